This is an optimization exercise on Yosys and OpenROAD, whose aim is small area, not a production implementation.
RTL that was checked went through simulation tests only; none was proved equivalent to the original.
Runs are listed by start time; runs that overlapped did not see each other's results, and the first one shown may already differ from the original design.
Some runs may be left out. An edit can pass the tests and still lose a function that they never use.
Function not checked in runs 1 and 3 to 7: the RTL went through the layout flow alone.
In runs 10 to 19 the design's own scripts or RTL, not TritonCTS, make the clock network.
The clock input has no modelled driver; a real chip could not lean on it and would need a root buffer or a full tree.

==> flow/design.v <==
`timescale 1ns / 1ps
module UART_RX 
  #(parameter CLKS_PER_BIT=217)
  (
   input        i_Clock,
   input        i_Rst,
   input        i_Rx_Serial,
   output       o_Rx_DV,
   output [7:0] o_Rx_Byte
   );
  parameter s_IDLE         = 3'b000;
  parameter s_RX_START_BIT = 3'b001;
  parameter s_RX_DATA_BITS = 3'b010;
  parameter s_RX_STOP_BIT  = 3'b011;
  parameter s_CLEANUP      = 3'b100;
  reg           r_Rx_Data_R;
  reg           r_Rx_Data;
  reg [7:0]     r_Clock_Count;
  reg [2:0]     r_Bit_Index;  
  reg [7:0]     r_Rx_Byte;
  reg           r_Rx_DV;
  reg [2:0]     r_SM_Main;
  always @(posedge i_Clock)
    begin
      if (i_Rst)
        begin
          r_Rx_Data_R <= 1'b1;
          r_Rx_Data   <= 1'b1;
        end
      else
        begin
          r_Rx_Data_R <= i_Rx_Serial;
          r_Rx_Data   <= r_Rx_Data_R;
        end
    end
  always @(posedge i_Clock)
    begin
      if (i_Rst)
        begin
          r_Clock_Count <= 0;
          r_Bit_Index   <= 0;
          r_Rx_Byte     <= 0;
          r_Rx_DV       <= 1'b0;
          r_SM_Main     <= s_IDLE;
        end
      else
      case (r_SM_Main)
        s_IDLE :
          begin
            r_Rx_DV       <= 1'b0;
            r_Clock_Count <= 0;
            r_Bit_Index   <= 0;
            if (r_Rx_Data == 1'b0)           
              r_SM_Main <= s_RX_START_BIT;
            else
              r_SM_Main <= s_IDLE;
          end
        s_RX_START_BIT :
          begin
            if (r_Clock_Count == (CLKS_PER_BIT-1)/2)
              begin
                if (r_Rx_Data == 1'b0)
                  begin
                    r_Clock_Count <= 0;   
                    r_SM_Main     <= s_RX_DATA_BITS;
                  end
                else
                  r_SM_Main <= s_IDLE;
              end
            else
              begin
                r_Clock_Count <= r_Clock_Count + 1;
                r_SM_Main     <= s_RX_START_BIT;
              end
          end  
        s_RX_DATA_BITS :
          begin
            if (r_Clock_Count < CLKS_PER_BIT-1)
              begin
                r_Clock_Count <= r_Clock_Count + 1;
                r_SM_Main     <= s_RX_DATA_BITS;
              end
            else
              begin
                r_Clock_Count          <= 0;
                r_Rx_Byte[r_Bit_Index] <= r_Rx_Data;
                if (r_Bit_Index < 7)
                  begin
                    r_Bit_Index <= r_Bit_Index + 1;
                    r_SM_Main   <= s_RX_DATA_BITS;
                  end
                else
                  begin
                    r_Bit_Index <= 0;
                    r_SM_Main   <= s_RX_STOP_BIT;
                  end
              end
          end  
        s_RX_STOP_BIT :
          begin
            if (r_Clock_Count < CLKS_PER_BIT-1)
              begin
                r_Clock_Count <= r_Clock_Count + 1;
                r_SM_Main     <= s_RX_STOP_BIT;
              end
            else
              begin
                r_Rx_DV       <= 1'b1;
                r_Clock_Count <= 0;
                r_SM_Main     <= s_CLEANUP;
              end
          end  
        s_CLEANUP :
          begin
            r_SM_Main <= s_IDLE;
            r_Rx_DV   <= 1'b0;
          end
        default :
          r_SM_Main <= s_IDLE;
      endcase
    end   
  assign o_Rx_DV   = r_Rx_DV;
  assign o_Rx_Byte = r_Rx_Byte;
endmodule
`timescale 1ns / 1ps
module VGA_Sync_Pulses
    #(parameter TOTAL_COLS = 800,
    parameter TOTAL_ROWS = 525,
    parameter ACTIVE_COLS = 640,
    parameter ACTIVE_ROWS = 480)
    (input i_Clk,
    input i_Rst,
    output o_HSync,
    output o_VSync,
    output reg [9:0] o_Col_Count,
    output reg [9:0] o_Row_Count
    );
    always @(posedge i_Clk)
    begin
        if (i_Rst)
        begin
            o_Col_Count <= 0;
            o_Row_Count <= 0;
        end
        else
        begin
        o_Col_Count <= 0;
        if (o_Col_Count == TOTAL_COLS-1)
        begin
            o_Col_Count <= 0;
            if (o_Row_Count == TOTAL_ROWS-1)
                o_Row_Count <= 0;
            else
                o_Row_Count <= o_Row_Count+1;
        end
        else
            o_Col_Count <= o_Col_Count+1;
        end
    end
    assign o_HSync = o_Col_Count < ACTIVE_COLS-1 ? 1'b1: 1'b0;
    assign o_VSync = o_Row_Count < ACTIVE_ROWS-1 ? 1'b1: 1'b0;
endmodule
`timescale 1ns / 1ps
module Debounce_Switch(input clk, rst, pb_1, output pb_out);
wire slow_clk_en;
wire Q1,Q2,Q2_bar,Q0;
clock_enable u1(clk,rst,slow_clk_en);
my_dff_en d0(clk,rst,slow_clk_en,pb_1,Q0);
my_dff_en d1(clk,rst,slow_clk_en,Q0,Q1);
my_dff_en d2(clk,rst,slow_clk_en,Q1,Q2);
assign Q2_bar = ~Q2;
assign pb_out = Q1 & Q2_bar;
endmodule
module clock_enable(input Clk_100M,input rst,output slow_clk_en);
    reg [26:0]counter;
    always @(posedge Clk_100M)
    begin
       if (rst)
           counter <= 0;
       else
           counter <= (counter>=24999)?0:counter+1;
    end
    assign slow_clk_en = (counter == 24999)?1'b1:1'b0;
endmodule
module my_dff_en(input DFF_CLOCK, rst, clock_enable,D, output reg Q);
    always @ (posedge DFF_CLOCK) begin
  if(rst)
           Q <= 1'b0;
  else if(clock_enable==1) 
           Q <= D;
    end
endmodule
`timescale 1ns / 1ps
module Sync_To_Count #(
                        parameter TOTAL_COLS = 800,
                        parameter TOTAL_ROWS = 525
                    )
                    (
                        input i_Clk,
                        input i_Rst,
                        input i_HSync,
                        input i_VSync,
                        output reg o_HSync,
                        output reg o_VSync,
                        output reg [9:0] o_Col_Count,
                        output reg [9:0] o_Row_Count
                    );
    wire w_Frame_Start;
    always @(posedge i_Clk)
    begin
        if (i_Rst)
        begin
            o_VSync <= 1'b0;
            o_HSync <= 1'b0;
        end
        else
        begin
            o_VSync <= i_VSync;
            o_HSync <= i_HSync;
        end
    end
    always @(posedge i_Clk)
    begin
        if (i_Rst == 1'b1 || w_Frame_Start == 1'b1)
        begin
            o_Col_Count <= 0;
            o_Row_Count <= 0;
        end
        else
        begin
            if(o_Col_Count == TOTAL_COLS-1)
            begin
                if (o_Row_Count == TOTAL_ROWS-1)
                begin
                    o_Row_Count <= 0;
                end
                else
                begin
                    o_Row_Count <= o_Row_Count+1;
                end
                o_Col_Count <= 0;
            end
            else
            begin
                o_Col_Count <= o_Col_Count+1;
            end
        end
    end
    assign w_Frame_Start = (~o_VSync & i_VSync);
endmodule
`timescale 1ns / 1ps
module Pong_Paddle_Ctrl
  #(parameter c_PLAYER_PADDLE_X=0,
    parameter c_PADDLE_HEIGHT=6,
    parameter c_GAME_HEIGHT=30)
  (input            i_Clk,
   input            i_Rst,
   input [5:0]      i_Col_Count_Div,
   input [5:0]      i_Row_Count_Div,
   input            i_Paddle_Up,
   input            i_Paddle_Dn,
   output reg       o_Draw_Paddle,
   output reg [5:0] o_Paddle_Y);
  parameter c_PADDLE_SPEED = 125000;
  reg [31:0] r_Paddle_Count;
  wire w_Paddle_Count_En;
  assign w_Paddle_Count_En = i_Paddle_Up ^ i_Paddle_Dn;
  always @(posedge i_Clk)
  begin
    if (i_Rst == 1'b1)
    begin
      r_Paddle_Count <= 0;
      o_Paddle_Y     <= 0;
    end
    else
    begin
    if (w_Paddle_Count_En == 1'b1)
    begin
      if (r_Paddle_Count == c_PADDLE_SPEED)
        r_Paddle_Count <= 0;
      else
        r_Paddle_Count <= r_Paddle_Count + 1;
    end
    if (i_Paddle_Up == 1'b1 && r_Paddle_Count == c_PADDLE_SPEED &&
        o_Paddle_Y !== 0)
      o_Paddle_Y <= o_Paddle_Y - 1;
    else if (i_Paddle_Dn == 1'b1 && r_Paddle_Count == c_PADDLE_SPEED &&
             o_Paddle_Y !== c_GAME_HEIGHT-c_PADDLE_HEIGHT-1)
      o_Paddle_Y <= o_Paddle_Y + 1;
    end
    end
    always @(posedge i_Clk) begin
      if (i_Rst == 1'b1)
      o_Draw_Paddle <= 1'b0;
    else if (i_Col_Count_Div == c_PLAYER_PADDLE_X && i_Row_Count_Div >= o_Paddle_Y &&
        i_Row_Count_Div <= o_Paddle_Y + c_PADDLE_HEIGHT)
      o_Draw_Paddle <= 1'b1;
    else
      o_Draw_Paddle <= 1'b0;
  end
endmodule
`timescale 1ns / 1ps
module Pong_Ball_Ctrl 
  #(parameter c_GAME_WIDTH=40, 
    parameter c_GAME_HEIGHT=30) 
  (input            i_Clk,
   input            i_Rst,
   input            i_Game_Active,
   input [5:0]      i_Col_Count_Div,
   input [5:0]      i_Row_Count_Div,
   output reg       o_Draw_Ball,
   output reg [5:0] o_Ball_X,
   output reg [5:0] o_Ball_Y);
  parameter c_BALL_SPEED = 125000;
  reg [5:0]  r_Ball_X_Prev;
  reg [5:0]  r_Ball_Y_Prev;    
  reg [31:0] r_Ball_Count;
  always @(posedge i_Clk)
  begin
    if (i_Rst == 1'b1)
    begin
      o_Ball_X      <= 0;
      o_Ball_Y      <= 0;
      r_Ball_X_Prev <= 0;
      r_Ball_Y_Prev <= 0;
      r_Ball_Count  <= 0;
    end
    else if (i_Game_Active == 1'b0)
    begin
      o_Ball_X      <= c_GAME_WIDTH/2;
      o_Ball_Y      <= c_GAME_HEIGHT/2;
      r_Ball_X_Prev <= c_GAME_WIDTH/2 + 1;
      r_Ball_Y_Prev <= c_GAME_HEIGHT/2 - 1;
    end
    else
    begin
      if (r_Ball_Count < c_BALL_SPEED)
        r_Ball_Count <= r_Ball_Count + 1;
      else
      begin
        r_Ball_Count <= 0;
        r_Ball_X_Prev <= o_Ball_X;
        r_Ball_Y_Prev <= o_Ball_Y;
        if ((r_Ball_X_Prev < o_Ball_X && o_Ball_X == c_GAME_WIDTH-1) || (r_Ball_X_Prev > o_Ball_X && o_Ball_X != 0))
          o_Ball_X <= o_Ball_X - 1;
        else
          o_Ball_X <= o_Ball_X + 1;
        if ((r_Ball_Y_Prev < o_Ball_Y && o_Ball_Y == c_GAME_HEIGHT-1) || (r_Ball_Y_Prev > o_Ball_Y && o_Ball_Y != 0))
          o_Ball_Y <= o_Ball_Y - 1;
        else
          o_Ball_Y <= o_Ball_Y + 1;
      end
    end
  end  
  always @(posedge i_Clk)
  begin
    if (i_Rst == 1'b1)
      o_Draw_Ball <= 1'b0;
    else if (i_Col_Count_Div == o_Ball_X && i_Row_Count_Div == o_Ball_Y)
      o_Draw_Ball <= 1'b1;
    else
      o_Draw_Ball <= 1'b0;
  end
endmodule
`timescale 1ns / 1ps
module Pong_Top
  #(parameter c_TOTAL_COLS=800,
    parameter c_TOTAL_ROWS=525,
    parameter c_ACTIVE_COLS=640,
    parameter c_ACTIVE_ROWS=480)
  (input            i_Clk,
   input            i_Rst,
   input            i_HSync,
   input            i_VSync,
   input            i_Game_Start,
   input            i_Paddle_Up_P1,
   input            i_Paddle_Dn_P1,
   input            i_Paddle_Up_P2,
   input            i_Paddle_Dn_P2,
   output reg       o_HSync,
   output reg       o_VSync,
   output [3:0] o_Red_Video,
   output [3:0] o_Grn_Video,
   output [3:0] o_Blu_Video);
  parameter c_GAME_WIDTH  = 40;
  parameter c_GAME_HEIGHT = 30;
  parameter c_SCORE_LIMIT = 9;
  parameter c_PADDLE_HEIGHT = 6;
  parameter c_PADDLE_COL_P1 = 0;   
  parameter c_PADDLE_COL_P2 = c_GAME_WIDTH-1;  
  parameter IDLE    = 3'b000;
  parameter RUNNING = 3'b001;
  parameter P1_WINS = 3'b010;
  parameter P2_WINS = 3'b011;
  parameter CLEANUP = 3'b100;
  reg [2:0] r_SM_Main;
  wire       w_HSync, w_VSync;
  wire [9:0] w_Col_Count, w_Row_Count;
  wire       w_Draw_Paddle_P1, w_Draw_Paddle_P2;
  wire [5:0] w_Paddle_Y_P1, w_Paddle_Y_P2;
  wire       w_Draw_Ball, w_Draw_Any;
  wire       w_Game_Active;
  wire [5:0] w_Ball_X, w_Ball_Y;
  reg [3:0] r_P1_Score;
  reg [3:0] r_P2_Score;
  wire [5:0] w_Col_Count_Div, w_Row_Count_Div;
  Sync_To_Count #(.TOTAL_COLS(c_TOTAL_COLS),
                  .TOTAL_ROWS(c_TOTAL_ROWS)) Sync_To_Count_Inst
    (.i_Clk(i_Clk),
     .i_Rst(i_Rst),
     .i_HSync(i_HSync),
     .i_VSync(i_VSync),
     .o_HSync(w_HSync),
     .o_VSync(w_VSync),
     .o_Col_Count(w_Col_Count),
     .o_Row_Count(w_Row_Count));
  always @(posedge i_Clk)
  begin
    if (i_Rst == 1'b1)
    begin
      o_HSync <= 1'b0;
      o_VSync <= 1'b0;
    end
    else
    begin
      o_HSync <= w_HSync;
      o_VSync <= w_VSync;
    end
  end
  assign w_Col_Count_Div = w_Col_Count[9:4];
  assign w_Row_Count_Div = w_Row_Count[9:4];
  Pong_Paddle_Ctrl #(.c_PLAYER_PADDLE_X(c_PADDLE_COL_P1),
                     .c_GAME_HEIGHT(c_GAME_HEIGHT)) P1_Inst
    (.i_Clk(i_Clk),
     .i_Rst(i_Rst),
     .i_Col_Count_Div(w_Col_Count_Div),
     .i_Row_Count_Div(w_Row_Count_Div),
     .i_Paddle_Up(i_Paddle_Up_P1),
     .i_Paddle_Dn(i_Paddle_Dn_P1),
     .o_Draw_Paddle(w_Draw_Paddle_P1),
     .o_Paddle_Y(w_Paddle_Y_P1));
  Pong_Paddle_Ctrl #(.c_PLAYER_PADDLE_X(c_PADDLE_COL_P2),
                     .c_GAME_HEIGHT(c_GAME_HEIGHT)) P2_Inst
    (.i_Clk(i_Clk),
     .i_Rst(i_Rst),
     .i_Col_Count_Div(w_Col_Count_Div),
     .i_Row_Count_Div(w_Row_Count_Div),
     .i_Paddle_Up(i_Paddle_Up_P2),
     .i_Paddle_Dn(i_Paddle_Dn_P2),
     .o_Draw_Paddle(w_Draw_Paddle_P2),
     .o_Paddle_Y(w_Paddle_Y_P2));
  Pong_Ball_Ctrl Pong_Ball_Ctrl_Inst
    (.i_Clk(i_Clk),
     .i_Rst(i_Rst),
     .i_Game_Active(w_Game_Active),
     .i_Col_Count_Div(w_Col_Count_Div),
     .i_Row_Count_Div(w_Row_Count_Div),
     .o_Draw_Ball(w_Draw_Ball),
     .o_Ball_X(w_Ball_X),
     .o_Ball_Y(w_Ball_Y));
  always @(posedge i_Clk)
  begin
    if (i_Rst == 1'b1)
    begin
      r_SM_Main  <= IDLE;
      r_P1_Score <= 0;
      r_P2_Score <= 0;
    end
    else
    case (r_SM_Main)
    IDLE :
    begin
      if (i_Game_Start == 1'b1)
        r_SM_Main <= RUNNING;
    end
    RUNNING :
    begin
      if (w_Ball_X == 0 && 
          (w_Ball_Y < w_Paddle_Y_P1 || w_Ball_Y > w_Paddle_Y_P1 + c_PADDLE_HEIGHT))
        r_SM_Main <= P2_WINS;
      else if (w_Ball_X == c_GAME_WIDTH-1 && 
               (w_Ball_Y < w_Paddle_Y_P2 || w_Ball_Y > w_Paddle_Y_P2  + c_PADDLE_HEIGHT))
        r_SM_Main <= P1_WINS;
    end
    P1_WINS :
    begin
      if (r_P1_Score == c_SCORE_LIMIT-1)
        r_P1_Score <= 0;
      else
      begin
        r_P1_Score <= r_P1_Score + 1;
        r_SM_Main <= CLEANUP;
      end
    end
    P2_WINS :
    begin
      if (r_P2_Score == c_SCORE_LIMIT-1)
        r_P2_Score <= 0;
      else
      begin
        r_P2_Score <= r_P2_Score + 1;
        r_SM_Main <= CLEANUP;
      end
    end
    CLEANUP :
      r_SM_Main <= IDLE;
    endcase
  end
  assign w_Game_Active = (r_SM_Main == RUNNING) ? 1'b1 : 1'b0;
  assign w_Draw_Any = w_Draw_Ball | w_Draw_Paddle_P1 | w_Draw_Paddle_P2;
  assign o_Red_Video = w_Draw_Any ? 4'b1111 : 4'b0000;
  assign o_Grn_Video = w_Draw_Any ? 4'b1111 : 4'b0000;
  assign o_Blu_Video = w_Draw_Any ? 4'b1111 : 4'b0000;
endmodule
`timescale 1ns / 1ps
module VGA_Sync_Porch #(parameter VIDEO_WIDTH = 3,   
                        parameter TOTAL_COLS  = 3,   
                        parameter TOTAL_ROWS  = 3,   
                        parameter ACTIVE_COLS = 2,
                        parameter ACTIVE_ROWS = 2)
  (input i_Clk,
   input i_Rst,
   input i_HSync,
   input i_VSync,
   input [VIDEO_WIDTH-1:0] i_Red_Video,
   input [VIDEO_WIDTH-1:0] i_Grn_Video,
   input [VIDEO_WIDTH-1:0] i_Blu_Video,
   output reg o_HSync,
   output reg o_VSync,
   output reg [VIDEO_WIDTH-1:0] o_Red_Video,
   output reg [VIDEO_WIDTH-1:0] o_Grn_Video,
   output reg [VIDEO_WIDTH-1:0] o_Blu_Video
   );
  parameter c_FRONT_PORCH_HORZ = 18;
  parameter c_BACK_PORCH_HORZ  = 50;
  parameter c_FRONT_PORCH_VERT = 10;
  parameter c_BACK_PORCH_VERT  = 33;
  wire w_HSync;
  wire w_VSync;
  wire [9:0] w_Col_Count;
  wire [9:0] w_Row_Count;
  reg [VIDEO_WIDTH-1:0] r_Red_Video;
  reg [VIDEO_WIDTH-1:0] r_Grn_Video;
  reg [VIDEO_WIDTH-1:0] r_Blu_Video;
  Sync_To_Count #(.TOTAL_COLS(TOTAL_COLS),
                  .TOTAL_ROWS(TOTAL_ROWS)) UUT 
  (.i_Clk      (i_Clk),
   .i_Rst      (i_Rst),
   .i_HSync    (i_HSync),
   .i_VSync    (i_VSync),
   .o_HSync    (w_HSync),
   .o_VSync    (w_VSync),
   .o_Col_Count(w_Col_Count),
   .o_Row_Count(w_Row_Count)
  );
  always @(posedge i_Clk)
  begin
    if (i_Rst)
    begin
      o_HSync <= 1'b0;
      o_VSync <= 1'b0;
    end
    else
    begin
    if ((w_Col_Count < c_FRONT_PORCH_HORZ + ACTIVE_COLS) || 
        (w_Col_Count > TOTAL_COLS - c_BACK_PORCH_HORZ - 1))
      o_HSync <= 1'b1;
    else
      o_HSync <= w_HSync;
    if ((w_Row_Count < c_FRONT_PORCH_VERT + ACTIVE_ROWS) ||
        (w_Row_Count > TOTAL_ROWS - c_BACK_PORCH_VERT - 1))
      o_VSync <= 1'b1;
    else
      o_VSync <= w_VSync;
    end
  end
  always @(posedge i_Clk)
  begin
    if (i_Rst)
    begin
      r_Red_Video <= 0;
      r_Grn_Video <= 0;
      r_Blu_Video <= 0;
      o_Red_Video <= 0;
      o_Grn_Video <= 0;
      o_Blu_Video <= 0;
    end
    else
    begin
    r_Red_Video <= i_Red_Video;
    r_Grn_Video <= i_Grn_Video;
    r_Blu_Video <= i_Blu_Video;
    o_Red_Video <= r_Red_Video;
    o_Grn_Video <= r_Grn_Video;
    o_Blu_Video <= r_Blu_Video;
    end
  end
endmodule
`timescale 1ns / 1ps
module Project10_Pong_Top
  (input  i_Clk,        
   input  i_Rst,        
   input  i_UART_RX,  
   input  i_Switch_1,
   input  i_Switch_2,
   input  i_Switch_3,
   input  i_Switch_4,
   output o_VGA_HSync,
   output o_VGA_VSync,
   output o_VGA_Red_0,
   output o_VGA_Red_1,
   output o_VGA_Red_2,
   output o_VGA_Grn_0,
   output o_VGA_Grn_1,
   output o_VGA_Grn_2,
   output o_VGA_Blu_0,
   output o_VGA_Blu_1,
   output o_VGA_Blu_2   
   );
  parameter c_VIDEO_WIDTH = 3;
  parameter c_TOTAL_COLS  = 800;
  parameter c_TOTAL_ROWS  = 525;
  parameter c_ACTIVE_COLS = 640;
  parameter c_ACTIVE_ROWS = 480;
  wire [c_VIDEO_WIDTH-1:0] w_Red_Video_Pong, w_Red_Video_Porch;
  wire [c_VIDEO_WIDTH-1:0] w_Grn_Video_Pong, w_Grn_Video_Porch;
  wire [c_VIDEO_WIDTH-1:0] w_Blu_Video_Pong, w_Blu_Video_Porch;
  wire w_RX_DV, w_HSync_VGA, w_VSync_VGA, w_HSync_Pong, w_VSync_Pong;
  wire w_Switch_1, w_Switch_2, w_Switch_3, w_Switch_4;
  UART_RX #(.CLKS_PER_BIT(217)) UART_RX_Inst
  (.i_Clock(i_Clk),
   .i_Rst(i_Rst),
   .i_Rx_Serial(i_UART_RX),
   .o_Rx_DV(w_RX_DV),
   .o_Rx_Byte());
  VGA_Sync_Pulses #(.TOTAL_COLS(c_TOTAL_COLS),
                    .TOTAL_ROWS(c_TOTAL_ROWS),
                    .ACTIVE_COLS(c_ACTIVE_COLS),
                    .ACTIVE_ROWS(c_ACTIVE_ROWS)) VGA_Sync_Pulses_Inst 
  (.i_Clk(i_Clk),
   .i_Rst(i_Rst),
   .o_HSync(w_HSync_VGA),
   .o_VSync(w_VSync_VGA),
   .o_Col_Count(),
   .o_Row_Count()
  );
  Debounce_Switch Switch_1
    (.clk(i_Clk),
     .rst(i_Rst),
     .pb_1(i_Switch_1),
     .pb_out(w_Switch_1));
  Debounce_Switch Switch_2
    (.clk(i_Clk),
     .rst(i_Rst),
     .pb_1(i_Switch_2),
     .pb_out(w_Switch_2));
  Debounce_Switch Switch_3
    (.clk(i_Clk),
     .rst(i_Rst),
     .pb_1(i_Switch_3),
     .pb_out(w_Switch_3));
  Debounce_Switch Switch_4
    (.clk(i_Clk),
     .rst(i_Rst),
     .pb_1(i_Switch_4),
     .pb_out(w_Switch_4));
  Pong_Top #(.c_TOTAL_COLS(c_TOTAL_COLS),
             .c_TOTAL_ROWS(c_TOTAL_ROWS),
             .c_ACTIVE_COLS(c_ACTIVE_COLS),
             .c_ACTIVE_ROWS(c_ACTIVE_ROWS)) Pong_Inst
  (.i_Clk(i_Clk),
   .i_Rst(i_Rst),
   .i_HSync(w_HSync_VGA),
   .i_VSync(w_VSync_VGA),
   .i_Game_Start(w_RX_DV),
   .i_Paddle_Up_P1(w_Switch_1),
   .i_Paddle_Dn_P1(w_Switch_2),
   .i_Paddle_Up_P2(w_Switch_3),
   .i_Paddle_Dn_P2(w_Switch_4),
   .o_HSync(w_HSync_Pong),
   .o_VSync(w_VSync_Pong),
   .o_Red_Video(w_Red_Video_Pong),
   .o_Grn_Video(w_Grn_Video_Pong),
   .o_Blu_Video(w_Blu_Video_Pong));
  VGA_Sync_Porch  #(.VIDEO_WIDTH(c_VIDEO_WIDTH),
                    .TOTAL_COLS(c_TOTAL_COLS),
                    .TOTAL_ROWS(c_TOTAL_ROWS),
                    .ACTIVE_COLS(c_ACTIVE_COLS),
                    .ACTIVE_ROWS(c_ACTIVE_ROWS))
  VGA_Sync_Porch_Inst
   (.i_Clk(i_Clk),
    .i_Rst(i_Rst),
    .i_HSync(w_HSync_Pong),
    .i_VSync(w_VSync_Pong),
    .i_Red_Video(w_Red_Video_Pong),
    .i_Grn_Video(w_Grn_Video_Pong),
    .i_Blu_Video(w_Blu_Video_Pong),
    .o_HSync(o_VGA_HSync),
    .o_VSync(o_VGA_VSync),
    .o_Red_Video(w_Red_Video_Porch),
    .o_Grn_Video(w_Grn_Video_Porch),
    .o_Blu_Video(w_Blu_Video_Porch));
  assign o_VGA_Red_0 = w_Red_Video_Porch[0];
  assign o_VGA_Red_1 = w_Red_Video_Porch[1];
  assign o_VGA_Red_2 = w_Red_Video_Porch[2];
  assign o_VGA_Grn_0 = w_Grn_Video_Porch[0];
  assign o_VGA_Grn_1 = w_Grn_Video_Porch[1];
  assign o_VGA_Grn_2 = w_Grn_Video_Porch[2];
  assign o_VGA_Blu_0 = w_Blu_Video_Porch[0];
  assign o_VGA_Blu_1 = w_Blu_Video_Porch[1];
  assign o_VGA_Blu_2 = w_Blu_Video_Porch[2];
endmodule
==> flow/run.sh <==
#!/bin/bash
# synth_recipe.tcl (not shown) runs the flow's synth.tcl, then flattens the netlist and writes it again
# the make line also repeats each setting of config.mk as NAME=value (left out here)
make -C /OpenROAD-flow-scripts/flow DESIGN_CONFIG=/design/flow/config.mk WORK_HOME=/design/flow/orfs CLKGATE_MAP_FILE= SYNTH_SCRIPT=/design/flow/synth_recipe.tcl finish
==> flow/config.mk <==
export PLATFORM = sky130hd
export DESIGN_NAME = Project10_Pong_Top
export DESIGN_NICKNAME = Project10_Pong_Top
export VERILOG_FILES = /design/flow/design.v
export SDC_FILE = /design/flow/constraint.sdc
export NUM_CORES = 4
export LEC_CHECK = 0
export CAP_MARGIN = 20
export CORE_MARGIN = 2
export CORE_UTILIZATION = 40
export SLEW_MARGIN = 20
==> flow/constraint.sdc <==
create_clock -name core_clock -period 10.0 [get_ports {i_Clk}]
set_input_delay 2.0000 -clock core_clock [delete_from_list [all_inputs] [get_ports {i_Clk}]]
set_output_delay 2.0000 -clock core_clock [all_outputs]
set_load 0.01 [all_outputs]
==> results of run 1 <==
final timing paths:
kind,startpoint,end,slack (ps),cells after the start
max,Pong_Inst.Pong_Ball_Ctrl_Inst.o_Ball_Y[3],Pong_Inst.Pong_Ball_Ctrl_Inst.o_Ball_Y[5],6330,13
min,UART_RX_Inst.r_Rx_Data_R,UART_RX_Inst.r_Rx_Data,410,1
max reg2reg,Pong_Inst.Pong_Ball_Ctrl_Inst.o_Ball_Y[3],Pong_Inst.Pong_Ball_Ctrl_Inst.o_Ball_Y[5],6330,13
min reg2reg,UART_RX_Inst.r_Rx_Data_R,UART_RX_Inst.r_Rx_Data,410,1
placed cells by master (no fill, tap or decap), types with 16 or more instances in the layout:
cell type / count
a21o_1: 26
a21oi_1: 78
and3_1: 25
and4_1: 19
clkbuf_16: 38
clkdlybuf4s50_1: 16
conb_1: 48
dfxtp_1: 353
ha_1: 99
inv_1: 78
mux2i_1: 33
nand2_1: 126
nand3_1: 89
nand4_1: 51
nor2_1: 343
nor2b_1: 18
nor3_1: 40
nor4_1: 34
o21ai_0: 33
xnor2_1: 86
xor2_1: 123
metrics by stage:
step	hold slack [ps]	instances	setup slack [ps]	area, sq um
2_1_floorplan	389	1935	6760	16800
3_3_place_gp	403	2427	5760	17400
3_5_place_dp	396	2427	5730	17400
4_1_cts	414	2497	6300	18600
5_1_grt	438	2497	5980	18700
6_report	411	2497	6330	18700
sequential cells by signal, indices dropped and copies added, names as in the netlist, 27 cells and up:
register and flops:
Switch_4.u1.counter 27, Switch_2.u1.counter 27, Pong_Inst.Pong_Ball_Ctrl_Inst.r_Ball_Count 32, Pong_Inst.P1_Inst.r_Paddle_Count 32
Switch_1.u1.counter 27, Switch_3.u1.counter 27, Pong_Inst.P2_Inst.r_Paddle_Count 32
Yosys cell counts (8+ instances only):
master,count,area share (%)
a21o_1,26,1.2
a21oi_1,78,2.4
a31oi_1,15,0.57
and2_1,15,0.57
and3_1,25,0.94
and4_1,19,1.0
buf_1,8,0.18
buf_4,8,0.36
clkbuf_1,42,0.95
dfxtp_1,353,43
ha_1,99,7.5
inv_1,78,1.8
mux2i_1,33,2.0
nand2_1,128,2.9
nand2b_1,9,0.34
nand3_1,89,2.7
nand4_1,51,1.9
nor2_1,343,7.8
nor2b_1,18,0.68
nor3_1,40,1.2
nor4_1,34,1.3
nor4b_1,8,0.42
o21ai_0,33,1.0
or3_1,15,0.57
xnor2_1,86,4.5
xor2_1,123,6.5
routing by layer:
layer	share of wire (%)	routed length [microns]
met1	51	15800
met4	1.7	518
met2	45	13900
met5	0	0
met3	2.6	816
final cells by class:
| cell class | count | area share (%) |
|---|---|---|
| Sequential cell | 353 | 37.9 |
| Inverter | 78 | 1.57 |
| Timing Repair Buffer | 21 | 1.05 |
| Tap cell | 532 | 3.57 |
| Multi-Input combinational cell | 1443 | 49.1 |
| Clock inverter | 17 | 1.12 |
| Clock buffer | 53 | 5.72 |
cells by family after synthesis:
group,share of synthesized area (%)
buffers and inverters,3.35
AOI/OAI and AO/OA,8.34
other,0.0226
and+or+nand+nor,24.2
xor gates and xnor gates,11.2
muxes,2.20
adders and majority gates,8.01
DFF,42.6
==> summary.md, run 1 <==
| Metric | Value |
|---|---|
| Status | `no timing/DRC/antenna violations` |
| Syn_area_per_cell | `8.78 sq um` |
| Met2 Use GR | `24.0%` |
| First-pass GRT wire length | `54800 microns` |
| Number of enable flip-flop cells after synthesis | `0` |
| Clock latency (worst-skew pair) | `540 ps` |
| Final Util | `45.6%` |
| Worst path bufs/invs | `1` |
| Dpl hpwl | `21200 microns` |
| Final hold viol count | `0` |
| Routing usage on met3 | `2.44%` |
| Post-CTS Resized | `0` |
| Sequential-to-total area share from yosys stat | `42.6%` |
| Hold buffer count at CTS | `0` |
| Layout Skew | `22.3 ps` |
| RePlAce Congestion | `0.786` |
| Vias in the first global route | `11880` |
| Fmax | `272 MHz` |
| Largest net degree at the start of global routing | `76` |
| Critical path launch point type | `register` |
| Via density | `4.96` |
| Number of port buffers | `17` |
| Synth unique cells | `78` |
| Gr busiest metal | `met2` |
| Number of CTS-inserted buffers | `38` |
| Post-route ant nets | `0` |
| DRC | `0` |
| Wirelength, routed | `31100 microns` |
| Critical Path AT | `4100 ps` |
| CTS tree | `built` |
| Mapped Area | `16600 sq um` |
| Tcrit/Tclk final | `36.7%` |
| Initial Util | `40.5%` |
| Postcts setup bufs | `0` |
| Post-synth ARST share | `0%` |
| # diodes | `0` |
| Core area | `40900 sq um` |
| Core Rows | `74` |
| Reg area | `7070 sq um` |
| CTS root buf | `clkbuf_16` |
| Remaining Overflow, GRT | `0` |
| Total Routing Usage GR | `14.6%` |
| CP required | `10430 ps` |
| Slowest stage delay, CP | `660 ps` |
| 1st-pass router iterations | `7` |
| Max Cap Viol | `0` |
| Slew Viols, Final | `0` |
| Multi-input gate area | `9160 sq um` |
| Clk buf depth | `3` |
| Synth Register Bits | `353` |
| Clk slew on worst S/H paths | `60 ps` |
| Num ports | `18` |
| Die X | `208 microns` |
| Die H | `208 microns` |
| Setup Viol. Count Final | `0` |
| Crit path cell chain | `inv_1, ha_1, a21o_1, a21o_1, a221oi_1, mux2_2, ha_1, a21o_1, a21oi_1, o21ai_0, xor2_1, a211oi_1, a31o_2` |
| Via count | `12393` |
| CP max-delay cell | `dfxtp_1` |
| Final nets | `2045` |
| Area Growth Syn to Fin | `12.5%` |
| Unrepaired setup endpoints after global routing | `false` |
| Iteration-0 DRC count of the detailed router | `561` |
| HP Class | `register to register` |
| Clock sink total | `353` |
| Worst-Margin Slew | `1070 ps` |
| Share of layout cells above drive strength 1 | `5.04%` |
| M1 GR Usage | `19.8%` |
| Initial antenna violation count | `0` |
| Fillers | `3999` |
| H-tree levels | `2` |
| Avg WL per Cell | `12.5 microns` |
| Synth warnings | `13` |
| Worst path top cell family by delay | `compound AO/OA/AOI/OAI gates` |
| Synth Instances | `1888` |
| Relative slew margins | `28.1%` |
| Fin Setup TNS | `0 ps` |
| Kind of critical path | `register to register` |
| Critical path fanouts, max | `11` |
| Main synth FF type | `dfxtp_1` |
| Tmin final | `3670 ps` |
| Critical Path Sink Type | `register` |
| Die area | `43100 sq um` |
| Most frequent CP cell | `a21o_1` |
Power of run 1 is not shown: the default activity estimate is doubtful for this run.
==> run 2, diff against run 1 <==
==> flow/design.v (replaced) <==
`timescale 1ns / 1ps
module Project10_Pong_Top
  (input  i_Clk,
   input  i_Rst,
   input  i_UART_RX,
   input  i_Switch_1,
   input  i_Switch_2,
   input  i_Switch_3,
   input  i_Switch_4,
   output o_VGA_HSync,
   output o_VGA_VSync,
   output o_VGA_Red_0,
   output o_VGA_Red_1,
   output o_VGA_Red_2,
   output o_VGA_Grn_0,
   output o_VGA_Grn_1,
   output o_VGA_Grn_2,
   output o_VGA_Blu_0,
   output o_VGA_Blu_1,
   output o_VGA_Blu_2);
  reg       r_Rx_R, r_Rx;
  reg [11:0] r_U_Cnt;
  wire      w_U_Idle = &r_U_Cnt;
  wire      w_Rx_DV  = (r_U_Cnt == 12'd2062);
  always @(posedge i_Clk)
    if (i_Rst) begin
      r_Rx_R  <= 1'b1;
      r_Rx    <= 1'b1;
      r_U_Cnt <= 12'hFFF;
    end else begin
      r_Rx_R <= i_UART_RX;
      r_Rx   <= r_Rx_R;
      if (w_U_Idle) begin
        if (!r_Rx) r_U_Cnt <= 12'd0;
      end else if ((r_U_Cnt == 12'd108 && r_Rx) || w_Rx_DV)
        r_U_Cnt <= 12'hFFF;
      else
        r_U_Cnt <= r_U_Cnt + 1'b1;
    end
  reg [14:0] r_Db_Cnt;
  wire       w_Db_En = (r_Db_Cnt == 15'd24999);
  reg  [3:0] r_Q0, r_Q1, r_Q2;
  wire [3:0] w_Pb = r_Q1 & ~r_Q2;
  always @(posedge i_Clk)
    if (i_Rst || w_Db_En) r_Db_Cnt <= 0;
    else                  r_Db_Cnt <= r_Db_Cnt + 1'b1;
  always @(posedge i_Clk)
    if (i_Rst) begin
      r_Q0 <= 0;
      r_Q1 <= 0;
      r_Q2 <= 0;
    end else if (w_Db_En) begin
      r_Q0 <= {i_Switch_4, i_Switch_3, i_Switch_2, i_Switch_1};
      r_Q1 <= r_Q0;
      r_Q2 <= r_Q1;
    end
  localparam SPEED = 17'd125000;
  reg [16:0] r_P1_Cnt, r_P2_Cnt;
  reg  [4:0] r_P1_Y, r_P2_Y;
  wire       w_P1_Lim = (r_P1_Cnt == SPEED);
  wire       w_P2_Lim = (r_P2_Cnt == SPEED);
  always @(posedge i_Clk)
    if (i_Rst) begin
      r_P1_Cnt <= 0;
      r_P1_Y   <= 0;
    end else begin
      if (w_Pb[0] ^ w_Pb[1])
        r_P1_Cnt <= w_P1_Lim ? 17'd0 : r_P1_Cnt + 1'b1;
      if (w_Pb[0] && w_P1_Lim && r_P1_Y != 0)
        r_P1_Y <= r_P1_Y - 1'b1;
      else if (w_Pb[1] && w_P1_Lim && r_P1_Y != 23)
        r_P1_Y <= r_P1_Y + 1'b1;
    end
  always @(posedge i_Clk)
    if (i_Rst) begin
      r_P2_Cnt <= 0;
      r_P2_Y   <= 0;
    end else begin
      if (w_Pb[2] ^ w_Pb[3])
        r_P2_Cnt <= w_P2_Lim ? 17'd0 : r_P2_Cnt + 1'b1;
      if (w_Pb[2] && w_P2_Lim && r_P2_Y != 0)
        r_P2_Y <= r_P2_Y - 1'b1;
      else if (w_Pb[3] && w_P2_Lim && r_P2_Y != 23)
        r_P2_Y <= r_P2_Y + 1'b1;
    end
  localparam IDLE = 3'd0, RUNNING = 3'd1, P1_WINS = 3'd2, P2_WINS = 3'd3, CLEANUP = 3'd4;
  reg  [2:0] r_SM;
  reg  [3:0] r_P1_Score, r_P2_Score;
  wire       w_Active = (r_SM == RUNNING);
  reg [16:0] r_B_Cnt;
  reg  [5:0] r_B_X;
  reg  [4:0] r_B_Y;
  reg        r_B_DX, r_B_DY;
  wire       w_B_Lim = (r_B_Cnt == SPEED);
  wire w_Miss1 = ({1'b0, r_B_Y} < {1'b0, r_P1_Y}) || ({1'b0, r_B_Y} > {1'b0, r_P1_Y} + 6'd6);
  wire w_Miss2 = ({1'b0, r_B_Y} < {1'b0, r_P2_Y}) || ({1'b0, r_B_Y} > {1'b0, r_P2_Y} + 6'd6);
  always @(posedge i_Clk)
    if (i_Rst) begin
      r_SM       <= IDLE;
      r_P1_Score <= 0;
      r_P2_Score <= 0;
    end else
      case (r_SM)
        IDLE:    if (w_Rx_DV) r_SM <= RUNNING;
        RUNNING: if (r_B_X == 0 && w_Miss1) r_SM <= P2_WINS;
                 else if (r_B_X == 39 && w_Miss2) r_SM <= P1_WINS;
        P1_WINS: if (r_P1_Score == 8) r_P1_Score <= 0;
                 else begin
                   r_P1_Score <= r_P1_Score + 1'b1;
                   r_SM       <= CLEANUP;
                 end
        P2_WINS: if (r_P2_Score == 8) r_P2_Score <= 0;
                 else begin
                   r_P2_Score <= r_P2_Score + 1'b1;
                   r_SM       <= CLEANUP;
                 end
        CLEANUP: r_SM <= IDLE;
        default: ;
      endcase
  always @(posedge i_Clk)
    if (i_Rst || !w_Active) begin
      if (i_Rst) r_B_Cnt <= 0;
      r_B_X  <= 6'd20;
      r_B_Y  <= 5'd15;
      r_B_DX <= 1'b0;
      r_B_DY <= 1'b1;
    end else begin
      r_B_Cnt <= w_B_Lim ? 17'd0 : r_B_Cnt + 1'b1;
      if (w_B_Lim) begin
        if ((r_B_DX && r_B_X == 39) || (!r_B_DX && r_B_X != 0)) begin
          r_B_X  <= r_B_X - 1'b1;
          r_B_DX <= 1'b0;
        end else begin
          r_B_X  <= r_B_X + 1'b1;
          r_B_DX <= 1'b1;
        end
        if ((r_B_DY && r_B_Y == 29) || (!r_B_DY && r_B_Y != 0)) begin
          r_B_Y  <= r_B_Y - 1'b1;
          r_B_DY <= 1'b0;
        end else begin
          r_B_Y  <= r_B_Y + 1'b1;
          r_B_DY <= 1'b1;
        end
      end
    end
  reg [9:0] r_Col, r_Row;
  reg       r_Rst_D;    
  always @(posedge i_Clk) r_Rst_D <= i_Rst;
  always @(posedge i_Clk)
    if (i_Rst) begin
      r_Col <= 10'd799;
      r_Row <= 10'd524;
    end else if (r_Col == 10'd799) begin
      r_Col <= 0;
      r_Row <= (r_Row == 10'd524) ? 10'd0 : r_Row + 1'b1;
    end else
      r_Col <= r_Col + 1'b1;
  wire [5:0] w_Col_Div = r_Col[9:4];
  wire [5:0] w_Row_Div = r_Row[9:4];
  wire w_Draw_Ball = (w_Col_Div == r_B_X) && (w_Row_Div == {1'b0, r_B_Y});
  wire w_Draw_P1   = (w_Col_Div == 0) && (w_Row_Div >= {1'b0, r_P1_Y}) &&
                     (w_Row_Div <= {1'b0, r_P1_Y} + 6'd6);
  wire w_Draw_P2   = (w_Col_Div == 39) && (w_Row_Div >= {1'b0, r_P2_Y}) &&
                     (w_Row_Div <= {1'b0, r_P2_Y} + 6'd6);
  reg r_Draw, r_Vid1, r_Vid2;
  always @(posedge i_Clk)
    if (i_Rst) begin
      r_Draw <= 1'b0;
      r_Vid1 <= 1'b0;
      r_Vid2 <= 1'b0;
    end else begin
      r_Draw <= r_Rst_D | w_Draw_Ball | w_Draw_P1 | w_Draw_P2;
      r_Vid1 <= r_Draw;
      r_Vid2 <= r_Vid1;
    end
  wire w_HS_Low = (r_Col >= 10'd661) && (r_Col <= 10'd752);
  wire w_VS_Low = (r_Row == 10'd490 && r_Col >= 10'd3) || (r_Row == 10'd491) ||
                  (r_Row == 10'd492 && r_Col <= 10'd2);
  assign o_VGA_HSync = ~r_Rst_D & ~w_HS_Low;
  assign o_VGA_VSync = ~r_Rst_D & ~w_VS_Low;
  assign o_VGA_Red_0 = r_Vid2;
  assign o_VGA_Red_1 = r_Vid2;
  assign o_VGA_Red_2 = r_Vid2;
  assign o_VGA_Grn_0 = r_Vid2;
  assign o_VGA_Grn_1 = r_Vid2;
  assign o_VGA_Grn_2 = r_Vid2;
  assign o_VGA_Blu_0 = r_Vid2;
  assign o_VGA_Blu_1 = r_Vid2;
  assign o_VGA_Blu_2 = r_Vid2;
endmodule
==> run 2 against run 1 <==
Against the previous run:
- largest cell class unchanged
- design area shrank 49%
- hold slack better by 1.5 ps
- cell count decreased by 48%
- highest routed layer unchanged
- die area down 47%
- setup slack lost 1400 ps
- non-clock buffer count is the same
- routed wire length decreased by 47%
- core utilization shrank 0.22 points
==> summary.md, run 2 <==
| Metric | Value |
|---|---|
| Status | `no timing/DRC/antenna violations` |
| Iteration-0 DRC count of the detailed router | `312 (-44%)` |
| Yosys top cell area share | `30.8% (-12 points)` |
| HP Class | `register to register` |
| Critical Path Sink Type | `output pin` |
| Initial Util | `40.9% (+0.35 points)` |
| 1st-pass router iterations | `4 (-3)` |
| Postcts setup bufs | `0 (unchanged)` |
| Number of enable flip-flop cells after synthesis | `17 (+17)` |
| Tmin final | `5030 ps (+1350 ps)` |
| Final hold viol count | `0 (unchanged)` |
| Wirelength, routed | `16400 microns (-47%)` |
| Dpl hpwl | `11500 microns (-46%)` |
| Die area | `22800 sq um (-47%)` |
| Clk buf depth | `2 (-1)` |
| Clk slew on worst S/H paths | `60 ps (about the same)` |
| CTS tree | `built` |
| Top Registers | `r_B_Cnt x17, r_P1_Cnt x17, r_P2_Cnt x17` |
| Largest net degree at the start of global routing | `63 (-17%)` |
| First-pass GRT wire length | `28500 microns (-48%)` |
| Syn_area_per_cell | `8.71 sq um (-0.86%)` |
| Via count | `6628 (-47%)` |
| Slew Viols, Final | `0 (unchanged)` |
| Critical path fanouts, max | `6 (-5)` |
| Synth unique cells | `62 (-21%)` |
| Fin Setup TNS | `0 ps (unchanged)` |
| Post-CTS Resized | `0 (unchanged)` |
| Top-count cell post-synth | `nor2_1` |
| Kind of critical path | `register to output pin` |
| Most frequent cells after synthesis | `134 x nor2_1, 133 x dfxtp_1, 72 x ha_1` |
| Core area | `21200 sq um (-48%)` |
| Number of CTS-inserted buffers | `17 (-55%)` |
| Avg WL per Cell | `12.7 microns (+2.1%)` |
| Main synth FF type | `dfxtp_1` |
| Top cells by area, synth | `dfxtp_1 31%, ha_1 10%, xor2_1 6.0%, edfxtp_1 5.9%, nor2_1 5.8%` |
| Total Routing Usage GR | `15.3% (+0.75 points)` |
| Via density | `5.15 (+3.7%)` |
| CTS root buf | `clkbuf_16` |
| Vias in the first global route | `6150 (-48%)` |
| Worst hold slack | `412 ps (+1.47 ps)` |
| Relative slew margins | `45.4% (+17 points)` |
| Critical path launch point type | `register` |
| Clock sink total | `150 (-58%)` |
| Tcrit/Tclk final | `50.3% (+14 points)` |
| CP required | `8000 ps (-2430 ps)` |
| Setup ws final | `4970 ps (-1350 ps)` |
| Hold Crit Start | `r_Rx_R` |
| Remaining Overflow, GRT | `0 (unchanged)` |
| Fmax | `199 MHz (-27%)` |
| Worst-Margin Slew | `817 ps (-252 ps)` |
| Final nets | `1083 (-47%)` |
| Crit path launch | `r_Col[5]` |
| Post-route ant nets | `0 (unchanged)` |
| Max Cap Viol | `0 (unchanged)` |
| Post-Place Setup Slack | `5430 ps (-301 ps)` |
| # diodes | `0 (unchanged)` |
| Area Growth Syn to Fin | `11.0%` |
| Num ports | `18 (unchanged)` |
| Critical Path AT | `3030 ps (-1070 ps)` |
| Post-synth ARST share | `0% (unchanged)` |
| Number of port buffers | `17 (unchanged)` |
| Synth Instances | `993 (-47%)` |
| Core Rows | `53 (-28%)` |
| Mapped Area | `8650 sq um (-48%)` |
| DRC | `0 (unchanged)` |
| Sequential-to-total area share from yosys stat | `36.7% (-5.9 points)` |
| Unrepaired setup endpoints after global routing | `false` |
| Initial antenna violation count | `0 (unchanged)` |
| Layout Skew | `10.5 ps (-11.8 ps)` |
| Most frequent cells in the layout | `134 x nor2_1, 133 x dfxtp_1, 72 x ha_1, 65 x nand2_1, 59 x xor2_1` |
| Hold buffer count at CTS | `0 (unchanged)` |
| Setup Viol. Count Final | `0 (unchanged)` |
| Most common cell after layout, fill and taps aside | `nor2_1` |
| Die H | `151 microns (-27%)` |
| Clock latency (worst-skew pair) | `430 ps (-110 ps)` |
| Synth warnings | `1 (-12)` |
| Share of layout cells above drive strength 1 | `4.74% (-0.30 points)` |
| Post-synth top area cell | `dfxtp_1` |
| H-tree levels | `4 (+2)` |
| Synth Register Bits | `150 (-58%)` |
| Critical R2R Launch | `r_B_X[0]` |
| RePlAce Congestion | `0.837 (+6.5%)` |
| Die X | `151 microns (-27%)` |
==> run 2: cell count changes in the layout (fill, tap and decap cells not counted), moves of 21 or more <==
cell | previous run | this run
dfxtp_1 | 353 | 133
nor2_1 | 343 | 134
xor2_1 | 123 | 59
nand2_1 | 126 | 65
nand3_1 | 89 | 35
conb_1 | 48 | 0
xnor2_1 | 86 | 44
inv_1 | 78 | 48
a21oi_1 | 78 | 49
ha_1 | 99 | 72
nand4_1 | 51 | 26
clkbuf_16 | 38 | 17
==> run 2: critical path, stage by stage (launching register included) <==
cell	delay, ps
dfxtp_1	370
or3_4	410
or4_4	440
or4_1	410
a21oi_1	160
o21ai_1	90
a21oi_1	170
clkdlybuf4s50_1	560
==> run 2: worst paths after layout <==
kind | slack (ps) | to | cells past startpoint
hold / removal | 410 | r_Rx | 1
setup reg to reg | 7030 | r_B_X[5] | 11
hold reg to reg | 410 | r_Rx | 1
setup / recovery | 4970 | o_VGA_VSync | 7
==> run 2: cell families after synthesis <==
group	count (synthesis)	synth area share, %
compound gates	160	11.1
xor+xnor	103	10.4
fa+ha+maj	78	11.6
buf+inv	82	3.98
flops	150	36.7
simple gates	395	23.3
mux	25	2.89
==> run 2: final cells by class <==
type	count	area, sq um
clock buffers	19	443
clock inverters	13	123
fillers	2020	11600
inverters	49	184
multi-input cells	761	5130
flip-flops and latches	150	3170
well taps	275	344
repair buffers	21	199
==> run 2: routing by layer <==
metal  share of wire, %  track usage, %  wire length (microns)  vias up
met1                 51            20.4                   8300     3059
met4                1.2            4.77                    193        0
met3                2.6            3.46                    429       12
met5                  0               0                      0        -
met2                 46            24.7                   7460       56
li1                   -               -                      -     3501
==> run 2: through the flow <==
step	cells	util [%]	instance area (sq um)
floorplan	993	-	8650
global placement	1255	42.6	9020
detailed placement	1255	42.6	9020
global route	1288	45.4	9600
finish	1288	45.4	9600
CTS	1287	45.3	9590
Power of run 2 is not shown: the default activity estimate is doubtful for this run.
==> run 3, diff against run 2 <==
==> flow/design.v (replaced) <==
`timescale 1ns / 1ps
module Project10_Pong_Top
  (input  i_Clk,
   input  i_Rst,
   input  i_UART_RX,
   input  i_Switch_1,
   input  i_Switch_2,
   input  i_Switch_3,
   input  i_Switch_4,
   output o_VGA_HSync,
   output o_VGA_VSync,
   output o_VGA_Red_0,
   output o_VGA_Red_1,
   output o_VGA_Red_2,
   output o_VGA_Grn_0,
   output o_VGA_Grn_1,
   output o_VGA_Grn_2,
   output o_VGA_Blu_0,
   output o_VGA_Blu_1,
   output o_VGA_Blu_2);
  function automatic ge6(input [5:0] a, input [5:0] b);
    integer i;
    reg gt, eq;
    begin
      gt = 1'b0;
      eq = 1'b1;
      for (i = 5; i >= 0; i = i - 1) begin
        gt = gt | (eq & a[i] & ~b[i]);
        eq = eq & ~(a[i] ^ b[i]);
      end
      ge6 = gt | eq;
    end
  endfunction
  function automatic [5:0] add6(input [4:0] p);
    reg c3, c4;
    begin
      c3 = p[2] | p[1];
      c4 = p[3] & c3;
      add6 = {p[4] & c4, p[4] ^ c4, p[3] ^ c3, ~(p[2] ^ p[1]), ~p[1], p[0]};
    end
  endfunction
  function automatic in_paddle(input [5:0] a, input [4:0] p);
    in_paddle = ge6(a, {1'b0, p}) & ge6(add6(p), a);
  endfunction
  localparam [11:0] U_MID_M = 12'hFE7, U_MID_V = 12'h303;
  localparam [11:0] U_END_M = 12'hDEF, U_END_V = 12'h889;
  reg        r_Rx_R, r_Rx;
  reg [11:0] r_U;
  wire       w_U_Idle = ~|r_U[10:0];
  wire       w_U_Mid  = ((r_U & U_MID_M) == U_MID_V);
  wire       w_Rx_DV  = ((r_U & U_END_M) == U_END_V);
  always @(posedge i_Clk)
    if (i_Rst) begin
      r_Rx_R <= 1'b1;
      r_Rx   <= 1'b1;
    end else begin
      r_Rx_R <= i_UART_RX;
      r_Rx   <= r_Rx_R;
    end
  always @(posedge i_Clk)
    if (i_Rst || (w_U_Mid && r_Rx) || w_Rx_DV)
      r_U <= 12'd0;
    else
      r_U <= {r_U[10:0], (r_U[11] ^ r_U[10]) | (w_U_Idle & ~r_Rx)};
  localparam [14:0] DB_START = 15'd2935;
  localparam [14:0] DB_END_M = 15'h7B3F, DB_END_V = 15'h612E;
  reg [14:0] r_Db;
  wire       w_Db_En = ((r_Db & DB_END_M) == DB_END_V);
  reg  [3:0] r_Q0, r_Q1, r_Q2;
  wire [3:0] w_Pb = r_Q1 & ~r_Q2;
  always @(posedge i_Clk)
    if (i_Rst || w_Db_En) r_Db <= DB_START;
    else                  r_Db <= {r_Db[13:0], r_Db[14] ^ r_Db[13]};
  always @(posedge i_Clk)
    if (i_Rst) begin
      r_Q0 <= 0;
      r_Q1 <= 0;
      r_Q2 <= 0;
    end else if (w_Db_En) begin
      r_Q0 <= {i_Switch_4, i_Switch_3, i_Switch_2, i_Switch_1};
      r_Q1 <= r_Q0;
      r_Q2 <= r_Q1;
    end
  reg [16:0] r_P1_Cnt, r_P2_Cnt;
  reg  [4:0] r_P1_Y, r_P2_Y;
  wire       w_P1_En  = w_Pb[0] ^ w_Pb[1];
  wire       w_P2_En  = w_Pb[2] ^ w_Pb[3];
  wire       w_P1_Lim = &{r_P1_Cnt[16:13], r_P1_Cnt[11], r_P1_Cnt[6], r_P1_Cnt[3]};
  wire       w_P2_Lim = &{r_P2_Cnt[16:13], r_P2_Cnt[11], r_P2_Cnt[6], r_P2_Cnt[3]};
  wire       w_P1_Dec = w_Pb[0] & w_P1_Lim & (r_P1_Y != 0);
  wire       w_P1_Inc = ~w_P1_Dec & w_Pb[1] & w_P1_Lim & (r_P1_Y != 23);
  wire       w_P2_Dec = w_Pb[2] & w_P2_Lim & (r_P2_Y != 0);
  wire       w_P2_Inc = ~w_P2_Dec & w_Pb[3] & w_P2_Lim & (r_P2_Y != 23);
  always @(posedge i_Clk)
    if (i_Rst || (w_P1_En && w_P1_Lim)) r_P1_Cnt <= 0;
    else                                r_P1_Cnt <= r_P1_Cnt + w_P1_En;
  always @(posedge i_Clk)
    if (i_Rst || (w_P2_En && w_P2_Lim)) r_P2_Cnt <= 0;
    else                                r_P2_Cnt <= r_P2_Cnt + w_P2_En;
  always @(posedge i_Clk)
    if (i_Rst) begin
      r_P1_Y <= 0;
      r_P2_Y <= 0;
    end else begin
      if (w_P1_Dec)      r_P1_Y <= r_P1_Y - 1'b1;
      else if (w_P1_Inc) r_P1_Y <= r_P1_Y + 1'b1;
      if (w_P2_Dec)      r_P2_Y <= r_P2_Y - 1'b1;
      else if (w_P2_Inc) r_P2_Y <= r_P2_Y + 1'b1;
    end
  localparam IDLE = 3'b000, RUNNING = 3'b001, P1_WINS = 3'b010,
             P2_WINS = 3'b110, CLEANUP = 3'b100;
  reg  [2:0] r_SM;
  reg  [3:0] r_P1_Score, r_P2_Score;    
  wire       w_Active = r_SM[0];
  reg [16:0] r_B_Cnt;
  reg  [5:0] r_B_X;
  reg  [4:0] r_B_Y;
  reg        r_B_DX, r_B_DY;
  wire       w_B_Lim = &{r_B_Cnt[16:13], r_B_Cnt[11], r_B_Cnt[6], r_B_Cnt[3]};
  wire       w_B_Edge = (r_B_X == 6'd0) | (r_B_X == 6'd39);
  wire [4:0] w_Edge_Paddle = r_B_X[5] ? r_P2_Y : r_P1_Y;
  wire       w_Miss = w_B_Edge & ~in_paddle({1'b0, r_B_Y}, w_Edge_Paddle);
  always @(posedge i_Clk)
    if (i_Rst) begin
      r_SM       <= IDLE;
      r_P1_Score <= 0;
      r_P2_Score <= 0;
    end else
      case (r_SM)
        IDLE:    if (w_Rx_DV) r_SM <= RUNNING;
        RUNNING: if (w_Miss) r_SM <= r_B_X[5] ? P1_WINS : P2_WINS;
        P1_WINS: if (r_P1_Score[3]) r_P1_Score <= 0;
                 else begin
                   r_P1_Score <= r_P1_Score + 1'b1;
                   r_SM       <= CLEANUP;
                 end
        P2_WINS: if (r_P2_Score[3]) r_P2_Score <= 0;
                 else begin
                   r_P2_Score <= r_P2_Score + 1'b1;
                   r_SM       <= CLEANUP;
                 end
        CLEANUP: r_SM <= IDLE;
        default: ;
      endcase
  always @(posedge i_Clk)
    if (i_Rst || (w_Active && w_B_Lim)) r_B_Cnt <= 0;
    else                                r_B_Cnt <= r_B_Cnt + w_Active;
  always @(posedge i_Clk)
    if (i_Rst || !w_Active) begin
      r_B_X  <= 6'd20;
      r_B_Y  <= 5'd15;
      r_B_DX <= 1'b0;
      r_B_DY <= 1'b1;
    end else if (w_B_Lim) begin
      if ((r_B_DX && r_B_X == 39) || (!r_B_DX && r_B_X != 0)) begin
        r_B_X  <= r_B_X - 1'b1;
        r_B_DX <= 1'b0;
      end else begin
        r_B_X  <= r_B_X + 1'b1;
        r_B_DX <= 1'b1;
      end
      if ((r_B_DY && r_B_Y == 29) || (!r_B_DY && r_B_Y != 0)) begin
        r_B_Y  <= r_B_Y - 1'b1;
        r_B_DY <= 1'b0;
      end else begin
        r_B_Y  <= r_B_Y + 1'b1;
        r_B_DY <= 1'b1;
      end
    end
  reg [9:0] r_Col, r_Row;
  reg       r_Rst_D;    
  wire      w_Col_End = &{r_Col[9:8], r_Col[4:0]};    
  wire      w_Row_End = r_Row[9] & r_Row[3] & r_Row[2];   
  always @(posedge i_Clk) r_Rst_D <= i_Rst;
  always @(posedge i_Clk)
    if (i_Rst) begin
      r_Col <= 10'd799;
      r_Row <= 10'd524;
    end else if (w_Col_End) begin
      r_Col <= 0;
      r_Row <= w_Row_End ? 10'd0 : r_Row + 1'b1;
    end else
      r_Col <= r_Col + 1'b1;
  wire [5:0] w_Col_Div = r_Col[9:4];
  wire [5:0] w_Row_Div = r_Row[9:4];
  wire w_Draw_Ball   = (w_Col_Div == r_B_X) && (w_Row_Div == {1'b0, r_B_Y});
  wire w_Col_Paddle  = (w_Col_Div == 6'd0) | (w_Col_Div == 6'd39);
  wire [4:0] w_Col_Paddle_Y = w_Col_Div[5] ? r_P2_Y : r_P1_Y;
  wire w_Draw_Paddle = w_Col_Paddle & in_paddle(w_Row_Div, w_Col_Paddle_Y);
  reg r_Draw, r_Vid1, r_Vid2;
  always @(posedge i_Clk)
    if (i_Rst) begin
      r_Draw <= 1'b0;
      r_Vid1 <= 1'b0;
      r_Vid2 <= 1'b0;
    end else begin
      r_Draw <= r_Rst_D | w_Draw_Ball | w_Draw_Paddle;
      r_Vid1 <= r_Draw;
      r_Vid2 <= r_Vid1;
    end
  wire w_HS_Low = (r_Col >= 10'd661) && (r_Col <= 10'd752);
  wire w_VS_Low = (r_Row == 10'd490 && r_Col >= 10'd3) || (r_Row == 10'd491) ||
                  (r_Row == 10'd492 && r_Col <= 10'd2);
  assign o_VGA_HSync = ~r_Rst_D & ~w_HS_Low;
  assign o_VGA_VSync = ~r_Rst_D & ~w_VS_Low;
  assign o_VGA_Red_0 = r_Vid2;
  assign o_VGA_Red_1 = r_Vid2;
  assign o_VGA_Red_2 = r_Vid2;
  assign o_VGA_Grn_0 = r_Vid2;
  assign o_VGA_Grn_1 = r_Vid2;
  assign o_VGA_Grn_2 = r_Vid2;
  assign o_VGA_Blu_0 = r_Vid2;
  assign o_VGA_Blu_1 = r_Vid2;
  assign o_VGA_Blu_2 = r_Vid2;
endmodule
--- a/flow/config.mk
+++ b/flow/config.mk
@@ -9,3 +9,6 @@
 export CORE_MARGIN = 2
-export CORE_UTILIZATION = 40
+export CORE_UTILIZATION = 60
+export CTS_BUF_LIST = sky130_fd_sc_hd__clkbuf_8
+export CTS_CLUSTER_DIAMETER = 200
+export CTS_CLUSTER_SIZE = 60
 export SLEW_MARGIN = 20
==> run 3 against run 2 <==
Against the previous run:
- still clean
- setup slack better by 480 ps
- non-clock buffer count down 3
- clock skew up 2.2 ps
- hold slack worse by 3.9 ps
- sequential cell count unchanged
- synthesized area down 14%
- die area down 41%
- via count down 14%
- count of clock-buffer cells in the layout up 1
- core utilization up 22 points
- fmax up 11%
- largest cell class unchanged
- highest routed layer unchanged
==> summary.md, run 3 <==
| Metric | Value |
|---|---|
| Wirelength, routed | `14400 microns (-12%)` |
| Fmax | `220 MHz (+11%)` |
| Area Growth Syn to Fin | `8.06%` |
| Vias in the first global route | `5614 (-8.7%)` |
| Via count | `5732 (-14%)` |
| Die H | `116 microns (-23%)` |
| RePlAce Congestion | `0.814 (-2.8%)` |
| Synth Register Bits | `150 (unchanged)` |
| Synth unique cells | `66 (+6.5%)` |
| Final hold viol count | `0 (unchanged)` |
| Initial antenna violation count | `0 (unchanged)` |
| # diodes | `0 (unchanged)` |
| Syn_area_per_cell | `8.71 sq um (about the same)` |
| Synth warnings | `1 (unchanged)` |
| Reg-to-reg slack, setup | `7160 ps (+130 ps)` |
| Tmin final | `4540 ps (-484 ps)` |
| Worst-Margin Slew | `832 ps (+15.1 ps)` |
| Slew Viols, Final | `0 (unchanged)` |
| Num ports | `18 (unchanged)` |
| Main synth FF type | `dfxtp_1` |
| Mapped Area | `7470 sq um (-14%)` |
| Layout Cells excl Fill | `1029 (-20%)` |
| Critical Path AT | `2540 ps (-490 ps)` |
| CP required | `8000 ps (about the same)` |
| Critical path fanouts, max | `16 (+10)` |
| Total Routing Usage GR | `23.2% (+7.9 points)` |
| Top-count cell post-synth | `dfxtp_1` |
| Fin Setup TNS | `0 ps (unchanged)` |
| Post-synth ARST share | `0% (unchanged)` |
| Top Registers | `r_B_Cnt x17, r_P1_Cnt x17, r_P2_Cnt x17` |
| Iteration-0 DRC count of the detailed router | `390 (+25%)` |
| Critical path launch point type | `register` |
| Post-CTS Resized | `0 (unchanged)` |
| Kind of critical path | `register to output pin` |
| 1st-pass router iterations | `4 (unchanged)` |
| Clk buf depth | `2 (unchanged)` |
| Number of port buffers | `17 (unchanged)` |
| Number of enable flip-flop cells after synthesis | `0 (-17)` |
| Hold buffer count at CTS | `0 (unchanged)` |
| Layout Skew | `12.7 ps (+2.19 ps)` |
| Post-Place Setup Slack | `5940 ps (+509 ps)` |
| Post-route ant nets | `0 (unchanged)` |
| Number of CTS-inserted buffers | `17 (unchanged)` |
| Relative slew margins | `44.4% (-1.0 points)` |
| Clk slew on worst S/H paths | `80 ps (+20 ps)` |
| Most frequent cells in the layout | `150 x dfxtp_1, 116 x nor2_1, 62 x nand2_1, 47 x xor2_1, 39 x ha_1` |
| Sequential-to-total area share from yosys stat | `40.2% (+3.5 points)` |
| Tcrit/Tclk final | `45.4% (-4.8 points)` |
| Via density | `5.57 (+8.2%)` |
| Setup ws final | `5460 ps (+484 ps)` |
| Remaining Overflow, GRT | `0 (unchanged)` |
| Post-synth top area cell | `dfxtp_1` |
| Largest net degree at the start of global routing | `61 (-3.2%)` |
| Share of layout cells above drive strength 1 | `6.16% (+1.4 points)` |
| First-pass GRT wire length | `25000 microns (-12%)` |
| Unrepaired setup endpoints after global routing | `false` |
| Final nets | `900 (-17%)` |
| Max Cap Viol | `0 (unchanged)` |
| Clock sink total | `150 (unchanged)` |
| CTS root buf | `clkbuf_8` |
| Core area | `12100 sq um (-43%)` |
| Critical Path Sink Type | `output pin` |
| Avg WL per Cell | `14.0 microns (+10%)` |
| Clock latency (worst-skew pair) | `460 ps (+30 ps)` |
| Postcts setup bufs | `0 (unchanged)` |
| Die area | `13400 sq um (-41%)` |
| Synth Instances | `857 (-14%)` |
| Setup Viol. Count Final | `0 (unchanged)` |
| Die X | `116 microns (-23%)` |
| Most common cell after layout, fill and taps aside | `dfxtp_1` |
| Dpl hpwl | `10200 microns (-11%)` |
| Fillers | `1020 (-50%)` |
| CTS tree | `built` |
| Cells after DPL | `998 (-20%)` |
| Most frequent cells after synthesis | `150 x dfxtp_1, 116 x nor2_1, 62 x nand2_1` |
| Core Rows | `40 (-25%)` |
| HP Class | `register to register` |
| Initial Util | `61.9% (+21 points)` |
| H-tree levels | `4 (unchanged)` |
| Top cells by area, synth | `dfxtp_1 40%, ha_1 6.5%, nor2_1 5.8%, xor2_1 5.5%, xnor2_1 4.2%` |
| Status | `no timing/DRC/antenna violations` |
| Yosys top cell area share | `40.2% (+9.4 points)` |
| DRC | `0 (unchanged)` |
==> run 3: cell types whose count changed after synthesis, moves of 14 or more <==
cell | previous run | this run
o21ai_0 | 52 | 16
ha_1 | 72 | 39
inv_1 | 48 | 34
nor2_1 | 134 | 116
edfxtp_1 | 17 | 0
dfxtp_1 | 133 | 150
==> run 3: cell families (layout without fill, tap and decap cells) <==
| family | Yosys count | after routing | share of synthesized area, % |
|---|---|---|---|
| AND/OR/NAND/NOR | 363 | 363 | 24.2 |
| flip-flops | 150 | 150 | 40.2 |
| AO/OA/AOI/OAI | 114 | 114 | 9.95 |
| XOR/XNOR | 83 | 83 | 9.74 |
| buffers and inverters | 79 | 83 | 4.79 |
| adder cells (fa/ha/maj) | 45 | 45 | 8.01 |
| multiplexers | 23 | 23 | 3.12 |
==> run 3: worst paths after layout <==
check	from	end	depth (start not counted)
max	r_Col[9]	o_VGA_VSync	6
min	r_Rx_R	r_Rx	1
max reg2reg	r_Col[9]	r_Draw	10
min reg2reg	r_Rx_R	r_Rx	1
==> run 3: per-stage QoR <==
step	hold slack (ps)	utilization [%]	instance area, sq um
after detailed placement	401	63.2	7620
after CTS	415	66.9	8070
after global placement	393	63.2	7620
final	408	66.9	8070
after global routing	420	66.9	8070
after floorplan	386	-	7470
==> run 3: cell type report <==
type                    instances  area [sq um]  share of cell area [%]
multi-input cells             628          4110                    50.9
flip-flops and latches        150          3000                    37.2
clock buffers                  20           275                    3.41
well taps                     168           210                    2.61
clock inverters                11           174                    2.16
repair buffers                 18           173                    2.14
inverters                      34           128                    1.58
==> run 3: critical path, cell delays in order, from the launching register on <==
cell and delay (ps):
dfxtp_1 510, nor4_1 540, nand2_1 90, o21ai_0 160
a22oi_1 80, a21oi_1 170, clkdlybuf4s50_1 550
==> run 3: metal layers <==
layer / routed length, microns / track usage [%]
met5: 0 / 0
met4: 206 / 8.51
met1: 6670 / 28.5
met3: 315 / 5.07
met2: 7200 / 40.1
Power of run 3 is not shown: the default activity estimate is doubtful for this run.
==> run 4, diff against run 3 <==
--- a/flow/config.mk
+++ b/flow/config.mk
@@ -11,4 +11,4 @@
 export CTS_BUF_LIST = sky130_fd_sc_hd__clkbuf_8
-export CTS_CLUSTER_DIAMETER = 200
-export CTS_CLUSTER_SIZE = 60
+export CTS_CLUSTER_DIAMETER = 50
+export CTS_CLUSTER_SIZE = 10
 export SLEW_MARGIN = 20
==> run 4 against run 3 <==
Against the previous run:
- fmax unchanged
- setup slack unchanged
- non-clock buffer count unchanged
- core utilization is the same
- largest cell class unchanged
- global-route usage unchanged
- clock skew is the same
- sequential cell count did not move
- count of clock-buffer cells in the layout unchanged
- cell count is the same
- synthesized cell count is the same
- sequential share of layout area unchanged
- die area unchanged
==> summary.md, run 4 <==
| Metric | Value |
|---|---|
| Status | `no timing/DRC/antenna violations` |
| Clock latency (worst-skew pair) | `460 ps (about the same)` |
| Area share of fa/ha/maj cells after synthesis | `8.01% (unchanged)` |
| CP required | `8000 ps (about the same)` |
| Top cells by area, synth | `dfxtp_1 40%, ha_1 6.5%, nor2_1 5.8%, xor2_1 5.5%, xnor2_1 4.2%` |
| Main combinational cell family by area after synthesis | `simple AND/OR/NAND/NOR gates` |
| Core area | `12100 sq um (unchanged)` |
| Finished Cell Area | `8070 sq um (unchanged)` |
| Reg area | `3000 sq um (unchanged)` |
| Setup Viol. Count Final | `0 (unchanged)` |
| Initial Util | `61.9% (unchanged)` |
| Post-route ant nets | `0 (unchanged)` |
| Clock sink total | `150 (unchanged)` |
| Synth Register Bits | `150 (unchanged)` |
| Total Routing Usage GR | `23.2% (unchanged)` |
| Critical path launch point type | `register` |
| Post-synth ARST share | `0% (unchanged)` |
| Largest net degree at the start of global routing | `61 (unchanged)` |
| Wirelength, routed | `14400 microns (unchanged)` |
| # diodes | `0 (unchanged)` |
| Most common cell after layout, fill and taps aside | `dfxtp_1` |
| Slew Viols, Final | `0 (unchanged)` |
| Top-count cell post-synth | `dfxtp_1` |
| Area Growth Syn to Fin | `8.06% (unchanged)` |
| Initial antenna violation count | `0 (unchanged)` |
| Clk buf depth | `2 (unchanged)` |
| Most frequent cells after synthesis | `150 x dfxtp_1, 116 x nor2_1, 62 x nand2_1` |
| Via count | `5732 (unchanged)` |
| Crit path cell chain | `nor4_1, nand2_1, o21ai_0, a22oi_1, a21oi_1, clkdlybuf4s50_1` |
| DRC | `0 (unchanged)` |
| Synth unique cells | `66 (unchanged)` |
| XOR/XNOR share of the synthesized area | `9.74% (unchanged)` |
| Layout Skew | `12.7 ps (unchanged)` |
| Die H | `116 microns (unchanged)` |
| Final Util | `66.9% (unchanged)` |
| CTS root buf | `clkbuf_8` |
| Worst path top cell family by delay | `simple AND/OR/NAND/NOR gates` |
| Critical Path AT | `2540 ps (about the same)` |
| Synth warnings | `1 (unchanged)` |
| Number of port buffers | `17 (unchanged)` |
| Sequential-to-total area share from yosys stat | `40.2% (unchanged)` |
| Via density | `5.57 (unchanged)` |
| Simple-Gate Fraction of Synth Area | `24.2% (unchanged)` |
| Fin Setup TNS | `0 ps (unchanged)` |
| Dpl hpwl | `10200 microns (unchanged)` |
| Synth Instances | `857 (unchanged)` |
| Share of layout cells above drive strength 1 | `6.16% (unchanged)` |
| Mux cell area share after synthesis | `3.12% (unchanged)` |
| Final hold viol count | `0 (unchanged)` |
| Relative slew margins | `44.4% (unchanged)` |
| First-pass GRT wire length | `25000 microns (unchanged)` |
| RePlAce Congestion | `0.814 (unchanged)` |
| Multi-input gate area | `4110 sq um (unchanged)` |
| Clk slew on worst S/H paths | `80 ps (about the same)` |
| Avg WL per Cell | `14.0 microns (unchanged)` |
| Mapped Area | `7470 sq um (unchanged)` |
| Top Registers | `r_B_Cnt x17, r_P1_Cnt x17, r_P2_Cnt x17` |
| Tmin final | `4540 ps (unchanged)` |
| Most frequent cells in the layout | `150 x dfxtp_1, 116 x nor2_1, 62 x nand2_1, 47 x xor2_1, 39 x ha_1` |
| Syn_area_per_cell | `8.71 sq um (unchanged)` |
| Post-Place Setup Slack | `5940 ps (unchanged)` |
| Post-synth top area cell | `dfxtp_1` |
| Placed Area | `7620 sq um (unchanged)` |
| Postcts setup bufs | `0 (unchanged)` |
| Worst-Margin Slew | `832 ps (unchanged)` |
| Setup ws final | `5460 ps (unchanged)` |
| Main synth FF type | `dfxtp_1` |
| Iteration-0 DRC count of the detailed router | `390 (unchanged)` |
| Worst path bufs/invs | `1 (unchanged)` |
| Die X | `116 microns (unchanged)` |
| Kind of critical path | `register to output pin` |
| Tcrit/Tclk final | `45.4% (unchanged)` |
| Post-CTS Resized | `0 (unchanged)` |
| Fillers | `1020 (unchanged)` |
| Unrepaired setup endpoints after global routing | `false` |
| Max Cap Viol | `0 (unchanged)` |
| CP max-delay cell | `clkdlybuf4s50_1` |
| Fmax | `220 MHz (unchanged)` |
| Hold buffer count at CTS | `0 (unchanged)` |
| Slowest stage delay, CP | `550 ps (about the same)` |
| Critical Path Sink Type | `output pin` |
| Num ports | `18 (unchanged)` |
| Number of enable flip-flop cells after synthesis | `0 (unchanged)` |
| Critical path fanouts, max | `16 (unchanged)` |
| Final nets | `900 (unchanged)` |
| Core Rows | `40 (unchanged)` |
| Vias in the first global route | `5614 (unchanged)` |
| Remaining Overflow, GRT | `0 (unchanged)` |
| CTS tree | `built` |
| HP Class | `register to register` |
| Die area | `13400 sq um (unchanged)` |
| 1st-pass router iterations | `4 (unchanged)` |
| H-tree levels | `4 (unchanged)` |
| Number of CTS-inserted buffers | `17 (unchanged)` |
| Yosys top cell area share | `40.2% (unchanged)` |
| Synth Area in Compound Gates | `9.95% (unchanged)` |
[run 4: cell counts after synthesis]
Identical to the previous run, type by type.
[run 4: stage by stage]
step                hold WS [ps]  cells
floorplan                    386    857
global placement             393    998
detailed placement           401    998
CTS                          415   1029
global route                 420   1029
finish                       408   1029
[run 4: final timing paths]
path                 start  slack [ps]          end  cells past startpoint
setup / recovery  r_Col[9]        5460  o_VGA_VSync                      6
hold / removal      r_Rx_R         410         r_Rx                      1
hold reg to reg     r_Rx_R         410         r_Rx                      1
setup reg to reg  r_Col[9]        7160       r_Draw                     10
[run 4: logic make-up after synthesis]
kind of cell / after synthesis
and+or+nand+nor: 363
buffers and inverters: 79
xor gates and xnor gates: 83
AOI/OAI and AO/OA: 114
DFF: 150
muxes: 23
adders and majority gates: 45
[run 4: layout make-up]
type,count,area share [%]
multi-input cells,628,50.9
flip-flops and latches,150,37.2
clock buffers,20,3.41
well taps,168,2.61
clock inverters,11,2.16
repair buffers,18,2.14
inverters,34,1.58
[run 4: routing by layer]
| metal | global-route usage (%) | wire length, microns |
|---|---|---|
| met1 | 28.5 | 6670 |
| met5 | 0 | 0 |
| met3 | 5.07 | 315 |
| met4 | 8.51 | 206 |
| met2 | 40.1 | 7200 |
Power of run 4 is not shown: the default activity estimate is doubtful for this run.
==> run 5, diff against run 4 <==
--- a/flow/config.mk
+++ b/flow/config.mk
@@ -10,5 +10,5 @@
 export CORE_UTILIZATION = 60
-export CTS_BUF_LIST = sky130_fd_sc_hd__clkbuf_8
-export CTS_CLUSTER_DIAMETER = 50
-export CTS_CLUSTER_SIZE = 10
+export CTS_BUF_LIST = sky130_fd_sc_hd__clkbuf_16
+export CTS_CLUSTER_DIAMETER = 500
+export CTS_CLUSTER_SIZE = 100
 export SLEW_MARGIN = 20
==> run 5 against run 4 <==
Against the previous run:
- design area is 2.0% higher
- die area stayed put
- critical path type unchanged
- non-clock buffer count stayed put
- cell count stayed put
- global-route usage is 0.29 points higher
- routed wire length is 1.2% higher
- setup slack better by 52 ps
==> summary.md, run 5 <==
| Metric | Value |
|---|---|
| Clk buf depth | `2 (unchanged)` |
| Synth Register Bits | `150 (unchanged)` |
| DRC | `0 (unchanged)` |
| Sequential-to-total area share from yosys stat | `40.2% (unchanged)` |
| Core Rows | `40 (unchanged)` |
| Top Registers | `r_B_Cnt x17, r_P1_Cnt x17, r_P2_Cnt x17` |
| Most common cell after layout, fill and taps aside | `dfxtp_1` |
| # diodes | `0 (unchanged)` |
| RePlAce Congestion | `0.814 (unchanged)` |
| R2R cell count | `11 (+1)` |
| Setup Viol. Count Final | `0 (unchanged)` |
| Via density | `5.62 (+0.92%)` |
| Iteration-0 DRC count of the detailed router | `314 (-19%)` |
| Die X | `116 microns (unchanged)` |
| Fillers | `995 (-2.5%)` |
| Vias in the first global route | `5681 (+1.2%)` |
| Tmin final | `4490 ps (-52.3 ps)` |
| Critical Path Sink Type | `output pin` |
| Wirelength, routed | `14600 microns (+1.2%)` |
| Clock latency (worst-skew pair) | `430 ps (-30 ps)` |
| Crit path cell chain | `nor4_1, nand2_1, o21ai_0, a22oi_1, a21oi_1, clkdlybuf4s50_1` |
| H-tree levels | `4 (unchanged)` |
| CP required | `8000 ps (about the same)` |
| Worst path bufs/invs | `1 (unchanged)` |
| Largest net degree at the start of global routing | `61 (unchanged)` |
| Critical path fanouts, max | `16 (unchanged)` |
| Number of CTS-inserted buffers | `17 (unchanged)` |
| Worst path top cell family by delay | `simple AND/OR/NAND/NOR gates` |
| Clock sink total | `150 (unchanged)` |
| HP Class | `register to register` |
| CP max-delay cell | `clkdlybuf4s50_1` |
| Area Growth Syn to Fin | `10.2%` |
| Post-synth ARST share | `0% (unchanged)` |
| CTS tree | `built` |
| Slowest stage delay, CP | `550 ps (about the same)` |
| Via count | `5785 (+0.92%)` |
| Number of enable flip-flop cells after synthesis | `0 (unchanged)` |
| Total Routing Usage GR | `23.5% (+0.29 points)` |
| Final nets | `900 (unchanged)` |
| Top-count cell post-synth | `dfxtp_1` |
| Critical path launch point type | `register` |
| Syn_area_per_cell | `8.71 sq um (unchanged)` |
| Max Cap Viol | `0 (unchanged)` |
| CP Depth | `6 (unchanged)` |
| Post-CTS Resized | `0 (unchanged)` |
| Unrepaired setup endpoints after global routing | `false` |
| Worst-Margin Slew | `819 ps (-13.2 ps)` |
| Yosys top cell area share | `40.2% (unchanged)` |
| Dpl hpwl | `10200 microns (unchanged)` |
| Tcrit/Tclk final | `44.9% (-0.52 points)` |
| Synth unique cells | `66 (unchanged)` |
| Postcts setup bufs | `0 (unchanged)` |
| CTS root buf | `clkbuf_16` |
| Most frequent cells after synthesis | `150 x dfxtp_1, 116 x nor2_1, 62 x nand2_1` |
| Main synth FF type | `dfxtp_1` |
| Clk slew on worst S/H paths | `60 ps (-20 ps)` |
| Slew Viols, Final | `0 (unchanged)` |
| Hold buffer count at CTS | `0 (unchanged)` |
| Final hold viol count | `0 (unchanged)` |
| Worst hold path stage count | `1 (unchanged)` |
| First-pass GRT wire length | `25200 microns (+0.80%)` |
| Fmax | `223 MHz (+1.2%)` |
| 1st-pass router iterations | `5 (+1)` |
| Initial antenna violation count | `0 (unchanged)` |
| Critical Path AT | `2490 ps (-50 ps)` |
| Mapped Area | `7470 sq um (unchanged)` |
| Post-route ant nets | `0 (unchanged)` |
| Synth warnings | `1 (unchanged)` |
| Reg area | `3000 sq um (unchanged)` |
| Avg WL per Cell | `14.2 microns (+1.2%)` |
| Die H | `116 microns (unchanged)` |
| Status | `no timing/DRC/antenna violations` |
| Num ports | `18 (unchanged)` |
| Layout Skew | `11.1 ps (-1.56 ps)` |
| Post-synth top area cell | `dfxtp_1` |
| Remaining Overflow, GRT | `0 (unchanged)` |
| Fin Setup TNS | `0 ps (unchanged)` |
| Most frequent cells in the layout | `150 x dfxtp_1, 116 x nor2_1, 62 x nand2_1, 47 x xor2_1, 39 x ha_1` |
| Relative slew margins | `45.3% (+0.88 points)` |
| Synth Instances | `857 (unchanged)` |
| Number of port buffers | `17 (unchanged)` |
| Initial Util | `61.9% (unchanged)` |
| Die area | `13400 sq um (unchanged)` |
| Share of layout cells above drive strength 1 | `5.81% (-0.35 points)` |
| Top cells by area, synth | `dfxtp_1 40%, ha_1 6.5%, nor2_1 5.8%, xor2_1 5.5%, xnor2_1 4.2%` |
| Kind of critical path | `register to output pin` |
| Core area | `12100 sq um (unchanged)` |
| Multi-input gate area | `4110 sq um (unchanged)` |
[run 5: cell counts after synthesis]
No cell type changed its count.
[run 5: metrics by stage]
stage,cell area (sq um),util [%],std cells,hold slack [ps],setup slack [ps]
6_report,8230,68.2,1029,408,5510
3_3_place_gp,7620,63.2,998,393,5940
5_1_grt,8230,68.2,1029,420,5210
3_5_place_dp,7620,63.2,998,401,5940
4_1_cts,8230,68.2,1029,416,5490
2_1_floorplan,7470,-,857,386,6440
[run 5: metal layers]
layer / global-route usage, % / part of all wire, % / vias up
met5: 0 / 0 / -
met4: 10.2 / 2.0 / 0
met3: 4.76 / 2.7 / 28
met2: 40.7 / 50 / 88
met1: 28.4 / 46 / 2748
li1: - / - / 2921
[run 5: worst paths after layout]
| check | start | to | slack (ps) |
|---|---|---|---|
| setup / recovery | r_Col[9] | o_VGA_VSync | 5510 |
| hold / removal | r_Rx_R | r_Rx | 410 |
| setup reg to reg | r_B_X[0] | r_B_X[5] | 7180 |
| hold reg to reg | r_Rx_R | r_Rx | 410 |
[run 5: kinds of logic (layout without fill, tap and decap cells)]
family / count (synthesis) / in the layout / synth area share [%]
compound gates: 114 / 114 / 9.95
xor+xnor: 83 / 83 / 9.74
simple gates: 363 / 363 / 24.2
buf+inv: 79 / 83 / 4.79
mux: 23 / 23 / 3.12
flops: 150 / 150 / 40.2
fa+ha+maj: 45 / 45 / 8.01
[run 5: layout make-up]
type / count / share of cell area [%]
clock buffer: 17 / 5.17
clock inverter: 14 / 2.25
inverter: 34 / 1.55
multi-input combinational: 628 / 49.9
sequential: 150 / 36.5
tap: 168 / 2.55
timing repair buffer: 18 / 2.10
[run 5: worst register-to-register path: stages, from the launching register on]
cell,delay (ps)
dfxtp_1,410
nor3_1,290
a21oi_1,100
o2bb2ai_1,270
inv_1,180
ha_1,320
a211oi_1,310
o21bai_1,130
a21oi_1,190
xnor2_1,100
or3_1,310
a21oi_1,140
Power of run 5 is not shown: the default activity estimate is doubtful for this run.
==> run 6, diff against run 5 <==
--- a/flow/config.mk
+++ b/flow/config.mk
@@ -10,5 +10,3 @@
 export CORE_UTILIZATION = 60
-export CTS_BUF_LIST = sky130_fd_sc_hd__clkbuf_16
-export CTS_CLUSTER_DIAMETER = 500
-export CTS_CLUSTER_SIZE = 100
+export CTS_BUF_LIST = sky130_fd_sc_hd__clkbuf_4 sky130_fd_sc_hd__clkbuf_8 sky130_fd_sc_hd__clkbuf_16
 export SLEW_MARGIN = 20
==> run 6 against run 5 <==
Against the previous run:
- sequential cell count is the same
- fmax is essentially flat
- setup slack lost 1.1 ps
- sequential share of layout area shrank 0.15 points
- synthesized cell count is the same
- register-to-register slack is essentially flat
- clock skew grew 2.5 ps
- global-route usage grew 0.11 points
- count of clock-buffer cells in the layout grew 4
- via count is essentially flat
- still clean
- highest routed layer unchanged
==> summary.md, run 6 <==
| Metric | Value |
|---|---|
| Status | `no timing/DRC/antenna violations` |
| Slowest stage delay, CP | `550 ps (about the same)` |
| Wire length on met3 | `489 microns (+23%)` |
| Final Util | `68.5% (+0.28 points)` |
| Initial Util | `61.9% (unchanged)` |
| Clk slew on worst S/H paths | `60 ps (about the same)` |
| Wirelength, routed | `14700 microns (+0.79%)` |
| Die H | `116 microns (unchanged)` |
| Number of port buffers | `17 (unchanged)` |
| Post-CTS Resized | `0 (unchanged)` |
| Layout Cells excl Fill | `1029 (unchanged)` |
| Final nets | `900 (unchanged)` |
| Unrepaired setup endpoints after global routing | `false` |
| Final hold viol count | `0 (unchanged)` |
| Most common cell after layout, fill and taps aside | `dfxtp_1` |
| Number of CTS-inserted buffers | `17 (unchanged)` |
| CTS root buf | `clkbuf_16` |
| Metal2 WL | `7270 microns (+0.75%)` |
| Worst-Margin Slew | `819 ps (+0.944 ps)` |
| Remaining Overflow, GRT | `0 (unchanged)` |
| Relative slew margins | `45.2% (-0.063 points)` |
| Most frequent cells after synthesis | `150 x dfxtp_1, 116 x nor2_1, 62 x nand2_1` |
| Fmax | `223 MHz (about the same)` |
| Avg WL per Cell | `14.3 microns (+0.79%)` |
| Hold buffer count at CTS | `0 (unchanged)` |
| Kind of critical path | `register to output pin` |
| Top-count cell post-synth | `dfxtp_1` |
| HP Class | `register to register` |
| Cells after DPL | `998 (unchanged)` |
| Critical path launch point type | `register` |
| Num ports | `18 (unchanged)` |
| Die area | `13400 sq um (unchanged)` |
| Critical path fanouts, max | `16 (unchanged)` |
| Finished Cell Area | `8260 sq um (+0.41%)` |
| Area Growth Syn to Fin | `10.7%` |
| Syn_area_per_cell | `8.71 sq um (unchanged)` |
| Most frequent cells in the layout | `150 x dfxtp_1, 116 x nor2_1, 62 x nand2_1, 47 x xor2_1, 39 x ha_1` |
| First-pass GRT wire length | `25300 microns (+0.30%)` |
| Critical Path AT | `2490 ps (about the same)` |
| Die X | `116 microns (unchanged)` |
| Setup Viol. Count Final | `0 (unchanged)` |
| Post-synth ARST share | `0% (unchanged)` |
| Top Registers | `r_B_Cnt x17, r_P1_Cnt x17, r_P2_Cnt x17` |
| Tmin final | `4490 ps (+1.09 ps)` |
| Sequential-to-total area share from yosys stat | `40.2% (unchanged)` |
| Share of layout cells above drive strength 1 | `6.27% (+0.46 points)` |
| Synth Instances | `857 (unchanged)` |
| Synth warnings | `1 (unchanged)` |
| Clock sink total | `150 (unchanged)` |
| Core area | `12100 sq um (unchanged)` |
| CP max-delay cell | `clkdlybuf4s50_1` |
| Clock latency (worst-skew pair) | `440 ps (about the same)` |
| Largest net degree at the start of global routing | `61 (unchanged)` |
| H-tree levels | `4 (unchanged)` |
| Post-synth top area cell | `dfxtp_1` |
| Top cells by area, synth | `dfxtp_1 40%, ha_1 6.5%, nor2_1 5.8%, xor2_1 5.5%, xnor2_1 4.2%` |
| Synth unique cells | `66 (unchanged)` |
| Slew Viols, Final | `0 (unchanged)` |
| Crit path cell chain | `nor4_1, nand2_1, o21ai_0, a22oi_1, a21oi_1, clkdlybuf4s50_1` |
| Vias in the first global route | `5691 (+0.18%)` |
| Via count | `5789 (+0.069%)` |
| Core Rows | `40 (unchanged)` |
| Highest Signal Layer | `met4` |
| Met1 WL | `6620 microns (-0.81%)` |
| Placed Area | `7620 sq um (unchanged)` |
| Dpl hpwl | `10200 microns (unchanged)` |
| Critical Path Sink Type | `output pin` |
| Layout Skew | `13.7 ps (+2.50 ps)` |
| Iteration-0 DRC count of the detailed router | `337 (+7.3%)` |
| Initial antenna violation count | `0 (unchanged)` |
| 1st-pass router iterations | `5 (unchanged)` |
| Yosys top cell area share | `40.2% (unchanged)` |
| Main synth FF type | `dfxtp_1` |
| Fin Setup TNS | `0 ps (unchanged)` |
| Postcts setup bufs | `0 (unchanged)` |
| Tcrit/Tclk final | `44.9% (about the same)` |
| Post-route ant nets | `0 (unchanged)` |
| Number of enable flip-flop cells after synthesis | `0 (unchanged)` |
| Mapped Area | `7470 sq um (unchanged)` |
| Total Routing Usage GR | `23.6% (+0.11 points)` |
| Synth Register Bits | `150 (unchanged)` |
| Via density | `5.63 (about the same)` |
| # diodes | `0 (unchanged)` |
| Max Cap Viol | `0 (unchanged)` |
| CP required | `8000 ps (about the same)` |
| DRC | `0 (unchanged)` |
| Clk buf depth | `2 (unchanged)` |
| CTS tree | `built` |
| RePlAce Congestion | `0.814 (unchanged)` |
run 6: cell counts after synthesis:
Identical to the previous run, type by type.
run 6: worst paths after layout:
check,to,start,slack [ps],cells past startpoint
worst min-delay path,r_Rx,r_Rx_R,410,1
worst max register to register,r_Draw,r_Col[9],7180,10
worst max-delay path,o_VGA_VSync,r_Col[9],5510,6
worst min register to register,r_Rx,r_Rx_R,410,1
run 6: final cells by class:
type / instances / area (sq um)
clock buffers: 21 / 474
clock inverters: 10 / 170
fillers: 995 / 3800
inverters: 34 / 128
multi-input cells: 628 / 4110
flip-flops and latches: 150 / 3000
well taps: 168 / 210
repair buffers: 18 / 173
run 6: kinds of logic after synthesis:
kind of cell,share of synthesized area [%]
buffers and inverters,4.79
flip-flops,40.2
XOR/XNOR,9.74
multiplexers,3.12
AO/OA/AOI/OAI,9.95
adder cells (fa/ha/maj),8.01
AND/OR/NAND/NOR,24.2
run 6: per-stage QoR:
stage          hold slack, ps  setup WS (ps)
2_1_floorplan             386           6440
3_3_place_gp              393           5940
3_5_place_dp              401           5940
4_1_cts                   415           5490
5_1_grt                   418           5210
6_report                  407           5510
run 6: metal layers:
metal | up-vias | global-route usage (%)
met3 | 29 | 4.92
met1 | 2747 | 28.4
li1 | 2919 | -
met4 | 0 | 10.7
met2 | 94 | 40.7
met5 | - | 0
run 6: worst max-delay path: cells and delay by family, from the launching register on:
family | cells | cell delay (ps)
AO/OA/AOI/OAI | 3 | 400
buffers and inverters | 1 | 550
flip-flops | 1 | 500
AND/OR/NAND/NOR | 2 | 620
Power of run 6 is not shown: the default activity estimate is doubtful for this run.
==> run 7, diff against run 6 <==
==> flow/flow/run.sh (new file) <==
#!/bin/bash
# The standard layout (standard.sh, standard synthesis unchanged),
# with two changes to how the layout is made:
#  - the ports are buffered with sky130_fd_sc_hd__buf_1;
#  - clock tree synthesis does not add dummy load cells.
# ORFS writes each step's full log under orfs/logs/; the make output is
# in standard.log.
set -euo pipefail
bash standard.sh \
  BUFFER_PORTS_ARGS="-buffer_cell sky130_fd_sc_hd__buf_1" \
  CTS_ARGS="-sink_clustering_enable -repair_clock_nets -dont_use_dummy_load -buf_list sky130_fd_sc_hd__clkbuf_8" \
  finish > standard.log 2>&1
==> flow/standard.sh (new file) <==
#!/bin/bash
# synth_recipe.tcl (not shown) runs the flow's synth.tcl, then flattens the netlist and writes it again
# the make line also repeats each setting of config.mk as NAME=value (left out here)
make -C /OpenROAD-flow-scripts/flow DESIGN_CONFIG=/design/flow/config.mk WORK_HOME=/design/flow/orfs CLKGATE_MAP_FILE= SYNTH_SCRIPT=/design/flow/synth_recipe.tcl "${@:-finish}"
--- a/flow/config.mk
+++ b/flow/config.mk
@@ -10,3 +10,3 @@
 export CORE_UTILIZATION = 60
-export CTS_BUF_LIST = sky130_fd_sc_hd__clkbuf_4 sky130_fd_sc_hd__clkbuf_8 sky130_fd_sc_hd__clkbuf_16
+export CTS_BUF_LIST = sky130_fd_sc_hd__clkbuf_8
 export SLEW_MARGIN = 20
removed: flow/run.sh
==> run 7 against run 6 <==
Against the previous run:
- register-to-register slack barely moved
- via count fell by 2.7%
- die area did not move
- count of clock-buffer cells in the layout fell by 4
- synthesized area did not move
- first-iteration DRC count fell by 21%
- sequential share of layout area rose by 2.4 points
- highest routed layer unchanged
==> summary.md, run 7 <==
| Metric | Value |
|---|---|
| Number of CTS-inserted buffers | `17 (unchanged)` |
| Syn_area_per_cell | `8.71 sq um (unchanged)` |
| Fmax | `237 MHz (+6.5%)` |
| Synth warnings | `1 (unchanged)` |
| Area Growth Syn to Fin | `3.84%` |
| Fillers | `1065 (+7.0%)` |
| RR Endpoint | `r_SM[2]` |
| Layout Skew | `17.9 ps (+4.21 ps)` |
| R2R cell count | `9 (-1)` |
| Slew Viols, Final | `0 (unchanged)` |
| Critical R2R Launch | `r_B_X[5]` |
| Relative slew margins | `46.9% (+1.7 points)` |
| Share of layout cells above drive strength 1 | `4.72% (-1.5 points)` |
| Number of port buffers | `17 (unchanged)` |
| Total Routing Usage GR | `21.6% (-2.0 points)` |
| Critical path fanouts, max | `16 (unchanged)` |
| Worst-Margin Slew | `794 ps (-25.5 ps)` |
| Clk buf depth | `2 (unchanged)` |
| RePlAce Congestion | `0.836 (+2.7%)` |
| CTS tree | `built` |
| CTS root buf | `clkbuf_8` |
| Tmin final | `4220 ps (-276 ps)` |
| Reg-to-reg slack, setup | `7190 ps (about the same)` |
| Multi-input gate area | `4110 sq um (unchanged)` |
| Vias in the first global route | `5374 (-5.6%)` |
| Critical path launch point type | `register` |
| H-tree levels | `4 (unchanged)` |
| Fin Setup TNS | `0 ps (unchanged)` |
| DRC | `0 (unchanged)` |
| Most frequent cells in the layout | `150 x dfxtp_1, 116 x nor2_1, 62 x nand2_1, 47 x xor2_1, 39 x ha_1` |
| Status | `no timing/DRC/antenna violations` |
| Initial Util | `61.9% (unchanged)` |
| Core area | `12100 sq um (unchanged)` |
| First-pass GRT wire length | `23600 microns (-6.6%)` |
| Main synth FF type | `dfxtp_1` |
| Synth Instances | `857 (unchanged)` |
| Dpl hpwl | `9630 microns (-5.5%)` |
| CP required | `8000 ps (about the same)` |
| Crit path to | `o_VGA_VSync` |
| Most common cell after layout, fill and taps aside | `dfxtp_1` |
| Setup Viol. Count Final | `0 (unchanged)` |
| Mapped Area | `7470 sq um (unchanged)` |
| Critical Path AT | `2220 ps (-270 ps)` |
| Via density | `5.55 (-1.4%)` |
| Iteration-0 DRC count of the detailed router | `267 (-21%)` |
| Die X | `116 microns (unchanged)` |
| Synth unique cells | `66 (unchanged)` |
| Yosys top cell area share | `40.2% (unchanged)` |
| Post-synth ARST share | `0% (unchanged)` |
| Final nets | `900 (unchanged)` |
| Number of enable flip-flop cells after synthesis | `0 (unchanged)` |
| Postcts setup bufs | `0 (unchanged)` |
| Top cells by area, synth | `dfxtp_1 40%, ha_1 6.5%, nor2_1 5.8%, xor2_1 5.5%, xnor2_1 4.2%` |
| Die H | `116 microns (unchanged)` |
| # diodes | `0 (unchanged)` |
| Max Cap Viol | `0 (unchanged)` |
| Hold buffer count at CTS | `0 (unchanged)` |
| Top Registers | `r_B_Cnt x17, r_P1_Cnt x17, r_P2_Cnt x17` |
| Avg WL per Cell | `13.4 microns (-6.3%)` |
| Die area | `13400 sq um (unchanged)` |
| Clock latency (worst-skew pair) | `440 ps (about the same)` |
| Final hold viol count | `0 (unchanged)` |
| Unrepaired setup endpoints after global routing | `false` |
| Critical Path Sink Type | `output pin` |
| 1st-pass router iterations | `4 (-1)` |
| Initial antenna violation count | `0 (unchanged)` |
| Most frequent cells after synthesis | `150 x dfxtp_1, 116 x nor2_1, 62 x nand2_1` |
| Post-CTS Resized | `0 (unchanged)` |
| Core Rows | `40 (unchanged)` |
| Remaining Overflow, GRT | `0 (unchanged)` |
| Synth Register Bits | `150 (unchanged)` |
| Clk slew on worst S/H paths | `60 ps (about the same)` |
| Num ports | `18 (unchanged)` |
| Clock sink total | `150 (unchanged)` |
| Wirelength, routed | `13600 microns (-7.6%)` |
| Post-route ant nets | `0 (unchanged)` |
| Sequential-to-total area share from yosys stat | `40.2% (unchanged)` |
| Top-count cell post-synth | `dfxtp_1` |
| Post-synth top area cell | `dfxtp_1` |
| Tcrit/Tclk final | `42.2% (-2.8 points)` |
| Kind of critical path | `register to output pin` |
| HP Class | `register to register` |
| Largest net degree at the start of global routing | `61 (unchanged)` |
| Reg area | `3000 sq um (unchanged)` |
| Via count | `5633 (-2.7%)` |
| Crit path launch | `r_Col[9]` |
run 7: how the worst min path moves through the flow:
stage,start,to,slack (ps),cells after the start
global route,r_Db[10],r_Db[11],440,1
CTS,r_Db[10],r_Db[11],420,1
global placement,r_Db[10],r_Db[11],390,1
finish,r_Db[7],r_Db[8],420,1
floorplan,r_Db[10],r_Db[11],390,1
detailed placement,r_Db[10],r_Db[11],400,1
run 7: stage by stage:
stage / area, sq um / hold WS, ps / cells / worst slack [ps] / util (%)
2_1_floorplan: 7470 / 386 / 857 / 6440 / -
3_3_place_gp: 7520 / 393 / 998 / 6060 / 62.3
3_5_place_dp: 7520 / 399 / 998 / 5990 / 62.3
4_1_cts: 7750 / 419 / 1015 / 5770 / 64.3
5_1_grt: 7750 / 438 / 1015 / 5560 / 64.3
6_report: 7750 / 419 / 1015 / 5780 / 64.3
run 7: critical path, stage by stage, from the launching register on:
cell and delay [ps]:
dfxtp_1 520, nor4_1 540, nand2_1 100, o21ai_0 200, a22oi_1 90, a21oi_1 170, buf_1 180
run 7: kinds of logic after synthesis:
group                    share of synthesized area [%]
AO/OA/AOI/OAI                                     9.95
adder cells (fa/ha/maj)                           8.01
flip-flops                                        40.2
multiplexers                                      3.12
XOR/XNOR                                          9.74
AND/OR/NAND/NOR                                   24.2
buffers and inverters                             4.79
run 7: final cells by class:
class	instances	area share, %
multi-input cells	628	53.0
flip-flops and latches	150	38.7
clock buffers	17	3.02
well taps	168	2.71
inverters	34	1.65
repair buffers	18	0.936
run 7: routing by layer:
layer / global-route usage, % / routed length, microns
met5: 0 / 0
met4: 5.70 / 91
met3: 5.49 / 351
met2: 36.3 / 6390
met1: 27.8 / 6730
Power of run 7 is not shown: the default activity estimate is doubtful for this run.
==> run 8, diff against run 7 <==
--- a/flow/design.v
+++ b/flow/design.v
@@ -20,21 +20,11 @@
    output o_VGA_Blu_2);
-  function automatic ge6(input [5:0] a, input [5:0] b);
+  function automatic [16:0] inc(input [16:0] q, input cin);
     integer i;
-    reg gt, eq;
+    reg c;
     begin
-      gt = 1'b0;
-      eq = 1'b1;
-      for (i = 5; i >= 0; i = i - 1) begin
-        gt = gt | (eq & a[i] & ~b[i]);
-        eq = eq & ~(a[i] ^ b[i]);
+      c = cin;
+      for (i = 0; i < 17; i = i + 1) begin
+        inc[i] = q[i] ^ c;
+        c = c & q[i];
       end
-      ge6 = gt | eq;
-    end
-  endfunction
-  function automatic [5:0] add6(input [4:0] p);
-    reg c3, c4;
-    begin
-      c3 = p[2] | p[1];
-      c4 = p[3] & c3;
-      add6 = {p[4] & c4, p[4] ^ c4, p[3] ^ c3, ~(p[2] ^ p[1]), ~p[1], p[0]};
     end
@@ -42,3 +32,14 @@
   function automatic in_paddle(input [5:0] a, input [4:0] p);
-    in_paddle = ge6(a, {1'b0, p}) & ge6(add6(p), a);
+    integer i;
+    reg b;
+    reg [5:0] d, pp;
+    begin
+      b = 1'b0;
+      pp = {1'b0, p};
+      for (i = 0; i < 6; i = i + 1) begin
+        d[i] = a[i] ^ pp[i] ^ b;
+        b = (~a[i] & pp[i]) | (~(a[i] ^ pp[i]) & b);
+      end
+      in_paddle = ~b & ~(d[5] | d[4] | d[3]) & ~(d[2] & d[1] & d[0]);
+    end
   endfunction
@@ -93,8 +94,6 @@
   wire       w_P2_Inc = ~w_P2_Dec & w_Pb[3] & w_P2_Lim & (r_P2_Y != 23);
-  always @(posedge i_Clk)
-    if (i_Rst || (w_P1_En && w_P1_Lim)) r_P1_Cnt <= 0;
-    else                                r_P1_Cnt <= r_P1_Cnt + w_P1_En;
-  always @(posedge i_Clk)
-    if (i_Rst || (w_P2_En && w_P2_Lim)) r_P2_Cnt <= 0;
-    else                                r_P2_Cnt <= r_P2_Cnt + w_P2_En;
+  always @(posedge i_Clk) begin
+    r_P1_Cnt <= (i_Rst | (w_P1_En & w_P1_Lim)) ? 17'd0 : inc(r_P1_Cnt, w_P1_En);
+    r_P2_Cnt <= (i_Rst | (w_P2_En & w_P2_Lim)) ? 17'd0 : inc(r_P2_Cnt, w_P2_En);
+  end
   always @(posedge i_Clk)
@@ -145,26 +144,18 @@
   always @(posedge i_Clk)
-    if (i_Rst || (w_Active && w_B_Lim)) r_B_Cnt <= 0;
-    else                                r_B_Cnt <= r_B_Cnt + w_Active;
-  always @(posedge i_Clk)
-    if (i_Rst || !w_Active) begin
-      r_B_X  <= 6'd20;
-      r_B_Y  <= 5'd15;
-      r_B_DX <= 1'b0;
-      r_B_DY <= 1'b1;
-    end else if (w_B_Lim) begin
-      if ((r_B_DX && r_B_X == 39) || (!r_B_DX && r_B_X != 0)) begin
-        r_B_X  <= r_B_X - 1'b1;
-        r_B_DX <= 1'b0;
-      end else begin
-        r_B_X  <= r_B_X + 1'b1;
-        r_B_DX <= 1'b1;
-      end
-      if ((r_B_DY && r_B_Y == 29) || (!r_B_DY && r_B_Y != 0)) begin
-        r_B_Y  <= r_B_Y - 1'b1;
-        r_B_DY <= 1'b0;
-      end else begin
-        r_B_Y  <= r_B_Y + 1'b1;
-        r_B_DY <= 1'b1;
-      end
-    end
+    r_B_Cnt <= (i_Rst | (w_Active & w_B_Lim)) ? 17'd0 : inc(r_B_Cnt, w_Active);
+  wire       w_Bounce_X = r_B_DX ? (r_B_X[5] & r_B_X[2] & r_B_X[1] & r_B_X[0]) : ~|r_B_X;
+  wire       w_Bounce_Y = r_B_DY ? (r_B_Y[4] & r_B_Y[3] & r_B_Y[2] & r_B_Y[0]) : ~|r_B_Y;
+  wire       w_New_DX = r_B_DX ^ w_Bounce_X;
+  wire       w_New_DY = r_B_DY ^ w_Bounce_Y;
+  wire [5:0] w_XC = r_B_X ^ {6{~w_New_DX}};
+  wire [4:0] w_YC = r_B_Y ^ {5{~w_New_DY}};
+  wire [5:0] w_XT = {&w_XC[4:0], &w_XC[3:0], &w_XC[2:0], &w_XC[1:0], w_XC[0], 1'b1} & {6{w_B_Lim}};
+  wire [4:0] w_YT = {&w_YC[3:0], &w_YC[2:0], &w_YC[1:0], w_YC[0], 1'b1} & {5{w_B_Lim}};
+  wire       w_B_Hold = i_Rst | ~w_Active;    
+  always @(posedge i_Clk) begin
+    r_B_X  <= w_B_Hold ? 6'd20 : r_B_X ^ w_XT;
+    r_B_Y  <= w_B_Hold ? 5'd15 : r_B_Y ^ w_YT;
+    r_B_DX <= ~w_B_Hold & (w_B_Lim ? w_New_DX : r_B_DX);
+    r_B_DY <= w_B_Hold | (w_B_Lim ? w_New_DY : r_B_DY);
+  end
   reg [9:0] r_Col, r_Row;
@@ -174,11 +165,8 @@
   always @(posedge i_Clk) r_Rst_D <= i_Rst;
-  always @(posedge i_Clk)
-    if (i_Rst) begin
-      r_Col <= 10'd799;
-      r_Row <= 10'd524;
-    end else if (w_Col_End) begin
-      r_Col <= 0;
-      r_Row <= w_Row_End ? 10'd0 : r_Row + 1'b1;
-    end else
-      r_Col <= r_Col + 1'b1;
+  wire [16:0] w_Col_Inc = inc({7'd0, r_Col}, 1'b1);
+  wire [16:0] w_Row_Inc = inc({7'd0, r_Row}, w_Col_End);
+  always @(posedge i_Clk) begin
+    r_Col <= i_Rst ? 10'd799 : w_Col_End ? 10'd0 : w_Col_Inc[9:0];
+    r_Row <= i_Rst ? 10'd524 : (w_Col_End & w_Row_End) ? 10'd0 : w_Row_Inc[9:0];
+  end
   wire [5:0] w_Col_Div = r_Col[9:4];
==> run 8 against run 7 <==
Against the previous run:
- first-iteration DRC count decreased by 22%
- register-to-register slack got worse by 1200 ps
- clock skew increased by 7.0 ps
- sequential cell count unchanged
==> summary.md, run 8 <==
| Metric | Value |
|---|---|
| Status | `no timing/DRC/antenna violations` |
| Fillers | `961 (-9.8%)` |
| Total Routing Usage GR | `19.4% (-2.3 points)` |
| Die H | `113 microns (-2.5%)` |
| Initial Util | `61.8% (-0.15 points)` |
| Fmax | `245 MHz (+3.5%)` |
| Fin Setup TNS | `0 ps (unchanged)` |
| Core Rows | `39 (-2.5%)` |
| Mapped Area | `7080 sq um (-5.2%)` |
| Wirelength, routed | `11400 microns (-16%)` |
| DRC | `0 (unchanged)` |
| Final hold viol count | `0 (unchanged)` |
| Number of port buffers | `17 (unchanged)` |
| Kind of critical path | `register to output pin` |
| Yosys top cell area share | `42.4% (+2.2 points)` |
| Dpl hpwl | `8190 microns (-15%)` |
| Main synth FF type | `dfxtp_1` |
| HP Class | `register to register` |
| Most frequent cells in the layout | `150 x dfxtp_1, 81 x ha_1, 71 x and2_1, 45 x nor2_1` |
| H-tree levels | `4 (unchanged)` |
| Num ports | `18 (unchanged)` |
| Largest net degree at the start of global routing | `39 (-36%)` |
| Area Growth Syn to Fin | `4.58%` |
| RePlAce Congestion | `0.829 (-0.83%)` |
| Top cells by area, synth | `dfxtp_1 42%, ha_1 14%, and2_1 6.3%, mux2i_1 3.1%, fa_1 2.8%` |
| Clk buf depth | `2 (unchanged)` |
| Most frequent cells after synthesis | `150 x dfxtp_1, 81 x ha_1, 71 x and2_1` |
| Hold buffer count at CTS | `0 (unchanged)` |
| Slew Viols, Final | `0 (unchanged)` |
| Critical Path Sink Type | `output pin` |
| Clock sink total | `150 (unchanged)` |
| Via density | `5.54 (about the same)` |
| 1st-pass router iterations | `4 (unchanged)` |
| Synth unique cells | `59 (-11%)` |
| Synth Register Bits | `150 (unchanged)` |
| Layout Skew | `24.8 ps (+6.97 ps)` |
| Clk slew on worst S/H paths | `80 ps (+20 ps)` |
| Sequential-to-total area share from yosys stat | `42.4% (+2.2 points)` |
| Die area | `12700 sq um (-5.0%)` |
| Die X | `113 microns (-2.5%)` |
| Post-CTS Resized | `0 (unchanged)` |
| CTS root buf | `clkbuf_8` |
| Synth Instances | `706 (-18%)` |
| Relative slew margins | `39.0% (-7.9 points)` |
| Initial antenna violation count | `0 (unchanged)` |
| Syn_area_per_cell | `10.0 sq um (+15%)` |
| Finished Cell Area | `7410 sq um (-4.5%)` |
| Number of enable flip-flop cells after synthesis | `0 (unchanged)` |
| Top Registers | `r_B_Cnt x17, r_P1_Cnt x17, r_P2_Cnt x17` |
| Tmin final | `4070 ps (-142 ps)` |
| Tcrit/Tclk final | `40.7% (-1.4 points)` |
| Core area | `11500 sq um (-4.9%)` |
| Number of CTS-inserted buffers | `17 (unchanged)` |
| Critical path launch point type | `register` |
| Avg WL per Cell | `13.4 microns (+0.40%)` |
| Worst-Margin Slew | `915 ps (+121 ps)` |
| Most common cell after layout, fill and taps aside | `dfxtp_1` |
| Iteration-0 DRC count of the detailed router | `207 (-22%)` |
| Vias in the first global route | `4640 (-14%)` |
| Post-synth top area cell | `dfxtp_1` |
| Synth warnings | `1 (unchanged)` |
| Final nets | `809 (-10%)` |
| Top-count cell post-synth | `dfxtp_1` |
| CTS tree | `built` |
| Post-route ant nets | `0 (unchanged)` |
| Post-synth ARST share | `0% (unchanged)` |
| Unrepaired setup endpoints after global routing | `false` |
| Remaining Overflow, GRT | `0 (unchanged)` |
| Via count | `4724 (-16%)` |
| Critical Path AT | `2070 ps (-150 ps)` |
| Max Cap Viol | `0 (unchanged)` |
| # diodes | `0 (unchanged)` |
| Setup Viol. Count Final | `0 (unchanged)` |
| Worst hold slack | `419 ps (+0.575 ps)` |
| Critical path fanouts, max | `11 (-5)` |
| Clock latency (worst-skew pair) | `430 ps (about the same)` |
| Placed Area | `7170 sq um (-4.6%)` |
| CP required | `8000 ps (about the same)` |
| Share of layout cells above drive strength 1 | `5.50% (+0.78 points)` |
| First-pass GRT wire length | `20200 microns (-15%)` |
| Postcts setup bufs | `0 (unchanged)` |
[run 8: changes by cell type in the layout (fill, tap and decap cells not counted), moves of 23 or more]
cell | previous run | this run
nand3_1 | 37 | 7
xnor2_1 | 36 | 13
nand2_1 | 62 | 26
and2_1 | 13 | 71
xor2_1 | 47 | 18
ha_1 | 39 | 81
nor2_1 | 116 | 45
[run 8: final timing paths]
path / slack (ps) / start / depth (start not counted) / endpoint
worst max-delay path: 5930 / r_Col[9] / 6 / o_VGA_VSync
worst min-delay path: 420 / r_Rx_R / 1 / r_Rx
worst max register to register: 6000 / r_Q1[3] / 20 / r_P2_Cnt[16]
worst min register to register: 420 / r_Rx_R / 1 / r_Rx
[run 8: stage by stage]
step	cells	setup slack (ps)	util, %
after floorplan	706	6240	-
after global placement	835	6120	62.5
after detailed placement	835	5970	62.5
after CTS	852	5870	64.6
after global routing	852	5610	64.6
final	852	5930	64.6
[run 8: final cells by class]
class	instances	area [sq um]	area share (%)
clock buffers	17	234	3.16
repair buffers	19	80.1	1.08
flip-flops and latches	150	3000	40.5
well taps	143	179	2.42
inverters	31	116	1.57
multi-input cells	492	3790	51.2
[run 8: cells by family (layout without fill, tap and decap cells)]
group	count (synthesis)	in the layout	synth area share (%)
multiplexers	29	29	4.22
adder cells (fa/ha/maj)	91	91	17.1
AND/OR/NAND/NOR	248	248	19.7
buffers and inverters	64	67	4.03
AO/OA/AOI/OAI	93	93	8.64
flip-flops	150	150	42.4
XOR/XNOR	31	31	3.83
[run 8: per-layer routing]
metal | routed length [microns] | vias up | GRT usage, %
li1 | - | 2437 | -
met1 | 5620 | 2218 | 24.0
met2 | 5330 | 57 | 32.8
met3 | 335 | 12 | 5.18
met4 | 139 | 0 | 6.42
met5 | 0 | - | 0
[run 8: critical path: stages, from the launching register on]
cell      delay, ps
dfxtp_1         460
nor4_1          400
nand2_1         130
o311ai_1        250
o31ai_1         110
a21oi_1         150
buf_1           160
Power of run 8 is not shown: the default activity estimate is doubtful for this run.
==> run 9, diff against run 8 <==
--- a/flow/design.v
+++ b/flow/design.v
@@ -30,2 +30,5 @@
     end
+  endfunction
+  function automatic [3:0] score_next(input [3:0] s, input en);
+    score_next = s ^ {en & (s[3] | (s[2] & s[1] & s[0])), en & s[1] & s[0], en & s[0], en & ~s[3]};
   endfunction
@@ -90,6 +93,8 @@
   wire       w_P2_Lim = &{r_P2_Cnt[16:13], r_P2_Cnt[11], r_P2_Cnt[6], r_P2_Cnt[3]};
-  wire       w_P1_Dec = w_Pb[0] & w_P1_Lim & (r_P1_Y != 0);
-  wire       w_P1_Inc = ~w_P1_Dec & w_Pb[1] & w_P1_Lim & (r_P1_Y != 23);
-  wire       w_P2_Dec = w_Pb[2] & w_P2_Lim & (r_P2_Y != 0);
-  wire       w_P2_Inc = ~w_P2_Dec & w_Pb[3] & w_P2_Lim & (r_P2_Y != 23);
+  wire       w_P1_Dec = w_Pb[0] & w_P1_Lim & (|r_P1_Y);
+  wire       w_P1_Inc = ~w_P1_Dec & w_Pb[1] & w_P1_Lim &
+                        ~(r_P1_Y[4] & r_P1_Y[2] & r_P1_Y[1] & r_P1_Y[0]);
+  wire       w_P2_Dec = w_Pb[2] & w_P2_Lim & (|r_P2_Y);
+  wire       w_P2_Inc = ~w_P2_Dec & w_Pb[3] & w_P2_Lim &
+                        ~(r_P2_Y[4] & r_P2_Y[2] & r_P2_Y[1] & r_P2_Y[0]);
   always @(posedge i_Clk) begin
@@ -98,14 +103,6 @@
   end
-  always @(posedge i_Clk)
-    if (i_Rst) begin
-      r_P1_Y <= 0;
-      r_P2_Y <= 0;
-    end else begin
-      if (w_P1_Dec)      r_P1_Y <= r_P1_Y - 1'b1;
-      else if (w_P1_Inc) r_P1_Y <= r_P1_Y + 1'b1;
-      if (w_P2_Dec)      r_P2_Y <= r_P2_Y - 1'b1;
-      else if (w_P2_Inc) r_P2_Y <= r_P2_Y + 1'b1;
-    end
-  localparam IDLE = 3'b000, RUNNING = 3'b001, P1_WINS = 3'b010,
-             P2_WINS = 3'b110, CLEANUP = 3'b100;
+  always @(posedge i_Clk) begin
+    r_P1_Y <= {5{~i_Rst}} & (r_P1_Y + {{4{w_P1_Dec}}, w_P1_Dec | w_P1_Inc});
+    r_P2_Y <= {5{~i_Rst}} & (r_P2_Y + {{4{w_P2_Dec}}, w_P2_Dec | w_P2_Inc});
+  end
   reg  [2:0] r_SM;
@@ -121,24 +118,16 @@
   wire       w_Miss = w_B_Edge & ~in_paddle({1'b0, r_B_Y}, w_Edge_Paddle);
-  always @(posedge i_Clk)
-    if (i_Rst) begin
-      r_SM       <= IDLE;
-      r_P1_Score <= 0;
-      r_P2_Score <= 0;
-    end else
-      case (r_SM)
-        IDLE:    if (w_Rx_DV) r_SM <= RUNNING;
-        RUNNING: if (w_Miss) r_SM <= r_B_X[5] ? P1_WINS : P2_WINS;
-        P1_WINS: if (r_P1_Score[3]) r_P1_Score <= 0;
-                 else begin
-                   r_P1_Score <= r_P1_Score + 1'b1;
-                   r_SM       <= CLEANUP;
-                 end
-        P2_WINS: if (r_P2_Score[3]) r_P2_Score <= 0;
-                 else begin
-                   r_P2_Score <= r_P2_Score + 1'b1;
-                   r_SM       <= CLEANUP;
-                 end
-        CLEANUP: r_SM <= IDLE;
-        default: ;
-      endcase
+  wire       w_Idle = ~|r_SM;
+  wire       w_P1_Wins = r_SM[1] & ~r_SM[2];
+  wire       w_P2_Wins = r_SM[1] & r_SM[2];
+  wire [2:0] w_SM_Next;
+  assign w_SM_Next[0] = (w_Idle & w_Rx_DV) | (w_Active & ~w_Miss);
+  assign w_SM_Next[1] = (w_Active & w_Miss) | (w_P1_Wins & r_P1_Score[3]) |
+                        (w_P2_Wins & r_P2_Score[3]);
+  assign w_SM_Next[2] = (w_Active & w_Miss & ~r_B_X[5]) | w_P2_Wins |
+                        (w_P1_Wins & ~r_P1_Score[3]);
+  always @(posedge i_Clk) begin
+    r_SM       <= {3{~i_Rst}} & w_SM_Next;
+    r_P1_Score <= {4{~i_Rst}} & score_next(r_P1_Score, w_P1_Wins);
+    r_P2_Score <= {4{~i_Rst}} & score_next(r_P2_Score, w_P2_Wins);
+  end
   always @(posedge i_Clk)
@@ -165,7 +154,7 @@
   always @(posedge i_Clk) r_Rst_D <= i_Rst;
-  wire [16:0] w_Col_Inc = inc({7'd0, r_Col}, 1'b1);
+  wire [16:0] w_Col_Inc = inc({7'd0, r_Col}, ~r_Rst_D);
   wire [16:0] w_Row_Inc = inc({7'd0, r_Row}, w_Col_End);
   always @(posedge i_Clk) begin
-    r_Col <= i_Rst ? 10'd799 : w_Col_End ? 10'd0 : w_Col_Inc[9:0];
-    r_Row <= i_Rst ? 10'd524 : (w_Col_End & w_Row_End) ? 10'd0 : w_Row_Inc[9:0];
+    r_Col <= (i_Rst | w_Col_End) ? 10'd0 : w_Col_Inc[9:0];
+    r_Row <= (i_Rst | (w_Col_End & w_Row_End)) ? 10'd0 : w_Row_Inc[9:0];
   end
@@ -184,3 +173,3 @@
     end else begin
-      r_Draw <= r_Rst_D | w_Draw_Ball | w_Draw_Paddle;
+      r_Draw <= w_Draw_Ball | w_Draw_Paddle;
       r_Vid1 <= r_Draw;
==> run 9 against run 8 <==
Against the previous run:
- still clean on timing, DRC and antenna
- via count is 7.2% lower
- clock skew is 12 ps lower
- register-to-register slack better by 20 ps
- sequential share of layout area is 1.3 points higher
- core utilization is 0.97 points lower
- synthesized area is 3.4% lower
- global-route usage is 0.23 points lower
- cell count is 4.3% lower
- count of clock-buffer cells in the layout stayed put
- synthesized cell count is 5.2% lower
- die area is 3.2% lower
- critical path type unchanged
- largest cell class unchanged
- highest routed layer unchanged
==> summary.md, run 9 <==
| Metric | Value |
|---|---|
| Status | `no timing/DRC/antenna violations` |
| Remaining Overflow, GRT | `0 (unchanged)` |
| Wirelength, routed | `10700 microns (-6.6%)` |
| Dpl hpwl | `7680 microns (-6.2%)` |
| Num ports | `18 (unchanged)` |
| Core Rows | `39 (unchanged)` |
| Number of enable flip-flop cells after synthesis | `0 (unchanged)` |
| CP required | `8000 ps (about the same)` |
| Most common cell after layout, fill and taps aside | `dfxtp_1` |
| Crit path cell chain | `nor4_1, a31oi_1, nand2_1, o21ai_0, a21oi_1, buf_1` |
| Sequential-to-total area share from yosys stat | `43.9% (+1.5 points)` |
| RR Endpoint | `r_P1_Cnt[16]` |
| Main synth FF type | `dfxtp_1` |
| Post-synth top area cell | `dfxtp_1` |
| Fin Setup TNS | `0 ps (unchanged)` |
| Worst path bufs/invs | `1 (unchanged)` |
| Unrepaired setup endpoints after global routing | `false` |
| Top Registers | `r_B_Cnt x17, r_P1_Cnt x17, r_P2_Cnt x17` |
| Reg-to-reg slack, setup | `6020 ps (+20 ps)` |
| Hold buffer count at CTS | `0 (unchanged)` |
| Yosys top cell area share | `43.9% (+1.5 points)` |
| HP Class | `register to register` |
| Synth unique cells | `51 (-14%)` |
| Worst hold endpoint | `r_Db[11]` |
| Critical path fanouts, max | `10 (-1)` |
| Most frequent cells in the layout | `150 x dfxtp_1, 81 x and2_1, 80 x ha_1, 46 x nor2_1, 25 x nand2_1` |
| Critical path launch point type | `register` |
| DRC | `0 (unchanged)` |
| Setup Viol. Count Final | `0 (unchanged)` |
| Area Growth Syn to Fin | `4.77%` |
| Fmax | `249 MHz (+1.6%)` |
| Most frequent cells after synthesis | `150 x dfxtp_1, 81 x and2_1, 80 x ha_1` |
| Via density | `5.38 (-3.0%)` |
| Slowest stage delay, CP | `510 ps (+50 ps)` |
| Tcrit/Tclk final | `40.1% (-0.66 points)` |
| Initial antenna violation count | `0 (unchanged)` |
| Mapped Area | `6840 sq um (-3.4%)` |
| Clk buf depth | `2 (unchanged)` |
| Iteration-0 DRC count of the detailed router | `214 (+3.4%)` |
| Share of layout cells above drive strength 1 | `6.10% (+0.60 points)` |
| Synth warnings | `1 (unchanged)` |
| Syn_area_per_cell | `10.2 sq um (+2.0%)` |
| Number of port buffers | `17 (unchanged)` |
| Post-synth ARST share | `0% (unchanged)` |
| Worst-Margin Slew | `883 ps (-31.8 ps)` |
| Clk slew on worst S/H paths | `70 ps (about the same)` |
| Postcts setup bufs | `0 (unchanged)` |
| Die H | `111 microns (-1.6%)` |
| Clock sink total | `150 (unchanged)` |
| Worst hold path stage count | `1 (unchanged)` |
| Via count | `4384 (-7.2%)` |
| # diodes | `0 (unchanged)` |
| Kind of critical path | `register to output pin` |
| Critical Path Sink Type | `output pin` |
| Number of CTS-inserted buffers | `17 (unchanged)` |
| Top-count cell post-synth | `dfxtp_1` |
| Max Cap Viol | `0 (unchanged)` |
| Largest net degree at the start of global routing | `60 (+54%)` |
| Synth Register Bits | `150 (unchanged)` |
| CTS root buf | `clkbuf_8` |
| Layout Skew | `13.1 ps (-11.8 ps)` |
| 1st-pass router iterations | `4 (unchanged)` |
| Hold Crit Start | `r_Db[10]` |
| Top cells by area, synth | `dfxtp_1 44%, ha_1 15%, and2_1 7.4%, xor2_1 2.9%, fa_1 2.9%` |
| CP max-delay cell | `nor4_1` |
| Critical Path AT | `2010 ps (-60 ps)` |
| Final nets | `771 (-4.7%)` |
| Slew Viols, Final | `0 (unchanged)` |
| Post-CTS Resized | `0 (unchanged)` |
| Post-route ant nets | `0 (unchanged)` |
| Crit path launch | `r_Col[9]` |
| Tmin final | `4010 ps (-65.6 ps)` |
| R2R cell count | `20 (unchanged)` |
| Die area | `12300 sq um (-3.2%)` |
| Initial Util | `60.7% (-1.0 points)` |
| Vias in the first global route | `4264 (-8.1%)` |
| CTS tree | `built` |
| RePlAce Congestion | `0.812 (-2.0%)` |
| Relative slew margins | `41.1% (+2.1 points)` |
| Final hold viol count | `0 (unchanged)` |
| Critical R2R Launch | `r_Q1[1]` |
| Total Routing Usage GR | `19.1% (-0.23 points)` |
| First-pass GRT wire length | `19100 microns (-5.1%)` |
| Worst path top cell family by delay | `simple AND/OR/NAND/NOR gates` |
| Synth Instances | `669 (-5.2%)` |
| Die X | `111 microns (-1.6%)` |
| Clock latency (worst-skew pair) | `440 ps (about the same)` |
| H-tree levels | `4 (unchanged)` |
| Core area | `11300 sq um (-1.7%)` |
| Avg WL per Cell | `13.1 microns (-2.4%)` |
[run 9: cell count changes after synthesis, sizes merged, moves of 4 or more]
cell and delta:
nand3 +9, a211oi -5, o21ai -8, a21oi -11, mux2i -7, a21o -6
xor2 +5, inv -14, and2 +10, buf -4
[run 9: layer usage]
metal	vias to the layer above	wire length [microns]	track usage, %	share of wire [%]
li1	2275	-	-	-
met1	2044	5250	24.6	49
met2	46	4870	30.3	46
met3	19	394	6.45	3.7
met4	0	159	6.75	1.5
met5	-	0	0	0
[run 9: through the flow]
| step | utilization, % | worst slack [ps] | hold slack (ps) | cell area (sq um) | instances |
|---|---|---|---|---|---|
| global placement | 61.5 | 6130 | 395 | 6940 | 798 |
| CTS | 63.6 | 5940 | 410 | 7170 | 815 |
| global route | 63.6 | 5720 | 427 | 7170 | 815 |
| floorplan | - | 6260 | 386 | 6840 | 669 |
| detailed placement | 61.5 | 6030 | 393 | 6940 | 798 |
| finish | 63.6 | 5990 | 407 | 7170 | 815 |
[run 9: worst max path at each step]
stage | slack (ps) | to | depth (start not counted)
floorplan | 6260 | r_P2_Cnt[16] | 20
global placement | 6130 | r_P1_Cnt[16] | 20
detailed placement | 6030 | r_P1_Cnt[16] | 20
CTS | 5940 | o_VGA_VSync | 6
global route | 5720 | r_P1_Cnt[16] | 20
finish | 5990 | o_VGA_VSync | 6
[run 9: cell families (layout without fill, tap and decap cells)]
family                     after synthesis  count (layout)  synth area share, %
AOI/OAI and AO/OA                       56              56                 5.48
xor gates and xnor gates                38              38                 4.86
and+or+nand+nor                        264             264                 21.6
buffers and inverters                   49              52                 3.25
DFF                                    150             150                 43.9
adders and majority gates               90              90                 17.6
muxes                                   22              22                 3.35
[run 9: cell type report]
| type | count | area, sq um |
|---|---|---|
| Fill cell | 941 | 4100 |
| Inverter | 17 | 63.8 |
| Timing Repair Buffer | 18 | 72.6 |
| Tap cell | 143 | 179 |
| Multi-Input combinational cell | 470 | 3620 |
| Clock buffer | 17 | 234 |
| Sequential cell | 150 | 3000 |
Power of run 9 is not shown: the default activity estimate is doubtful for this run.
==> run 10, diff against run 9 <==
==> flow/flow/run.sh (replaced) <==
#!/bin/bash
# The standard layout (standard.sh, standard synthesis unchanged),
# with two changes to how the layout is made:
#  - the ports are buffered with sky130_fd_sc_hd__buf_1;
#  - the clock tree is built by flow/cts.tcl (flow/mycts.tcl) instead of
#    TritonCTS: the clock port drives 3 buffers, which drive 10 leaf
#    buffers, each driving a group of about 15 flip-flops.
# Each tool's full log: ORFS's under orfs/logs/, make's output in
# place.log and finish.log, the clock tree step's in cts.log.
set -euo pipefail
here=$(pwd)
bash standard.sh BUFFER_PORTS_ARGS="-buffer_cell sky130_fd_sc_hd__buf_1" place > place.log 2>&1
RESULTS_DIR=$here/orfs/results/sky130hd/Project10_Pong_Top/base \
CLK_NLEAF=10 CLK_NTOP=3 CLK_LEAF=sky130_fd_sc_hd__clkbuf_8 CLK_TOP=sky130_fd_sc_hd__clkbuf_4 \
  openroad -no_init -exit flow/cts.tcl > cts.log 2>&1
sleep 1
touch orfs/results/sky130hd/Project10_Pong_Top/base/4_cts.odb orfs/results/sky130hd/Project10_Pong_Top/base/4_cts.sdc
bash standard.sh BUFFER_PORTS_ARGS="-buffer_cell sky130_fd_sc_hd__buf_1" finish > finish.log 2>&1
==> flow/flow/cts.tcl (new file) <==
# Clock tree step run in place of ORFS's TritonCTS step: reads the placed
# design, builds the clock tree of mycts.tcl, legalizes, repairs hold if
# needed and writes the files ORFS's cts step would (4_1_cts.odb,
# 4_cts.odb, 4_cts.sdc).
set res $::env(RESULTS_DIR)
set plat $::env(FLOW_HOME)/platforms/sky130hd
read_liberty $plat/lib/sky130_fd_sc_hd__tt_025C_1v80.lib
read_db $res/3_place.odb
read_sdc $res/3_place.sdc
source $plat/setRC.tcl

source [file dirname [info script]]/mycts.tcl

detailed_placement
check_placement -verbose
set_propagated_clock [all_clocks]
estimate_parasitics -placement

set worst 0
foreach pin [get_pins -of_objects [all_registers] -filter "is_clock==1"] {
  set s [get_property $pin slew_max]
  if {$s > $worst} { set worst $s }
}
puts "cts: largest flip-flop clock-pin slew (placement estimate) $worst"
report_clock_skew
report_worst_slack -min
report_worst_slack -max

if {[sta::worst_slack -min] < 0} {
  puts "cts: repairing hold"
  set_dont_use {sky130_fd_sc_hd__probe_p_8 sky130_fd_sc_hd__probec_p_8 sky130_fd_sc_hd__lpflow_*}
  repair_timing -hold
  detailed_placement
  check_placement -verbose
  report_worst_slack -min
}

write_db $res/4_1_cts.odb
write_sdc -no_timestamp $res/4_cts.sdc
file copy -force $res/4_1_cts.odb $res/4_cts.odb
file mtime $res/4_cts.sdc [clock seconds]
==> flow/flow/mycts.tcl (new file) <==
# Manual clock tree. The flip-flops are split into CLK_NLEAF groups by
# k-means on their placed positions; each group is driven by one leaf
# buffer (CLK_LEAF). With CLK_NTOP > 0 the leaf buffers are split the same
# way into CLK_NTOP groups, each driven by one CLK_TOP buffer; the clock
# port drives the top buffers (or the leaf buffers when CLK_NTOP is 0).
proc env_or {name def} { if {[info exists ::env($name)]} { return $::env($name) } ; return $def }

# pts: list of {x y}; returns {assignment centres}. Balanced k-means: each
# group holds at most ceil(n/k) + slack points.
proc kmeans {pts k {slack 1}} {
  set n [llength $pts]
  set cap [expr {($n + $k - 1) / $k + $slack}]
  set sorted [lsort -real -index 0 $pts]
  set cs {}
  for {set j 0} {$j < $k} {incr j} {
    lappend cs [lindex $sorted [expr {int(($j + 0.5) * $n / $k)}]]
  }
  set asg {}
  for {set iter 0} {$iter < 60} {incr iter} {
    # all point/centre pairs by distance, assigned greedily within capacity
    set pairs {}
    set i 0
    foreach p $pts {
      for {set j 0} {$j < $k} {incr j} {
        set c [lindex $cs $j]
        lappend pairs [list [expr {abs([lindex $p 0] - [lindex $c 0]) + abs([lindex $p 1] - [lindex $c 1])}] $i $j]
      }
      incr i
    }
    set asg [lrepeat $n -1]
    set sc [lrepeat $k 0]
    foreach pr [lsort -real -index 0 $pairs] {
      lassign $pr d i j
      if {[lindex $asg $i] >= 0 || [lindex $sc $j] >= $cap} { continue }
      lset asg $i $j
      lset sc $j [expr {[lindex $sc $j] + 1}]
    }
    set sx [lrepeat $k 0.0]; set sy [lrepeat $k 0.0]
    set i 0
    foreach p $pts {
      set j [lindex $asg $i]
      lset sx $j [expr {[lindex $sx $j] + [lindex $p 0]}]
      lset sy $j [expr {[lindex $sy $j] + [lindex $p 1]}]
      incr i
    }
    set new {}
    for {set j 0} {$j < $k} {incr j} {
      if {[lindex $sc $j] > 0} {
        lappend new [list [expr {[lindex $sx $j] / [lindex $sc $j]}] [expr {[lindex $sy $j] / [lindex $sc $j]}]]
      } else {
        lappend new [lindex $cs $j]
      }
    }
    if {$new == $cs} { break }
    set cs $new
  }
  return [list $asg $cs]
}

proc add_buffer {block master name innet x y} {
  set inst [odb::dbInst_create $block $master $name]
  set net [odb::dbNet_create $block "${name}_net"]
  $net setSigType CLOCK
  [$inst findITerm A] connect $innet
  [$inst findITerm X] connect $net
  set w [[$inst getMaster] getWidth]
  set h [[$inst getMaster] getHeight]
  $inst setLocation [expr int($x - $w / 2)] [expr int($y - $h / 2)]
  $inst setPlacementStatus PLACED
  return $net
}

set nleaf [env_or CLK_NLEAF 8]
set ntop [env_or CLK_NTOP 2]
set leafcell [env_or CLK_LEAF sky130_fd_sc_hd__clkbuf_8]
set topcell [env_or CLK_TOP sky130_fd_sc_hd__clkbuf_8]
set db [ord::get_db]
set block [ord::get_db_block]
set clknet [$block findNet [env_or CLK_PORT i_Clk]]

set sinks {}
set pts {}
foreach it [$clknet getITerms] {
  set bb [[$it getInst] getBBox]
  lappend sinks $it
  lappend pts [list [expr ([$bb xMin] + [$bb xMax]) / 2.0] [expr ([$bb yMin] + [$bb yMax]) / 2.0]]
}
puts "mycts: [llength $sinks] clock sinks, $nleaf x $leafcell leaves, $ntop x $topcell tops"
lassign [kmeans $pts $nleaf] lasg lcs
set lcnt [lrepeat $nleaf 0]
foreach a $lasg { lset lcnt $a [expr [lindex $lcnt $a] + 1] }
puts "mycts: leaf group sizes $lcnt"

set topnets {}
if {$ntop > 0} {
  lassign [kmeans $lcs $ntop] tasg tcs
  for {set t 0} {$t < $ntop} {incr t} {
    set c [lindex $tcs $t]
    lappend topnets [add_buffer $block [$db findMaster $topcell] "clkbuf_top_$t" $clknet [lindex $c 0] [lindex $c 1]]
  }
}
set leafnets {}
for {set j 0} {$j < $nleaf} {incr j} {
  set c [lindex $lcs $j]
  set drv $clknet
  if {$ntop > 0} { set drv [lindex $topnets [lindex $tasg $j]] }
  lappend leafnets [add_buffer $block [$db findMaster $leafcell] "clkbuf_leaf_$j" $drv [lindex $c 0] [lindex $c 1]]
}
set i 0
foreach it $sinks {
  $it disconnect
  $it connect [lindex $leafnets [lindex $lasg $i]]
  incr i
}
==> run 10 against run 9 <==
Against the previous run:
- still clean on timing, DRC and antenna
- register-to-register slack better by 20 ps
- via count down 0.75%
- sequential share of layout area rose by 0.44 points
- synthesized cell count is the same
- critical endpoint is now r_P1_Cnt[16]
- first-iteration DRC count grew 8.4%
- critical path type is now register to register
- die area did not move
- critical path depth increased by 14
- setup slack improved by 53 ps
- routed wire length decreased by 0.18%
- highest routed layer unchanged
- global-route usage shrank 1.4 points
- sequential cell count unchanged
- design area down 1.0%
==> summary.md, run 10 <==
| Metric | Value |
|---|---|
| Avg WL per Cell | `13.1 microns (+0.31%)` |
| Die area | `12300 sq um (unchanged)` |
| Worst path bufs/invs | `0 (-1)` |
| Tmin final | `3960 ps (-53.2 ps)` |
| Clock latency (worst-skew pair) | `360 ps (-80 ps)` |
| Syn_area_per_cell | `10.2 sq um (unchanged)` |
| Layout Skew | `37.2 ps (+24.1 ps)` |
| Initial Util | `60.7% (unchanged)` |
| Most common cell after layout, fill and taps aside | `dfxtp_1` |
| Number of port buffers | `17 (unchanged)` |
| Via count | `4351 (-0.75%)` |
| Fmax | `253 MHz (+1.3%)` |
| Met2 Use GR | `29.9% (-0.41 points)` |
| First-pass GRT wire length | `19200 microns (+0.11%)` |
| Cells after DPL | `798 (unchanged)` |
| Setup ws final | `6040 ps (+53.2 ps)` |
| Top cells by area, synth | `dfxtp_1 44%, ha_1 15%, and2_1 7.4%, xor2_1 2.9%, fa_1 2.9%` |
| Vias in the first global route | `4251 (-0.30%)` |
| Setup Viol. Count Final | `0 (unchanged)` |
| Yosys top cell area share | `43.9% (unchanged)` |
| Top-count cell post-synth | `dfxtp_1` |
| Post-route ant nets | `0 (unchanged)` |
| Via density | `5.36 (-0.26%)` |
| Fillers | `957 (+1.7%)` |
| Reg area | `3000 sq um (unchanged)` |
| Synth warnings | `1 (unchanged)` |
| RePlAce Congestion | `0.812 (unchanged)` |
| Share of layout cells above drive strength 1 | `5.54% (-0.56 points)` |
| Critical Path Sink Type | `register` |
| Most frequent cells after synthesis | `150 x dfxtp_1, 81 x and2_1, 80 x ha_1` |
| Gr busiest metal | `met2` |
| CP max-delay cell | `dfxtp_1` |
| Synth unique cells | `51 (unchanged)` |
| Iteration-0 DRC count of the detailed router | `232 (+8.4%)` |
| Post-Place Setup Slack | `6030 ps (unchanged)` |
| Crit path cell chain | `nor2b_1, xnor2_1, ha_1, ha_1, ha_1, ha_1, ha_1, ha_1, ha_1, ha_1, ha_1, ha_1, ha_1, ha_1, ha_1, ha_1, ha_1, ha_1, xor2_1, and2_1` |
| CP required | `10260 ps (+2260 ps)` |
| Critical path launch point type | `register` |
| Mapped Area | `6840 sq um (unchanged)` |
| Total Routing Usage GR | `17.8% (-1.4 points)` |
| Kind of critical path | `register to register` |
| M1 GR Usage | `24.8% (+0.18 points)` |
| DRC | `0 (unchanged)` |
| Main synth FF type | `dfxtp_1` |
| Layout Cells excl Fill | `811 (-0.49%)` |
| Multi-input gate area | `3620 sq um (unchanged)` |
| Relative slew margins | `39.5% (-1.7 points)` |
| Top Registers | `r_B_Cnt x17, r_P1_Cnt x17, r_P2_Cnt x17` |
| HP Class | `register to register` |
| Dpl hpwl | `7680 microns (unchanged)` |
| Die H | `111 microns (unchanged)` |
| Slew Viols, Final | `0 (unchanged)` |
| Final nets | `767 (-0.52%)` |
| Synth Instances | `669 (unchanged)` |
| Final hold viol count | `0 (unchanged)` |
| Core Rows | `39 (unchanged)` |
| Routing usage on met3 | `2.13% (-4.3 points)` |
| Max Cap Viol | `0 (unchanged)` |
| Remaining Overflow, GRT | `0 (unchanged)` |
| Status | `no timing/DRC/antenna violations` |
| Num ports | `18 (unchanged)` |
| Clk slew on worst S/H paths | `100 ps (+30 ps)` |
| Post-synth top area cell | `dfxtp_1` |
| Critical path fanouts, max | `3 (-7)` |
| Largest net degree at the start of global routing | `60 (unchanged)` |
| Fin Setup TNS | `0 ps (unchanged)` |
| Synth Register Bits | `150 (unchanged)` |
| Wirelength, routed | `10700 microns (-0.18%)` |
| Critical Path AT | `4210 ps (+2200 ps)` |
| Slowest stage delay, CP | `370 ps (-140 ps)` |
| Post-synth ARST share | `0% (unchanged)` |
| Unrepaired setup endpoints after global routing | `false` |
| Number of enable flip-flop cells after synthesis | `0 (unchanged)` |
| # diodes | `0 (unchanged)` |
| Core area | `11300 sq um (unchanged)` |
| Sequential-to-total area share from yosys stat | `43.9% (unchanged)` |
| Initial antenna violation count | `0 (unchanged)` |
| Tcrit/Tclk final | `39.6% (-0.53 points)` |
| Most frequent CP cell | `ha_1` |
| 1st-pass router iterations | `4 (unchanged)` |
| Area Growth Syn to Fin | `3.69%` |
| Die X | `111 microns (unchanged)` |
| Worst-Margin Slew | `906 ps (+22.9 ps)` |
| Worst path top cell family by delay | `adder cells` |
| Most frequent cells in the layout | `150 x dfxtp_1, 81 x and2_1, 80 x ha_1, 46 x nor2_1, 25 x nand2_1` |
==> run 10: cell counts after synthesis <==
Identical to the previous run, type by type.
==> run 10: final cells by class <==
type                       instances  area share (%)
sequential                       150            42.3
timing repair buffer              18            1.02
buffer                            13            2.26
multi-input combinational        470            51.0
tap                              143            2.52
inverter                          17           0.899
==> run 10: path summary, 6_finish.rpt <==
| check | start | end | slack (ps) | cells past startpoint |
|---|---|---|---|---|
| worst max-delay path | r_Q1[1] | r_P1_Cnt[16] | 6040 | 20 |
| worst min-delay path | r_Db[7] | r_Db[8] | 420 | 1 |
| worst max register to register | r_Q1[1] | r_P1_Cnt[16] | 6040 | 20 |
| worst min register to register | r_Db[7] | r_Db[8] | 420 | 1 |
==> run 10: per-layer routing <==
metal  wire length (microns)  vias to the layer above
met5                       0                        -
met4                     202                        0
met3                     366                       18
met1                    5280                     2014
li1                        -                     2265
met2                    4810                       54
==> run 10: cells by family (layout without fill, tap and decap cells) <==
family | count (synthesis) | count (layout) | share of synthesized area [%]
simple gates | 264 | 264 | 21.6
flops | 150 | 150 | 43.9
fa+ha+maj | 90 | 90 | 17.6
compound gates | 56 | 56 | 5.48
buf+inv | 49 | 48 | 3.25
xor+xnor | 38 | 38 | 4.86
mux | 22 | 22 | 3.35
==> run 10: per-stage QoR <==
stage	hold WS (ps)	cell area, sq um	utilization (%)
global placement	395	6940	61.5
detailed placement	393	6940	61.5
finish	422	7100	63.0
global route	440	7100	63.0
floorplan	386	6840	-
Power of run 10 is not shown: the default activity estimate is doubtful for this run.
==> run 11, diff against run 10 <==
--- a/flow/design.v
+++ b/flow/design.v
@@ -115,3 +115,3 @@
   wire       w_B_Lim = &{r_B_Cnt[16:13], r_B_Cnt[11], r_B_Cnt[6], r_B_Cnt[3]};
-  wire       w_B_Edge = (r_B_X == 6'd0) | (r_B_X == 6'd39);
+  wire       w_B_Edge = ~|r_B_X | (r_B_X[5] & r_B_X[2] & r_B_X[1] & r_B_X[0]);
   wire [4:0] w_Edge_Paddle = r_B_X[5] ? r_P2_Y : r_P1_Y;
==> run 11 against run 10 <==
Against the previous run:
- design area did not move
- still clean
- critical path depth did not move
- core utilization fell by 0.27 points
- cell count fell by 0.49%
- via count barely moved
- sequential share of layout area did not move
- hold slack barely moved
==> summary.md, run 11 <==
| Metric | Value |
|---|---|
| Main synth FF type | `dfxtp_1` |
| Wirelength, routed | `10800 microns (+1.0%)` |
| Relative slew margins | `38.4% (-1.1 points)` |
| Multi-input gate area | `3610 sq um (-0.24%)` |
| Top cells by area, synth | `dfxtp_1 43%, ha_1 14%, and2_1 7.3%, xor2_1 2.9%, fa_1 2.9%` |
| Number of enable flip-flop cells after synthesis | `0 (unchanged)` |
| HP Class | `register to register` |
| Dpl hpwl | `7660 microns (-0.30%)` |
| R2R cell count | `20 (unchanged)` |
| Post-synth ARST share | `0% (unchanged)` |
| Synth Register Bits | `150 (unchanged)` |
| Layout Skew | `34.8 ps (-2.43 ps)` |
| Die X | `111 microns (+0.48%)` |
| Final hold viol count | `0 (unchanged)` |
| Critical Path Sink Type | `register` |
| Core area | `11300 sq um (+0.43%)` |
| Via count | `4352 (+0.023%)` |
| CP max-delay cell | `dfxtp_1` |
| Crit path to | `r_P1_Cnt[16]` |
| Slew Viols, Final | `0 (unchanged)` |
| Critical Path AT | `4210 ps (about the same)` |
| Iteration-0 DRC count of the detailed router | `154 (-34%)` |
| Syn_area_per_cell | `10.4 sq um (+1.9%)` |
| Core Rows | `39 (unchanged)` |
| Most frequent cells after synthesis | `150 x dfxtp_1, 81 x and2_1, 80 x ha_1` |
| Kind of critical path | `register to register` |
| Yosys top cell area share | `43.4% (-0.43 points)` |
| Post-synth top area cell | `dfxtp_1` |
| Largest net degree at the start of global routing | `60 (unchanged)` |
| Crit path launch | `r_Q2[1]` |
| Area Growth Syn to Fin | `2.68%` |
| Clock latency (worst-skew pair) | `350 ps (about the same)` |
| Remaining Overflow, GRT | `0 (unchanged)` |
| Die H | `111 microns (+0.48%)` |
| Fillers | `979 (+2.3%)` |
| DRC | `0 (unchanged)` |
| Initial Util | `61.1% (+0.34 points)` |
| Most common cell after layout, fill and taps aside | `dfxtp_1` |
| Avg WL per Cell | `13.3 microns (+1.5%)` |
| Sequential-to-total area share from yosys stat | `43.4% (-0.43 points)` |
| Synth warnings | `1 (unchanged)` |
| Crit path cell chain | `and2b_1, xnor2_1, ha_1, ha_1, ha_1, ha_1, ha_1, ha_1, ha_1, ha_1, ha_1, ha_1, ha_1, ha_1, ha_1, ha_1, ha_1, ha_1, xor2_1, and2_1` |
| Reg-to-reg slack, setup | `6010 ps (-30 ps)` |
| Clk slew on worst S/H paths | `90 ps (about the same)` |
| Tmin final | `3990 ps (+32.6 ps)` |
| Synth Instances | `663 (-0.90%)` |
| Worst-Margin Slew | `924 ps (+18.5 ps)` |
| Setup Viol. Count Final | `0 (unchanged)` |
| Die area | `12400 sq um (+0.96%)` |
| RePlAce Congestion | `0.818 (+0.70%)` |
| 1st-pass router iterations | `4 (unchanged)` |
| Finished Cell Area | `7100 sq um (unchanged)` |
| Top Registers | `r_B_Cnt x17, r_P1_Cnt x17, r_P2_Cnt x17` |
| First-pass GRT wire length | `19300 microns (+0.93%)` |
| Final nets | `761 (-0.78%)` |
| Critical path fanouts, max | `2 (-1)` |
| Critical path launch point type | `register` |
| Total Routing Usage GR | `17.8% (about the same)` |
| Tcrit/Tclk final | `39.9% (+0.33 points)` |
| Placed Area | `6930 sq um (about the same)` |
| Max Cap Viol | `0 (unchanged)` |
| Post-route ant nets | `0 (unchanged)` |
| Via density | `5.39 (+0.52%)` |
| Post-Place Setup Slack | `6020 ps (-15.1 ps)` |
| Number of port buffers | `17 (unchanged)` |
| Top-count cell post-synth | `dfxtp_1` |
| CP required | `10230 ps (-30 ps)` |
| Fmax | `251 MHz (-0.82%)` |
| Num ports | `18 (unchanged)` |
| Mapped Area | `6910 sq um (+0.99%)` |
| Status | `no timing/DRC/antenna violations` |
| Unrepaired setup endpoints after global routing | `false` |
| RR Endpoint | `r_P1_Cnt[16]` |
| Synth unique cells | `61 (+20%)` |
| Critical R2R Launch | `r_Q2[1]` |
| Vias in the first global route | `4353 (+2.4%)` |
| Slowest stage delay, CP | `330 ps (-40 ps)` |
| Most frequent CP cell | `ha_1` |
| Share of layout cells above drive strength 1 | `6.19% (+0.65 points)` |
| Fin Setup TNS | `0 ps (unchanged)` |
| Reg area | `3000 sq um (unchanged)` |
| Setup ws final | `6010 ps (-32.6 ps)` |
| Initial antenna violation count | `1 (+1)` |
| Most frequent cells in the layout | `150 x dfxtp_1, 81 x and2_1, 80 x ha_1, 46 x nor2_1` |
## run 11: kinds of logic after synthesis
family | share of synthesized area (%)
xor gates and xnor gates | 4.82
AOI/OAI and AO/OA | 5.47
and+or+nand+nor | 21.3
adders and majority gates | 17.4
muxes | 3.31
DFF | 43.4
buffers and inverters | 4.33
## run 11: worst min-delay path by stage
stage                         from  depth (start not counted)  slack (ps)        to
after floorplan           r_Db[10]                          1         390  r_Db[11]
after global placement      r_Rx_R                          1         400      r_Rx
after detailed placement   r_Db[7]                          1         400   r_Db[8]
after global routing        r_Rx_R                          1         450      r_Rx
final                      r_Db[7]                          1         420   r_Db[8]
## run 11: per-layer routing
metal | wire length, microns | vias up | part of all wire (%) | global-route usage (%)
met5 | 0 | - | 0 | 0
met3 | 281 | 15 | 2.6 | 1.74
met2 | 5010 | 55 | 47 | 30.9
li1 | - | 2253 | - | -
met1 | 5250 | 2029 | 49 | 24.5
met4 | 224 | 0 | 2.1 | 3.21
## run 11: layout make-up
cell class / count / share of cell area, %
inverter: 18 / 0.952
timing repair buffer: 18 / 1.02
antenna: 2 / 0.0705
sequential: 150 / 42.3
tap: 143 / 2.52
buffer: 13 / 2.26
multi-input combinational: 463 / 50.9
## run 11: critical path: cells and delay by family (launching register included)
| kind | cells | cell delay (ps) |
|---|---|---|
| and+or+nand+nor | 2 | 360 |
| DFF | 1 | 330 |
| adders and majority gates | 16 | 2930 |
| xor gates and xnor gates | 2 | 290 |
## run 11: stage by stage
| stage | hold slack, ps | utilization [%] | cells |
|---|---|---|---|
| after floorplan | 386 | - | 663 |
| after global placement | 396 | 61.2 | 792 |
| after detailed placement | 401 | 61.2 | 792 |
| after global routing | 455 | 62.7 | 806 |
| final | 422 | 62.7 | 807 |
Power of run 11 is not shown: the default activity estimate is doubtful for this run.
==> run 12, diff against run 11 <==
--- a/flow/design.v
+++ b/flow/design.v
@@ -34,36 +34,31 @@
   endfunction
-  function automatic in_paddle(input [5:0] a, input [4:0] p);
+  function automatic in_paddle(input [4:0] a, input [4:0] p);
     integer i;
     reg b;
-    reg [5:0] d, pp;
+    reg [4:0] d;
     begin
       b = 1'b0;
-      pp = {1'b0, p};
-      for (i = 0; i < 6; i = i + 1) begin
-        d[i] = a[i] ^ pp[i] ^ b;
-        b = (~a[i] & pp[i]) | (~(a[i] ^ pp[i]) & b);
+      for (i = 0; i < 5; i = i + 1) begin
+        d[i] = a[i] ^ p[i] ^ b;
+        b = (~a[i] & p[i]) | (~(a[i] ^ p[i]) & b);
       end
-      in_paddle = ~b & ~(d[5] | d[4] | d[3]) & ~(d[2] & d[1] & d[0]);
+      in_paddle = ~b & ~(d[4] | d[3]) & ~(d[2] & d[1] & d[0]);
     end
   endfunction
-  localparam [11:0] U_MID_M = 12'hFE7, U_MID_V = 12'h303;
-  localparam [11:0] U_END_M = 12'hDEF, U_END_V = 12'h889;
-  reg        r_Rx_R, r_Rx;
+  localparam [11:0] U_MID_M = 12'hB7F, U_MID_V = 12'h303;
+  localparam [11:0] U_ID2_M = 12'hBDF, U_ID2_V = 12'h113;
   reg [11:0] r_U;
-  wire       w_U_Idle = ~|r_U[10:0];
-  wire       w_U_Mid  = ((r_U & U_MID_M) == U_MID_V);
-  wire       w_Rx_DV  = ((r_U & U_END_M) == U_END_V);
-  always @(posedge i_Clk)
-    if (i_Rst) begin
-      r_Rx_R <= 1'b1;
-      r_Rx   <= 1'b1;
-    end else begin
-      r_Rx_R <= i_UART_RX;
-      r_Rx   <= r_Rx_R;
-    end
-  always @(posedge i_Clk)
-    if (i_Rst || (w_U_Mid && r_Rx) || w_Rx_DV)
-      r_U <= 12'd0;
+  reg        r_Rx_DV;
+  wire       w_U_Idle2 = ((r_U & U_ID2_M) == U_ID2_V);
+  wire       w_U_Idle  = ~|r_U[10:0] | w_U_Idle2;
+  wire       w_U_Mid   = ((r_U & U_MID_M) == U_MID_V);
+  wire       w_U_Start = w_U_Idle & ~i_UART_RX;
+  wire       w_Rx_DV   = r_Rx_DV;
+  always @(posedge i_Clk) begin
+    r_Rx_DV <= ~i_Rst & w_U_Idle2;
+    if (i_Rst || (w_U_Mid && i_UART_RX) || w_U_Idle2)
+      r_U <= {11'd0, ~i_Rst & w_U_Start};
     else
-      r_U <= {r_U[10:0], (r_U[11] ^ r_U[10]) | (w_U_Idle & ~r_Rx)};
+      r_U <= {r_U[10:0], (r_U[11] ^ r_U[10]) | w_U_Start};
+  end
   localparam [14:0] DB_START = 15'd2935;
@@ -117,3 +112,3 @@
   wire [4:0] w_Edge_Paddle = r_B_X[5] ? r_P2_Y : r_P1_Y;
-  wire       w_Miss = w_B_Edge & ~in_paddle({1'b0, r_B_Y}, w_Edge_Paddle);
+  wire       w_Miss = w_B_Edge & ~in_paddle(r_B_Y, w_Edge_Paddle);
   wire       w_Idle = ~|r_SM;
@@ -165,3 +160,3 @@
   wire [4:0] w_Col_Paddle_Y = w_Col_Div[5] ? r_P2_Y : r_P1_Y;
-  wire w_Draw_Paddle = w_Col_Paddle & in_paddle(w_Row_Div, w_Col_Paddle_Y);
+  wire w_Draw_Paddle = w_Col_Paddle & ~w_Row_Div[5] & in_paddle(w_Row_Div[4:0], w_Col_Paddle_Y);
   reg r_Draw, r_Vid1, r_Vid2;
--- a/flow/flow/run.sh
+++ b/flow/flow/run.sh
@@ -5,4 +5,5 @@
 #  - the clock tree is built by flow/cts.tcl (flow/mycts.tcl) instead of
-#    TritonCTS: the clock port drives 3 buffers, which drive 10 leaf
-#    buffers, each driving a group of about 15 flip-flops.
+#    TritonCTS: the clock port drives 3 inverters, which drive 10 leaf
+#    inverters, each driving a group of about 15 flip-flops (two
+#    inversions, so every flip-flop sees the clock's own polarity).
 # Each tool's full log: ORFS's under orfs/logs/, make's output in
@@ -13,3 +14,3 @@
 RESULTS_DIR=$here/orfs/results/sky130hd/Project10_Pong_Top/base \
-CLK_NLEAF=10 CLK_NTOP=3 CLK_LEAF=sky130_fd_sc_hd__clkbuf_8 CLK_TOP=sky130_fd_sc_hd__clkbuf_4 \
+CLK_NLEAF=10 CLK_NTOP=3 CLK_LEAF=sky130_fd_sc_hd__inv_8 CLK_TOP=sky130_fd_sc_hd__inv_2 \
   openroad -no_init -exit flow/cts.tcl > cts.log 2>&1
--- a/flow/flow/mycts.tcl
+++ b/flow/flow/mycts.tcl
@@ -1,6 +1,7 @@
 # Manual clock tree. The flip-flops are split into CLK_NLEAF groups by
-# k-means on their placed positions; each group is driven by one leaf
-# buffer (CLK_LEAF). With CLK_NTOP > 0 the leaf buffers are split the same
-# way into CLK_NTOP groups, each driven by one CLK_TOP buffer; the clock
-# port drives the top buffers (or the leaf buffers when CLK_NTOP is 0).
+# balanced k-means on their placed positions; each group is driven by one
+# leaf cell (CLK_LEAF, a buffer or an inverter). With CLK_NTOP > 0 the leaf
+# cells are split the same way into CLK_NTOP groups, each driven by one
+# CLK_TOP cell; the clock port drives the top cells (or the leaf cells when
+# CLK_NTOP is 0). With inverters, use them at both levels.
 proc env_or {name def} { if {[info exists ::env($name)]} { return $::env($name) } ; return $def }
@@ -64,3 +65,5 @@
   [$inst findITerm A] connect $innet
-  [$inst findITerm X] connect $net
+  set out [$inst findITerm X]
+  if {$out == "NULL"} { set out [$inst findITerm Y] }
+  $out connect $net
   set w [[$inst getMaster] getWidth]
==> run 12 against run 11 <==
Against the previous run:
- still clean on timing, DRC and antenna
- synthesized area shrank 0.18%
- setup slack got worse by 19 ps
- clock skew rose by 28 ps
- die area decreased by 0.18%
- first-iteration DRC count grew 7.1%
- cell count fell by 1.1%
- global-route usage down 0.18 points
- critical endpoint unchanged
- highest routed layer unchanged
==> summary.md, run 12 <==
| Metric | Value |
|---|---|
| Fillers | `952 (-2.8%)` |
| Most common cell after layout, fill and taps aside | `dfxtp_1` |
| Tmin final | `4010 ps (+19.3 ps)` |
| Top-count cell post-synth | `dfxtp_1` |
| Die X | `111 microns (about the same)` |
| Clock latency (worst-skew pair) | `290 ps (-60 ps)` |
| Iteration-0 DRC count of the detailed router | `165 (+7.1%)` |
| Yosys top cell area share | `43.2% (-0.21 points)` |
| Crit path cell chain | `and2b_1, xnor2_1, ha_1, ha_1, ha_1, ha_1, ha_1, ha_1, ha_1, ha_1, ha_1, ha_1, ha_1, ha_1, ha_1, ha_1, ha_1, ha_1, xor2_1, and2_1` |
| Slew Viols, Final | `0 (unchanged)` |
| Reg area | `2980 sq um (-0.67%)` |
| Critical path fanouts, max | `2 (unchanged)` |
| Tcrit/Tclk final | `40.1% (+0.19 points)` |
| Core Rows | `39 (unchanged)` |
| Initial Util | `60.9% (-0.11 points)` |
| Wirelength, routed | `10700 microns (-0.46%)` |
| Most frequent cells in the layout | `149 x dfxtp_1, 82 x and2_1, 77 x ha_1, 48 x nor2_1, 23 x xor2_1` |
| Sequential-to-total area share from yosys stat | `43.2% (-0.21 points)` |
| Critical Path Sink Type | `register` |
| Clk slew on worst S/H paths | `90 ps (about the same)` |
| CP Depth | `20 (unchanged)` |
| CP required | `10140 ps (-90 ps)` |
| # diodes | `0 (-2)` |
| Post-synth top area cell | `dfxtp_1` |
| Post-Place Setup Slack | `6040 ps (+20.0 ps)` |
| Via count | `4313 (-0.90%)` |
| Worst path bufs/invs | `0 (unchanged)` |
| RePlAce Congestion | `0.794 (-3.0%)` |
| Vias in the first global route | `4297 (-1.3%)` |
| Final hold viol count | `0 (unchanged)` |
| R2R cell count | `20 (unchanged)` |
| Synth Register Bits | `149 (-0.67%)` |
| Crit path launch | `r_Q2[1]` |
| Syn_area_per_cell | `10.5 sq um (+0.73%)` |
| Mapped Area | `6900 sq um (-0.18%)` |
| Remaining Overflow, GRT | `0 (unchanged)` |
| Initial antenna violation count | `0 (-1)` |
| Post-synth ARST share | `0% (unchanged)` |
| Simple-Gate Fraction of Synth Area | `21.9% (+0.64 points)` |
| Most frequent CP cell | `ha_1` |
| First-pass GRT wire length | `18900 microns (-2.0%)` |
| Largest net degree at the start of global routing | `60 (unchanged)` |
| RR Endpoint | `r_P1_Cnt[16]` |
| Via density | `5.40 (+0.22%)` |
| 1st-pass router iterations | `4 (unchanged)` |
| Critical path launch point type | `register` |
| Worst-Margin Slew | `920 ps (-4.57 ps)` |
| Top cells by area, synth | `dfxtp_1 43%, ha_1 14%, and2_1 7.4%, xor2_1 2.9%, fa_1 2.9%` |
| Total Routing Usage GR | `17.6% (-0.18 points)` |
| Fin Setup TNS | `0 ps (unchanged)` |
| Kind of critical path | `register to register` |
| Critical Path AT | `4150 ps (-60 ps)` |
| Number of port buffers | `17 (unchanged)` |
| Relative slew margins | `38.7% (+0.30 points)` |
| Main combinational cell family by area after synthesis | `simple AND/OR/NAND/NOR gates` |
| Unrepaired setup endpoints after global routing | `false` |
| Core area | `11300 sq um (unchanged)` |
| Post-route ant nets | `0 (unchanged)` |
| Multi-input gate area | `3680 sq um (+2.0%)` |
| Mux cell area share after synthesis | `3.34% (+0.024 points)` |
| Critical R2R Launch | `r_Q2[1]` |
| Share of layout cells above drive strength 1 | `7.33% (+1.1 points)` |
| Number of enable flip-flop cells after synthesis | `0 (unchanged)` |
| Status | `no timing/DRC/antenna violations` |
| CP max-delay cell | `dfxtp_1` |
| Max Cap Viol | `0 (unchanged)` |
| XOR/XNOR share of the synthesized area | `4.95% (+0.14 points)` |
| Fmax | `250 MHz (-0.48%)` |
| Top Registers | `r_B_Cnt x17, r_P1_Cnt x17, r_P2_Cnt x17` |
| DRC | `0 (unchanged)` |
| Setup Viol. Count Final | `0 (unchanged)` |
| Worst path top cell family by delay | `adder cells` |
| Synth Instances | `657 (-0.90%)` |
| HP Class | `register to register` |
| Crit path to | `r_P1_Cnt[16]` |
| Slowest stage delay, CP | `330 ps (about the same)` |
| Main synth FF type | `dfxtp_1` |
| Synth unique cells | `65 (+6.6%)` |
| Layout Skew | `62.3 ps (+27.5 ps)` |
| Setup ws final | `5990 ps (-19.3 ps)` |
| Synth Area in Compound Gates | `6.33% (+0.86 points)` |
| Num ports | `18 (unchanged)` |
| Most frequent cells after synthesis | `149 x dfxtp_1, 82 x and2_1, 77 x ha_1` |
| Reg-to-reg slack, setup | `5990 ps (-20 ps)` |
| Avg WL per Cell | `13.4 microns (+0.67%)` |
| Die H | `111 microns (about the same)` |
| Synth warnings | `1 (unchanged)` |
| Dpl hpwl | `7790 microns (+1.8%)` |
| Die area | `12400 sq um (-0.18%)` |
| Final nets | `751 (-1.3%)` |
| Area share of fa/ha/maj cells after synthesis | `16.9% (-0.51 points)` |
| Area Growth Syn to Fin | `2.81%` |
-- run 12: final cells by class --
cell class | instances | area share, %
inverters | 27 | 2.49
multi-input cells | 461 | 51.9
flip-flops and latches | 149 | 42.1
well taps | 143 | 2.52
repair buffers | 18 | 1.02
-- run 12: worst min path at each step --
stage | startpoint | endpoint | slack (ps) | cells past startpoint
3_3_place_gp | r_Db[10] | r_Db[11] | 400 | 1
5_1_grt | r_Db[2] | r_Db[3] | 410 | 1
2_1_floorplan | r_Db[10] | r_Db[11] | 390 | 1
3_5_place_dp | r_Db[7] | r_Db[8] | 400 | 1
6_report | r_Db[2] | r_Db[3] | 400 | 1
-- run 12: worst register-to-register path, delay by kind of cell (launching register included) --
kind	cells	cell delay, ps
XOR/XNOR	2	280
adder cells (fa/ha/maj)	16	2900
flip-flops	1	330
AND/OR/NAND/NOR	2	350
-- run 12: per-stage QoR --
step / std cells / util [%] / instance area [sq um] / hold slack, ps
floorplan: 657 / - / 6900 / 386
global placement: 785 / 61.6 / 6970 / 396
finish: 798 / 62.7 / 7090 / 399
global route: 798 / 62.7 / 7090 / 409
detailed placement: 785 / 61.6 / 6970 / 397
-- run 12: cells by family after synthesis --
| group | count (synthesis) |
|---|---|
| AO/OA/AOI/OAI | 58 |
| AND/OR/NAND/NOR | 255 |
| XOR/XNOR | 39 |
| flip-flops | 149 |
| adder cells (fa/ha/maj) | 87 |
| multiplexers | 22 |
| buffers and inverters | 47 |
-- run 12: routing by layer --
layer	vias up	global-route usage [%]	share of wire, %
met4	0	3.79	2.1
met1	2016	23.3	48
met3	12	1.15	1.7
met2	33	31.7	48
li1	2252	-	-
met5	-	0	0
Power of run 12 is not shown: the default activity estimate is doubtful for this run.
==> run 13, diff against run 12 <==
--- a/flow/design.v
+++ b/flow/design.v
@@ -50,3 +50,2 @@
   reg [11:0] r_U;
-  reg        r_Rx_DV;
   wire       w_U_Idle2 = ((r_U & U_ID2_M) == U_ID2_V);
@@ -55,5 +54,4 @@
   wire       w_U_Start = w_U_Idle & ~i_UART_RX;
-  wire       w_Rx_DV   = r_Rx_DV;
+  wire       w_Rx_Early = w_U_Idle2;    
   always @(posedge i_Clk) begin
-    r_Rx_DV <= ~i_Rst & w_U_Idle2;
     if (i_Rst || (w_U_Mid && i_UART_RX) || w_U_Idle2)
@@ -104,3 +102,3 @@
   reg  [3:0] r_P1_Score, r_P2_Score;    
-  wire       w_Active = r_SM[0];
+  wire       w_Active = r_SM[0] & ~r_SM[1] & ~r_SM[2];
   reg [16:0] r_B_Cnt;
@@ -113,13 +111,16 @@
   wire       w_Miss = w_B_Edge & ~in_paddle(r_B_Y, w_Edge_Paddle);
-  wire       w_Idle = ~|r_SM;
-  wire       w_P1_Wins = r_SM[1] & ~r_SM[2];
+  wire       w_Idle_Or_Cleanup = ~r_SM[1] & ~r_SM[0];
+  wire       w_Start = r_SM[2] & r_SM[0];    
+  wire       w_Go = w_Idle_Or_Cleanup & w_Rx_Early;
+  wire       w_First = r_SM[1] & r_SM[0];    
+  wire       w_P1_Wins = r_SM[1] & ~r_SM[2] & ~r_SM[0];
   wire       w_P2_Wins = r_SM[1] & r_SM[2];
   wire [2:0] w_SM_Next;
-  assign w_SM_Next[0] = (w_Idle & w_Rx_DV) | (w_Active & ~w_Miss);
+  assign w_SM_Next[0] = w_Go | w_Start | (w_Active & ~w_Miss);
   assign w_SM_Next[1] = (w_Active & w_Miss) | (w_P1_Wins & r_P1_Score[3]) |
                         (w_P2_Wins & r_P2_Score[3]);
-  assign w_SM_Next[2] = (w_Active & w_Miss & ~r_B_X[5]) | w_P2_Wins |
+  assign w_SM_Next[2] = w_Go | (w_Active & w_Miss & ~r_B_X[5]) | w_P2_Wins |
                         (w_P1_Wins & ~r_P1_Score[3]);
   always @(posedge i_Clk) begin
-    r_SM       <= {3{~i_Rst}} & w_SM_Next;
+    r_SM       <= i_Rst ? 3'b011 : w_SM_Next;
     r_P1_Score <= {4{~i_Rst}} & score_next(r_P1_Score, w_P1_Wins);
@@ -145,7 +146,5 @@
   reg [9:0] r_Col, r_Row;
-  reg       r_Rst_D;    
   wire      w_Col_End = &{r_Col[9:8], r_Col[4:0]};    
   wire      w_Row_End = r_Row[9] & r_Row[3] & r_Row[2];   
-  always @(posedge i_Clk) r_Rst_D <= i_Rst;
-  wire [16:0] w_Col_Inc = inc({7'd0, r_Col}, ~r_Rst_D);
+  wire [16:0] w_Col_Inc = inc({7'd0, r_Col}, ~w_First);
   wire [16:0] w_Row_Inc = inc({7'd0, r_Row}, w_Col_End);
@@ -175,4 +174,4 @@
                   (r_Row == 10'd492 && r_Col <= 10'd2);
-  assign o_VGA_HSync = ~r_Rst_D & ~w_HS_Low;
-  assign o_VGA_VSync = ~r_Rst_D & ~w_VS_Low;
+  assign o_VGA_HSync = ~w_First & ~w_HS_Low;
+  assign o_VGA_VSync = ~w_First & ~w_VS_Low;
   assign o_VGA_Red_0 = r_Vid2;
--- a/flow/flow/run.sh
+++ b/flow/flow/run.sh
@@ -5,5 +5,4 @@
 #  - the clock tree is built by flow/cts.tcl (flow/mycts.tcl) instead of
-#    TritonCTS: the clock port drives 3 inverters, which drive 10 leaf
-#    inverters, each driving a group of about 15 flip-flops (two
-#    inversions, so every flip-flop sees the clock's own polarity).
+#    TritonCTS: the clock port drives 3 buffers, which drive 10 leaf
+#    buffers, each driving a group of about 15 flip-flops.
 # Each tool's full log: ORFS's under orfs/logs/, make's output in
@@ -14,3 +13,3 @@
 RESULTS_DIR=$here/orfs/results/sky130hd/Project10_Pong_Top/base \
-CLK_NLEAF=10 CLK_NTOP=3 CLK_LEAF=sky130_fd_sc_hd__inv_8 CLK_TOP=sky130_fd_sc_hd__inv_2 \
+CLK_NLEAF=10 CLK_NTOP=3 CLK_LEAF=sky130_fd_sc_hd__clkbuf_8 CLK_TOP=sky130_fd_sc_hd__clkbuf_4 \
   openroad -no_init -exit flow/cts.tcl > cts.log 2>&1
==> run 13 against run 12 <==
Against the previous run:
- still clean
- synthesized cell count down 1.1%
- setup slack worse by 150 ps
- fmax down 3.6%
==> summary.md, run 13 <==
| Metric | Value |
|---|---|
| Simple-Gate Fraction of Synth Area | `20.6% (-1.3 points)` |
| Tcrit/Tclk final | `41.6% (+1.5 points)` |
| Unrepaired setup endpoints after global routing | `false` |
| Post-route ant nets | `0 (unchanged)` |
| Kind of critical path | `register to register` |
| Most frequent CP cell | `ha_1` |
| Worst path top cell family by delay | `adder cells` |
| Synth unique cells | `58 (-11%)` |
| Number of enable flip-flop cells after synthesis | `0 (unchanged)` |
| Via density | `5.41 (+0.16%)` |
| Avg WL per Cell | `13.6 microns (+1.2%)` |
| Final nets | `746 (-0.67%)` |
| Post-Place Setup Slack | `5860 ps (-179 ps)` |
| Fillers | `931 (-2.2%)` |
| Tmin final | `4160 ps (+150 ps)` |
| Most common cell after layout, fill and taps aside | `dfxtp_1` |
| Mapped Area | `6730 sq um (-2.5%)` |
| 1st-pass router iterations | `4 (unchanged)` |
| Synth Instances | `650 (-1.1%)` |
| Setup ws final | `5840 ps (-150 ps)` |
| Synth Register Bits | `147 (-1.3%)` |
| CP max-delay cell | `dfxtp_1` |
| Status | `no timing/DRC/antenna violations` |
| Initial Util | `61.8% (+0.85 points)` |
| Top-count cell post-synth | `dfxtp_1` |
| Area Growth Syn to Fin | `3.63%` |
| Critical path launch point type | `register` |
| Core area | `10900 sq um (-3.8%)` |
| Number of port buffers | `17 (unchanged)` |
| Yosys top cell area share | `43.7% (+0.51 points)` |
| Top cells by area, synth | `dfxtp_1 44%, ha_1 14%, and2_1 7.4%, xor2_1 3.0%, fa_1 3.0%` |
| Most frequent cells in the layout | `147 x dfxtp_1, 80 x and2_1, 77 x ha_1, 44 x nor2_1, 23 x xor2_1` |
| Critical Path Sink Type | `register` |
| Top Registers | `r_B_Cnt x17, r_P1_Cnt x17, r_P2_Cnt x17` |
| Slowest stage delay, CP | `520 ps (+190 ps)` |
| Num ports | `18 (unchanged)` |
| Main synth FF type | `dfxtp_1` |
| Initial antenna violation count | `1 (+1)` |
| HP Class | `register to register` |
| Core Rows | `38 (-2.6%)` |
| Die area | `12100 sq um (-2.4%)` |
| Mux cell area share after synthesis | `3.57% (+0.23 points)` |
| DRC | `0 (unchanged)` |
| Slew Viols, Final | `0 (unchanged)` |
| Relative slew margins | `32.5% (-6.1 points)` |
| XOR/XNOR share of the synthesized area | `5.08% (+0.13 points)` |
| Worst-Margin Slew | `1000 ps (+84.4 ps)` |
| Die X | `110 microns (-1.2%)` |
| Critical path fanouts, max | `11 (+9)` |
| Final hold viol count | `0 (unchanged)` |
| Max Cap Viol | `0 (unchanged)` |
| Main combinational cell family by area after synthesis | `simple AND/OR/NAND/NOR gates` |
| Synth warnings | `1 (unchanged)` |
| Largest net degree at the start of global routing | `56 (-6.7%)` |
| Die H | `110 microns (-1.2%)` |
| Fmax | `241 MHz (-3.6%)` |
| Dpl hpwl | `7770 microns (-0.28%)` |
| Post-synth top area cell | `dfxtp_1` |
| Layout Skew | `45.9 ps (-16.3 ps)` |
| Via count | `4282 (-0.72%)` |
| Worst path bufs/invs | `0 (unchanged)` |
| Sequential-to-total area share from yosys stat | `43.7% (+0.51 points)` |
| Remaining Overflow, GRT | `0 (unchanged)` |
| Most frequent cells after synthesis | `147 x dfxtp_1, 80 x and2_1, 77 x ha_1` |
| Iteration-0 DRC count of the detailed router | `197 (+19%)` |
| Post-synth ARST share | `0% (unchanged)` |
| CP required | `10250 ps (+110 ps)` |
| First-pass GRT wire length | `18700 microns (-1.3%)` |
| Share of layout cells above drive strength 1 | `5.69% (-1.6 points)` |
| Area share of fa/ha/maj cells after synthesis | `17.3% (+0.43 points)` |
| Setup Viol. Count Final | `0 (unchanged)` |
| Syn_area_per_cell | `10.4 sq um (-1.4%)` |
| Total Routing Usage GR | `18.6% (+0.95 points)` |
| Crit path cell chain | `nand2b_1, nor2_1, ha_1, ha_1, ha_1, ha_1, ha_1, ha_1, ha_1, ha_1, ha_1, ha_1, ha_1, ha_1, ha_1, ha_1, ha_1, ha_1, xor2_1, and2_1` |
| Fin Setup TNS | `0 ps (unchanged)` |
| Wirelength, routed | `10700 microns (+0.27%)` |
| Synth Area in Compound Gates | `6.49% (+0.16 points)` |
| Vias in the first global route | `4183 (-2.7%)` |
| Clk slew on worst S/H paths | `90 ps (about the same)` |
| RePlAce Congestion | `0.782 (-1.5%)` |
| Critical Path AT | `4400 ps (+250 ps)` |
| Clock latency (worst-skew pair) | `350 ps (+60 ps)` |
-- run 13: final cells by class --
class / count / area (sq um) / share of cell area, %
antenna: 1 / 2.50 / 0.0359
buffer: 13 / 160 / 2.30
inverter: 14 / 52.6 / 0.754
multi-input combinational: 458 / 3570 / 51.1
sequential: 147 / 2940 / 42.2
tap: 140 / 175 / 2.51
timing repair buffer: 18 / 72.6 / 1.04
-- run 13: kinds of logic (layout without fill, tap and decap cells) --
| kind of cell | after synthesis | count (layout) |
|---|---|---|
| AOI/OAI and AO/OA | 64 | 64 |
| xor gates and xnor gates | 39 | 39 |
| adders and majority gates | 87 | 87 |
| buffers and inverters | 45 | 45 |
| DFF | 147 | 147 |
| muxes | 23 | 23 |
| other | 0 | 1 |
| and+or+nand+nor | 245 | 245 |
-- run 13: final timing paths --
check	startpoint	endpoint	slack, ps	cells past startpoint
worst max-delay path	r_SM[1]	r_B_Cnt[16]	5840	20
worst min-delay path	r_Db[10]	r_Db[11]	430	1
worst max register to register	r_SM[1]	r_B_Cnt[16]	5840	20
worst min register to register	r_Db[10]	r_Db[11]	430	1
-- run 13: layer usage --
metal / up-vias / wire (microns) / GRT usage (%)
met1: 2000 / 5080 / 24.3
met3: 16 / 296 / 1.66
met5: - / 0 / 0
li1: 2223 / - / -
met4: 0 / 223 / 3.35
met2: 43 / 5140 / 33.5
-- run 13: through the flow --
step           instance area, sq um  hold slack (ps)  utilization [%]  std cells
3_3_place_gp                   6810              392             62.5        777
6_report                       6970              428             64.0        791
3_5_place_dp                   6810              404             62.5        777
2_1_floorplan                  6730              386                -        650
5_1_grt                        6970              443             64.0        791
-- run 13: worst register-to-register path, delay by kind of cell, from the launching register on --
kind	cells	cell delay, ps
xor gates and xnor gates	1	130
adders and majority gates	16	2910
DFF	1	520
and+or+nand+nor	3	480
Power of run 13 is not shown: the default activity estimate is doubtful for this run.
==> run 14, diff against run 13 <==
--- a/flow/config.mk
+++ b/flow/config.mk
@@ -9,4 +9,5 @@
 export CORE_MARGIN = 2
-export CORE_UTILIZATION = 60
+export CORE_UTILIZATION = 80
 export CTS_BUF_LIST = sky130_fd_sc_hd__clkbuf_8
+export PLACE_DENSITY = 0.85
 export SLEW_MARGIN = 20
==> run 14 against run 13 <==
Against the previous run:
- still clean on timing, DRC and antenna
- synthesized area is the same
- design area is 0.66% lower
- setup slack got worse by 2.1 ps
- register-to-register slack barely moved
- clock skew is 45 ps higher
- synthesized cell count did not move
- core utilization rose by 21 points
- cell count is 4.6% lower
- first-iteration DRC count down 12%
==> summary.md, run 14 <==
| Metric | Value |
|---|---|
| Top-count cell post-synth | `dfxtp_1` |
| First-pass GRT wire length | `19100 microns (+2.0%)` |
| Syn_area_per_cell | `10.4 sq um (unchanged)` |
| Die H | `95.7 microns (-13%)` |
| Area Growth Syn to Fin | `2.94%` |
| Slowest stage delay, CP | `510 ps (about the same)` |
| Die area | `9160 sq um (-24%)` |
| Via count | `4430 (+3.5%)` |
| Worst path top cell family by delay | `adder cells` |
| Initial Util | `82.3% (+21 points)` |
| Sequential-to-total area share from yosys stat | `43.7% (unchanged)` |
| Clock latency (worst-skew pair) | `380 ps (+30 ps)` |
| Largest net degree at the start of global routing | `56 (unchanged)` |
| Worst-Margin Slew | `1020 ps (+16.8 ps)` |
| Post-synth ARST share | `0% (unchanged)` |
| Num ports | `18 (unchanged)` |
| Core Rows | `33 (-13%)` |
| Yosys top cell area share | `43.7% (unchanged)` |
| Post-Place Setup Slack | `5870 ps (+12.6 ps)` |
| Fmax | `240 MHz (about the same)` |
| Most frequent CP cell | `ha_1` |
| Most common cell after layout, fill and taps aside | `dfxtp_1` |
| Synth unique cells | `58 (unchanged)` |
| 1st-pass router iterations | `5 (+1)` |
| Die X | `95.7 microns (-13%)` |
| CP max-delay cell | `dfxtp_1` |
| Crit path cell chain | `nand2b_1, nor2_1, ha_1, ha_1, ha_1, ha_1, ha_1, ha_1, ha_1, ha_1, ha_1, ha_1, ha_1, ha_1, ha_1, ha_1, ha_1, ha_1, xor2_1, and2_1` |
| Number of enable flip-flop cells after synthesis | `0 (unchanged)` |
| Wirelength, routed | `11100 microns (+3.1%)` |
| Critical Path AT | `4380 ps (-20 ps)` |
| Fin Setup TNS | `0 ps (unchanged)` |
| Share of layout cells above drive strength 1 | `5.69% (unchanged)` |
| DRC | `0 (unchanged)` |
| Synth Register Bits | `147 (unchanged)` |
| RePlAce Congestion | `0.823 (+5.2%)` |
| Top Registers | `r_B_Cnt x17, r_P1_Cnt x17, r_P2_Cnt x17` |
| Most frequent cells after synthesis | `147 x dfxtp_1, 80 x and2_1, 77 x ha_1` |
| Setup Viol. Count Final | `0 (unchanged)` |
| Most frequent cells in the layout | `147 x dfxtp_1, 80 x and2_1, 77 x ha_1, 44 x nor2_1, 23 x xor2_1` |
| Layout Skew | `91.1 ps (+45.1 ps)` |
| Fillers | `468 (-50%)` |
| Max Cap Viol | `0 (unchanged)` |
| Tcrit/Tclk final | `41.6% (about the same)` |
| Mapped Area | `6730 sq um (unchanged)` |
| Initial antenna violation count | `0 (-1)` |
| Post-route ant nets | `0 (unchanged)` |
| Tmin final | `4160 ps (+2.07 ps)` |
| Slew Viols, Final | `0 (unchanged)` |
| Remaining Overflow, GRT | `0 (unchanged)` |
| Dpl hpwl | `8130 microns (+4.6%)` |
| Synth Instances | `650 (unchanged)` |
| Unrepaired setup endpoints after global routing | `false` |
| Worst path bufs/invs | `0 (unchanged)` |
| Avg WL per Cell | `14.7 microns (+8.0%)` |
| Status | `no timing/DRC/antenna violations` |
| Total Routing Usage GR | `25.1% (+6.5 points)` |
| Vias in the first global route | `4395 (+5.1%)` |
| Core area | `8180 sq um (-25%)` |
| Critical path fanouts, max | `11 (unchanged)` |
| Via density | `5.87 (+8.4%)` |
| Setup ws final | `5840 ps (-2.07 ps)` |
| Final nets | `746 (unchanged)` |
| Top cells by area, synth | `dfxtp_1 44%, ha_1 14%, and2_1 7.4%, xor2_1 3.0%, fa_1 3.0%` |
| Synth warnings | `1 (unchanged)` |
| Number of port buffers | `17 (unchanged)` |
| CP required | `10220 ps (-30 ps)` |
| Clk slew on worst S/H paths | `90 ps (about the same)` |
| Critical Path Sink Type | `register` |
| Main synth FF type | `dfxtp_1` |
| # diodes | `0 (-1)` |
| Iteration-0 DRC count of the detailed router | `173 (-12%)` |
| Final hold viol count | `0 (unchanged)` |
| Critical path launch point type | `register` |
| Relative slew margins | `31.4% (-1.1 points)` |
| Kind of critical path | `register to register` |
| Post-synth top area cell | `dfxtp_1` |
| HP Class | `register to register` |
[run 14: cell counts after synthesis]
Identical to the previous run, type by type.
[run 14: cell families after synthesis]
kind of cell,after synthesis,synth area share (%)
AND/OR/NAND/NOR,245,20.6
flip-flops,147,43.7
adder cells (fa/ha/maj),87,17.3
AO/OA/AOI/OAI,64,6.49
buffers and inverters,45,3.25
XOR/XNOR,39,5.08
multiplexers,23,3.57
[run 14: worst paths after layout]
path | start | end | slack, ps | depth (start not counted)
hold reg to reg | r_Db[10] | r_Db[11] | 420 | 1
setup / recovery | r_SM[1] | r_B_Cnt[16] | 5840 | 20
setup reg to reg | r_SM[1] | r_B_Cnt[16] | 5840 | 20
hold / removal | r_Db[10] | r_Db[11] | 420 | 1
[run 14: worst reg2reg max path: cells and delay by family, from the launching register on]
kind / cells / cell delay [ps]
adder cells (fa/ha/maj): 16 / 2940
flip-flops: 1 / 510
AND/OR/NAND/NOR: 3 / 440
XOR/XNOR: 1 / 140
[run 14: cell type report]
class	instances	area, sq um	area share (%)
buffer	13	160	2.31
inverter	14	52.6	0.759
multi-input combinational	458	3570	51.5
sequential	147	2940	42.5
tap	105	131	1.90
timing repair buffer	18	72.6	1.05
[run 14: per-layer routing]
layer  vias to the layer above  GRT usage, %  share of wire, %
met5                         -             0                 0
met4                         0          5.00               1.8
met3                        22          2.74               4.3
met2                       102          45.5                49
met1                      2087          32.5                45
li1                       2219             -                 -
[run 14: per-stage QoR]
stage | area, sq um | hold WS (ps) | utilization, % | std cells
final | 6930 | 423 | 84.7 | 755
after global routing | 6930 | 431 | 84.7 | 755
after detailed placement | 6770 | 403 | 82.8 | 742
after global placement | 6770 | 389 | 82.8 | 742
after floorplan | 6730 | 386 | - | 650
Power of run 14 is not shown: the default activity estimate is doubtful for this run.
==> run 15, diff against run 14 <==
--- a/flow/design.v
+++ b/flow/design.v
@@ -80,2 +80,6 @@
     end
+  localparam [16:0] MV_START = 17'd67690, MV_END_M = 17'h1FFF6;
+  function automatic [16:0] mv_step(input [16:0] q);
+    mv_step = {q[15:0], q[16] ^ q[13]};
+  endfunction
   reg [16:0] r_P1_Cnt, r_P2_Cnt;
@@ -84,4 +88,4 @@
   wire       w_P2_En  = w_Pb[2] ^ w_Pb[3];
-  wire       w_P1_Lim = &{r_P1_Cnt[16:13], r_P1_Cnt[11], r_P1_Cnt[6], r_P1_Cnt[3]};
-  wire       w_P2_Lim = &{r_P2_Cnt[16:13], r_P2_Cnt[11], r_P2_Cnt[6], r_P2_Cnt[3]};
+  wire       w_P1_Lim = ~|(r_P1_Cnt & MV_END_M);
+  wire       w_P2_Lim = ~|(r_P2_Cnt & MV_END_M);
   wire       w_P1_Dec = w_Pb[0] & w_P1_Lim & (|r_P1_Y);
@@ -92,6 +96,8 @@
                         ~(r_P2_Y[4] & r_P2_Y[2] & r_P2_Y[1] & r_P2_Y[0]);
-  always @(posedge i_Clk) begin
-    r_P1_Cnt <= (i_Rst | (w_P1_En & w_P1_Lim)) ? 17'd0 : inc(r_P1_Cnt, w_P1_En);
-    r_P2_Cnt <= (i_Rst | (w_P2_En & w_P2_Lim)) ? 17'd0 : inc(r_P2_Cnt, w_P2_En);
-  end
+  always @(posedge i_Clk)
+    if (i_Rst) r_P1_Cnt <= MV_START;
+    else if (w_P1_En) r_P1_Cnt <= w_P1_Lim ? MV_START : mv_step(r_P1_Cnt);
+  always @(posedge i_Clk)
+    if (i_Rst) r_P2_Cnt <= MV_START;
+    else if (w_P2_En) r_P2_Cnt <= w_P2_Lim ? MV_START : mv_step(r_P2_Cnt);
   always @(posedge i_Clk) begin
@@ -107,3 +113,3 @@
   reg        r_B_DX, r_B_DY;
-  wire       w_B_Lim = &{r_B_Cnt[16:13], r_B_Cnt[11], r_B_Cnt[6], r_B_Cnt[3]};
+  wire       w_B_Lim = ~|(r_B_Cnt & MV_END_M);
   wire       w_B_Edge = ~|r_B_X | (r_B_X[5] & r_B_X[2] & r_B_X[1] & r_B_X[0]);
@@ -129,3 +135,4 @@
   always @(posedge i_Clk)
-    r_B_Cnt <= (i_Rst | (w_Active & w_B_Lim)) ? 17'd0 : inc(r_B_Cnt, w_Active);
+    if (i_Rst) r_B_Cnt <= MV_START;
+    else if (w_Active) r_B_Cnt <= w_B_Lim ? MV_START : mv_step(r_B_Cnt);
   wire       w_Bounce_X = r_B_DX ? (r_B_X[5] & r_B_X[2] & r_B_X[1] & r_B_X[0]) : ~|r_B_X;
--- a/flow/flow/run.sh
+++ b/flow/flow/run.sh
@@ -5,4 +5,5 @@
 #  - the clock tree is built by flow/cts.tcl (flow/mycts.tcl) instead of
-#    TritonCTS: the clock port drives 3 buffers, which drive 10 leaf
-#    buffers, each driving a group of about 15 flip-flops.
+#    TritonCTS: the clock port drives 3 inverters, which drive 10 leaf
+#    inverters, each driving a group of about 15 flip-flops (two
+#    inversions, so every flip-flop sees the clock's own polarity).
 # Each tool's full log: ORFS's under orfs/logs/, make's output in
@@ -13,3 +14,3 @@
 RESULTS_DIR=$here/orfs/results/sky130hd/Project10_Pong_Top/base \
-CLK_NLEAF=10 CLK_NTOP=3 CLK_LEAF=sky130_fd_sc_hd__clkbuf_8 CLK_TOP=sky130_fd_sc_hd__clkbuf_4 \
+CLK_NLEAF=10 CLK_NTOP=3 CLK_LEAF=sky130_fd_sc_hd__inv_8 CLK_TOP=sky130_fd_sc_hd__inv_2 \
   openroad -no_init -exit flow/cts.tcl > cts.log 2>&1
--- a/flow/config.mk
+++ b/flow/config.mk
@@ -9,5 +9,4 @@
 export CORE_MARGIN = 2
-export CORE_UTILIZATION = 80
+export CORE_UTILIZATION = 60
 export CTS_BUF_LIST = sky130_fd_sc_hd__clkbuf_8
-export PLACE_DENSITY = 0.85
 export SLEW_MARGIN = 20
==> run 15 against run 14 <==
Against the previous run:
- highest routed layer unchanged
- largest cell class unchanged
- via count grew 7.2%
- first-iteration DRC count rose by 62%
- core utilization decreased by 22 points
- critical path depth shrank 14
- still clean
==> summary.md, run 15 <==
| Metric | Value |
|---|---|
| Status | `no timing/DRC/antenna violations` |
| Synth unique cells | `55 (-5.2%)` |
| Number of port buffers | `17 (unchanged)` |
| Critical path fanouts, max | `11 (unchanged)` |
| Max Cap Viol | `0 (unchanged)` |
| Placed Area | `6640 sq um (-1.8%)` |
| Wirelength, routed | `11900 microns (+7.5%)` |
| Largest net degree at the start of global routing | `63 (+13%)` |
| Sequential-to-total area share from yosys stat | `44.8% (+1.0 points)` |
| Vias in the first global route | `4408 (+0.30%)` |
| Main synth FF type | `dfxtp_1` |
| Top cells by area, synth | `dfxtp_1 45%, ha_1 5.5%, nand2_1 4.7%, xnor2_1 4.1%, a21oi_1 3.9%` |
| Area Growth Syn to Fin | `2.93% (about the same)` |
| Kind of critical path | `register to output pin` |
| Synth Instances | `717 (+10%)` |
| 1st-pass router iterations | `5 (unchanged)` |
| HP Class | `register to register` |
| Initial Util | `61.2% (-21 points)` |
| Dpl hpwl | `8210 microns (+0.95%)` |
| Most frequent cells after synthesis | `147 x dfxtp_1, 83 x nand2_1, 54 x nor2_1` |
| Critical path launch point type | `register` |
| Setup ws final | `5980 ps (+141 ps)` |
| Crit path launch | `r_Col[9]` |
| Clk slew on worst S/H paths | `90 ps (about the same)` |
| Critical R2R Launch | `r_B_X[5]` |
| Relative slew margins | `43.3% (+12 points)` |
| Remaining Overflow, GRT | `0 (unchanged)` |
| Via count | `4747 (+7.2%)` |
| Core Rows | `38 (+15%)` |
| Fin Setup TNS | `0 ps (unchanged)` |
| Die H | `109 microns (+14%)` |
| Avg WL per Cell | `14.0 microns (-4.4%)` |
| Finished Cell Area | `6770 sq um (-2.3%)` |
| Share of layout cells above drive strength 1 | `4.23% (-1.5 points)` |
| Layout Skew | `58.1 ps (-32.9 ps)` |
| First-pass GRT wire length | `20200 microns (+5.7%)` |
| Critical Path AT | `2020 ps (-2360 ps)` |
| Worst-Margin Slew | `847 ps (-174 ps)` |
| Post-Place Setup Slack | `6160 ps (+285 ps)` |
| Synth warnings | `1 (unchanged)` |
| Initial antenna violation count | `0 (unchanged)` |
| Final nets | `757 (+1.5%)` |
| Core area | `10700 sq um (+31%)` |
| Yosys top cell area share | `44.8% (+1.0 points)` |
| Num ports | `18 (unchanged)` |
| Clock latency (worst-skew pair) | `290 ps (-90 ps)` |
| Mapped Area | `6570 sq um (-2.3%)` |
| Slew Viols, Final | `0 (unchanged)` |
| RePlAce Congestion | `0.788 (-4.2%)` |
| Hold Crit Start | `r_B_Cnt[1]` |
| # diodes | `0 (unchanged)` |
| Most common cell after layout, fill and taps aside | `dfxtp_1` |
| Cells after DPL | `836 (+13%)` |
| Final hold viol count | `0 (unchanged)` |
| Top-count cell post-synth | `dfxtp_1` |
| Via density | `5.59 (-4.7%)` |
| Most frequent cells in the layout | `147 x dfxtp_1, 83 x nand2_1, 54 x nor2_1, 51 x a21oi_1, 34 x and2_1` |
| Total Routing Usage GR | `20.2% (-4.9 points)` |
| CP required | `8000 ps (-2220 ps)` |
| Layout Cells excl Fill | `849 (+12%)` |
| Critical Path Sink Type | `output pin` |
| Tcrit/Tclk final | `40.2% (-1.4 points)` |
| Post-synth top area cell | `dfxtp_1` |
| DRC | `0 (unchanged)` |
| Die X | `109 microns (+14%)` |
| Number of enable flip-flop cells after synthesis | `0 (unchanged)` |
| Post-synth ARST share | `0% (unchanged)` |
| Fmax | `249 MHz (+3.5%)` |
| Unrepaired setup endpoints after global routing | `false` |
| Reg area | `2940 sq um (unchanged)` |
| Iteration-0 DRC count of the detailed router | `280 (+62%)` |
| Setup Viol. Count Final | `0 (unchanged)` |
| Die area | `11800 sq um (+29%)` |
| Multi-input gate area | `3380 sq um (-5.2%)` |
| Fillers | `959 (+100%)` |
| Syn_area_per_cell | `9.17 sq um (-11%)` |
| Tmin final | `4020 ps (-141 ps)` |
| Post-route ant nets | `0 (unchanged)` |
| Synth Register Bits | `147 (unchanged)` |
| Top Registers | `r_B_Cnt x17, r_P1_Cnt x17, r_P2_Cnt x17` |
==> run 15: critical path: stages (launching register included) <==
cell,delay [ps]
dfxtp_1,470
nor4_1,550
nand4_1,160
nor2_1,110
a21oi_1,50
o41a_1,300
buf_1,130
==> run 15: cell type report <==
cell class,count,share of cell area [%]
Multi-Input combinational cell,514,50.0
Tap cell,140,2.59
Timing Repair Buffer,20,1.29
Inverter,28,2.66
Sequential cell,147,43.5
==> run 15: metal layers <==
layer / share of wire, % / vias up / GRT usage (%)
li1: - / 2452 / -
met1: 49 / 2224 / 28.0
met2: 46 / 52 / 33.9
met3: 3.0 / 19 / 2.33
met4: 2.4 / 0 / 4.85
met5: 0 / - / 0
==> run 15: through the flow <==
step / hold slack, ps / util, %
after floorplan: 386 / -
after global placement: 393 / 61.8
after detailed placement: 400 / 61.8
after global routing: 433 / 63.0
final: 409 / 63.0
==> run 15: cells by family after synthesis <==
kind of cell | after synthesis | synth area share, %
flops | 147 | 44.8
xor+xnor | 42 | 5.60
fa+ha+maj | 39 | 8.56
simple gates | 301 | 23.5
buf+inv | 56 | 3.81
compound gates | 110 | 10.3
mux | 22 | 3.48
==> run 15: worst paths after layout <==
check,end,slack [ps],depth (start not counted)
worst max-delay path,o_VGA_VSync,5980,6
worst max register to register,r_SM[0],6400,13
worst min-delay path,r_B_Cnt[2],410,2
worst min register to register,r_B_Cnt[2],410,2
Power of run 15 is not shown: the default activity estimate is doubtful for this run.
==> run 16, diff against run 15 <==
--- a/flow/flow/run.sh
+++ b/flow/flow/run.sh
@@ -14,3 +14,3 @@
 RESULTS_DIR=$here/orfs/results/sky130hd/Project10_Pong_Top/base \
-CLK_NLEAF=10 CLK_NTOP=3 CLK_LEAF=sky130_fd_sc_hd__inv_8 CLK_TOP=sky130_fd_sc_hd__inv_2 \
+CLK_NLEAF=9 CLK_NTOP=3 CLK_LEAF=sky130_fd_sc_hd__inv_8 CLK_TOP=sky130_fd_sc_hd__inv_2 \
   openroad -no_init -exit flow/cts.tcl > cts.log 2>&1
--- a/flow/config.mk
+++ b/flow/config.mk
@@ -7,6 +7,5 @@
 export LEC_CHECK = 0
-export CAP_MARGIN = 20
+export CAP_MARGIN = 0
 export CORE_MARGIN = 2
 export CORE_UTILIZATION = 60
-export CTS_BUF_LIST = sky130_fd_sc_hd__clkbuf_8
-export SLEW_MARGIN = 20
+export SLEW_MARGIN = 0
==> run 16 against run 15 <==
Against the previous run:
- first-iteration DRC count decreased by 15%
- still clean
- die area stayed put
- critical endpoint unchanged
- setup slack better by 16 ps
- core utilization decreased by 0.10 points
- largest cell class unchanged
- cell count down 0.12%
- critical path type unchanged
- sequential cell count did not move
- highest routed layer unchanged
==> summary.md, run 16 <==
| Metric | Value |
|---|---|
| Status | `no timing/DRC/antenna violations` |
| Clk slew on worst S/H paths | `90 ps (about the same)` |
| Main synth FF type | `dfxtp_1` |
| Worst path top cell family by delay | `simple AND/OR/NAND/NOR gates` |
| Unrepaired setup endpoints after global routing | `false` |
| Tcrit/Tclk final | `40.0% (-0.16 points)` |
| Num ports | `18 (unchanged)` |
| Slew Viols, Final | `0 (unchanged)` |
| Worst-Margin Slew | `854 ps (+6.45 ps)` |
| Avg WL per Cell | `13.8 microns (-1.4%)` |
| Final nets | `756 (-0.13%)` |
| Top-count cell post-synth | `dfxtp_1` |
| Number of enable flip-flop cells after synthesis | `0 (unchanged)` |
| Wirelength, routed | `11700 microns (-1.5%)` |
| Setup ws final | `6000 ps (+16.0 ps)` |
| Top Registers | `r_B_Cnt x17, r_P1_Cnt x17, r_P2_Cnt x17` |
| Met2 Use GR | `33.8% (-0.045 points)` |
| Critical path fanouts, max | `11 (unchanged)` |
| Synth warnings | `1 (unchanged)` |
| Vias in the first global route | `4359 (-1.1%)` |
| Post-synth ARST share | `0% (unchanged)` |
| Critical path launch point type | `register` |
| Most common cell after layout, fill and taps aside | `dfxtp_1` |
| Synth Instances | `717 (unchanged)` |
| # diodes | `0 (unchanged)` |
| Fmax | `250 MHz (+0.40%)` |
| Total Routing Usage GR | `20.0% (-0.22 points)` |
| Fin Setup TNS | `0 ps (unchanged)` |
| Critical Path AT | `2000 ps (-20 ps)` |
| RePlAce Congestion | `0.788 (unchanged)` |
| Post-synth top area cell | `dfxtp_1` |
| Die X | `109 microns (unchanged)` |
| Gr busiest metal | `met2` |
| CP required | `8000 ps (about the same)` |
| Initial antenna violation count | `0 (unchanged)` |
| Area Growth Syn to Fin | `2.76%` |
| First-pass GRT wire length | `20000 microns (-0.71%)` |
| HP Class | `register to register` |
| Number of port buffers | `17 (unchanged)` |
| Post-Place Setup Slack | `6160 ps (unchanged)` |
| Die H | `109 microns (unchanged)` |
| Share of layout cells above drive strength 1 | `4.10% (-0.14 points)` |
| Via density | `5.58 (-0.24%)` |
| Setup Viol. Count Final | `0 (unchanged)` |
| Synth unique cells | `55 (unchanged)` |
| Relative slew margins | `42.9% (-0.43 points)` |
| Clock latency (worst-skew pair) | `240 ps (-50 ps)` |
| Most frequent cells after synthesis | `147 x dfxtp_1, 83 x nand2_1, 54 x nor2_1` |
| Tmin final | `4000 ps (-16.0 ps)` |
| DRC | `0 (unchanged)` |
| Kind of critical path | `register to output pin` |
| Core area | `10700 sq um (unchanged)` |
| Post-route ant nets | `0 (unchanged)` |
| Largest net degree at the start of global routing | `63 (unchanged)` |
| Final hold viol count | `0 (unchanged)` |
| Worst path bufs/invs | `1 (unchanged)` |
| Die area | `11800 sq um (unchanged)` |
| Max Cap Viol | `0 (unchanged)` |
| Via count | `4730 (-0.36%)` |
| Crit path cell chain | `nor4_1, nand4_1, nor2_1, a21oi_1, o41a_1, buf_1` |
| M1 GR Usage | `27.9% (-0.15 points)` |
| Critical Path Sink Type | `output pin` |
| Synth Register Bits | `147 (unchanged)` |
| Dpl hpwl | `8210 microns (unchanged)` |
| Yosys top cell area share | `44.8% (unchanged)` |
| Layout Skew | `27.9 ps (-30.3 ps)` |
| Mapped Area | `6570 sq um (unchanged)` |
| 1st-pass router iterations | `7 (+2)` |
| Syn_area_per_cell | `9.17 sq um (unchanged)` |
| Top cells by area, synth | `dfxtp_1 45%, ha_1 5.5%, nand2_1 4.7%, xnor2_1 4.1%, a21oi_1 3.9%` |
| Routing usage on met3 | `1.55% (-0.78 points)` |
| Core Rows | `38 (unchanged)` |
| Iteration-0 DRC count of the detailed router | `238 (-15%)` |
| CP max-delay cell | `nor4_1` |
| Remaining Overflow, GRT | `0 (unchanged)` |
| Most frequent cells in the layout | `147 x dfxtp_1, 83 x nand2_1, 54 x nor2_1, 51 x a21oi_1, 34 x and2_1` |
| Slowest stage delay, CP | `550 ps (about the same)` |
| Initial Util | `61.2% (unchanged)` |
| Sequential-to-total area share from yosys stat | `44.8% (unchanged)` |
## run 16: cell counts after synthesis
No cell type changed its count.
## run 16: path summary, 6_finish.rpt
check	slack [ps]	cells past startpoint	to	from
setup / recovery	6000	6	o_VGA_VSync	r_Col[9]
hold / removal	430	1	r_Db[11]	r_Db[10]
setup reg to reg	6380	13	r_SM[0]	r_B_X[5]
hold reg to reg	430	1	r_Db[11]	r_Db[10]
## run 16: cell type report
type / instances / area [sq um]
fillers: 962 / 3990
multi-input cells: 514 / 3380
inverters: 27 / 169
flip-flops and latches: 147 / 2940
repair buffers: 20 / 87.6
well taps: 140 / 175
## run 16: logic make-up after synthesis
group	count (synthesis)	share of synthesized area, %
and+or+nand+nor	301	23.5
DFF	147	44.8
AOI/OAI and AO/OA	110	10.3
buffers and inverters	56	3.81
adders and majority gates	39	8.56
muxes	22	3.48
xor gates and xnor gates	42	5.60
## run 16: through the flow
stage                     hold WS [ps]  cell area, sq um  utilization [%]  cells
after floorplan                    386              6570                -    717
after global routing               444              6760             62.9    848
after detailed placement           400              6640             61.8    836
final                              426              6760             62.9    848
after global placement             393              6640             61.8    836
## run 16: worst reg2reg max path, stage by stage, from the launching register on
cell and delay, ps:
dfxtp_1 620, mux2_2 400, ha_1 170, inv_1 60
fa_1 150, inv_1 50, fa_1 370, fa_1 390
fa_1 480, nand2_1 50, a211oi_1 460, a21oi_1 110
o21bai_1 150, a21o_1 130
## run 16: routing by layer
layer  share of wire [%]  wire, microns
met5                   0              0
met3                 3.0            352
met2                  46           5390
met1                  49           5690
met4                 2.5            290
Power of run 16 is not shown: the default activity estimate is doubtful for this run.
==> run 17, diff against run 16 <==
--- a/flow/flow/run.sh
+++ b/flow/flow/run.sh
@@ -5,4 +5,4 @@
 #  - the clock tree is built by flow/cts.tcl (flow/mycts.tcl) instead of
-#    TritonCTS: the clock port drives 3 inverters, which drive 10 leaf
-#    inverters, each driving a group of about 15 flip-flops (two
+#    TritonCTS: the clock port drives 3 inverters, which drive 9 leaf
+#    inverters, each driving a group of about 16 flip-flops (two
 #    inversions, so every flip-flop sees the clock's own polarity).
--- a/flow/config.mk
+++ b/flow/config.mk
@@ -7,5 +7,5 @@
 export LEC_CHECK = 0
-export CAP_MARGIN = 0
+export CAP_MARGIN = 20
 export CORE_MARGIN = 2
 export CORE_UTILIZATION = 60
-export SLEW_MARGIN = 0
+export SLEW_MARGIN = 20
==> run 17 against run 16 <==
Against the previous run:
- critical path type unchanged
- synthesized cell count unchanged
- synthesized area did not move
- sequential share of layout area unchanged
- fmax did not move
- core utilization stayed put
- setup slack unchanged
- via count is the same
==> summary.md, run 17 <==
| Metric | Value |
|---|---|
| Status | `no timing/DRC/antenna violations` |
| Crit path to | `o_VGA_VSync` |
| Post-synth top area cell | `dfxtp_1` |
| Met2 Use GR | `33.8% (unchanged)` |
| Initial Util | `61.2% (unchanged)` |
| Final Util | `62.9% (unchanged)` |
| CP required | `8000 ps (about the same)` |
| Critical path launch point type | `register` |
| Clock latency (worst-skew pair) | `240 ps (about the same)` |
| Synth Instances | `717 (unchanged)` |
| # diodes | `0 (unchanged)` |
| Relative slew margins | `42.9% (unchanged)` |
| Avg WL per Cell | `13.8 microns (unchanged)` |
| Mapped Area | `6570 sq um (unchanged)` |
| Total Routing Usage GR | `20.0% (unchanged)` |
| Number of port buffers | `17 (unchanged)` |
| Num ports | `18 (unchanged)` |
| Share of layout cells above drive strength 1 | `4.10% (unchanged)` |
| Synth warnings | `1 (unchanged)` |
| Critical Path AT | `2000 ps (about the same)` |
| Via count | `4730 (unchanged)` |
| Die H | `109 microns (unchanged)` |
| Max Cap Viol | `0 (unchanged)` |
| Initial antenna violation count | `0 (unchanged)` |
| Final hold viol count | `0 (unchanged)` |
| Slew Viols, Final | `0 (unchanged)` |
| RePlAce Congestion | `0.788 (unchanged)` |
| First-pass GRT wire length | `20000 microns (unchanged)` |
| Post-synth ARST share | `0% (unchanged)` |
| Fmax | `250 MHz (unchanged)` |
| 1st-pass router iterations | `7 (unchanged)` |
| Die X | `109 microns (unchanged)` |
| Core area | `10700 sq um (unchanged)` |
| Iteration-0 DRC count of the detailed router | `238 (unchanged)` |
| Synth unique cells | `55 (unchanged)` |
| Tcrit/Tclk final | `40.0% (unchanged)` |
| DRC | `0 (unchanged)` |
| Clk slew on worst S/H paths | `90 ps (about the same)` |
| Most common cell after layout, fill and taps aside | `dfxtp_1` |
| Wirelength, routed | `11700 microns (unchanged)` |
| Most frequent cells in the layout | `147 x dfxtp_1, 83 x nand2_1, 54 x nor2_1, 51 x a21oi_1, 34 x and2_1` |
| Fin Setup TNS | `0 ps (unchanged)` |
| Core Rows | `38 (unchanged)` |
| Top cells by area, synth | `dfxtp_1 45%, ha_1 5.5%, nand2_1 4.7%, xnor2_1 4.1%, a21oi_1 3.9%` |
| Routing usage on met3 | `1.55% (unchanged)` |
| R2R cell count | `13 (unchanged)` |
| M1 GR Usage | `27.9% (unchanged)` |
| Most frequent cells after synthesis | `147 x dfxtp_1, 83 x nand2_1, 54 x nor2_1` |
| Remaining Overflow, GRT | `0 (unchanged)` |
| Number of enable flip-flop cells after synthesis | `0 (unchanged)` |
| Largest net degree at the start of global routing | `63 (unchanged)` |
| Synth Register Bits | `147 (unchanged)` |
| Critical path fanouts, max | `11 (unchanged)` |
| Worst-Margin Slew | `854 ps (unchanged)` |
| Syn_area_per_cell | `9.17 sq um (unchanged)` |
| Layout Skew | `27.9 ps (unchanged)` |
| Critical Path Sink Type | `output pin` |
| Crit path launch | `r_Col[9]` |
| Tmin final | `4000 ps (unchanged)` |
| Vias in the first global route | `4359 (unchanged)` |
| Critical R2R Launch | `r_B_X[5]` |
| Final nets | `756 (unchanged)` |
| Area Growth Syn to Fin | `2.76% (unchanged)` |
| Via density | `5.58 (unchanged)` |
| Gr busiest metal | `met2` |
| Setup Viol. Count Final | `0 (unchanged)` |
| Die area | `11800 sq um (unchanged)` |
| Post-route ant nets | `0 (unchanged)` |
| Worst hold slack | `426 ps (unchanged)` |
| Kind of critical path | `register to output pin` |
| Main synth FF type | `dfxtp_1` |
| Reg-to-reg slack, setup | `6380 ps (about the same)` |
| Yosys top cell area share | `44.8% (unchanged)` |
| Sequential-to-total area share from yosys stat | `44.8% (unchanged)` |
| RR Endpoint | `r_SM[0]` |
| HP Class | `register to register` |
| Unrepaired setup endpoints after global routing | `false` |
| Top-count cell post-synth | `dfxtp_1` |
| Dpl hpwl | `8210 microns (unchanged)` |
| Top Registers | `r_B_Cnt x17, r_P1_Cnt x17, r_P2_Cnt x17` |
[run 17: cell counts after synthesis]
No cell type changed its count.
[run 17: stage by stage]
| stage | std cells | setup slack [ps] | area (sq um) |
|---|---|---|---|
| 3_5_place_dp | 836 | 6160 | 6640 |
| 6_report | 848 | 6000 | 6760 |
| 3_3_place_gp | 836 | 6200 | 6640 |
| 5_1_grt | 848 | 5710 | 6760 |
| 2_1_floorplan | 717 | 6450 | 6570 |
[run 17: cell type report]
type / instances / area [sq um]
well taps: 140 / 175
flip-flops and latches: 147 / 2940
fillers: 962 / 3990
repair buffers: 20 / 87.6
inverters: 27 / 169
multi-input cells: 514 / 3380
[run 17: how the worst min path moves through the flow]
stage                           to  depth (start not counted)     start  slack, ps
final                     r_Db[11]                          1  r_Db[10]        430
after global routing      r_Db[11]                          1  r_Db[10]        440
after detailed placement   r_Db[8]                          1   r_Db[7]        400
after global placement    r_Db[11]                          1  r_Db[10]        390
after floorplan           r_Db[11]                          1  r_Db[10]        390
[run 17: kinds of logic after synthesis]
logic type	count (synthesis)	share of synthesized area, %
simple gates	301	23.5
flops	147	44.8
compound gates	110	10.3
buf+inv	56	3.81
xor+xnor	42	5.60
fa+ha+maj	39	8.56
mux	22	3.48
[run 17: worst max-delay path, stage by stage, from the launching register on]
cell and delay (ps):
dfxtp_1 470, nor4_1 550, nand4_1 150, nor2_1 110
a21oi_1 50, o41a_1 300, buf_1 130
[run 17: routing by layer]
layer	part of all wire [%]	routed length [microns]
met5	0	0
met2	46	5390
met4	2.5	290
met3	3.0	352
met1	49	5690
Power of run 17 is not shown: the default activity estimate is doubtful for this run.
==> run 18, diff against run 17 <==
--- a/flow/flow/run.sh
+++ b/flow/flow/run.sh
@@ -5,4 +5,4 @@
 #  - the clock tree is built by flow/cts.tcl (flow/mycts.tcl) instead of
-#    TritonCTS: the clock port drives 3 inverters, which drive 9 leaf
-#    inverters, each driving a group of about 16 flip-flops (two
+#    TritonCTS: the clock port drives 3 inverters, which drive 8 leaf
+#    inverters, each driving a group of about 18 flip-flops (two
 #    inversions, so every flip-flop sees the clock's own polarity).
@@ -14,3 +14,3 @@
 RESULTS_DIR=$here/orfs/results/sky130hd/Project10_Pong_Top/base \
-CLK_NLEAF=9 CLK_NTOP=3 CLK_LEAF=sky130_fd_sc_hd__inv_8 CLK_TOP=sky130_fd_sc_hd__inv_2 \
+CLK_NLEAF=8 CLK_NTOP=3 CLK_LEAF=sky130_fd_sc_hd__inv_8 CLK_TOP=sky130_fd_sc_hd__inv_2 \
   openroad -no_init -exit flow/cts.tcl > cts.log 2>&1
==> run 18 against run 17 <==
Against the previous run:
- still clean
- sequential share of layout area is 0.073 points higher
- register-to-register slack lost 70 ps
- critical path depth unchanged
- sequential cell count unchanged
- cell count is 0.12% lower
- synthesized cell count unchanged
- fmax is 0.29% higher
- global-route usage is essentially flat
- highest routed layer unchanged
==> summary.md, run 18 <==
| Metric | Value |
|---|---|
| Status | `no timing/DRC/antenna violations` |
| Worst path bufs/invs | `1 (unchanged)` |
| Post-synth ARST share | `0% (unchanged)` |
| Slew Viols, Final | `0 (unchanged)` |
| Clock latency (worst-skew pair) | `300 ps (+60 ps)` |
| Top-count cell post-synth | `dfxtp_1` |
| Main synth FF type | `dfxtp_1` |
| Sequential-to-total area share from yosys stat | `44.8% (unchanged)` |
| Top Registers | `r_B_Cnt x17, r_P1_Cnt x17, r_P2_Cnt x17` |
| Synth Instances | `717 (unchanged)` |
| Die area | `11800 sq um (unchanged)` |
| Avg WL per Cell | `13.9 microns (+0.38%)` |
| Fin Setup TNS | `0 ps (unchanged)` |
| CP required | `8000 ps (about the same)` |
| CP max-delay cell | `nor4_1` |
| RePlAce Congestion | `0.788 (unchanged)` |
| Largest net degree at the start of global routing | `63 (unchanged)` |
| Layout Skew | `129 ps (+102 ps)` |
| Critical path fanouts, max | `11 (unchanged)` |
| Syn_area_per_cell | `9.17 sq um (unchanged)` |
| Core Rows | `38 (unchanged)` |
| Multi-input gate area | `3380 sq um (unchanged)` |
| Mapped Area | `6570 sq um (unchanged)` |
| Die H | `109 microns (unchanged)` |
| Relative slew margins | `42.9% (+0.056 points)` |
| Final nets | `755 (-0.13%)` |
| Area Growth Syn to Fin | `2.59%` |
| Number of port buffers | `17 (unchanged)` |
| First-pass GRT wire length | `20000 microns (unchanged)` |
| Core area | `10700 sq um (unchanged)` |
| Kind of critical path | `register to output pin` |
| Slowest stage delay, CP | `560 ps (about the same)` |
| Wirelength, routed | `11800 microns (+0.26%)` |
| Final Util | `62.8% (-0.10 points)` |
| Number of enable flip-flop cells after synthesis | `0 (unchanged)` |
| Post-synth top area cell | `dfxtp_1` |
| 1st-pass router iterations | `4 (-3)` |
| Max Cap Viol | `0 (unchanged)` |
| Total Routing Usage GR | `20.0% (about the same)` |
| Vias in the first global route | `4383 (+0.55%)` |
| DRC | `0 (unchanged)` |
| Fmax | `251 MHz (+0.29%)` |
| Remaining Overflow, GRT | `0 (unchanged)` |
| Worst path top cell family by delay | `simple AND/OR/NAND/NOR gates` |
| Most frequent cells in the layout | `147 x dfxtp_1, 83 x nand2_1, 54 x nor2_1, 51 x a21oi_1, 34 x and2_1` |
| Critical Path AT | `1990 ps (about the same)` |
| Fillers | `967 (+0.52%)` |
| Initial antenna violation count | `0 (unchanged)` |
| Post-route ant nets | `0 (unchanged)` |
| Synth Register Bits | `147 (unchanged)` |
| Final hold viol count | `0 (unchanged)` |
| Iteration-0 DRC count of the detailed router | `251 (+5.5%)` |
| Most common cell after layout, fill and taps aside | `dfxtp_1` |
| HP Class | `register to register` |
| Critical Path Sink Type | `output pin` |
| Tcrit/Tclk final | `39.9% (-0.12 points)` |
| Top cells by area, synth | `dfxtp_1 45%, ha_1 5.5%, nand2_1 4.7%, xnor2_1 4.1%, a21oi_1 3.9%` |
| Unrepaired setup endpoints after global routing | `false` |
| Worst-Margin Slew | `853 ps (-0.840 ps)` |
| Synth warnings | `1 (unchanged)` |
| Yosys top cell area share | `44.8% (unchanged)` |
| Via count | `4717 (-0.27%)` |
| Reg area | `2940 sq um (unchanged)` |
| # diodes | `0 (unchanged)` |
| Critical path launch point type | `register` |
| Tmin final | `3990 ps (-11.6 ps)` |
| Via density | `5.57 (-0.16%)` |
| Num ports | `18 (unchanged)` |
| Most frequent cells after synthesis | `147 x dfxtp_1, 83 x nand2_1, 54 x nor2_1` |
| Clk slew on worst S/H paths | `100 ps (about the same)` |
| Crit path cell chain | `nor4_1, nand4_1, nor2_1, a21oi_1, o41a_1, buf_1` |
| Synth unique cells | `55 (unchanged)` |
| Initial Util | `61.2% (unchanged)` |
| Dpl hpwl | `8210 microns (unchanged)` |
| Setup Viol. Count Final | `0 (unchanged)` |
| Die X | `109 microns (unchanged)` |
| Share of layout cells above drive strength 1 | `3.96% (-0.14 points)` |
-- run 18: cell counts after synthesis --
No cell type changed its count.
-- run 18: area by class of cell --
type | instances | area share (%)
multi-input combinational | 514 | 50.1
timing repair buffer | 20 | 1.30
sequential | 147 | 43.6
inverter | 26 | 2.34
tap | 140 | 2.60
-- run 18: logic make-up (layout without fill, tap and decap cells) --
| kind of cell | after synthesis | count (layout) | share of synthesized area (%) |
|---|---|---|---|
| and+or+nand+nor | 301 | 301 | 23.5 |
| buffers and inverters | 56 | 46 | 3.81 |
| muxes | 22 | 22 | 3.48 |
| adders and majority gates | 39 | 39 | 8.56 |
| DFF | 147 | 147 | 44.8 |
| AOI/OAI and AO/OA | 110 | 110 | 10.3 |
| xor gates and xnor gates | 42 | 42 | 5.60 |
-- run 18: stage by stage --
stage / cell area [sq um] / std cells / setup WS, ps / hold slack [ps]
global route: 6740 / 847 / 5730 / 394
finish: 6740 / 847 / 6010 / 390
floorplan: 6570 / 717 / 6450 / 386
detailed placement: 6640 / 836 / 6160 / 400
global placement: 6640 / 836 / 6200 / 393
-- run 18: layer usage --
layer	track usage [%]	vias to the layer above	wire, microns
met4	3.66	0	224
met5	0	-	0
li1	-	2448	-
met1	27.8	2213	5830
met3	2.21	16	264
met2	34.1	40	5440
-- run 18: worst paths after layout --
check             startpoint     endpoint  slack [ps]  cells past startpoint
setup / recovery    r_Col[9]  o_VGA_VSync        6010                      6
hold / removal        r_U[6]       r_U[7]         390                      1
setup reg to reg    r_B_X[5]      r_SM[0]        6310                     13
hold reg to reg       r_U[6]       r_U[7]         390                      1
Power of run 18 is not shown: the default activity estimate is doubtful for this run.
==> run 19, diff against run 18 <==
--- a/flow/config.mk
+++ b/flow/config.mk
@@ -9,3 +9,4 @@
 export CORE_MARGIN = 2
-export CORE_UTILIZATION = 60
+export CORE_UTILIZATION = 80
+export PLACE_DENSITY = 0.85
 export SLEW_MARGIN = 20
==> run 19 against run 18 <==
Against the previous run:
- clock skew down 68 ps
- highest routed layer unchanged
- via count up 3.7%
- critical path depth unchanged
- synthesized area unchanged
- global-route usage up 8.2 points
- sequential share of layout area up 0.29 points
- first-iteration DRC count up 16%
- sequential cell count unchanged
- still clean on timing, DRC and antenna
- synthesized cell count unchanged
==> summary.md, run 19 <==
| Metric | Value |
|---|---|
| Most common cell after layout, fill and taps aside | `dfxtp_1` |
| Synth Instances | `717 (unchanged)` |
| Worst-Margin Slew | `853 ps (+0.120 ps)` |
| 1st-pass router iterations | `6 (+2)` |
| Vias in the first global route | `4735 (+8.0%)` |
| Relative slew margins | `43.0% (about the same)` |
| Number of port buffers | `17 (unchanged)` |
| Final hold viol count | `0 (unchanged)` |
| Fmax | `249 MHz (-0.58%)` |
| Via density | `6.02 (+8.1%)` |
| Main synth FF type | `dfxtp_1` |
| Critical path launch point type | `register` |
| Synth Register Bits | `147 (unchanged)` |
| Post-synth top area cell | `dfxtp_1` |
| Die H | `94.7 microns (-13%)` |
| Top cells by area, synth | `dfxtp_1 45%, ha_1 5.5%, nand2_1 4.7%, xnor2_1 4.1%, a21oi_1 3.9%` |
| Final nets | `755 (unchanged)` |
| Slew Viols, Final | `0 (unchanged)` |
| Clk slew on worst S/H paths | `100 ps (about the same)` |
| RePlAce Congestion | `0.851 (+8.0%)` |
| Num ports | `18 (unchanged)` |
| Kind of critical path | `register to output pin` |
| Critical Path AT | `2010 ps (+20 ps)` |
| Core area | `8090 sq um (-25%)` |
| Tmin final | `4010 ps (+23.5 ps)` |
| DRC | `0 (unchanged)` |
| Via count | `4890 (+3.7%)` |
| Syn_area_per_cell | `9.17 sq um (unchanged)` |
| Multi-input gate area | `3380 sq um (unchanged)` |
| Status | `no timing/DRC/antenna violations` |
| # diodes | `0 (unchanged)` |
| Post-route ant nets | `0 (unchanged)` |
| Initial Util | `81.2% (+20 points)` |
| Yosys top cell area share | `44.8% (unchanged)` |
| Max Cap Viol | `0 (unchanged)` |
| Wirelength, routed | `12500 microns (+6.1%)` |
| HP Class | `register to register` |
| Share of layout cells above drive strength 1 | `3.96% (unchanged)` |
| Top-count cell post-synth | `dfxtp_1` |
| Remaining Overflow, GRT | `0 (unchanged)` |
| Total Routing Usage GR | `28.2% (+8.2 points)` |
| Initial antenna violation count | `0 (unchanged)` |
| Most frequent cells after synthesis | `147 x dfxtp_1, 83 x nand2_1, 54 x nor2_1` |
| Synth warnings | `1 (unchanged)` |
| Critical Path Sink Type | `output pin` |
| Synth unique cells | `55 (unchanged)` |
| Unrepaired setup endpoints after global routing | `false` |
| Clock latency (worst-skew pair) | `250 ps (-50 ps)` |
| Mapped Area | `6570 sq um (unchanged)` |
| Setup Viol. Count Final | `0 (unchanged)` |
| Fin Setup TNS | `0 ps (unchanged)` |
| Core Rows | `33 (-13%)` |
| Fillers | `523 (-46%)` |
| Dpl hpwl | `8980 microns (+9.5%)` |
| Sequential-to-total area share from yosys stat | `44.8% (unchanged)` |
| Most frequent cells in the layout | `147 x dfxtp_1, 83 x nand2_1, 54 x nor2_1, 51 x a21oi_1, 34 x and2_1` |
| Layout Skew | `61.9 ps (-67.5 ps)` |
| Reg area | `2940 sq um (unchanged)` |
| First-pass GRT wire length | `21000 microns (+5.0%)` |
| Tcrit/Tclk final | `40.1% (+0.23 points)` |
| Die X | `94.7 microns (-13%)` |
| Largest net degree at the start of global routing | `70 (+11%)` |
| Iteration-0 DRC count of the detailed router | `291 (+16%)` |
| CP required | `8000 ps (about the same)` |
| Post-synth ARST share | `0% (unchanged)` |
| Area Growth Syn to Fin | `1.92%` |
| Avg WL per Cell | `15.4 microns (+11%)` |
| Top Registers | `r_B_Cnt x17, r_P1_Cnt x17, r_P2_Cnt x17` |
| Die area | `8960 sq um (-24%)` |
| Layout Cells excl Fill | `812 (-4.1%)` |
| Number of enable flip-flop cells after synthesis | `0 (unchanged)` |
| Critical path fanouts, max | `11 (unchanged)` |
| Cells after DPL | `801 (-4.2%)` |
-- run 19: cell counts after synthesis --
No cell type changed its count.
-- run 19: worst max-delay path, stage by stage (launching register included) --
cell	delay, ps
dfxtp_1	480
nor4_1	570
nand4_1	150
nor2_1	110
a21oi_1	50
o41a_1	300
buf_1	130
-- run 19: cell type report --
type	count	share of cell area, %
inverter	26	2.35
multi-input combinational	514	50.5
sequential	147	43.9
tap	105	1.96
timing repair buffer	20	1.31
-- run 19: worst paths after layout --
kind / to / start / cells past startpoint / slack, ps
hold / removal: r_B_Cnt[15] / r_B_Cnt[14] / 2 / 420
setup / recovery: o_VGA_VSync / r_Col[9] / 6 / 5990
setup reg to reg: r_SM[0] / r_B_X[5] / 13 / 6220
hold reg to reg: r_B_Cnt[15] / r_B_Cnt[14] / 2 / 420
-- run 19: metal layers --
layer	up-vias	track usage [%]	wire [microns]
met1	2305	33.7	5270
met2	108	54.1	6430
met3	31	2.55	430
met4	0	7.00	346
li1	2446	-	-
met5	-	0	0
-- run 19: per-stage QoR --
step / instance area [sq um] / hold WS [ps] / util, % / worst slack (ps)
2_1_floorplan: 6570 / 386 / - / 6450
3_3_place_gp: 6600 / 394 / 81.5 / 6250
3_5_place_dp: 6600 / 416 / 81.5 / 6190
5_1_grt: 6700 / 434 / 82.8 / 5890
6_report: 6700 / 422 / 82.8 / 5990
-- run 19: kinds of logic after synthesis --
logic type / Yosys count / synth area share (%)
AO/OA/AOI/OAI: 110 / 10.3
XOR/XNOR: 42 / 5.60
adder cells (fa/ha/maj): 39 / 8.56
buffers and inverters: 56 / 3.81
flip-flops: 147 / 44.8
multiplexers: 22 / 3.48
AND/OR/NAND/NOR: 301 / 23.5
Power of run 19 is not shown: the default activity estimate is doubtful for this run.

## re-timing with driven ports
How much do the figures lean on ideal ports? The routed layouts below were timed once more, with nothing changed but the port constraints. Step 1 (the two cells are an assumption about what drives the block):
set clk [get_ports {i_Clk}]
set_driving_cell -lib_cell sky130_fd_sc_hd__clkbuf_16 $clk
set_driving_cell -lib_cell sky130_fd_sc_hd__buf_2 [delete_from_list [all_inputs] $clk]
Step 2 times the ports against the registers' clock, not the clock port: input delays grow and output delays shrink by t, the midpoint of the rising clock arrivals with the driver on. Slacks: ideal ports / drivers / drivers and shift; pairs: ideal ports / drivers.
run	shift t [ns]	setup WS [ns]	hold WS [ns]	worst register clock-pin slew, ns	cell pins on the clock port's net
run 1	0.583	6.325 / 6.325 / 5.840	0.411 / 0.411 / 0.411	0.06 / 0.06	1
run 2	0.467	4.973 / 4.926 / 5.393	0.412 / 0.412 / 0.412	0.07 / 0.07	1
run 3	0.488	5.456 / 5.423 / 5.912	0.408 / 0.408 / 0.408	0.09 / 0.09	1
run 4	0.488	5.456 / 5.423 / 5.912	0.408 / 0.408 / 0.408	0.09 / 0.09	1
run 5	0.463	5.509 / 5.471 / 5.933	0.408 / 0.408 / 0.408	0.06 / 0.06	1
run 6	0.467	5.507 / 5.469 / 5.936	0.407 / 0.407 / 0.407	0.06 / 0.06	1
run 7	0.462	5.783 / 5.749 / 6.027	0.419 / 0.419 / 0.419	0.08 / 0.08	1
run 8	0.457	5.925 / 5.893 / 6.000	0.419 / 0.419 / 0.419	0.08 / 0.08	1
run 9	0.464	5.991 / 5.956 / 6.018	0.407 / 0.407 / 0.407	0.08 / 0.08	1
run 10	0.387	6.044 / 6.023 / 6.044	0.422 / 0.422 / 0.422	0.10 / 0.10	3
run 11	0.388	6.012 / 6.002 / 6.012	0.422 / 0.422 / 0.422	0.10 / 0.10	3
run 12	0.313	5.992 / 5.993 / 5.993	0.399 / 0.399 / 0.399	0.10 / 0.10	3
run 13	0.379	5.843 / 5.826 / 5.843	0.428 / 0.428 / 0.428	0.10 / 0.10	3
run 14	0.390	5.841 / 5.791 / 5.841	0.423 / 0.423 / 0.423	0.10 / 0.10	3
run 15	0.325	5.981 / 5.914 / 6.150	0.409 / 0.410 / 0.410	0.09 / 0.09	3
run 16	0.283	5.997 / 5.945 / 6.185	0.426 / 0.426 / 0.426	0.09 / 0.09	3
run 17	0.283	5.997 / 5.945 / 6.185	0.426 / 0.426 / 0.426	0.09 / 0.09	3
run 18	0.299	6.009 / 5.946 / 6.142	0.390 / 0.390 / 0.390	0.11 / 0.11	3
run 19	0.276	5.985 / 5.926 / 6.183	0.422 / 0.423 / 0.423	0.10 / 0.10	3
After both steps setup and hold are still met in every run listed. The setup slack of run 1, which loses most, moves by 0.000 ns with the drivers and by -0.485 ns with both steps.
